Context: an optimization exercise on an open-source flow, tuned for small area. The choices shown serve that exercise and are no tape-out recipe.
At most, simulation tests tie the RTL to the original design; equivalence was not proved.
Runs are listed by start time; runs that overlapped did not see each other's results, and the first one shown may already differ from the original design.
Not every run is shown, and edits may drop behaviour that the tests do not exercise.
Only the layout flow was run in runs 1 and 4; the RTL was not checked for function there.
Power and IR drop assume default switching activity.

==> flow/design.v <==
module normalize (
    input signed [15:0] data_in,
    output reg signed [7:0] data_out
);
    always @(*) begin
        if (data_in >= 128) begin
            data_out = 8'd127;
        end else if (data_in <= -128) begin
            data_out = -8'd128;
        end else begin
            data_out = $signed(data_in[7:0]);
        end
    end
endmodule
module int8mac (
    input signed [7:0] inA,
    input signed [7:0] inB,
    input clk, reset,
    output reg signed [7:0] outA,
    output reg signed [7:0] outB,
    output signed [7:0] result 
);
reg signed [15:0] product;
wire [7:0] norm_product;
normalize norm(.data_in(product), .data_out(norm_product));
always @(posedge clk or negedge reset) begin
    if (!reset) begin
        product <= 16'd0;
        outA <= 8'd0;
        outB <= 8'd0;
    end
    else begin
        product <= product + inA*inB;
        outA <= inA;
        outB <= inB;
    end
end
assign result = norm_product;
endmodule
module systolic_array(
    input clk,
    input reset,
    input [31:0] matrixA,
    input [31:0] matrixB,
    input valid_in,
    output [127:0] result,
    output reg valid_out
);
    wire [31:0] inA,inB;
    wire [7:0] inA0,inA1,inA2,inA3,inA4,inA5,inA6,inA7,inA8,inA9,inA10,inA11,inA12,inA13,inA14,inA15;
    wire [7:0] inB0,inB1,inB2,inB3,inB4,inB5,inB6,inB7,inB8,inB9,inB10,inB11,inB12,inB13,inB14,inB15;
    wire [7:0] out0,out1,out2,out3,out4,out5,out6,out7,out8,out9,out10,out11,out12,out13,out14,out15;
    assign inA = valid_in ? matrixA : 32'd0;
    assign inB = valid_in ? matrixB : 32'd0;
    reg [3:0]count;
    reg [7:0] inA1_buf0,inA2_buf0,inA2_buf1,inA3_buf0,inA3_buf1,inA3_buf2;
    reg [7:0] inB4_buf0,inB8_buf0,inB8_buf1,inB12_buf0,inB12_buf1,inB12_buf2;
    assign inA0 = inA[31:24];
    assign inA1 = inA[23:16];
    assign inA2 = inA[15:8];
    assign inA3 = inA[7:0];
    assign inB0 = inB[31:24];
    assign inB4 = inB[23:16];
    assign inB8 = inB[15:8];
    assign inB12 = inB[7:0];
    assign result = {out0,out1,out2,out3,out4,out5,out6,out7,out8,out9,out10,out11,out12,out13,out14,out15};
    int8mac mac0(inA0,inB0,clk,reset,inA4,inB1,out0);
    int8mac mac1(inA1_buf0,inB1,clk,reset,inA5,inB2,out1);
    int8mac mac2(inA2_buf1,inB2,clk,reset,inA6,inB3,out2);
    int8mac mac3(inA3_buf2,inB3,clk,reset,inA7,,out3);
    int8mac mac4(inA4,inB4_buf0,clk,reset,inA8,inB5,out4);
    int8mac mac5(inA5,inB5,clk,reset,inA9,inB6,out5);
    int8mac mac6(inA6,inB6,clk,reset,inA10,inB7,out6);
    int8mac mac7(inA7,inB7,clk,reset,inA11,,out7);
    int8mac mac8(inA8,inB8_buf1,clk,reset,inA12,inB9,out8);
    int8mac mac9(inA9,inB9,clk,reset,inA13,inB10,out9);
    int8mac mac10(inA10,inB10,clk,reset,inA14,inB11,out10);
    int8mac mac11(inA11,inB11,clk,reset,inA15,,out11);
    int8mac mac12(inA12,inB12_buf2,clk,reset,,inB13,out12);
    int8mac mac13(inA13,inB13,clk,reset,,inB14,out13);
    int8mac mac14(inA14,inB14,clk,reset,,inB15,out14);
    int8mac mac15(inA15,inB15,clk,reset,,,out15);
    always @(posedge clk or negedge reset) begin
        if (!reset) begin
            inA1_buf0 <= 8'd0;
            inA2_buf0 <= 8'd0;
            inA2_buf1 <= 8'd0;
            inA3_buf0 <= 8'd0;
            inA3_buf1 <= 8'd0;
            inA3_buf2 <= 8'd0;
            inB4_buf0 <= 8'd0;
            inB8_buf0 <= 8'd0;
            inB8_buf1 <= 8'd0;
            inB12_buf0 <= 8'd0;
            inB12_buf1 <= 8'd0;
            inB12_buf2 <= 8'd0;
        end else begin
            inA1_buf0 <= inA1;
            inA2_buf0 <= inA2;
            inA2_buf1 <= inA2_buf0;
            inA3_buf0 <= inA3;
            inA3_buf1 <= inA3_buf0;
            inA3_buf2 <= inA3_buf1;
            inB4_buf0 <= inB4;
            inB8_buf0 <= inB8;
            inB8_buf1 <= inB8_buf0;
            inB12_buf0 <= inB12;
            inB12_buf1 <= inB12_buf0;
            inB12_buf2 <= inB12_buf1;
        end
    end
    always @(posedge clk or negedge reset) begin
        if (!reset) begin
            valid_out <= 0;
            count <= 0;
        end else begin
            if (!valid_in) begin
                if (count < 6) begin
                    count <= count + 1;
                end else begin
                    valid_out <= 1;
                end
            end else begin
                count <= 0;
                valid_out <= 0;
            end
        end
    end
endmodule
module top (
    input axi_clk,axi_rst_n,
    output reg m_axis_valid,
    output reg [127:0] m_axis_data,
    input m_axis_ready,
    input s_axis_valid,
    input [63:0] s_axis_data,
    output reg s_axis_ready
);
    wire [127:0] result;
    wire valid_out;
    systolic_array uut (
        .clk(axi_clk),
        .reset(axi_rst_n),
        .matrixA(s_axis_data[63:32]),
        .matrixB(s_axis_data[31:0]),
        .valid_in(s_axis_valid),
        .result(result),
        .valid_out(valid_out)
    );
    always @(posedge axi_clk or negedge axi_rst_n) begin
        if (!axi_rst_n) begin
            m_axis_valid <= 0;
            m_axis_data <= 128'd0;
            s_axis_ready <= 1;
        end else begin
            m_axis_valid <= valid_out & !s_axis_valid;
            m_axis_data <= result;
            s_axis_ready <= 1;
        end
    end
endmodule
==> flow/run.sh <==
#!/bin/bash
# synth_recipe.tcl (not shown) runs the flow's synth.tcl, then flattens the netlist and writes it again
# the make line also repeats each setting of config.mk as NAME=value (left out here)
make -C /OpenROAD-flow-scripts/flow DESIGN_CONFIG=/design/flow/config.mk WORK_HOME=/design/flow/orfs CLKGATE_MAP_FILE= SYNTH_SCRIPT=/design/flow/synth_recipe.tcl finish
==> flow/config.mk <==
export PLATFORM = sky130hd
export DESIGN_NAME = top
export DESIGN_NICKNAME = top
export VERILOG_FILES = /design/flow/design.v
export SDC_FILE = /design/flow/constraint.sdc
export NUM_CORES = 4
export LEC_CHECK = 0
export CAP_MARGIN = 20
export CORE_MARGIN = 2
export CORE_UTILIZATION = 40
export PLACE_DENSITY = 0.6
export SLEW_MARGIN = 20
==> flow/constraint.sdc <==
create_clock -name core_clock -period 8.0 [get_ports {axi_clk}]
set_input_delay 1.6000 -clock core_clock [delete_from_list [all_inputs] [get_ports {axi_clk}]]
set_output_delay 1.6000 -clock core_clock [all_outputs]
set_load 0.01 [all_outputs]
==> metrics.cfg, run 1 <==
[synth]
synth-async-reset-ratio_pct = 100.0
yosysSeqAreaShare_pct = 25.98
netlist-cell-type-count = 66
yosys_warnings = 4
syn_area_um2 = 65300
synth.most_common_cell = inv_1
yosys.area.top_type = fa_1
synth-main-ff-cell = dfrtp_1
synth-seq-cells = 678
synth-edff-count = 0
synth_top_area_share_pct = 34.83
syn_avg_cell_area_um2 = 10.98
yosys-top-cells-count = 1165 x inv_1, 1136 x fa_1, 678 x dfrtp_1, 593 x ha_1, 573 x and2_1
syn-instance-count = 5948
synth_area_leaders = fa_1 35%, dfrtp_1 26%, ha_1 11%

[die]
core_um2 = 162400
die_area_um2 = 166500
die_x_um = 408.0
ios = 198
row_count = 148
start_util_pct = 40.21
die_h_um = 408.0

[route]
post_drt_wl_per_cell_um = 16.44
via_per_inst = 4.840
totalWireLength_um = 138800
vias = 40870
ant_nets = 0
route.detailed.drc = 0
first_pass_iters = 5
drt_iter0_markers = 1902

[critical_path]
start_kind = input port
arrival_ps = 6790
crit_buf_inv = 6
cp.required_ps = 8620
crit_chain = clkdlybuf4s50_1 > and3_1 > buf_4 > inv_1 > fa_1 > inv_1 > fa_1 > fa_1 > fa_1 > inv_1 > fa_1 > inv_1 > ha_1 > o21ai_1 > nor2_1 > o41ai_2 > o21ai_1 > a31oi_1 > xnor2_1
cp_top_family = adder cells
crit_type = in -> reg
cp_common_cell = fa_1
cp-end-kind = flip-flop
crit_fanout = 9
max_stage_delay_ps = 630
critPathSlowestCell = clkdlybuf4s50_1

[sta]
fin_hold_ws_ps = 342.1
finalCritPeriodShare_pct = 77.11
layout_setup_ws_ps = 1831
finalSetupTns_ps = 0
max_freq_ghz = 0.1621
worst_pin_slew_ps = 925.1
final-hold-violation-count = 0
period_minus_slack_ps = 6169
rsz0062_at_grt = false
slew_headroom_pct = 38.33
clock_skew_ps = 22.97
final_max_slew_viol_count = 0
finalSetupViolations = 0

[layout]
nNetsFinal = 7997
area_growth_pct = 11.69
fill_cells = 15210
final_layout_size_suffix_gt1_share_pct = 2.840
multi_input_area_um2 = 43800
final_cells = 8445
regArea_um2 = 16970

[clock_network]
cts_buffers = 87
htreeDepth = 3
cts.clk_slew.worst_paths_ps = 60
cts.sinks = 678
clk_latency_ps = 700
postCtsSetupBuffers = 0
hold_buffers = 0
clock-root-buffer = clkbuf_16
post_cts_resize_count = 0
clk_path_buf_depth = 3
cts_tree = yes

[grt]
grt_remaining_overflow = 0
grt_max_degree = 160
grt_pass1_wl_um = 241900
antenna_found_initial = 2
track_usage_pct = 17.87
grt_pass1_vias = 46290

[placement]
gp_congestion = 0.8456
dpl_worst_slack_ps = 1094
dp.cells = 8286
io_buffers = 195
dp_hpwl_um = 111200

[run_status]
outcome = finished clean

[min_path]
hold_path_class = reg -> reg

[power]
power_density_nw_per_um2 = 346.5
ir_drop_uv = 255.3
leakage_nw = 36.95

[job]
maxCapViolCount = 0

==> cells by family after synthesis <==
family,share of synthesized area (%)
fa+ha+maj,46.19
simple gates,12.99
buf+inv,6.939
flops,25.98
compound gates,3.756
xor+xnor,4.091
mux,0.04790
other cells,0.005743
==> placed cells by master, fill, tap and decap left out, drive strengths merged, types with 17 or more instances in the layout <==
master,n
clkbuf,108
nor2b,36
ha,593
a21o,33
nor4,60
a211oi,29
nor3,24
xnor2,268
and2,573
o21ai,86
a31oi,17
xor2,37
dfrtp,678
clkinv,24
nand2b,59
fa,1136
nand2,386
clkdlybuf4s50,193
o31a,19
o21a,36
and3,37
nand4,44
or4,20
inv,1173
a21oi,79
nor2,387
==> state kept, by name, indices dropped and copies added (netlist names), 16 cells and up <==
name and cells:
uut.mac9.product 16, uut.mac5.product 16, m_axis_data 128, uut.mac15.product 16, uut.mac8.product 16, uut.mac4.product 16, uut.mac12.product 16, uut.mac1.product 16
uut.mac14.product 16, uut.mac3.product 16, uut.mac11.product 16, uut.mac7.product 16, uut.mac0.product 16, uut.mac10.product 16, uut.mac6.product 16, uut.mac13.product 16
uut.mac2.product 16
==> layer usage <==
metal / part of all wire [%] / global-route usage (%) / wire length [um] / vias up
li1: - / - / - / 18790
met1: 45 / 24.43 / 62570 / 21340
met2: 49 / 30.06 / 68540 / 586
met3: 3.6 / 2.312 / 5005 / 153
met4: 1.9 / 4.566 / 2704 / 2
met5: 0.0094 / 0 / 13 / -
==> where the power goes <==
part	total, mW	internal, mW	switching, mW
Sequential	5.86	4.70	1.16
Clock	4.11	2.45	1.66
Combinational	15.3	7.17	8.14
==> worst paths after layout <==
| path | startpoint | endpoint | slack, ps | cells after the start |
|---|---|---|---|---|
| min in group asynchronous | axi_rst_n | uut.mac14.product[1]$_DFF_PN0_ | 900 | 1 |
| setup / recovery | s_axis_data[63] | uut.mac0.product[15]$_DFF_PN0_ | 1830 | 19 |
| max in group asynchronous | axi_rst_n | m_axis_data[94]$_DFF_PN0_ | 5420 | 3 |
| hold reg to reg | uut.inA3_buf0[0]$_DFF_PN0_ | uut.inA3_buf1[0]$_DFF_PN0_ | 340 | 0 |
| hold / removal | uut.inA3_buf0[0]$_DFF_PN0_ | uut.inA3_buf1[0]$_DFF_PN0_ | 340 | 0 |
| setup reg to reg | uut.inB4_buf0[0]$_DFF_PN0_ | uut.mac4.product[15]$_DFF_PN0_ | 2460 | 15 |
==> stage by stage <==
| step | power [mW] | area (um2) | utilization [%] |
|---|---|---|---|
| after floorplan | 17.27 | 65300 | - |
| after global placement | 20.95 | 69930 | 43.06 |
| after detailed placement | 21.32 | 69930 | 43.06 |
| after CTS | 25.75 | 72920 | 44.90 |
| after global routing | 28.26 | 72920 | 44.90 |
| final | 25.27 | 72930 | 44.91 |
==> cell type report <==
type | instances | area share (%)
clock inverters | 49 | 0.7858
repair buffers | 204 | 2.841
diodes | 2 | 0.006863
clock buffers | 108 | 3.316
flip-flops and latches | 678 | 23.26
inverters | 1165 | 5.996
multi-input cells | 4064 | 60.06
well taps | 2175 | 3.732
==> run 2: changes to the inputs <==
==> flow/design.v (replaced) <==
module normalize (
    input  [15:0] data_in,
    output [7:0]  data_out
);
    wire ovf = ~((&data_in[15:7]) | ~(|data_in[15:7]));
    assign data_out = ovf ? {data_in[15], {7{~data_in[15]}}} : data_in[7:0];
endmodule
module int8mac (
    input  [7:0] inA,
    input  [7:0] inB,
    input        clk, reset,
    output [7:0] result
);
    reg  [15:0] acc;
    wire [7:0]  a = inA;
    wire [7:0]  b = inB;
    wire p0_0 = (a[0] & b[0]);
    wire p0_1 = (a[0] & b[1]);
    wire p0_2 = (a[0] & b[2]);
    wire p0_3 = (a[0] & b[3]);
    wire p0_4 = (a[0] & b[4]);
    wire p0_5 = (a[0] & b[5]);
    wire p0_6 = (a[0] & b[6]);
    wire p0_7 = ~(a[0] & b[7]);
    wire p1_0 = (a[1] & b[0]);
    wire p1_1 = (a[1] & b[1]);
    wire p1_2 = (a[1] & b[2]);
    wire p1_3 = (a[1] & b[3]);
    wire p1_4 = (a[1] & b[4]);
    wire p1_5 = (a[1] & b[5]);
    wire p1_6 = (a[1] & b[6]);
    wire p1_7 = ~(a[1] & b[7]);
    wire p2_0 = (a[2] & b[0]);
    wire p2_1 = (a[2] & b[1]);
    wire p2_2 = (a[2] & b[2]);
    wire p2_3 = (a[2] & b[3]);
    wire p2_4 = (a[2] & b[4]);
    wire p2_5 = (a[2] & b[5]);
    wire p2_6 = (a[2] & b[6]);
    wire p2_7 = ~(a[2] & b[7]);
    wire p3_0 = (a[3] & b[0]);
    wire p3_1 = (a[3] & b[1]);
    wire p3_2 = (a[3] & b[2]);
    wire p3_3 = (a[3] & b[3]);
    wire p3_4 = (a[3] & b[4]);
    wire p3_5 = (a[3] & b[5]);
    wire p3_6 = (a[3] & b[6]);
    wire p3_7 = ~(a[3] & b[7]);
    wire p4_0 = (a[4] & b[0]);
    wire p4_1 = (a[4] & b[1]);
    wire p4_2 = (a[4] & b[2]);
    wire p4_3 = (a[4] & b[3]);
    wire p4_4 = (a[4] & b[4]);
    wire p4_5 = (a[4] & b[5]);
    wire p4_6 = (a[4] & b[6]);
    wire p4_7 = ~(a[4] & b[7]);
    wire p5_0 = (a[5] & b[0]);
    wire p5_1 = (a[5] & b[1]);
    wire p5_2 = (a[5] & b[2]);
    wire p5_3 = (a[5] & b[3]);
    wire p5_4 = (a[5] & b[4]);
    wire p5_5 = (a[5] & b[5]);
    wire p5_6 = (a[5] & b[6]);
    wire p5_7 = ~(a[5] & b[7]);
    wire p6_0 = (a[6] & b[0]);
    wire p6_1 = (a[6] & b[1]);
    wire p6_2 = (a[6] & b[2]);
    wire p6_3 = (a[6] & b[3]);
    wire p6_4 = (a[6] & b[4]);
    wire p6_5 = (a[6] & b[5]);
    wire p6_6 = (a[6] & b[6]);
    wire p6_7 = ~(a[6] & b[7]);
    wire p7_0 = ~(a[7] & b[0]);
    wire p7_1 = ~(a[7] & b[1]);
    wire p7_2 = ~(a[7] & b[2]);
    wire p7_3 = ~(a[7] & b[3]);
    wire p7_4 = ~(a[7] & b[4]);
    wire p7_5 = ~(a[7] & b[5]);
    wire p7_6 = ~(a[7] & b[6]);
    wire p7_7 = (a[7] & b[7]);
    wire s1 = acc[0] ^ p0_0;
    wire c2 = acc[0] & p0_0;
    wire s3 = acc[1] ^ p0_1 ^ p1_0;
    wire c4 = (acc[1] & p0_1) | (acc[1] & p1_0) | (p0_1 & p1_0);
    wire s5 = c2 ^ s3;
    wire c6 = c2 & s3;
    wire s7 = acc[2] ^ p0_2 ^ p1_1;
    wire c8 = (acc[2] & p0_2) | (acc[2] & p1_1) | (p0_2 & p1_1);
    wire s9 = p2_0 ^ c4 ^ s7;
    wire c10 = (p2_0 & c4) | (p2_0 & s7) | (c4 & s7);
    wire s11 = c6 ^ s9;
    wire c12 = c6 & s9;
    wire s13 = acc[3] ^ p0_3 ^ p1_2;
    wire c14 = (acc[3] & p0_3) | (acc[3] & p1_2) | (p0_3 & p1_2);
    wire s15 = p2_1 ^ p3_0 ^ c8;
    wire c16 = (p2_1 & p3_0) | (p2_1 & c8) | (p3_0 & c8);
    wire s17 = s13 ^ c10 ^ s15;
    wire c18 = (s13 & c10) | (s13 & s15) | (c10 & s15);
    wire s19 = c12 ^ s17;
    wire c20 = c12 & s17;
    wire s21 = acc[4] ^ p0_4 ^ p1_3;
    wire c22 = (acc[4] & p0_4) | (acc[4] & p1_3) | (p0_4 & p1_3);
    wire s23 = p2_2 ^ p3_1 ^ p4_0;
    wire c24 = (p2_2 & p3_1) | (p2_2 & p4_0) | (p3_1 & p4_0);
    wire s25 = c14 ^ s21 ^ s23;
    wire c26 = (c14 & s21) | (c14 & s23) | (s21 & s23);
    wire s27 = c16 ^ s25 ^ c18;
    wire c28 = (c16 & s25) | (c16 & c18) | (s25 & c18);
    wire s29 = c20 ^ s27;
    wire c30 = c20 & s27;
    wire s31 = acc[5] ^ p0_5 ^ p1_4;
    wire c32 = (acc[5] & p0_5) | (acc[5] & p1_4) | (p0_5 & p1_4);
    wire s33 = p2_3 ^ p3_2 ^ p4_1;
    wire c34 = (p2_3 & p3_2) | (p2_3 & p4_1) | (p3_2 & p4_1);
    wire s35 = p5_0 ^ c22 ^ c24;
    wire c36 = (p5_0 & c22) | (p5_0 & c24) | (c22 & c24);
    wire s37 = s31 ^ s33 ^ c26;
    wire c38 = (s31 & s33) | (s31 & c26) | (s33 & c26);
    wire s39 = s35 ^ s37 ^ c28;
    wire c40 = (s35 & s37) | (s35 & c28) | (s37 & c28);
    wire s41 = c30 ^ s39;
    wire c42 = c30 & s39;
    wire s43 = acc[6] ^ p0_6 ^ p1_5;
    wire c44 = (acc[6] & p0_6) | (acc[6] & p1_5) | (p0_6 & p1_5);
    wire s45 = p2_4 ^ p3_3 ^ p4_2;
    wire c46 = (p2_4 & p3_3) | (p2_4 & p4_2) | (p3_3 & p4_2);
    wire s47 = p5_1 ^ p6_0 ^ c32;
    wire c48 = (p5_1 & p6_0) | (p5_1 & c32) | (p6_0 & c32);
    wire s49 = c34 ^ s43 ^ s45;
    wire c50 = (c34 & s43) | (c34 & s45) | (s43 & s45);
    wire s51 = c36 ^ s47 ^ s49;
    wire c52 = (c36 & s47) | (c36 & s49) | (s47 & s49);
    wire s53 = c38 ^ s51 ^ c40;
    wire c54 = (c38 & s51) | (c38 & c40) | (s51 & c40);
    wire s55 = c42 ^ s53;
    wire c56 = c42 & s53;
    wire s57 = acc[7] ^ p0_7 ^ p1_6;
    wire c58 = (acc[7] & p0_7) | (acc[7] & p1_6) | (p0_7 & p1_6);
    wire s59 = p2_5 ^ p3_4 ^ p4_3;
    wire c60 = (p2_5 & p3_4) | (p2_5 & p4_3) | (p3_4 & p4_3);
    wire s61 = p5_2 ^ p6_1 ^ p7_0;
    wire c62 = (p5_2 & p6_1) | (p5_2 & p7_0) | (p6_1 & p7_0);
    wire s63 = c44 ^ c46 ^ s57;
    wire c64 = (c44 & c46) | (c44 & s57) | (c46 & s57);
    wire s65 = s59 ^ s61 ^ c48;
    wire c66 = (s59 & s61) | (s59 & c48) | (s61 & c48);
    wire s67 = c50 ^ s63 ^ s65;
    wire c68 = (c50 & s63) | (c50 & s65) | (s63 & s65);
    wire s69 = c52 ^ s67 ^ c54;
    wire c70 = (c52 & s67) | (c52 & c54) | (s67 & c54);
    wire s71 = c56 ^ s69;
    wire c72 = c56 & s69;
    wire s73 = 1'b1 ^ acc[8] ^ p1_7;
    wire c74 = (1'b1 & acc[8]) | (1'b1 & p1_7) | (acc[8] & p1_7);
    wire s75 = p2_6 ^ p3_5 ^ p4_4;
    wire c76 = (p2_6 & p3_5) | (p2_6 & p4_4) | (p3_5 & p4_4);
    wire s77 = p5_3 ^ p6_2 ^ p7_1;
    wire c78 = (p5_3 & p6_2) | (p5_3 & p7_1) | (p6_2 & p7_1);
    wire s79 = c58 ^ c60 ^ c62;
    wire c80 = (c58 & c60) | (c58 & c62) | (c60 & c62);
    wire s81 = s73 ^ s75 ^ s77;
    wire c82 = (s73 & s75) | (s73 & s77) | (s75 & s77);
    wire s83 = c64 ^ s79 ^ s81;
    wire c84 = (c64 & s79) | (c64 & s81) | (s79 & s81);
    wire s85 = c66 ^ s83 ^ c68;
    wire c86 = (c66 & s83) | (c66 & c68) | (s83 & c68);
    wire s87 = s85 ^ c70 ^ c72;
    wire c88 = (s85 & c70) | (s85 & c72) | (c70 & c72);
    wire s89 = acc[9] ^ p2_7 ^ p3_6;
    wire c90 = (acc[9] & p2_7) | (acc[9] & p3_6) | (p2_7 & p3_6);
    wire s91 = p4_5 ^ p5_4 ^ p6_3;
    wire c92 = (p4_5 & p5_4) | (p4_5 & p6_3) | (p5_4 & p6_3);
    wire s93 = p7_2 ^ c74 ^ c76;
    wire c94 = (p7_2 & c74) | (p7_2 & c76) | (c74 & c76);
    wire s95 = c78 ^ s89 ^ s91;
    wire c96 = (c78 & s89) | (c78 & s91) | (s89 & s91);
    wire s97 = c80 ^ c82 ^ s93;
    wire c98 = (c80 & c82) | (c80 & s93) | (c82 & s93);
    wire s99 = s95 ^ c84 ^ s97;
    wire c100 = (s95 & c84) | (s95 & s97) | (c84 & s97);
    wire s101 = s99 ^ c86 ^ c88;
    wire c102 = (s99 & c86) | (s99 & c88) | (c86 & c88);
    wire s103 = acc[10] ^ p3_7 ^ p4_6;
    wire c104 = (acc[10] & p3_7) | (acc[10] & p4_6) | (p3_7 & p4_6);
    wire s105 = p5_5 ^ p6_4 ^ p7_3;
    wire c106 = (p5_5 & p6_4) | (p5_5 & p7_3) | (p6_4 & p7_3);
    wire s107 = c90 ^ c92 ^ s103;
    wire c108 = (c90 & c92) | (c90 & s103) | (c92 & s103);
    wire s109 = s105 ^ c94 ^ c96;
    wire c110 = (s105 & c94) | (s105 & c96) | (c94 & c96);
    wire s111 = s107 ^ c98 ^ s109;
    wire c112 = (s107 & c98) | (s107 & s109) | (c98 & s109);
    wire s113 = c100 ^ s111 ^ c102;
    wire c114 = (c100 & s111) | (c100 & c102) | (s111 & c102);
    wire s115 = acc[11] ^ p4_7 ^ p5_6;
    wire c116 = (acc[11] & p4_7) | (acc[11] & p5_6) | (p4_7 & p5_6);
    wire s117 = p6_5 ^ p7_4 ^ c104;
    wire c118 = (p6_5 & p7_4) | (p6_5 & c104) | (p7_4 & c104);
    wire s119 = c106 ^ s115 ^ c108;
    wire c120 = (c106 & s115) | (c106 & c108) | (s115 & c108);
    wire s121 = s117 ^ c110 ^ s119;
    wire c122 = (s117 & c110) | (s117 & s119) | (c110 & s119);
    wire s123 = c112 ^ s121 ^ c114;
    wire c124 = (c112 & s121) | (c112 & c114) | (s121 & c114);
    wire s125 = acc[12] ^ p5_7 ^ p6_6;
    wire c126 = (acc[12] & p5_7) | (acc[12] & p6_6) | (p5_7 & p6_6);
    wire s127 = p7_5 ^ c116 ^ s125;
    wire c128 = (p7_5 & c116) | (p7_5 & s125) | (c116 & s125);
    wire s129 = c118 ^ s127 ^ c120;
    wire c130 = (c118 & s127) | (c118 & c120) | (s127 & c120);
    wire s131 = c122 ^ s129 ^ c124;
    wire c132 = (c122 & s129) | (c122 & c124) | (s129 & c124);
    wire s133 = acc[13] ^ p6_7 ^ p7_6;
    wire c134 = (acc[13] & p6_7) | (acc[13] & p7_6) | (p6_7 & p7_6);
    wire s135 = c126 ^ s133 ^ c128;
    wire c136 = (c126 & s133) | (c126 & c128) | (s133 & c128);
    wire s137 = s135 ^ c130 ^ c132;
    wire c138 = (s135 & c130) | (s135 & c132) | (c130 & c132);
    wire s139 = acc[14] ^ p7_7 ^ c134;
    wire c140 = (acc[14] & p7_7) | (acc[14] & c134) | (p7_7 & c134);
    wire s141 = s139 ^ c136 ^ c138;
    wire c142 = (s139 & c136) | (s139 & c138) | (c136 & c138);
    wire [15:0] nxt;
    assign nxt[0] = s1;
    assign nxt[1] = s5;
    assign nxt[2] = s11;
    assign nxt[3] = s19;
    assign nxt[4] = s29;
    assign nxt[5] = s41;
    assign nxt[6] = s55;
    assign nxt[7] = s71;
    assign nxt[8] = s87;
    assign nxt[9] = s101;
    assign nxt[10] = s113;
    assign nxt[11] = s123;
    assign nxt[12] = s131;
    assign nxt[13] = s137;
    assign nxt[14] = s141;
    assign nxt[15] = acc[15] ^ 1'b1 ^ c140 ^ c142;
    always @(posedge clk or negedge reset) begin
        if (!reset) acc <= 16'd0;
        else        acc <= nxt;
    end
    normalize norm(.data_in(acc), .data_out(result));
endmodule
module systolic_array (
    input          clk,
    input          reset,
    input  [31:0]  matrixA,
    input  [31:0]  matrixB,
    input          valid_in,
    output [127:0] result
);
    wire [31:0] inA = valid_in ? matrixA : 32'd0;
    genvar r, c;
    generate
        for (r = 0; r < 4; r = r + 1) begin : row
            for (c = 0; c < 4; c = c + 1) begin : col
                int8mac mac (
                    .inA(inA[31-8*c -: 8]),
                    .inB(matrixB[31-8*r -: 8]),
                    .clk(clk), .reset(reset),
                    .result(result[127-8*(4*r+c) -: 8])
                );
            end
        end
    endgenerate
endmodule
module top (
    input axi_clk,axi_rst_n,
    output reg m_axis_valid,
    output [127:0] m_axis_data,
    input m_axis_ready,
    input s_axis_valid,
    input [63:0] s_axis_data,
    output s_axis_ready
);
    systolic_array uut (
        .clk(axi_clk),
        .reset(axi_rst_n),
        .matrixA(s_axis_data[63:32]),
        .matrixB(s_axis_data[31:0]),
        .valid_in(s_axis_valid),
        .result(m_axis_data)
    );
    assign s_axis_ready = 1'b1;
    always @(posedge axi_clk or negedge axi_rst_n) begin
        if (!axi_rst_n) m_axis_valid <= 1'b0;
        else            m_axis_valid <= 1'b1;
    end
endmodule
==> run 2 against run 1 <==
First-iteration DRC count decreased by 8.4%. Via count shrank 29%. Synthesized area fell by 38%. Utilization is 2.9 points higher. Critical endpoint is now uut.row[3].col[1].mac.acc[15]$_DFF_PN0_.
==> metrics.cfg, run 2 <==
[run_status]
outcome = finished clean

[clock_network]
cts_buffers = 40  ; -54%
clock-root-buffer = clkbuf_16
cts.clk_slew.worst_paths_ps = 60  ; about the same
clk_path_buf_depth = 3  ; unchanged
cts_tree = yes
cts.sinks = 257  ; -62%
clk_latency_ps = 590  ; -110 ps
hold_buffers = 0  ; unchanged
htreeDepth = 2  ; -1

[die]
start_util_pct = 40.19  ; about the same
die_h_um = 323.0  ; -21%
die_x_um = 323.0  ; -21%
core_um2 = 101300  ; -38%
ios = 198  ; unchanged
die_area_um2 = 104300  ; -37%
row_count = 117  ; -21%

[synth]
synth_simple_gate_area_share_pct = 15.74  ; +2.8 points
yosys.area.top_type = fa_1
syn_avg_cell_area_um2 = 9.881  ; -10%
synthAdderAreaFrac_pct = 53.21  ; +7.0 points
synth_top_area_share_pct = 48.78  ; +14 points
yosysSeqAreaShare_pct = 15.80  ; -10 points
yosys-top-cells-count = 1023 x inv_1, 992 x fa_1, 577 x and3_1, 474 x nand2_1, 282 x clkbuf_1
synth_top_family_by_area = adder cells
synth_area_leaders = fa_1 49%, dfrtp_1 16%, inv_1 9.4%
synthMuxAreaShare_pct = 0.6884  ; +0.64 points
syn_area_um2 = 40710  ; -38%
synth-async-reset-ratio_pct = 100.0  ; unchanged
synth_compound_area_share_pct = 1.666  ; -2.1 points
synth_xor_area_share_pct = 0.6884  ; -3.4 points
synth-seq-cells = 257  ; -62%
netlist-cell-type-count = 35  ; -47%
syn-instance-count = 4120  ; -31%
synth.most_common_cell = inv_1
synth-main-ff-cell = dfrtp_1
synth-edff-count = 0  ; unchanged
yosys_warnings = 2  ; -2

[sta]
slew_headroom_pct = 41.63  ; +3.3 points
clock_skew_ps = 20.12  ; -2.850 ps
final-hold-violation-count = 0  ; unchanged
fin_hold_ws_ps = 493.2  ; +151.2 ps
finalSetupTns_ps = 0  ; unchanged
final_max_slew_viol_count = 0  ; unchanged
finalSetupViolations = 0  ; unchanged
period_minus_slack_ps = 7860  ; +1692 ps
worst_pin_slew_ps = 875.6  ; -49.48 ps
finalCritPeriodShare_pct = 98.25  ; +21 points
max_freq_ghz = 0.1272  ; -22%

[critical_path]
crit_type = in -> reg
start_kind = input port
reg2regPathDepth = 18  ; +3
r2r_end = uut.row[3].col[1].mac.acc[15]$_DFF_PN0_
reg2reg_slack_ps = 1620  ; -840 ps
critPathSlowestCell = fa_1
arrival_ps = 8320  ; +1530 ps
crit_buf_inv = 4  ; -2
crit_fanout = 8  ; -1
max_stage_delay_ps = 510  ; -120 ps
crit_chain = clkdlybuf4s50_1 > buf_4 > and3_1 > fa_1 > inv_1 > fa_1 > fa_1 > fa_2 > fa_1 > fa_1 > inv_1 > ha_1 > fa_1 > fa_2 > fa_2 > fa_2 > fa_2 > fa_2 > fa_2 > xnor2_2 > xnor2_1
cp-end-kind = flip-flop
cp_top_family = adder cells
cp.required_ps = 8450  ; -170 ps
rr_startpoint = uut.row[3].col[1].mac.acc[4]$_DFF_PN0_
cp_common_cell = fa_2

[route]
route.detailed.drc = 0  ; unchanged
drt_iter0_markers = 1743  ; -8.4%
totalWireLength_um = 113800  ; -18%
vias = 28960  ; -29%
first_pass_iters = 5  ; unchanged
ant_nets = 0  ; unchanged
via_per_inst = 4.979  ; +2.9%
post_drt_wl_per_cell_um = 19.57  ; +19%

[layout]
area_growth_pct = 19.03
multi_input_area_um2 = 29710  ; -32%
nNetsFinal = 5618  ; -30%
postLayoutCoreUtil_pct = 47.83  ; +2.9 points
top_regs = uut.row.col.mac.acc (256), m_axis_valid (1)
fill_cells = 9510  ; -37%
most-common-layout-cells = 1023 x inv_1, 850 x fa_1, 577 x and3_1, 474 x nand2_1, 283 x buf_4
largest_reg_flops = 256  ; +100%
fin_area_um2 = 48460  ; -34%
final_layout_size_suffix_gt1_share_pct = 13.03  ; +10 points
top_register = uut.row.col.mac.acc
final_common_cell = inv_1
regArea_um2 = 6431  ; -62%

[grt]
grt_max_degree = 137  ; -14%
grt_pass1_vias = 32340  ; -30%
grt_pass1_wl_um = 184100  ; -24%
antenna_found_initial = 3  ; +1
track_usage_pct = 23.03  ; +5.2 points
grt_remaining_overflow = 0  ; unchanged

[min_path]
hold_path_class = reg -> reg
min_from = uut.row[0].col[1].mac.acc[0]$_DFF_PN0_
min_to = uut.row[0].col[1].mac.acc[0]$_DFF_PN0_
hold_depth = 1  ; +1

[placement]
io_buffers = 195  ; unchanged
gp_congestion = 0.8635  ; +2.1%
dp_hpwl_um = 90420  ; -19%
place_area_um2 = 47030  ; -33%

[power]
leakage_nw = 24.75  ; -33%
power_density_nw_per_um2 = 363.4  ; +4.9%
ir_drop_uv = 200.2  ; -22%

[job]
maxCapViolCount = 0  ; unchanged

==> run 2: changes by cell type in the layout (fill, tap and decap cells not counted), moves of 238 or more <==
| cell | change |
|---|---|
| dfrtp_1 | -421 |
| and2_1 | -556 |
| and3_1 | +540 |
| buf_4 | +277 |
| xnor2_1 | -238 |
| nor2_1 | -331 |
| ha_1 | -449 |
| fa_1 | -286 |
==> run 2: what timing repair did <==
item                       in CTS  in global routing
gates cloned                    0                  1
setup buffers                   1                  0
resized for setup               2                 14
setup endpoints to repair       3                 17
==> run 2: final cells by class <==
| cell class | instances | share of cell area (%) |
|---|---|---|
| multi-input combinational | 2548 | 61.31 |
| tap | 1368 | 3.532 |
| sequential | 257 | 13.27 |
| clock buffer | 59 | 2.505 |
| timing repair buffer | 544 | 11.13 |
| antenna | 3 | 0.01549 |
| inverter | 1023 | 7.924 |
| clock inverter | 13 | 0.3047 |
==> run 2: cell families (layout without fill, tap and decap cells) <==
family | Yosys count | count (layout)
buffers and inverters | 1317 | 1639
and+or+nand+nor | 1238 | 1239
adders and majority gates | 1136 | 1136
DFF | 257 | 257
AOI/OAI and AO/OA | 111 | 111
xor gates and xnor gates | 32 | 32
muxes | 28 | 28
other | 1 | 5
==> run 2: power by group <==
group          internal, mW  total, mW  switching, mW  leakage, nW
clock network          1.14       1.86          0.721        0.681
registers              2.33       3.04          0.705         2.99
logic                  6.09       12.7           6.62         21.1
total                  9.57       17.6           8.04         24.7
==> run 2: worst max-delay path by stage <==
stage / startpoint / endpoint / slack [ps] / cells after the start
after floorplan: s_axis_valid / uut.row[3].col[2].mac.acc[15]$_DFF_PN0_ / 1 / 23
after global placement: s_axis_data[40] / uut.row[2].col[2].mac.acc[15]$_DFF_PN0_ / -610 / 22
after detailed placement: s_axis_data[40] / uut.row[2].col[2].mac.acc[15]$_DFF_PN0_ / -650 / 22
after CTS: s_axis_data[48] / uut.row[2].col[1].mac.acc[15]$_DFF_PN0_ / 2 / 21
after global routing: s_axis_data[4] / uut.row[3].col[1].mac.acc[15]$_DFF_PN0_ / -3 / 21
final: s_axis_data[4] / uut.row[3].col[1].mac.acc[15]$_DFF_PN0_ / 140 / 21
==> run 2: metal layers <==
layer | GRT usage (%) | share of wire [%] | up-vias
met2 | 39.38 | 50 | 733
li1 | - | - | 12770
met4 | 6.274 | 2.9 | 0
met3 | 3.544 | 5.8 | 160
met5 | 0 | 0 | -
met1 | 30.54 | 41 | 15290
==> run 2: through the flow <==
step / power, mW / std cells / setup slack [ps]
4_1_cts: 17.98 / 5811 / 1.823
3_3_place_gp: 15.44 / 5738 / -614.6
2_1_floorplan: 11.99 / 4121 / 1.180
6_report: 17.61 / 5815 / 139.6
3_5_place_dp: 15.90 / 5738 / -653.3
5_1_grt: 20.05 / 5813 / -2.953
==> run 3: changes to the inputs <==
--- a/flow/config.mk
+++ b/flow/config.mk
@@ -7,2 +7,3 @@
 export LEC_CHECK = 0
+export ABC_AREA = 1
 export CAP_MARGIN = 20
==> run 3 against run 2 <==
Still clean. Clock skew increased by 2.3 ps. Synthesized area decreased by 3.4%. Flip-flop and latch count is the same. Design area fell by 1.9%. Worst setup slack worse by 32 ps. Power fell by 2.1%. Fmax fell by 0.40%. Global-route usage increased by 0.73 points. Worst hold slack hardly changed. First-iteration DRC count rose by 3.2%. Die area down 3.4%. Routed wire length increased by 0.12%. Critical endpoint is now uut.row[1].col[2].mac.acc[15]$_DFF_PN0_. Largest cell class unchanged. Largest power group unchanged.
==> metrics.cfg, run 3 <==
[run_status]
outcome = finished clean

[synth]
yosys_warnings = 2  ; unchanged
synth-edff-count = 0  ; unchanged
synth_area_leaders = fa_1 51%, dfrtp_1 16%, inv_1 10%
yosys-top-cells-count = 1084 x inv_1, 992 x fa_1, 813 x nand2_1, 652 x nor2_1, 257 x dfrtp_1
synth_top_area_share_pct = 50.51  ; +1.7 points
syn-instance-count = 4250  ; +3.2%
syn_avg_cell_area_um2 = 9.252  ; -6.4%
yosysSeqAreaShare_pct = 16.36  ; +0.56 points
synth-main-ff-cell = dfrtp_1
synth.most_common_cell = inv_1
synth-async-reset-ratio_pct = 100.0  ; unchanged
netlist-cell-type-count = 21  ; -40%
synth-seq-cells = 257  ; unchanged
syn_area_um2 = 39320  ; -3.4%
yosys.area.top_type = fa_1

[grt]
antenna_found_initial = 1  ; -2
grt_pass1_wl_um = 182100  ; -1.1%
track_usage_pct = 23.76  ; +0.73 points
grt_max_degree = 116  ; -15%
grt_remaining_overflow = 0  ; unchanged
grt_pass1_vias = 31990  ; -1.1%

[clock_network]
clk_path_buf_depth = 3  ; unchanged
clk_latency_ps = 580  ; about the same
clock-root-buffer = clkbuf_16
cts_buffers = 37  ; -7.5%
cts.sinks = 257  ; unchanged
cts.clk_slew.worst_paths_ps = 60  ; about the same
htreeDepth = 2  ; unchanged
hold_buffers = 0  ; unchanged
cts_tree = yes

[power]
sequentialPowerShare_pct = 17.1  ; about the same
sw_frac_of_total_pct = 46.32  ; +0.64 points
p_int_mw = 9.258  ; -3.2%
clkPwrFrac_pct = 9.7  ; -0.9 points
power_density_nw_per_um2 = 362.6  ; -0.22%
p_total_mw = 17.25  ; -2.1%
p_switching_mw = 7.988  ; -0.70%
leakage_nw = 23.72  ; -4.2%
pwr-share-comb_pct = 73.2  ; +1.0 points
ir_drop_uv = 190.0  ; -5.1%

[route]
totalWireLength_um = 114000  ; +0.12%
first_pass_iters = 6  ; +1
drt_iter0_markers = 1798  ; +3.2%
post_drt_wl_per_cell_um = 18.95  ; -3.2%
via_per_inst = 4.780  ; -4.0%
vias = 28740  ; -0.74%
route.detailed.drc = 0  ; unchanged
ant_nets = 0  ; unchanged

[sta]
finalSetupViolations = 0  ; unchanged
finalCritPeriodShare_pct = 98.65  ; +0.39 points
clock_skew_ps = 22.46  ; +2.345 ps
slew_headroom_pct = 35.23  ; -6.4 points
max_freq_ghz = 0.1267  ; -0.40%
final_max_slew_viol_count = 0  ; unchanged
final-hold-violation-count = 0  ; unchanged
worst_pin_slew_ps = 971.6  ; +96.00 ps
period_minus_slack_ps = 7892  ; +31.52 ps

[critical_path]
critPathSlowestCell = fa_1
cp_common_cell = fa_2
crit_chain = clkdlybuf4s50_1 > nand2_2 > inv_2 > buf_12 > nand2_1 > fa_1 > fa_1 > fa_2 > fa_2 > fa_2 > fa_1 > fa_1 > inv_1 > ha_1 > fa_2 > fa_2 > fa_2 > fa_2 > fa_2 > fa_2 > fa_2 > xnor2_2 > xor2_1
cp-end-kind = flip-flop
start_kind = input port
arrival_ps = 8330  ; about the same
max_stage_delay_ps = 490  ; -20 ps
cp.required_ps = 8440  ; about the same
crit_fanout = 9  ; +1
crit_type = in -> reg

[placement]
dp.cells = 5929  ; +3.3%
io_buffers = 195  ; unchanged
dp_hpwl_um = 96180  ; +6.4%
gp_congestion = 0.8970  ; +3.9%

[min_path]
hold_path_class = reg -> reg

[die]
row_count = 115  ; -1.7%
core_um2 = 97840  ; -3.4%
die_h_um = 317.5  ; -1.7%
ios = 198  ; unchanged
die_x_um = 317.5  ; -1.7%
die_area_um2 = 100800  ; -3.4%
start_util_pct = 40.19  ; about the same

[layout]
nNetsFinal = 5902  ; +5.1%
regArea_um2 = 6431  ; unchanged
final_common_cell = inv_1
final_layout_size_suffix_gt1_share_pct = 13.99  ; +0.96 points
postLayoutCoreUtil_pct = 48.61  ; +0.77 points
final_cells = 6013  ; +3.4%
most-common-layout-cells = 1075 x inv_1, 874 x fa_1, 808 x nand2_1, 629 x nor2_1, 343 x buf_4
area_growth_pct = 20.95
fill_cells = 9233  ; -2.9%
top_register = uut.row.col.mac.acc
largest_reg_flops = 256  ; unchanged
top_regs = uut.row.col.mac.acc (256), m_axis_valid (1)
multi_input_area_um2 = 28310  ; -4.7%

[job]
maxCapViolCount = 0  ; unchanged

[run 3: stage by stage]
stage | hold slack, ps | area [um2] | setup TNS, ps | setup WS [ps]
after floorplan | 466.4 | 39580 | -30.47 | -30.47
after global placement | 476.6 | 45840 | -17790 | -638.1
after detailed placement | 485.5 | 45840 | -20920 | -724.9
after CTS | 500.1 | 47150 | -48.45 | -18.10
after global routing | 521.3 | 47560 | -17.98 | -11.46
final | 493.7 | 47560 | 0 | 108.1
[run 3: worst max-delay path: cells and delay by family]
family | cells | cell delay (ps)
fa+ha+maj | 15 | 5530
buf+inv | 4 | 740
xor+xnor | 2 | 290
simple gates | 2 | 170
[run 3: logic make-up (layout without fill, tap and decap cells)]
kind of cell | Yosys count | count (layout) | share of synthesized area, %
other | 1 | 3 | 0.009537
flip-flops | 257 | 257 | 16.36
buffers and inverters | 1292 | 1766 | 12.86
adder cells (fa/ha/maj) | 1136 | 1136 | 55.09
AND/OR/NAND/NOR | 1532 | 1532 | 14.98
XOR/XNOR | 32 | 32 | 0.7128
[run 3: per-layer routing]
layer | track usage [%] | routed length, um | share of wire (%)
met1 | 30.96 | 45630 | 40
met2 | 39.34 | 54730 | 48
met3 | 4.318 | 8107 | 7.1
met4 | 9.693 | 5498 | 4.8
met5 | 0.04728 | 0 | 0
[run 3: path summary, 6_finish.rpt]
path                                                         from                                       to  slack [ps]  cells past startpoint
max                                               s_axis_data[40]  uut.row[1].col[2].mac.acc[15]$_DFF_PN0_         110                     23
max reg2reg                uut.row[1].col[0].mac.acc[2]$_DFF_PN0_  uut.row[1].col[0].mac.acc[15]$_DFF_PN0_        1590                     19
min reg2reg                uut.row[0].col[3].mac.acc[0]$_DFF_PN0_   uut.row[0].col[3].mac.acc[0]$_DFF_PN0_         490                      1
min in group asynchronous                               axi_rst_n   uut.row[2].col[0].mac.acc[0]$_DFF_PN0_        1110                      1
max in group asynchronous                               axi_rst_n   uut.row[3].col[2].mac.acc[3]$_DFF_PN0_        5390                      2
min                        uut.row[0].col[3].mac.acc[0]$_DFF_PN0_   uut.row[0].col[3].mac.acc[0]$_DFF_PN0_         490                      1
[run 3: final cells by class]
class | instances | area share [%]
multi-input combinational | 2702 | 59.52
sequential | 257 | 13.52
timing repair buffer | 608 | 12.41
inverter | 1092 | 8.674
tap | 1287 | 3.386
clock buffer | 47 | 2.110
clock inverter | 19 | 0.3762
antenna | 1 | 0.005262
[run 3: power groups by stage]
stage	combinational, mW	clock (mW)	sequential, mW
after floorplan	8.89	0	2.73
after global placement	12.1	0	2.96
after detailed placement	12.6	0	2.97
after CTS	12.8	1.71	2.96
after global routing	14.9	1.74	3.05
final	12.6	1.66	2.95
[run 3: repair_timing]
action,CTS,global route
setup buffers,7,10
pin swaps,1,11
endpoints found under the setup margin,13,28
gates resized for setup,17,98
==> run 4: changes to the inputs <==
==> flow/design.v (replaced) <==
module int8mac (
    input  [7:0] ag,      
    input  [7:0] agn,     
    input  [7:0] b,       
    input  [7:0] bn,      
    input        clk, reset,
    output [7:0] result
);
    reg  [15:0] nacc;
    wire [15:0] nxt;
    wire c66, c68, c70, c72, c74, c76, c78, c80, c82, c84, c86, c88, c90, c92, c94, c96, c98, c100, c102, c104, c106, c108, c110, c112, c114, c116, c118, c120, c122, c124, c126, c128, c130, c132, c134, c136, c138, c140, c142, c144, c146, c148, c150, c152, c154, c156, c158, c160, c162, c164, c166, c168, c170, c172, c174, c176, c178, c180, c182, c184, c186, c188, c190, c192, c194, c196, c198, c200, c202, c204, c206, p1, p2, p3, p4, p5, p6, p7, p8, p9, p10, p11, p12, p13, p14, p15, p16, p17, p18, p19, p20, p21, p22, p23, p24, p25, p26, p27, p28, p29, p30, p31, p32, p33, p34, p35, p36, p37, p38, p39, p40, p41, p42, p43, p44, p45, p46, p47, p48, p49, p50, p51, p52, p53, p54, p55, p56, p57, p58, p59, p60, p61, p62, p63, p64, q209, q210, q211, q212, q213, q214, s67, s71, s73, s77, s79, s81, s85, s87, s89, s91, s95, s97, s99, s101, s103, s107, s109, s111, s113, s115, s117, s121, s123, s125, s127, s129, s131, s133, s137, s139, s141, s143, s145, s147, s149, s153, s155, s157, s159, s161, s163, s167, s169, s171, s173, s175, s179, s181, s183, s185, s189, s191, s193, s197, s199, s203, x207;
    assign p1 = ~(ag[0] & b[0]);
    assign p2 = ~(ag[0] & b[1]);
    assign p3 = ~(ag[0] & b[2]);
    assign p4 = ~(ag[0] & b[3]);
    assign p5 = ~(ag[0] & b[4]);
    assign p6 = ~(ag[0] & b[5]);
    assign p7 = ~(ag[0] & b[6]);
    assign p8 = ~(agn[0] | bn[7]);
    assign p9 = ~(ag[1] & b[0]);
    assign p10 = ~(ag[1] & b[1]);
    assign p11 = ~(ag[1] & b[2]);
    assign p12 = ~(ag[1] & b[3]);
    assign p13 = ~(ag[1] & b[4]);
    assign p14 = ~(ag[1] & b[5]);
    assign p15 = ~(ag[1] & b[6]);
    assign p16 = ~(agn[1] | bn[7]);
    assign p17 = ~(ag[2] & b[0]);
    assign p18 = ~(ag[2] & b[1]);
    assign p19 = ~(ag[2] & b[2]);
    assign p20 = ~(ag[2] & b[3]);
    assign p21 = ~(ag[2] & b[4]);
    assign p22 = ~(ag[2] & b[5]);
    assign p23 = ~(ag[2] & b[6]);
    assign p24 = ~(agn[2] | bn[7]);
    assign p25 = ~(ag[3] & b[0]);
    assign p26 = ~(ag[3] & b[1]);
    assign p27 = ~(ag[3] & b[2]);
    assign p28 = ~(ag[3] & b[3]);
    assign p29 = ~(ag[3] & b[4]);
    assign p30 = ~(ag[3] & b[5]);
    assign p31 = ~(ag[3] & b[6]);
    assign p32 = ~(agn[3] | bn[7]);
    assign p33 = ~(ag[4] & b[0]);
    assign p34 = ~(ag[4] & b[1]);
    assign p35 = ~(ag[4] & b[2]);
    assign p36 = ~(ag[4] & b[3]);
    assign p37 = ~(ag[4] & b[4]);
    assign p38 = ~(ag[4] & b[5]);
    assign p39 = ~(ag[4] & b[6]);
    assign p40 = ~(agn[4] | bn[7]);
    assign p41 = ~(ag[5] & b[0]);
    assign p42 = ~(ag[5] & b[1]);
    assign p43 = ~(ag[5] & b[2]);
    assign p44 = ~(ag[5] & b[3]);
    assign p45 = ~(ag[5] & b[4]);
    assign p46 = ~(ag[5] & b[5]);
    assign p47 = ~(ag[5] & b[6]);
    assign p48 = ~(agn[5] | bn[7]);
    assign p49 = ~(ag[6] & b[0]);
    assign p50 = ~(ag[6] & b[1]);
    assign p51 = ~(ag[6] & b[2]);
    assign p52 = ~(ag[6] & b[3]);
    assign p53 = ~(ag[6] & b[4]);
    assign p54 = ~(ag[6] & b[5]);
    assign p55 = ~(ag[6] & b[6]);
    assign p56 = ~(agn[6] | bn[7]);
    assign p57 = ~(agn[7] | bn[0]);
    assign p58 = ~(agn[7] | bn[1]);
    assign p59 = ~(agn[7] | bn[2]);
    assign p60 = ~(agn[7] | bn[3]);
    assign p61 = ~(agn[7] | bn[4]);
    assign p62 = ~(agn[7] | bn[5]);
    assign p63 = ~(agn[7] | bn[6]);
    assign p64 = ~(ag[7] & b[7]);
    assign nxt[0] = ~(nacc[0] ^ p1);
    assign c66 = nacc[0] | p1;
    assign s67 = nacc[1] ^ p2 ^ p9;
    assign c68 = (nacc[1] & p2) | (nacc[1] & p9) | (p2 & p9);
    assign nxt[1] = ~(c66 ^ s67);
    assign c70 = c66 | s67;
    assign s71 = nacc[2] ^ p3 ^ p10;
    assign c72 = (nacc[2] & p3) | (nacc[2] & p10) | (p3 & p10);
    assign s73 = p17 ^ c68 ^ s71;
    assign c74 = (p17 & c68) | (p17 & s71) | (c68 & s71);
    assign nxt[2] = ~(c70 ^ s73);
    assign c76 = c70 | s73;
    assign s77 = nacc[3] ^ p4 ^ p11;
    assign c78 = (nacc[3] & p4) | (nacc[3] & p11) | (p4 & p11);
    assign s79 = p18 ^ p25 ^ c72;
    assign c80 = (p18 & p25) | (p18 & c72) | (p25 & c72);
    assign s81 = s77 ^ c74 ^ s79;
    assign c82 = (s77 & c74) | (s77 & s79) | (c74 & s79);
    assign nxt[3] = ~(c76 ^ s81);
    assign c84 = c76 | s81;
    assign s85 = nacc[4] ^ p5 ^ p12;
    assign c86 = (nacc[4] & p5) | (nacc[4] & p12) | (p5 & p12);
    assign s87 = p19 ^ p26 ^ p33;
    assign c88 = (p19 & p26) | (p19 & p33) | (p26 & p33);
    assign s89 = c78 ^ s85 ^ s87;
    assign c90 = (c78 & s85) | (c78 & s87) | (s85 & s87);
    assign s91 = c80 ^ s89 ^ c82;
    assign c92 = (c80 & s89) | (c80 & c82) | (s89 & c82);
    assign nxt[4] = ~(c84 ^ s91);
    assign c94 = c84 | s91;
    assign s95 = nacc[5] ^ p6 ^ p13;
    assign c96 = (nacc[5] & p6) | (nacc[5] & p13) | (p6 & p13);
    assign s97 = p20 ^ p27 ^ p34;
    assign c98 = (p20 & p27) | (p20 & p34) | (p27 & p34);
    assign s99 = p41 ^ c86 ^ c88;
    assign c100 = (p41 & c86) | (p41 & c88) | (c86 & c88);
    assign s101 = s95 ^ s97 ^ c90;
    assign c102 = (s95 & s97) | (s95 & c90) | (s97 & c90);
    assign s103 = s99 ^ s101 ^ c92;
    assign c104 = (s99 & s101) | (s99 & c92) | (s101 & c92);
    assign nxt[5] = ~(c94 ^ s103);
    assign c106 = c94 | s103;
    assign s107 = nacc[6] ^ p7 ^ p14;
    assign c108 = (nacc[6] & p7) | (nacc[6] & p14) | (p7 & p14);
    assign s109 = p21 ^ p28 ^ p35;
    assign c110 = (p21 & p28) | (p21 & p35) | (p28 & p35);
    assign s111 = p42 ^ p49 ^ c96;
    assign c112 = (p42 & p49) | (p42 & c96) | (p49 & c96);
    assign s113 = c98 ^ s107 ^ s109;
    assign c114 = (c98 & s107) | (c98 & s109) | (s107 & s109);
    assign s115 = c100 ^ s111 ^ s113;
    assign c116 = (c100 & s111) | (c100 & s113) | (s111 & s113);
    assign s117 = c102 ^ s115 ^ c104;
    assign c118 = (c102 & s115) | (c102 & c104) | (s115 & c104);
    assign nxt[6] = ~(c106 ^ s117);
    assign c120 = c106 | s117;
    assign s121 = nacc[7] ^ p8 ^ p15;
    assign c122 = (nacc[7] & p8) | (nacc[7] & p15) | (p8 & p15);
    assign s123 = p22 ^ p29 ^ p36;
    assign c124 = (p22 & p29) | (p22 & p36) | (p29 & p36);
    assign s125 = p43 ^ p50 ^ p57;
    assign c126 = (p43 & p50) | (p43 & p57) | (p50 & p57);
    assign s127 = c108 ^ c110 ^ s121;
    assign c128 = (c108 & c110) | (c108 & s121) | (c110 & s121);
    assign s129 = s123 ^ s125 ^ c112;
    assign c130 = (s123 & s125) | (s123 & c112) | (s125 & c112);
    assign s131 = c114 ^ s127 ^ s129;
    assign c132 = (c114 & s127) | (c114 & s129) | (s127 & s129);
    assign s133 = c116 ^ s131 ^ c118;
    assign c134 = (c116 & s131) | (c116 & c118) | (s131 & c118);
    assign nxt[7] = ~(c120 ^ s133);
    assign c136 = c120 | s133;
    assign s137 = nacc[8] ^ p16;
    assign c138 = nacc[8] & p16;
    assign s139 = p23 ^ p30 ^ p37;
    assign c140 = (p23 & p30) | (p23 & p37) | (p30 & p37);
    assign s141 = p44 ^ p51 ^ p58;
    assign c142 = (p44 & p51) | (p44 & p58) | (p51 & p58);
    assign s143 = s137 ^ c122 ^ c124;
    assign c144 = (s137 & c122) | (s137 & c124) | (c122 & c124);
    assign s145 = c126 ^ s139 ^ s141;
    assign c146 = (c126 & s139) | (c126 & s141) | (s139 & s141);
    assign s147 = c128 ^ s143 ^ s145;
    assign c148 = (c128 & s143) | (c128 & s145) | (s143 & s145);
    assign s149 = c130 ^ s147 ^ c132;
    assign c150 = (c130 & s147) | (c130 & c132) | (s147 & c132);
    assign nxt[8] = s149 ^ c134 ^ c136;
    assign c152 = (s149 & c134) | (s149 & c136) | (c134 & c136);
    assign s153 = nacc[9] ^ p24 ^ p31;
    assign c154 = (nacc[9] & p24) | (nacc[9] & p31) | (p24 & p31);
    assign s155 = p38 ^ p45 ^ p52;
    assign c156 = (p38 & p45) | (p38 & p52) | (p45 & p52);
    assign s157 = p59 ^ c138 ^ c140;
    assign c158 = (p59 & c138) | (p59 & c140) | (c138 & c140);
    assign s159 = c142 ^ s153 ^ s155;
    assign c160 = (c142 & s153) | (c142 & s155) | (s153 & s155);
    assign s161 = c144 ^ c146 ^ s157;
    assign c162 = (c144 & c146) | (c144 & s157) | (c146 & s157);
    assign s163 = s159 ^ c148 ^ s161;
    assign c164 = (s159 & c148) | (s159 & s161) | (c148 & s161);
    assign nxt[9] = s163 ^ c150 ^ c152;
    assign c166 = (s163 & c150) | (s163 & c152) | (c150 & c152);
    assign s167 = nacc[10] ^ p32 ^ p39;
    assign c168 = (nacc[10] & p32) | (nacc[10] & p39) | (p32 & p39);
    assign s169 = p46 ^ p53 ^ p60;
    assign c170 = (p46 & p53) | (p46 & p60) | (p53 & p60);
    assign s171 = c154 ^ c156 ^ s167;
    assign c172 = (c154 & c156) | (c154 & s167) | (c156 & s167);
    assign s173 = s169 ^ c158 ^ c160;
    assign c174 = (s169 & c158) | (s169 & c160) | (c158 & c160);
    assign s175 = s171 ^ c162 ^ s173;
    assign c176 = (s171 & c162) | (s171 & s173) | (c162 & s173);
    assign nxt[10] = c164 ^ s175 ^ c166;
    assign c178 = (c164 & s175) | (c164 & c166) | (s175 & c166);
    assign s179 = nacc[11] ^ p40 ^ p47;
    assign c180 = (nacc[11] & p40) | (nacc[11] & p47) | (p40 & p47);
    assign s181 = p54 ^ p61 ^ c168;
    assign c182 = (p54 & p61) | (p54 & c168) | (p61 & c168);
    assign s183 = c170 ^ s179 ^ c172;
    assign c184 = (c170 & s179) | (c170 & c172) | (s179 & c172);
    assign s185 = s181 ^ c174 ^ s183;
    assign c186 = (s181 & c174) | (s181 & s183) | (c174 & s183);
    assign nxt[11] = c176 ^ s185 ^ c178;
    assign c188 = (c176 & s185) | (c176 & c178) | (s185 & c178);
    assign s189 = nacc[12] ^ p48 ^ p55;
    assign c190 = (nacc[12] & p48) | (nacc[12] & p55) | (p48 & p55);
    assign s191 = p62 ^ c180 ^ s189;
    assign c192 = (p62 & c180) | (p62 & s189) | (c180 & s189);
    assign s193 = c182 ^ s191 ^ c184;
    assign c194 = (c182 & s191) | (c182 & c184) | (s191 & c184);
    assign nxt[12] = c186 ^ s193 ^ c188;
    assign c196 = (c186 & s193) | (c186 & c188) | (s193 & c188);
    assign s197 = nacc[13] ^ p56 ^ p63;
    assign c198 = (nacc[13] & p56) | (nacc[13] & p63) | (p56 & p63);
    assign s199 = c190 ^ s197 ^ c192;
    assign c200 = (c190 & s197) | (c190 & c192) | (s197 & c192);
    assign nxt[13] = s199 ^ c194 ^ c196;
    assign c202 = (s199 & c194) | (s199 & c196) | (c194 & c196);
    assign s203 = nacc[14] ^ p64 ^ c198;
    assign c204 = (nacc[14] & p64) | (nacc[14] & c198) | (p64 & c198);
    assign nxt[14] = s203 ^ c200 ^ c202;
    assign c206 = (s203 & c200) | (s203 & c202) | (c200 & c202);
    assign x207 = nacc[15] ^ c204;
    assign nxt[15] = ~(x207 ^ c206);
    assign q209 = ~(nacc[14] & nacc[13] & nacc[12] & nacc[11]);
    assign q210 = ~(nacc[10] & nacc[9] & nacc[8] & nacc[7]);
    assign q211 = ~(nacc[14] | nacc[13] | nacc[12] | nacc[11]);
    assign q212 = ~(nacc[10] | nacc[9] | nacc[8] | nacc[7]);
    assign q213 = ~((q209 | q210) & nacc[15]);
    assign q214 = ~((q211 & q212) | nacc[15]);
    assign result[0] = ~((nacc[0] & q213) | q214);
    assign result[1] = ~((nacc[1] & q213) | q214);
    assign result[2] = ~((nacc[2] & q213) | q214);
    assign result[3] = ~((nacc[3] & q213) | q214);
    assign result[4] = ~((nacc[4] & q213) | q214);
    assign result[5] = ~((nacc[5] & q213) | q214);
    assign result[6] = ~((nacc[6] & q213) | q214);
    assign result[7] = ~nacc[15];
    always @(posedge clk or negedge reset) begin
        if (!reset) nacc <= 16'hffff;
        else        nacc <= nxt;
    end
endmodule
module systolic_array (
    input          clk,
    input          reset,
    input  [31:0]  matrixA,
    input  [31:0]  matrixB,
    input          valid_in,
    output [127:0] result
);
    wire [31:0] agn = ~(matrixA & {32{valid_in}});
    wire [31:0] ag  = ~agn;
    wire [31:0] bn  = ~matrixB;
    genvar r, c;
    generate
        for (r = 0; r < 4; r = r + 1) begin : row
            for (c = 0; c < 4; c = c + 1) begin : col
                int8mac mac (
                    .ag(ag[31-8*c -: 8]),
                    .agn(agn[31-8*c -: 8]),
                    .b(matrixB[31-8*r -: 8]),
                    .bn(bn[31-8*r -: 8]),
                    .clk(clk), .reset(reset),
                    .result(result[127-8*(4*r+c) -: 8])
                );
            end
        end
    endgenerate
endmodule
module top (
    input axi_clk,axi_rst_n,
    output reg m_axis_valid,
    output [127:0] m_axis_data,
    input m_axis_ready,
    input s_axis_valid,
    input [63:0] s_axis_data,
    output s_axis_ready
);
    systolic_array uut (
        .clk(axi_clk),
        .reset(axi_rst_n),
        .matrixA(s_axis_data[63:32]),
        .matrixB(s_axis_data[31:0]),
        .valid_in(s_axis_valid),
        .result(m_axis_data)
    );
    assign s_axis_ready = 1'b1;
    always @(posedge axi_clk or negedge axi_rst_n) begin
        if (!axi_rst_n) m_axis_valid <= 1'b0;
        else            m_axis_valid <= 1'b1;
    end
endmodule
==> flow/flow/run.sh (new file) <==
#!/bin/bash
# Layout flow: the standard synthesis (for the register set and names), then
# the combinational logic is replaced by the gate-level netlist that
# flow/gen.py builds (the same gates as rtl/), then the standard layout.
set -euo pipefail
R=orfs/results/sky130hd/top/base
bash standard.sh synth > synth.log 2>&1
cp $R/1_2_yosys.v $R/1_2_yosys_std.v
python3 flow/gen.py net $R/1_2_yosys_std.v $R/1_2_yosys.v > gen.log 2>&1
rm -f $R/1_synth.odb $R/1_synth.sdc
bash standard.sh finish > layout.log 2>&1
==> flow/flow/gen.py (new file) <==
#!/usr/bin/env python3
"""Gate-level generator for the 4x4 int8 MAC array.

One gate list describes every multiply-accumulate cell: Baugh-Wooley partial
products fused with the 16-bit accumulator into a single column-compression
tree of full and half adders.  The accumulator is stored inverted
(nacc = ~acc, reset to all ones), so every partial product is a NAND/NOR and
the whole tree runs on inverted bits without inverters (a full adder is
self-dual).

  gen.py rtl DIR              write DIR/rtl/*.v (plain Verilog, same gates)
  gen.py net STD.v OUT.v      write a sky130hd netlist for the layout, taking
                              the flip-flop instances verbatim from the
                              standard synthesis netlist STD.v
"""
import re
import sys

W = 16
T_IN, T_Q = 1.9, 0.45          # arrival of gated a / b and of flop outputs
D = {"fa_s": 0.50, "fa_c": 0.40, "ha_s": 0.30, "ha_c": 0.20, "x2": 0.22,
     "g": 0.12}


class Mac:
    """Gate list of one MAC cell with local net names."""

    def __init__(self):
        self.g = []            # (cell, {pin: net}) ; outputs included
        self.n = 0
        self.inv = {}          # net -> inverted net (shared inverters)

    def new(self, p="n"):
        self.n += 1
        return "%s%d" % (p, self.n)

    def add(self, cell, **pins):
        self.g.append((cell, pins))

    def invert(self, net):
        if net not in self.inv:
            o = self.new("i")
            self.add("inv_1", A=net, Y=o)
            self.inv[net] = o
        return self.inv[net]


def build_mac():
    m = Mac()
    # columns hold signals (net, pol, t): true value = net ^ pol
    cols = [[] for _ in range(W)]
    const = 0
    for i in range(8):
        for j in range(8):
            k = i + j
            if k >= W:
                continue
            o = m.new("p")
            if i == 7 and j < 7:
                # true term ~(a7 b_j); its inverse a7 b_j = nor(~a7, ~b_j)
                m.add("nor2_1", A="agn[7]", B="bn[%d]" % j, Y=o)
            elif j == 7 and i < 7:
                m.add("nor2_1", A="agn[%d]" % i, B="bn[7]", Y=o)
            else:
                m.add("nand2_1", A="ag[%d]" % i, B="b[%d]" % j, Y=o)
            cols[k].append((o, 1, T_IN + D["g"]))
    const = ((1 << 15) + (1 << 8)) % (1 << W)
    for k in range(W):
        cols[k].append(("nacc[%d]" % k, 1, T_Q))
    consts = [(const >> k) & 1 for k in range(W)]

    nxt = [None] * W
    stats = {"fa": 0, "ha": 0, "inv": 0, "x": 0}

    def same_pol(col, n):
        """pick n earliest signals, preferring one polarity"""
        col.sort(key=lambda s: s[2])
        best = None
        for pol in (1, 0):
            cand = [s for s in col if s[1] == pol][:n]
            if len(cand) == n:
                t = max(s[2] for s in cand)
                if best is None or t < best[0]:
                    best = (t, cand)
        if best is None:
            cand = col[:n]
        else:
            cand = best[1]
        for s in cand:
            col.remove(s)
        return cand

    def to_pol(s, pol):
        if s[1] == pol:
            return s
        stats["inv"] += 1
        return (m.invert(s[0]), pol, s[2] + 0.1)

    for k in range(W):
        col = cols[k]
        if k == W - 1:
            # only the sum bit: xor chain, parity of polarities and constant
            col.sort(key=lambda s: s[2])
            par = consts[k]
            nets = []
            for s in col:
                par ^= s[1]
                nets.append((s[0], s[2]))
            while len(nets) > 1:
                nets.sort(key=lambda s: s[1])
                (x, tx), (y, ty) = nets[0], nets[1]
                del nets[0:2]
                o = m.new("x")
                if len(nets) == 0 and par == 0:
                    # result must be stored inverted: ~(x ^ y)
                    m.add("xnor2_1", A=x, B=y, Y=o)
                    par = 1
                else:
                    m.add("xor2_1", A=x, B=y, X=o)
                stats["x"] += 1
                nets.append((o, max(tx, ty) + D["x2"]))
            if par == 0:
                nxt[k] = m.invert(nets[0][0])
            else:
                nxt[k] = nets[0][0]
            continue
        while True:
            q = consts[k]
            n = len(col)
            if n + q <= 1 and n == 1:
                break
            if q and n >= 2 and (n + q) % 2 == 1 or (q and n == 2):
                # full adder with constant 1: on inverted inputs this is a
                # half adder cell with inverted outputs
                x, y = same_pol(col, 2)
                if x[1] != y[1]:
                    y = to_pol(y, x[1])
                s, c = m.new("s"), m.new("c")
                t = max(x[2], y[2])
                if x[1] == 1:
                    m.add("ha_1", A=x[0], B=y[0], SUM=s, COUT=c)
                    col.append((s, 1, t + D["ha_s"]))
                    cols[k + 1].append((c, 1, t + D["ha_c"]))
                else:
                    m.add("xnor2_1", A=x[0], B=y[0], Y=s)
                    m.add("or2_1", A=x[0], B=y[0], X=c)
                    col.append((s, 0, t + D["ha_s"]))
                    cols[k + 1].append((c, 0, t + D["ha_c"]))
                consts[k] = 0
                stats["ha"] += 1
                continue
            if q and n == 1:
                # add constant 1 to a single bit: sum = ~x, carry = x
                x = col.pop()
                col.append((x[0], x[1] ^ 1, x[2]))
                cols[k + 1].append(x)
                consts[k] = 0
                continue
            if n >= 3:
                x, y, z = same_pol(col, 3)
                pol = 1 if (x[1] + y[1] + z[1]) >= 2 else 0
                x, y, z = to_pol(x, pol), to_pol(y, pol), to_pol(z, pol)
                s, c = m.new("s"), m.new("c")
                m.add("fa_1", A=x[0], B=y[0], CIN=z[0], SUM=s, COUT=c)
                t = max(x[2], y[2], z[2])
                col.append((s, pol, t + D["fa_s"]))
                cols[k + 1].append((c, pol, t + D["fa_c"]))
                stats["fa"] += 1
                continue
            # two bits: half adder
            x, y = same_pol(col, 2)
            if x[1] != y[1]:
                y = to_pol(y, x[1])
            s, c = m.new("s"), m.new("c")
            t = max(x[2], y[2])
            if x[1] == 0:
                m.add("ha_1", A=x[0], B=y[0], SUM=s, COUT=c)
                col.append((s, 0, t + D["ha_s"]))
                cols[k + 1].append((c, 0, t + D["ha_c"]))
            else:
                # true sum x^y = ~x ^ ~y, inverted: xnor ; true carry x&y,
                # inverted: ~x | ~y
                m.add("xnor2_1", A=x[0], B=y[0], Y=s)
                m.add("or2_1", A=x[0], B=y[0], X=c)
                col.append((s, 1, t + D["ha_s"]))
                cols[k + 1].append((c, 1, t + D["ha_c"]))
            stats["ha"] += 1
        s = col[0]
        if s[1] == 0:
            nxt[k] = m.invert(s[0])
        else:
            nxt[k] = s[0]
    # name each column's final bit after the register input it drives
    assert len(set(nxt)) == W
    ren = {}
    for k in range(W):
        assert not nxt[k].startswith("nacc") and "[" not in nxt[k]
        ren[nxt[k]] = "nxt[%d]" % k
    m.g = [(cell, dict((p, ren.get(v, v)) for p, v in pins.items()))
           for cell, pins in m.g]

    # saturation of acc = ~nacc to signed 8 bits
    x1, x2, y1, y2, A, B = (m.new("q") for _ in range(6))
    m.add("nand4_1", A="nacc[14]", B="nacc[13]", C="nacc[12]", D="nacc[11]", Y=x1)
    m.add("nand4_1", A="nacc[10]", B="nacc[9]", C="nacc[8]", D="nacc[7]", Y=x2)
    m.add("nor4_1", A="nacc[14]", B="nacc[13]", C="nacc[12]", D="nacc[11]", Y=y1)
    m.add("nor4_1", A="nacc[10]", B="nacc[9]", C="nacc[8]", D="nacc[7]", Y=y2)
    m.add("o21ai_0", A1=x1, A2=x2, B1="nacc[15]", Y=A)
    m.add("a21oi_1", A1=y1, A2=y2, B1="nacc[15]", Y=B)
    for i in range(7):
        m.add("a21oi_1", A1="nacc[%d]" % i, A2=A, B1=B, Y="result[%d]" % i)
    m.add("inv_1", A="nacc[15]", Y="result[7]")
    m.stats = stats
    return m


OUTS = {"Y", "X", "SUM", "COUT", "HI", "LO"}

EXPR = {
    "inv_1": lambda p: "~%s" % p["A"],
    "nand2_1": lambda p: "~(%s & %s)" % (p["A"], p["B"]),
    "nor2_1": lambda p: "~(%s | %s)" % (p["A"], p["B"]),
    "or2_1": lambda p: "%s | %s" % (p["A"], p["B"]),
    "xor2_1": lambda p: "%s ^ %s" % (p["A"], p["B"]),
    "xnor2_1": lambda p: "~(%s ^ %s)" % (p["A"], p["B"]),
    "nand4_1": lambda p: "~(%s & %s & %s & %s)" % (p["A"], p["B"], p["C"], p["D"]),
    "nor4_1": lambda p: "~(%s | %s | %s | %s)" % (p["A"], p["B"], p["C"], p["D"]),
    "o21ai_0": lambda p: "~((%s | %s) & %s)" % (p["A1"], p["A2"], p["B1"]),
    "a21oi_1": lambda p: "~((%s & %s) | %s)" % (p["A1"], p["A2"], p["B1"]),
    "buf_alias": lambda p: p["A"],
}


def rtl_lines(m):
    out = []
    for cell, p in m.g:
        if cell == "fa_1":
            a, b, c = p["A"], p["B"], p["CIN"]
            out.append("    assign %s = %s ^ %s ^ %s;" % (p["SUM"], a, b, c))
            out.append("    assign %s = (%s & %s) | (%s & %s) | (%s & %s);"
                       % (p["COUT"], a, b, a, c, b, c))
        elif cell == "ha_1":
            out.append("    assign %s = %s ^ %s;" % (p["SUM"], p["A"], p["B"]))
            out.append("    assign %s = %s & %s;" % (p["COUT"], p["A"], p["B"]))
        else:
            o = [v for k, v in p.items() if k in OUTS][0]
            out.append("    assign %s = %s;" % (o, EXPR[cell](p)))
    return out


def local_wires(m):
    ws = set()
    for cell, p in m.g:
        for k, v in p.items():
            if k in OUTS and "[" not in v:
                ws.add(v)
    return sorted(ws, key=lambda s: (s[0], int(s[1:])))


def write_rtl(d):
    m = build_mac()
    mac = ["// Generated by flow/gen.py (see gen/README.md). Do not edit.",
           "// One multiply-accumulate cell: nacc holds the inverted 16-bit",
           "// accumulator; each accepted beat adds ag*b to acc = ~nacc.",
           "module int8mac (",
           "    input  [7:0] ag,     // gated A[c]",
           "    input  [7:0] agn,    // ~ag",
           "    input  [7:0] b,      // B[r]",
           "    input  [7:0] bn,     // ~b",
           "    input        clk, reset,",
           "    output [7:0] result",
           ");",
           "    reg  [15:0] nacc;",
           "    wire [15:0] nxt;",
           "    wire " + ", ".join(local_wires(m)) + ";"]
    mac += rtl_lines(m)
    mac += ["",
            "    always @(posedge clk or negedge reset) begin",
            "        if (!reset) nacc <= 16'hffff;",
            "        else        nacc <= nxt;",
            "    end",
            "endmodule", ""]
    open(d + "/rtl/int8mac.v", "w").write("\n".join(mac))
    open(d + "/rtl/normalizer.v", "w").write(
        "// The saturation to signed 8 bits is part of int8mac (rtl/int8mac.v),\n"
        "// computed from the inverted accumulator.\n")
    sa = """// 4x4 array of multiply-accumulate cells; cell (r, c) accumulates
// A[c] * B[r] for every accepted beat, in the cycle the beat is accepted.
module systolic_array (
    input          clk,
    input          reset,
    input  [31:0]  matrixA,
    input  [31:0]  matrixB,
    input          valid_in,
    output [127:0] result
);
    wire [31:0] agn = ~(matrixA & {32{valid_in}});
    wire [31:0] ag  = ~agn;
    wire [31:0] bn  = ~matrixB;

    genvar r, c;
    generate
        for (r = 0; r < 4; r = r + 1) begin : row
            for (c = 0; c < 4; c = c + 1) begin : col
                int8mac mac (
                    .ag(ag[31-8*c -: 8]),
                    .agn(agn[31-8*c -: 8]),
                    .b(matrixB[31-8*r -: 8]),
                    .bn(bn[31-8*r -: 8]),
                    .clk(clk), .reset(reset),
                    .result(result[127-8*(4*r+c) -: 8])
                );
            end
        end
    endgenerate
endmodule
"""
    open(d + "/rtl/systolic_array.v", "w").write(sa)
    top = """module top (
    input axi_clk,axi_rst_n,
    //AXI4-S Master
    output reg m_axis_valid,
    output [127:0] m_axis_data,
    input m_axis_ready,
    //AXI4-S Slave
    input s_axis_valid,
    input [63:0] s_axis_data,
    output s_axis_ready
);
    // every accepted beat is in the accumulators right after its edge,
    // so the results are valid from the first edge after reset
    systolic_array uut (
        .clk(axi_clk),
        .reset(axi_rst_n),
        .matrixA(s_axis_data[63:32]),
        .matrixB(s_axis_data[31:0]),
        .valid_in(s_axis_valid),
        .result(m_axis_data)
    );

    assign s_axis_ready = 1'b1;

    always @(posedge axi_clk or negedge axi_rst_n) begin
        if (!axi_rst_n) m_axis_valid <= 1'b0;
        else            m_axis_valid <= 1'b1;
    end
endmodule
"""
    open(d + "/rtl/AXI4_Stream_wrapper.v", "w").write(top)
    sys.stderr.write("mac: %s, gates %d\n" % (m.stats, len(m.g)))


def esc(n):
    if re.match(r"^(s_axis_data|m_axis_data)\[\d+\]$", n):
        return n
    return n if re.match(r"^[A-Za-z_][A-Za-z0-9_]*$", n) else "\\" + n + " "


def write_net(std, outp):
    txt = open(std).read()
    cells = re.findall(r"^\s*(sky130_fd_sc_hd__\w+)\s+(\\\S+|\S+)\s*\((.*?)\);",
                       txt, re.S | re.M)
    flops = {}
    other = None
    keep = []
    for typ, name, body in cells:
        if not re.match(r"sky130_fd_sc_hd__(df|sdf|edf)", typ):
            continue
        pins = dict((p, v.strip()) for p, v in re.findall(r"\.(\w+)\(([^()]*)\)", body))
        nm = name.lstrip("\\").strip()
        mm = re.match(r"uut\.row\[(\d)\]\.col\[(\d)\]\.mac\.nacc\[(\d+)\]\$_DFF_PN1_$", nm)
        if mm:
            flops[tuple(int(x) for x in mm.groups())] = pins
        elif nm == "m_axis_valid$_DFF_PN0_":
            other = pins
        else:
            raise SystemExit("unexpected register " + nm)
        keep.append("  %s %s (%s);" % (typ, name.strip() if name.startswith("\\") else name,
                                        body.strip()))
    if len(flops) != 256 or other is None:
        raise SystemExit("register set differs: %d" % len(flops))
    m = build_mac()
    lines = []
    wires = set()
    cnt = [0]

    def inst(cell, pins):
        cnt[0] += 1
        lines.append("  sky130_fd_sc_hd__%s g%d (%s);" % (
            cell, cnt[0], ", ".join(".%s(%s)" % (k, esc(v)) for k, v in pins.items())))
        for k, v in pins.items():
            if k in OUTS:
                wires.add(v)

    def net_of(q, d_, v):
        return esc(v)

    # m_axis_valid's D and s_axis_ready are constant 1
    inst("conb_1", {"HI": other["D"].lstrip("\\").strip()})
    inst("conb_1", {"HI": "s_axis_ready"})
    # shared signals
    for c in range(4):
        for i in range(8):
            a = "s_axis_data[%d]" % (56 - 8 * c + i)
            inst("nand2_1", {"A": a, "B": "s_axis_valid", "Y": "agn_%d_%d" % (c, i)})
            inst("inv_1", {"A": "agn_%d_%d" % (c, i), "Y": "ag_%d_%d" % (c, i)})
    for r in range(4):
        for j in range(8):
            inst("inv_1", {"A": "s_axis_data[%d]" % (24 - 8 * r + j), "Y": "bn_%d_%d" % (r, j)})
    for r in range(4):
        for c in range(4):
            pre = "m%d%d_" % (r, c)

            def mp(v):
                mm = re.match(r"^(\w+)\[(\d+)\]$", v)
                if mm:
                    s, i = mm.group(1), int(mm.group(2))
                    if s == "ag":
                        return "ag_%d_%d" % (c, i)
                    if s == "agn":
                        return "agn_%d_%d" % (c, i)
                    if s == "b":
                        return "s_axis_data[%d]" % (24 - 8 * r + i)
                    if s == "bn":
                        return "bn_%d_%d" % (r, i)
                    if s == "nacc":
                        return flops[(r, c, i)]["Q"].lstrip("\\").strip()
                    if s == "nxt":
                        return flops[(r, c, i)]["D"].lstrip("\\").strip()
                    if s == "result":
                        return "m_axis_data[%d]" % (127 - 8 * (4 * r + c) - 7 + i)
                    raise SystemExit(v)
                return pre + v
            for cell, p in m.g:
                inst(cell, dict((k, mp(v)) for k, v in p.items()))
    ports = """module top(axi_clk, axi_rst_n, m_axis_valid, m_axis_data, m_axis_ready, s_axis_valid, s_axis_data, s_axis_ready);
  input axi_clk;
  input axi_rst_n;
  output m_axis_valid;
  output [127:0] m_axis_data;
  input m_axis_ready;
  input s_axis_valid;
  input [63:0] s_axis_data;
  output s_axis_ready;
"""
    portnames = {"m_axis_valid", "s_axis_ready"}
    decl = []
    allw = set(wires)
    for f in list(flops.values()) + [other]:
        allw.add(f["Q"].lstrip("\\").strip())
        allw.add(f["D"].lstrip("\\").strip())
    for w in sorted(allw):
        if "[" in w and w.split("[")[0] in ("m_axis_data", "s_axis_data"):
            continue
        if w in portnames:
            continue
        decl.append("  wire %s;" % esc(w))
    body = ports + "\n".join(decl) + "\n" + "\n".join(keep) + "\n" + "\n".join(lines) + "\nendmodule\n"
    open(outp, "w").write(body)


if __name__ == "__main__":
    if sys.argv[1] == "rtl":
        write_rtl(sys.argv[2])
    else:
        write_net(sys.argv[2], sys.argv[3])
==> flow/standard.sh (new file) <==
#!/bin/bash
# synth_recipe.tcl (not shown) runs the flow's synth.tcl, then flattens the netlist and writes it again
# the make line also repeats each setting of config.mk as NAME=value (left out here)
make -C /OpenROAD-flow-scripts/flow DESIGN_CONFIG=/design/flow/config.mk WORK_HOME=/design/flow/orfs CLKGATE_MAP_FILE= SYNTH_SCRIPT=/design/flow/synth_recipe.tcl "${@:-finish}"
--- a/flow/config.mk
+++ b/flow/config.mk
@@ -7,3 +7,2 @@
 export LEC_CHECK = 0
-export ABC_AREA = 1
 export CAP_MARGIN = 20
removed: flow/run.sh
==> run 4 against run 3 <==
Power up 14%. Critical path depth decreased by 3. Die area decreased by 12%. Clock-buffer cell count rose by 1. Routed wire length decreased by 5.4%. Largest power group unchanged. Clock skew rose by 0.84 ps. Cell count decreased by 20%. Still clean.
==> metrics.cfg, run 4 <==
[grt]
grt_pass1_wl_um = 169400  ; -7.0%
track_usage_pct = 25.58  ; +1.8 points
antenna_found_initial = 3  ; +2
grt_max_degree = 70  ; -40%
grt_pass1_vias = 28300  ; -12%
grt_remaining_overflow = 0  ; unchanged

[layout]
multi_input_area_um2 = 27790  ; -1.8%
top_regs = uut.row.col.mac.nacc (256), m_axis_valid (1)
regArea_um2 = 6751  ; +5.0%
nNetsFinal = 4701  ; -20%
final_cells = 4793  ; -20%
largest_reg_flops = 256  ; unchanged
most-common-layout-cells = 862 x fa_1, 805 x nand2_1, 415 x buf_4, 256 x dfstp_2, 224 x nor2_1
area_growth_pct = 28.02
final_layout_size_suffix_gt1_share_pct = 26.73  ; +13 points
fill_cells = 7574  ; -18%
top_register = uut.row.col.mac.nacc
final_common_cell = fa_1
fin_area_um2 = 44050  ; -7.4%

[synth]
syn_avg_cell_area_um2 = 11.87  ; +28%
syn_area_um2 = 34410  ; -12%
syn-instance-count = 2899  ; -32%
yosys_warnings = 2  ; unchanged

[route]
first_pass_iters = 6  ; unchanged
ant_nets = 0  ; unchanged
via_per_inst = 5.225  ; +9.3%
route.detailed.drc = 0  ; unchanged
totalWireLength_um = 107800  ; -5.4%
vias = 25040  ; -13%
post_drt_wl_per_cell_um = 22.48  ; +19%
drt_iter0_markers = 1788  ; -0.56%

[placement]
dp.cells = 4710  ; -21%
place_area_um2 = 42390  ; -7.5%
dp_hpwl_um = 85930  ; -11%
dpl_worst_slack_ps = -866.7  ; -141.8 ps
gp_congestion = 0.8911  ; -0.66%
io_buffers = 195  ; unchanged

[sta]
clock_skew_ps = 23.30  ; +0.8387 ps
max_freq_ghz = 0.1272  ; +0.38%
rsz0062_at_grt = false
finalSetupViolations = 0  ; unchanged
layout_setup_ws_ps = 138.0  ; +29.94 ps
finalCritPeriodShare_pct = 98.27  ; -0.37 points
slew_headroom_pct = 19.60  ; -16 points
final-hold-violation-count = 0  ; unchanged
final_max_slew_viol_count = 0  ; unchanged
worst_pin_slew_ps = 1193  ; +221.8 ps
period_minus_slack_ps = 7862  ; -29.94 ps

[critical_path]
crit_cells = 20  ; -13%
crit_buf_inv = 3  ; -1
critPathSlowestCell = fa_2
cp.required_ps = 8500  ; +60 ps
max_stage_delay_ps = 530  ; +40 ps
reg2regPathDepth = 15  ; -4
crit_type = in -> reg
start_kind = input port
arrival_ps = 8360  ; +30 ps
crit_fanout = 10  ; +1
cp-end-kind = flip-flop
cp_common_cell = fa_2
cp_top_family = adder cells
crit_chain = clkdlybuf4s50_1 > nand2_4 > clkinvlp_4 > buf_12 > nand2_1 > fa_1 > fa_1 > fa_2 > fa_1 > fa_1 > fa_2 > fa_1 > or2_1 > fa_2 > fa_1 > fa_2 > fa_2 > fa_2 > fa_2 > fa_2

[die]
row_count = 107  ; -7.0%
die_h_um = 297.3  ; -6.4%
ios = 198  ; unchanged
start_util_pct = 40.41  ; +0.22 points
die_x_um = 297.3  ; -6.4%
core_um2 = 85150  ; -13%
die_area_um2 = 88380  ; -12%

[clock_network]
hold_buffers = 0  ; unchanged
clk_path_buf_depth = 3  ; unchanged
clock-root-buffer = clkbuf_16
cts.sinks = 257  ; unchanged
htreeDepth = 2  ; unchanged
cts_buffers = 36  ; -2.7%
cts.clk_slew.worst_paths_ps = 60  ; about the same
clk_latency_ps = 570  ; about the same
cts_tree = yes

[power]
power_density_nw_per_um2 = 446.3  ; +23%
p_total_mw = 19.66  ; +14%
leakage_nw = 15.38  ; -35%
ir_drop_uv = 267.3  ; +41%

[job]
maxCapViolCount = 0  ; unchanged

[min_path]
hold_depth = 1  ; unchanged
hold_path_class = reg -> reg

[run_status]
outcome = finished clean

[run 4: power by group]
| group | leakage, nW | internal [mW] | switching (mW) |
|---|---|---|---|
| logic | 12.1 | 7.50 | 6.67 |
| clock network | 0.575 | 0.990 | 0.690 |
| registers | 2.70 | 2.96 | 0.841 |
[run 4: layout make-up]
cell class / count / area share (%)
clock inverter: 13 / 0.3636
tap: 1144 / 3.250
antenna: 1 / 0.005681
clock buffer: 48 / 2.309
sequential: 257 / 15.33
inverter: 80 / 0.7556
multi-input combinational: 2562 / 63.08
timing repair buffer: 688 / 14.90
[run 4: timing repair]
action	in CTS	in global routing
buffers inserted	11	6
resized for setup	66	28
endpoints found under the setup margin	32	32
hold endpoints to repair	0	0
cloned	2	0
pin swaps	1	4
[run 4: per-stage QoR]
stage               utilization, %  setup TNS, ps  hold slack, ps
floorplan                        -              0           474.4
global placement             49.78         -31260           482.0
detailed placement           49.78         -35270           488.1
CTS                          51.57              0           498.8
global route                 51.73              0           502.5
finish                       51.73              0           493.5
[run 4: worst reg2reg max path, delay by kind of cell, from the launching register on]
family / cells / cell delay (ps)
fa+ha+maj: 14 / 5510
flops: 1 / 560
simple gates: 1 / 230
[run 4: per-layer routing]
layer  track usage, %  up-vias  share of wire [%]
met4            10.32        2                4.7
met5                0        -              0.017
met2            38.35     1023                 45
met1            35.68    13360                 41
li1                 -    10450                  -
met3            6.580      210                9.4
[run 4: worst paths after layout]
kind / startpoint / endpoint / slack (ps)
max in group asynchronous: axi_rst_n / m_axis_valid$_DFF_PN0_ / 5640
min in group asynchronous: axi_rst_n / uut.row[2].col[3].mac.nacc[1]$_DFF_PN1_ / 1250
min: uut.row[1].col[0].mac.nacc[0]$_DFF_PN1_ / uut.row[1].col[0].mac.nacc[0]$_DFF_PN1_ / 490
min reg2reg: uut.row[1].col[0].mac.nacc[0]$_DFF_PN1_ / uut.row[1].col[0].mac.nacc[0]$_DFF_PN1_ / 490
max: s_axis_data[57] / uut.row[1].col[0].mac.nacc[14]$_DFF_PN1_ / 140
max reg2reg: uut.row[3].col[2].mac.nacc[2]$_DFF_PN1_ / uut.row[3].col[2].mac.nacc[14]$_DFF_PN1_ / 1640
==> run 5: changes to the inputs <==
--- a/flow/design.v
+++ b/flow/design.v
@@ -244,7 +244,19 @@
     input          valid_in,
-    output [127:0] result
+    output [127:0] result,
+    output         busy       
 );
-    wire [31:0] agn = ~(matrixA & {32{valid_in}});
+    reg  [31:0] a_q, b_q;
+    reg         pv;
+    always @(posedge clk) begin
+        a_q <= matrixA;
+        b_q <= matrixB;
+    end
+    always @(posedge clk or negedge reset) begin
+        if (!reset) pv <= 1'b0;
+        else        pv <= valid_in;
+    end
+    assign busy = pv;
+    wire [31:0] agn = ~(a_q & {32{pv}});
     wire [31:0] ag  = ~agn;
-    wire [31:0] bn  = ~matrixB;
+    wire [31:0] bn  = ~b_q;
     genvar r, c;
@@ -256,3 +268,3 @@
                     .agn(agn[31-8*c -: 8]),
-                    .b(matrixB[31-8*r -: 8]),
+                    .b(b_q[31-8*r -: 8]),
                     .bn(bn[31-8*r -: 8]),
@@ -274,2 +286,3 @@
 );
+    wire busy;
     systolic_array uut (
@@ -280,3 +293,4 @@
         .valid_in(s_axis_valid),
-        .result(m_axis_data)
+        .result(m_axis_data),
+        .busy(busy)
     );
@@ -285,3 +299,3 @@
         if (!axi_rst_n) m_axis_valid <= 1'b0;
-        else            m_axis_valid <= 1'b1;
+        else            m_axis_valid <= !s_axis_valid;
     end
--- a/flow/flow/gen.py
+++ b/flow/flow/gen.py
@@ -5,3 +5,4 @@
 products fused with the 16-bit accumulator into a single column-compression
-tree of full and half adders.  The accumulator is stored inverted
+tree of full and half adders.  The beat is registered first (a_q, b_q, pv),
+so the tree runs register to register.  The accumulator is stored inverted
 (nacc = ~acc, reset to all ones), so every partial product is a NAND/NOR and
@@ -19,3 +20,3 @@
 W = 16
-T_IN, T_Q = 1.9, 0.45          # arrival of gated a / b and of flop outputs
+T_IN, T_Q = 0.9, 0.45          # arrival of gated a / b and of flop outputs
 D = {"fa_s": 0.50, "fa_c": 0.40, "ha_s": 0.30, "ha_c": 0.20, "x2": 0.22,
@@ -263,3 +264,4 @@
            "// One multiply-accumulate cell: nacc holds the inverted 16-bit",
-           "// accumulator; each accepted beat adds ag*b to acc = ~nacc.",
+           "// accumulator; each step adds ag*b to acc = ~nacc, and result is",
+           "// acc saturated to signed 8 bits.",
            "module int8mac (",
@@ -286,4 +288,5 @@
         "// computed from the inverted accumulator.\n")
-    sa = """// 4x4 array of multiply-accumulate cells; cell (r, c) accumulates
-// A[c] * B[r] for every accepted beat, in the cycle the beat is accepted.
+    sa = """// 4x4 array of multiply-accumulate cells.  A beat is registered in the
+// cycle it is accepted (a_q, b_q, pv) and added in the next: cell (r, c)
+// accumulates A[c] * B[r].
 module systolic_array (
@@ -294,7 +297,23 @@
     input          valid_in,
-    output [127:0] result
+    output [127:0] result,
+    output         busy      // a registered beat is not yet accumulated
 );
-    wire [31:0] agn = ~(matrixA & {32{valid_in}});
+    reg  [31:0] a_q, b_q;
+    reg         pv;
+
+    always @(posedge clk) begin
+        a_q <= matrixA;
+        b_q <= matrixB;
+    end
+
+    always @(posedge clk or negedge reset) begin
+        if (!reset) pv <= 1'b0;
+        else        pv <= valid_in;
+    end
+
+    assign busy = pv;
+
+    wire [31:0] agn = ~(a_q & {32{pv}});
     wire [31:0] ag  = ~agn;
-    wire [31:0] bn  = ~matrixB;
+    wire [31:0] bn  = ~b_q;
 
@@ -307,3 +326,3 @@
                     .agn(agn[31-8*c -: 8]),
-                    .b(matrixB[31-8*r -: 8]),
+                    .b(b_q[31-8*r -: 8]),
                     .bn(bn[31-8*r -: 8]),
@@ -329,4 +348,4 @@
 );
-    // every accepted beat is in the accumulators right after its edge,
-    // so the results are valid from the first edge after reset
+    wire busy;
+
     systolic_array uut (
@@ -337,3 +356,4 @@
         .valid_in(s_axis_valid),
-        .result(m_axis_data)
+        .result(m_axis_data),
+        .busy(busy)
     );
@@ -342,5 +362,7 @@
 
+    // a beat accepted at an edge is in the accumulators one edge later, so
+    // the results are valid after every edge at which no beat is accepted
     always @(posedge axi_clk or negedge axi_rst_n) begin
         if (!axi_rst_n) m_axis_valid <= 1'b0;
-        else            m_axis_valid <= 1'b1;
+        else            m_axis_valid <= !s_axis_valid;
     end
@@ -358,2 +380,7 @@
 
+def unesc(n):
+    n = n.strip()
+    return n[1:].strip() if n.startswith("\\") else n
+
+
 def write_net(std, outp):
@@ -362,4 +389,3 @@
                        txt, re.S | re.M)
-    flops = {}
-    other = None
+    regs = {}
     keep = []
@@ -368,15 +394,28 @@
             continue
-        pins = dict((p, v.strip()) for p, v in re.findall(r"\.(\w+)\(([^()]*)\)", body))
-        nm = name.lstrip("\\").strip()
-        mm = re.match(r"uut\.row\[(\d)\]\.col\[(\d)\]\.mac\.nacc\[(\d+)\]\$_DFF_PN1_$", nm)
-        if mm:
-            flops[tuple(int(x) for x in mm.groups())] = pins
-        elif nm == "m_axis_valid$_DFF_PN0_":
-            other = pins
-        else:
-            raise SystemExit("unexpected register " + nm)
-        keep.append("  %s %s (%s);" % (typ, name.strip() if name.startswith("\\") else name,
+        pins = dict((p, unesc(v)) for p, v in re.findall(r"\.(\w+)\(([^()]*)\)", body))
+        nm = unesc(name)
+        base = nm.split("$")[0]
+        regs[base] = (typ, pins)
+        keep.append("  %s %s (%s);" % (typ, name.strip() + (" " if name.startswith("\\") else ""),
                                         body.strip()))
-    if len(flops) != 256 or other is None:
-        raise SystemExit("register set differs: %d" % len(flops))
+    expect = {"m_axis_valid": "dfrtp", "uut.pv": "dfrtp"}
+    for i in range(32):
+        expect["uut.a_q[%d]" % i] = "dfxtp"
+        expect["uut.b_q[%d]" % i] = "dfxtp"
+    for r in range(4):
+        for c in range(4):
+            for k in range(W):
+                expect["uut.row[%d].col[%d].mac.nacc[%d]" % (r, c, k)] = "dfstp"
+    if set(regs) != set(expect):
+        raise SystemExit("register set differs: %s" % sorted(set(regs) ^ set(expect))[:10])
+    for k, t in expect.items():
+        if not regs[k][0].startswith("sky130_fd_sc_hd__" + t):
+            raise SystemExit("register %s is %s" % (k, regs[k][0]))
+
+    def Q(b):
+        return regs[b][1]["Q"]
+
+    def Dn(b):
+        return regs[b][1]["D"]
+
     m = build_mac()
@@ -394,7 +433,11 @@
 
-    def net_of(q, d_, v):
-        return esc(v)
-
-    # m_axis_valid's D and s_axis_ready are constant 1
-    inst("conb_1", {"HI": other["D"].lstrip("\\").strip()})
+    # registers loaded straight from ports
+    direct = {"uut.pv": "s_axis_valid"}
+    for i in range(32):
+        direct["uut.a_q[%d]" % i] = "s_axis_data[%d]" % (32 + i)
+        direct["uut.b_q[%d]" % i] = "s_axis_data[%d]" % i
+    for b, p in direct.items():
+        if Dn(b) != p:
+            inst("buf_1", {"A": p, "X": Dn(b)})
+    inst("inv_1", {"A": "s_axis_valid", "Y": Dn("m_axis_valid")})
     inst("conb_1", {"HI": "s_axis_ready"})
@@ -403,4 +446,4 @@
         for i in range(8):
-            a = "s_axis_data[%d]" % (56 - 8 * c + i)
-            inst("nand2_1", {"A": a, "B": "s_axis_valid", "Y": "agn_%d_%d" % (c, i)})
+            a = Q("uut.a_q[%d]" % (24 - 8 * c + i))
+            inst("nand2_1", {"A": a, "B": Q("uut.pv"), "Y": "agn_%d_%d" % (c, i)})
             inst("inv_1", {"A": "agn_%d_%d" % (c, i), "Y": "ag_%d_%d" % (c, i)})
@@ -408,3 +451,3 @@
         for j in range(8):
-            inst("inv_1", {"A": "s_axis_data[%d]" % (24 - 8 * r + j), "Y": "bn_%d_%d" % (r, j)})
+            inst("inv_1", {"A": Q("uut.b_q[%d]" % (24 - 8 * r + j)), "Y": "bn_%d_%d" % (r, j)})
     for r in range(4):
@@ -412,2 +455,3 @@
             pre = "m%d%d_" % (r, c)
+            mac = "uut.row[%d].col[%d].mac." % (r, c)
 
@@ -422,3 +466,3 @@
                     if s == "b":
-                        return "s_axis_data[%d]" % (24 - 8 * r + i)
+                        return Q("uut.b_q[%d]" % (24 - 8 * r + i))
                     if s == "bn":
@@ -426,5 +470,5 @@
                     if s == "nacc":
-                        return flops[(r, c, i)]["Q"].lstrip("\\").strip()
+                        return Q(mac + "nacc[%d]" % i)
                     if s == "nxt":
-                        return flops[(r, c, i)]["D"].lstrip("\\").strip()
+                        return Dn(mac + "nacc[%d]" % i)
                     if s == "result":
@@ -445,12 +489,10 @@
 """
-    portnames = {"m_axis_valid", "s_axis_ready"}
-    decl = []
+    portnames = {"m_axis_valid", "s_axis_ready", "s_axis_valid", "axi_clk", "axi_rst_n"}
     allw = set(wires)
-    for f in list(flops.values()) + [other]:
-        allw.add(f["Q"].lstrip("\\").strip())
-        allw.add(f["D"].lstrip("\\").strip())
+    for typ, pins in regs.values():
+        allw.add(pins["Q"])
+        allw.add(pins["D"])
+    decl = []
     for w in sorted(allw):
-        if "[" in w and w.split("[")[0] in ("m_axis_data", "s_axis_data"):
-            continue
-        if w in portnames:
+        if re.match(r"^(m_axis_data|s_axis_data)\[\d+\]$", w) or w in portnames:
             continue
==> run 5 against run 4 <==
Worst setup slack better by 220 ps. Via count fell by 3.5%. Fmax up 2.8%. Clock skew increased by 6.7 ps. Die area is 3.7% higher. Synthesized area increased by 3.8%. Critical path type is now reg -> reg. Highest routed layer is now met4. Utilization is 4.4 points lower. Power down 5.3%. Global-route usage shrank 0.87 points. Largest power group unchanged. Clock power grew 19%. Critical path depth unchanged. Critical endpoint is now uut.row[1].col[0].mac.nacc[15]$_DFF_PN1_. Cell count fell by 5.2%.
==> metrics.cfg, run 5 <==
[sta]
slew_headroom_pct = 22.97  ; +3.4 points
worst_pin_slew_ps = 1143  ; -50.01 ps
max_freq_ghz = 0.1308  ; +2.8%
rsz0062_at_grt = false
period_minus_slack_ps = 7645  ; -216.5 ps
finalCritPeriodShare_pct = 95.57  ; -2.7 points
final-hold-violation-count = 0  ; unchanged
finalSetupViolations = 0  ; unchanged
finalSetupTns_ps = 0  ; unchanged
final_max_slew_viol_count = 0  ; unchanged
clock_skew_ps = 30.00  ; +6.702 ps

[critical_path]
crit_fanout = 21  ; +11
arrival_ps = 8140  ; -220 ps
crit_chain = buf_4 > nand2_1 > inv_1 > buf_12 > nand2_1 > fa_1 > fa_1 > fa_1 > fa_1 > fa_1 > fa_1 > or2_1 > fa_1 > fa_1 > fa_1 > fa_1 > fa_1 > fa_1 > fa_1 > xnor2_1
critPathSlowestCell = fa_1
start_kind = flip-flop
cp.required_ps = 8500  ; about the same
cp_common_cell = fa_1
reg2reg_slack_ps = 350  ; -1290 ps
rr_startpoint = uut.pv$_DFF_PN0_
crit_type = reg -> reg
startpoint = uut.pv$_DFF_PN0_
max_stage_delay_ps = 570  ; +40 ps
cp-end-kind = flip-flop

[layout]
most-common-layout-cells = 992 x fa_1, 832 x nand2_1, 256 x dfstp_2, 224 x nor2_1, 194 x clkdlybuf4s50_1
fin_area_um2 = 41830  ; -5.0%
largest_reg_flops = 256  ; unchanged
diodes = 0  ; -1
regArea_um2 = 8058  ; +19%
top_regs = uut.row.col.mac.nacc (256), uut.a_q (32), uut.b_q (32)
nNetsFinal = 4422  ; -5.9%
final_common_cell = fa_1
multi_input_area_um2 = 27350  ; -1.6%
fill_cells = 8126  ; +7.3%
top_register = uut.row.col.mac.nacc
final_layout_size_suffix_gt1_share_pct = 14.02  ; -13 points
area_growth_pct = 17.14

[route]
vias = 24160  ; -3.5%
totalWireLength_um = 106900  ; -0.78%
ant_nets = 0  ; unchanged
first_pass_iters = 6  ; unchanged
route.detailed.drc = 0  ; unchanged
drt_iter0_markers = 1537  ; -14%
via_per_inst = 5.313  ; +1.7%
post_drt_wl_per_cell_um = 23.52  ; +4.6%

[min_path]
hold_path_class = reg -> reg
min_from = uut.row[2].col[1].mac.nacc[0]$_DFF_PN1_

[run_status]
outcome = finished clean

[clock_network]
cts.sinks = 322  ; +25%
hold_buffers = 0  ; unchanged
postCtsSetupBuffers = 0  ; -11
post_cts_resize_count = 0  ; -100%
cts_tree = yes
cts.clk_slew.worst_paths_ps = 60  ; about the same
clk_latency_ps = 600  ; +30 ps
htreeDepth = 2  ; unchanged
clk_path_buf_depth = 3  ; unchanged
cts_buffers = 43  ; +19%
clock-root-buffer = clkbuf_16

[synth]
yosys_warnings = 3  ; +1
syn_area_um2 = 35710  ; +3.8%
syn-instance-count = 2964  ; +2.2%
syn_avg_cell_area_um2 = 12.05  ; +1.5%

[job]
maxCapViolCount = 0  ; unchanged

[die]
die_h_um = 302.8  ; +1.9%
ios = 198  ; unchanged
core_um2 = 88370  ; +3.8%
die_area_um2 = 91680  ; +3.7%
start_util_pct = 40.41  ; about the same
die_x_um = 302.8  ; +1.9%
row_count = 109  ; +1.9%

[grt]
grt_pass1_wl_um = 167900  ; -0.87%
grt_pass1_vias = 27420  ; -3.1%
antenna_found_initial = 0  ; -3
grt_remaining_overflow = 0  ; unchanged
grt_max_degree = 118  ; +69%
track_usage_pct = 24.71  ; -0.87 points

[placement]
dp_hpwl_um = 82460  ; -4.0%
place_area_um2 = 40390  ; -4.7%
gp_congestion = 0.9030  ; +1.3%
io_buffers = 195  ; unchanged

[power]
ir_drop_uv = 225.5  ; -16%
power_density_nw_per_um2 = 444.9  ; -0.32%
leakage_nw = 14.20  ; -7.7%

run 5: changes by cell type in the layout (fill, tap and decap cells not counted), sizes merged, moves of 5 or more:
cell / delta
buf: -348
dfxtp: +64
clkinv: +9
inv: +8
clkbuf: +6
clkinvlp: -5
run 5: area by class of cell:
cell class,instances,area share [%]
multi-input cells,2561,65.38
flip-flops and latches,322,19.26
repair buffers,337,7.705
well taps,1165,3.485
clock buffers,56,2.907
inverters,81,0.7268
clock inverters,24,0.5324
run 5: layer usage:
layer | GRT usage (%) | up-vias | wire [um]
li1 | - | 9942 | -
met1 | 34.15 | 13180 | 43940
met2 | 39.23 | 876 | 51080
met3 | 5.779 | 157 | 8650
met4 | 7.131 | 0 | 3248
met5 | 0 | - | 0
run 5: final timing paths:
kind | cells after the start | to
max | 20 | uut.row[1].col[0].mac.nacc[15]$_DFF_PN1_
min reg2reg | 1 | uut.row[2].col[1].mac.nacc[0]$_DFF_PN1_
min in group asynchronous | 1 | m_axis_valid$_DFF_PN0_
max in group asynchronous | 2 | uut.row[0].col[1].mac.nacc[0]$_DFF_PN1_
min | 1 | uut.row[2].col[1].mac.nacc[0]$_DFF_PN1_
max reg2reg | 20 | uut.row[1].col[0].mac.nacc[15]$_DFF_PN1_
run 5: where the power goes:
group	internal, mW	switching, mW	total (mW)
clock network	1.17	0.829	2.00
logic	6.21	6.25	12.5
registers	3.31	0.850	4.16
total	10.7	7.93	18.6
run 5: metrics by stage:
| step | hold slack, ps | setup slack (ps) | power (mW) | instances | utilization, % |
|---|---|---|---|---|---|
| floorplan | 475.0 | 447.0 | 12.94 | 2964 | - |
| global placement | 482.2 | 453.3 | 16.35 | 4466 | 45.71 |
| detailed placement | 484.9 | 361.6 | 16.70 | 4466 | 45.71 |
| CTS | 494.5 | 328.4 | 18.92 | 4546 | 47.33 |
| global route | 500.4 | 73.24 | 20.75 | 4546 | 47.33 |
| finish | 492.3 | 354.6 | 18.61 | 4546 | 47.33 |
run 5: worst max-delay path: cells and delay by family (launching register included):
family                   cells  cell delay [ps]
buffers and inverters        3              900
adder cells (fa/ha/maj)     13             5410
AND/OR/NAND/NOR              3              680
XOR/XNOR                     1              160
flip-flops                   1              340
==> run 6: changes to the inputs <==
--- a/flow/flow/run.sh
+++ b/flow/flow/run.sh
@@ -10,2 +10,2 @@
 rm -f $R/1_synth.odb $R/1_synth.sdc
-bash standard.sh finish > layout.log 2>&1
+bash standard.sh "BUFFER_PORTS_ARGS=-buffer_cell sky130_fd_sc_hd__buf_1" finish > layout.log 2>&1
--- a/flow/config.mk
+++ b/flow/config.mk
@@ -10,2 +10,3 @@
 export CORE_UTILIZATION = 40
+export GPL_TIMING_DRIVEN = 0
 export PLACE_DENSITY = 0.6
==> run 6 against run 5 <==
Worst setup slack worse by 140 ps. Clock skew is 11 ps lower. Via count about the same. Routed wire length fell by 0.16%. Power shrank 1.6%. First-iteration DRC count is 11% higher. Sequential power about the same. Sequential share of layout area rose by 0.70 points. Worst hold slack is essentially flat. Largest cell class unchanged.
==> metrics.cfg, run 6 <==
[clock_network]
cts_tree = yes
htreeDepth = 2  ; unchanged
cts.sinks = 322  ; unchanged
clk_latency_ps = 600  ; about the same
cts_buffers = 46  ; +7.0%
cts.clk_slew.worst_paths_ps = 50  ; about the same
clock-root-buffer = clkbuf_16
clk_path_buf_depth = 3  ; unchanged

[sta]
worst_pin_slew_ps = 1111  ; -32.72 ps
finalSetupViolations = 0  ; unchanged
slew_headroom_pct = 25.17  ; +2.2 points
max_freq_ghz = 0.1285  ; -1.8%
finalCritPeriodShare_pct = 97.28  ; +1.7 points
final-hold-violation-count = 0  ; unchanged
finalSetupTns_ps = 0  ; unchanged
period_minus_slack_ps = 7783  ; +137.2 ps
rsz0062_at_grt = false
final_max_slew_viol_count = 0  ; unchanged
layout_setup_ws_ps = 217.4  ; -137.2 ps
clock_skew_ps = 19.45  ; -10.56 ps

[grt]
track_usage_pct = 24.57  ; -0.14 points
grt_max_degree = 30  ; -75%
grt_pass1_vias = 27770  ; +1.3%
grt_pass1_wl_um = 168500  ; +0.35%
antenna_found_initial = 2  ; +2
grt_remaining_overflow = 0  ; unchanged

[placement]
dpl_worst_slack_ps = -413.5  ; -775.1 ps
dp_hpwl_um = 80520  ; -2.4%
gp_congestion = 0.8545  ; -5.4%
io_buffers = 195  ; unchanged

[critical_path]
cp_common_cell = fa_1
max_stage_delay_ps = 590  ; +20 ps
start_kind = flip-flop
crit_type = reg -> reg
crit_buf_inv = 2  ; -1
cp.required_ps = 8520  ; +20 ps
cp_top_family = adder cells
critPathSlowestCell = fa_1
cp-end-kind = flip-flop
crit_chain = buf_16 > nand2_1 > inv_6 > nand2_1 > fa_1 > fa_1 > fa_1 > fa_1 > fa_1 > fa_1 > or2_1 > fa_1 > fa_1 > fa_1 > fa_1 > fa_1 > fa_1 > fa_1 > xnor2_1
arrival_ps = 8300  ; +160 ps
crit_fanout = 28  ; +33%

[die]
start_util_pct = 40.41  ; unchanged
ios = 198  ; unchanged
die_x_um = 302.8  ; unchanged
die_h_um = 302.8  ; unchanged
row_count = 109  ; unchanged
core_um2 = 88370  ; unchanged
die_area_um2 = 91680  ; unchanged

[synth]
syn-instance-count = 2964  ; unchanged
syn_avg_cell_area_um2 = 12.05  ; unchanged
yosys_warnings = 3  ; unchanged
syn_area_um2 = 35710  ; unchanged

[layout]
top_regs = uut.row.col.mac.nacc (256), uut.a_q (32), uut.b_q (32)
final_common_cell = fa_1
diodes = 0  ; unchanged
nNetsFinal = 4332  ; -2.0%
final_layout_size_suffix_gt1_share_pct = 13.49  ; -0.53 points
postLayoutCoreUtil_pct = 45.91  ; -1.4 points
area_growth_pct = 13.60
largest_reg_flops = 256  ; unchanged
top_register = uut.row.col.mac.nacc
most-common-layout-cells = 992 x fa_1, 821 x nand2_1, 256 x dfstp_2, 224 x nor2_1, 194 x buf_1

[route]
via_per_inst = 5.425  ; +2.1%
totalWireLength_um = 106700  ; -0.16%
drt_iter0_markers = 1710  ; +11%
route.detailed.drc = 0  ; unchanged
post_drt_wl_per_cell_um = 23.95  ; +1.8%
vias = 24180  ; +0.091%
ant_nets = 0  ; unchanged
first_pass_iters = 5  ; -1

[power]
leakage_nw = 13.34  ; -6.0%
ir_drop_uv = 189.0  ; -16%
power_density_nw_per_um2 = 451.2  ; +1.4%

[run_status]
outcome = finished clean

[min_path]
hold_path_class = reg -> reg

[job]
maxCapViolCount = 0  ; unchanged

[run 6: stage by stage]
| stage | std cells | power, mW | area, um2 | hold WS, ps |
|---|---|---|---|---|
| global route | 4457 | 20.42 | 40570 | 499.9 |
| floorplan | 2964 | 12.94 | 35710 | 475.0 |
| CTS | 4450 | 18.58 | 40460 | 492.5 |
| detailed placement | 4363 | 16.15 | 38830 | 484.6 |
| finish | 4457 | 18.30 | 40570 | 492.3 |
| global placement | 4324 | 15.87 | 37900 | 483.2 |
[run 6: area by class of cell]
| type | count | area (um2) |
|---|---|---|
| flip-flops and latches | 322 | 8097 |
| fillers | 8156 | 47810 |
| clock inverters | 12 | 141.4 |
| well taps | 1165 | 1458 |
| clock buffers | 72 | 1400 |
| multi-input cells | 2561 | 27380 |
| repair buffers | 241 | 1672 |
| repair inverters | 3 | 22.52 |
| inverters | 81 | 401.6 |
[run 6: metal layers]
layer  up-vias  GRT usage [%]  share of wire, %
met4         6          7.495               3.4
met1     13240          33.22                40
met2       948          39.44                48
li1       9780              -                 -
met3       201          5.922               8.2
met5         -         0.6211             0.084
[run 6: power breakdown]
part           switching (mW)  internal, mW  leakage [nW]
Sequential              0.864          3.31          3.25
Clock                   0.839          1.29         0.761
Combinational            6.30          5.70          9.32
[run 6: path summary, 6_finish.rpt]
kind | start | cells after the start | to | slack [ps]
worst max-delay path | uut.pv$_DFF_PN0_ | 19 | uut.row[2].col[2].mac.nacc[15]$_DFF_PN1_ | 220
worst max register to register | uut.pv$_DFF_PN0_ | 19 | uut.row[2].col[2].mac.nacc[15]$_DFF_PN1_ | 220
worst min-delay path | uut.row[1].col[1].mac.nacc[0]$_DFF_PN1_ | 1 | uut.row[1].col[1].mac.nacc[0]$_DFF_PN1_ | 490
worst min register to register | uut.row[1].col[1].mac.nacc[0]$_DFF_PN1_ | 1 | uut.row[1].col[1].mac.nacc[0]$_DFF_PN1_ | 490
min in group asynchronous | axi_rst_n | 1 | uut.row[1].col[2].mac.nacc[0]$_DFF_PN1_ | 1350
max in group asynchronous | axi_rst_n | 6 | uut.row[1].col[0].mac.nacc[6]$_DFF_PN1_ | 5410
[run 6: what timing repair did]
action	in CTS	in global routing
cloned	2	1
gates resized for setup	22	31
buffers inserted	1	5
endpoints found under the setup margin	32	29
hold endpoints to repair	0	0
hold buffers	0	0
==> run 7: changes to the inputs <==
==> flow/design.v (replaced) <==
module int8mac (
    input  [7:0] ag,      
    input  [7:0] agn,     
    input  [7:0] b,       
    input  [7:0] bn,      
    input  [8:1] t,       
    input  [2:0] s1, s2, s3, s12, nzn,   
    input        clk, reset,
    output [7:0] result
);
    reg  [15:0] nacc;
    wire [15:0] nxt;
    reg  [2:0] cq;       
    wire [2:0] cqd;
    wire c48, c50, c52, c54, c56, c58, c60, c62, c64, c72, c74, c76, c78, c80, c82, c84, c86, c88, c90, c92, c94, c96, c98, c100, c102, c104, c106, c108, c111, c113, c115, c117, c119, c122, c124, c126, c128, c130, c132, c134, c136, c138, c141, c143, c145, c147, c150, c152, c154, p1, p2, p3, p4, p5, p6, p7, p8, p9, p10, p11, p12, p13, p14, p15, p16, p17, p18, p19, p20, p21, p22, p23, p24, p25, p26, p27, p28, p29, p30, p31, p32, p33, p34, p35, p36, p37, p38, p39, p40, p41, p42, p43, p44, p45, p46, q160, q161, q162, q163, q164, q165, s51, s55, s59, s61, s65, s67, s71, s73, s75, s79, s81, s83, s85, s89, s91, s93, s95, s99, s101, s103, s105, s107, s110, s112, s114, s116, s118, s121, s123, s125, s127, s131, s133, s135, s137, s140, s142, s144, s146, s149, s151, s153, x156, x157, x158;
    assign p1 = ~(ag[0] & b[0]);
    assign p2 = ~((s1[0] & ag[1]) | (s2[0] & ag[0]) | (s3[0] & t[1]));
    assign p3 = ~((s1[0] & ag[2]) | (s2[0] & ag[1]) | (s3[0] & t[2]));
    assign p4 = ~((s1[0] & ag[3]) | (s2[0] & ag[2]) | (s3[0] & t[3]));
    assign p5 = ~((s1[0] & ag[4]) | (s2[0] & ag[3]) | (s3[0] & t[4]));
    assign p6 = ~((s1[0] & ag[5]) | (s2[0] & ag[4]) | (s3[0] & t[5]));
    assign p7 = ~((s1[0] & ag[6]) | (s2[0] & ag[5]) | (s3[0] & t[6]));
    assign p8 = ~((s1[0] & ag[7]) | (s2[0] & ag[6]) | (s3[0] & t[7]));
    assign p9 = ~((s12[0] & ag[7]) | (s3[0] & t[8]));
    assign p10 = ~(nzn[0] | agn[7]);
    assign p11 = ~(ag[0] & b[2]);
    assign p12 = ~((s1[1] & ag[1]) | (s2[1] & ag[0]) | (s3[1] & t[1]));
    assign p13 = ~((s1[1] & ag[2]) | (s2[1] & ag[1]) | (s3[1] & t[2]));
    assign p14 = ~((s1[1] & ag[3]) | (s2[1] & ag[2]) | (s3[1] & t[3]));
    assign p15 = ~((s1[1] & ag[4]) | (s2[1] & ag[3]) | (s3[1] & t[4]));
    assign p16 = ~((s1[1] & ag[5]) | (s2[1] & ag[4]) | (s3[1] & t[5]));
    assign p17 = ~((s1[1] & ag[6]) | (s2[1] & ag[5]) | (s3[1] & t[6]));
    assign p18 = ~((s1[1] & ag[7]) | (s2[1] & ag[6]) | (s3[1] & t[7]));
    assign p19 = ~((s12[1] & ag[7]) | (s3[1] & t[8]));
    assign p20 = ~(nzn[1] | agn[7]);
    assign p21 = ~(ag[0] & b[4]);
    assign p22 = ~((s1[2] & ag[1]) | (s2[2] & ag[0]) | (s3[2] & t[1]));
    assign p23 = ~((s1[2] & ag[2]) | (s2[2] & ag[1]) | (s3[2] & t[2]));
    assign p24 = ~((s1[2] & ag[3]) | (s2[2] & ag[2]) | (s3[2] & t[3]));
    assign p25 = ~((s1[2] & ag[4]) | (s2[2] & ag[3]) | (s3[2] & t[4]));
    assign p26 = ~((s1[2] & ag[5]) | (s2[2] & ag[4]) | (s3[2] & t[5]));
    assign p27 = ~((s1[2] & ag[6]) | (s2[2] & ag[5]) | (s3[2] & t[6]));
    assign p28 = ~((s1[2] & ag[7]) | (s2[2] & ag[6]) | (s3[2] & t[7]));
    assign p29 = ~((s12[2] & ag[7]) | (s3[2] & t[8]));
    assign p30 = ~(nzn[2] | agn[7]);
    assign p31 = ~(ag[0] & b[6]);
    assign p32 = ~(ag[1] & b[6]);
    assign p33 = ~(ag[2] & b[6]);
    assign p34 = ~(ag[3] & b[6]);
    assign p35 = ~(ag[4] & b[6]);
    assign p36 = ~(ag[5] & b[6]);
    assign p37 = ~(ag[6] & b[6]);
    assign p38 = ~(agn[7] | bn[6]);
    assign p39 = ~(agn[0] | bn[7]);
    assign p40 = ~(agn[1] | bn[7]);
    assign p41 = ~(agn[2] | bn[7]);
    assign p42 = ~(agn[3] | bn[7]);
    assign p43 = ~(agn[4] | bn[7]);
    assign p44 = ~(agn[5] | bn[7]);
    assign p45 = ~(agn[6] | bn[7]);
    assign p46 = ~(ag[7] & b[7]);
    assign nxt[0] = ~(nacc[0] ^ p1);
    assign c48 = nacc[0] | p1;
    assign nxt[1] = nacc[1] ^ p2 ^ c48;
    assign c50 = (nacc[1] & p2) | (nacc[1] & c48) | (p2 & c48);
    assign s51 = nacc[2] ^ p11 ^ p3;
    assign c52 = (nacc[2] & p11) | (nacc[2] & p3) | (p11 & p3);
    assign nxt[2] = ~(s51 ^ c50);
    assign c54 = s51 | c50;
    assign s55 = nacc[3] ^ p12 ^ p4;
    assign c56 = (nacc[3] & p12) | (nacc[3] & p4) | (p12 & p4);
    assign nxt[3] = c52 ^ s55 ^ c54;
    assign c58 = (c52 & s55) | (c52 & c54) | (s55 & c54);
    assign s59 = nacc[4] ^ p21 ^ p5;
    assign c60 = (nacc[4] & p21) | (nacc[4] & p5) | (p21 & p5);
    assign s61 = p13 ^ c56 ^ s59;
    assign c62 = (p13 & c56) | (p13 & s59) | (c56 & s59);
    assign nxt[4] = ~(s61 ^ c58);
    assign c64 = s61 | c58;
    assign s65 = nacc[5] ^ p22 ^ p6;
    assign cqd[0] = (nacc[5] & p22) | (nacc[5] & p6) | (p22 & p6);
    assign s67 = p14 ^ c60 ^ s65;
    assign cqd[1] = (p14 & c60) | (p14 & s65) | (c60 & s65);
    assign nxt[5] = c62 ^ s67 ^ c64;
    assign cqd[2] = (c62 & s67) | (c62 & c64) | (s67 & c64);
    assign s71 = nacc[6] ^ cq[0] ^ cq[1];
    assign c72 = (nacc[6] & cq[0]) | (nacc[6] & cq[1]) | (cq[0] & cq[1]);
    assign s73 = cq[2] ^ s71 ^ p31;
    assign c74 = (cq[2] & s71) | (cq[2] & p31) | (s71 & p31);
    assign s75 = p7 ^ p15 ^ p23;
    assign c76 = (p7 & p15) | (p7 & p23) | (p15 & p23);
    assign nxt[6] = ~(s73 ^ s75);
    assign c78 = s73 | s75;
    assign s79 = nacc[7] ^ c72;
    assign c80 = nacc[7] & c72;
    assign s81 = s79 ^ p32 ^ p39;
    assign c82 = (s79 & p32) | (s79 & p39) | (p32 & p39);
    assign s83 = p8 ^ p16 ^ p24;
    assign c84 = (p8 & p16) | (p8 & p24) | (p16 & p24);
    assign s85 = c74 ^ s81 ^ c76;
    assign c86 = (c74 & s81) | (c74 & c76) | (s81 & c76);
    assign nxt[7] = s83 ^ c78 ^ s85;
    assign c88 = (s83 & c78) | (s83 & s85) | (c78 & s85);
    assign s89 = nacc[8] ^ c80 ^ p33;
    assign c90 = (nacc[8] & c80) | (nacc[8] & p33) | (c80 & p33);
    assign s91 = p40 ^ p9 ^ p17;
    assign c92 = (p40 & p9) | (p40 & p17) | (p9 & p17);
    assign s93 = p25 ^ c82 ^ s89;
    assign c94 = (p25 & c82) | (p25 & s89) | (c82 & s89);
    assign s95 = c84 ^ s91 ^ c86;
    assign c96 = (c84 & s91) | (c84 & c86) | (s91 & c86);
    assign nxt[8] = s93 ^ c88 ^ s95;
    assign c98 = (s93 & c88) | (s93 & s95) | (c88 & s95);
    assign s99 = nacc[9] ^ p10 ^ p34;
    assign c100 = (nacc[9] & p10) | (nacc[9] & p34) | (p10 & p34);
    assign s101 = p41 ^ p18 ^ p26;
    assign c102 = (p41 & p18) | (p41 & p26) | (p18 & p26);
    assign s103 = c90 ^ s99 ^ c92;
    assign c104 = (c90 & s99) | (c90 & c92) | (s99 & c92);
    assign s105 = s101 ^ c94 ^ s103;
    assign c106 = (s101 & c94) | (s101 & s103) | (c94 & s103);
    assign s107 = c96 ^ s105 ^ c98;
    assign c108 = (c96 & s105) | (c96 & c98) | (s105 & c98);
    assign nxt[9] = ~s107;
    assign s110 = nacc[10] ^ p35 ^ p42;
    assign c111 = (nacc[10] & p35) | (nacc[10] & p42) | (p35 & p42);
    assign s112 = p19 ^ p27 ^ c100;
    assign c113 = (p19 & p27) | (p19 & c100) | (p27 & c100);
    assign s114 = s110 ^ c102 ^ s112;
    assign c115 = (s110 & c102) | (s110 & s112) | (c102 & s112);
    assign s116 = c104 ^ s114 ^ c106;
    assign c117 = (c104 & s114) | (c104 & c106) | (s114 & c106);
    assign s118 = s116 ^ c108 ^ s107;
    assign c119 = (s116 & c108) | (s116 & s107) | (c108 & s107);
    assign nxt[10] = ~s118;
    assign s121 = nacc[11] ^ p20 ^ p36;
    assign c122 = (nacc[11] & p20) | (nacc[11] & p36) | (p20 & p36);
    assign s123 = p43 ^ p28 ^ c111;
    assign c124 = (p43 & p28) | (p43 & c111) | (p28 & c111);
    assign s125 = s121 ^ c113 ^ s123;
    assign c126 = (s121 & c113) | (s121 & s123) | (c113 & s123);
    assign s127 = c115 ^ s125 ^ c117;
    assign c128 = (c115 & s125) | (c115 & c117) | (s125 & c117);
    assign nxt[11] = s127 ^ c119 ^ s118;
    assign c130 = (s127 & c119) | (s127 & s118) | (c119 & s118);
    assign s131 = nacc[12] ^ p37 ^ p44;
    assign c132 = (nacc[12] & p37) | (nacc[12] & p44) | (p37 & p44);
    assign s133 = p29 ^ c122 ^ s131;
    assign c134 = (p29 & c122) | (p29 & s131) | (c122 & s131);
    assign s135 = c124 ^ s133 ^ c126;
    assign c136 = (c124 & s133) | (c124 & c126) | (s133 & c126);
    assign s137 = s135 ^ c128 ^ c130;
    assign c138 = (s135 & c128) | (s135 & c130) | (c128 & c130);
    assign nxt[12] = ~s137;
    assign s140 = nacc[13] ^ p30 ^ p38;
    assign c141 = (nacc[13] & p30) | (nacc[13] & p38) | (p30 & p38);
    assign s142 = p45 ^ c132 ^ s140;
    assign c143 = (p45 & c132) | (p45 & s140) | (c132 & s140);
    assign s144 = c134 ^ s142 ^ c136;
    assign c145 = (c134 & s142) | (c134 & c136) | (s142 & c136);
    assign s146 = s144 ^ c138 ^ s137;
    assign c147 = (s144 & c138) | (s144 & s137) | (c138 & s137);
    assign nxt[13] = ~s146;
    assign s149 = nacc[14] ^ p46 ^ c141;
    assign c150 = (nacc[14] & p46) | (nacc[14] & c141) | (p46 & c141);
    assign s151 = c143 ^ s149 ^ c145;
    assign c152 = (c143 & s149) | (c143 & c145) | (s149 & c145);
    assign s153 = s151 ^ c147 ^ s146;
    assign c154 = (s151 & c147) | (s151 & s146) | (c147 & s146);
    assign nxt[14] = ~s153;
    assign x156 = nacc[15] ^ c150;
    assign x157 = x156 ^ c152;
    assign x158 = x157 ^ c154;
    assign nxt[15] = s153 ^ x158;
    assign q160 = ~(nacc[14] & nacc[13] & nacc[12] & nacc[11]);
    assign q161 = ~(nacc[10] & nacc[9] & nacc[8] & nacc[7]);
    assign q162 = ~(nacc[14] | nacc[13] | nacc[12] | nacc[11]);
    assign q163 = ~(nacc[10] | nacc[9] | nacc[8] | nacc[7]);
    assign q164 = ~((q160 | q161) & nacc[15]);
    assign q165 = ~((q162 & q163) | nacc[15]);
    assign result[0] = ~((nacc[0] & q164) | q165);
    assign result[1] = ~((nacc[1] & q164) | q165);
    assign result[2] = ~((nacc[2] & q164) | q165);
    assign result[3] = ~((nacc[3] & q164) | q165);
    assign result[4] = ~((nacc[4] & q164) | q165);
    assign result[5] = ~((nacc[5] & q164) | q165);
    assign result[6] = ~((nacc[6] & q164) | q165);
    assign result[7] = ~nacc[15];
    always @(posedge clk or negedge reset) begin
        if (!reset) begin
            nacc <= 16'hffff;
            cq   <= 3'b111;
        end else begin
            nacc <= nxt;
            cq   <= cqd;
        end
    end
endmodule
module systolic_array (
    input          clk,
    input          reset,
    input  [31:0]  matrixA,
    input  [31:0]  matrixB,
    input          valid_in,
    output [127:0] result,
    output         busy       
);
    reg  [31:0] a_q, b_q;
    reg         pv;
    always @(posedge clk) begin
        a_q <= matrixA;
        b_q <= matrixB;
    end
    always @(posedge clk or negedge reset) begin
        if (!reset) pv <= 1'b0;
        else        pv <= valid_in;
    end
    assign busy = pv;
    wire [31:0] ag  = a_q;
    wire [31:0] agn = ~a_q;
    wire [31:0] bn  = ~(b_q & {32{pv}});
    wire [31:0] bg  = ~bn;
    wire [31:0] t;
    wire m3c0_C5, m3c0_C6, m3c0_C7, m3c0_G1, m3c0_G2, m3c0_G3, m3c0_G4, m3c0_G5, m3c0_G6, m3c0_G75, m3c0_P2, m3c0_P3, m3c0_P6, m3c0_P75, m3c0_g1, m3c0_g2, m3c0_g3, m3c0_g4, m3c0_g5, m3c0_g6, m3c0_g7, m3c0_p1, m3c0_p2, m3c0_p3, m3c0_p4, m3c0_p5, m3c0_p6, m3c0_p7;
    assign m3c0_p1 = ag[25] ^ ag[24];
    assign m3c0_g1 = ag[25] & ag[24];
    assign m3c0_p2 = ag[26] ^ ag[25];
    assign m3c0_g2 = ag[26] & ag[25];
    assign m3c0_p3 = ag[27] ^ ag[26];
    assign m3c0_g3 = ag[27] & ag[26];
    assign m3c0_p4 = ag[28] ^ ag[27];
    assign m3c0_g4 = ag[28] & ag[27];
    assign m3c0_p5 = ag[29] ^ ag[28];
    assign m3c0_g5 = ag[29] & ag[28];
    assign m3c0_p6 = ag[30] ^ ag[29];
    assign m3c0_g6 = ag[30] & ag[29];
    assign m3c0_p7 = ag[31] ^ ag[30];
    assign m3c0_g7 = ag[31] & ag[30];
    assign m3c0_G1 = (m3c0_p2 & m3c0_g1) | m3c0_g2;
    assign m3c0_G2 = (m3c0_p4 & m3c0_g3) | m3c0_g4;
    assign m3c0_P2 = m3c0_p4 & m3c0_p3;
    assign m3c0_G3 = (m3c0_p6 & m3c0_g5) | m3c0_g6;
    assign m3c0_P3 = m3c0_p6 & m3c0_p5;
    assign m3c0_G4 = (m3c0_p3 & m3c0_G1) | m3c0_g3;
    assign m3c0_G5 = (m3c0_P2 & m3c0_G1) | m3c0_G2;
    assign m3c0_G6 = (m3c0_p7 & m3c0_g6) | m3c0_g7;
    assign m3c0_P6 = m3c0_p7 & m3c0_p6;
    assign m3c0_G75 = (m3c0_P6 & m3c0_g5) | m3c0_G6;
    assign m3c0_P75 = m3c0_P6 & m3c0_p5;
    assign m3c0_C5 = (m3c0_p5 & m3c0_G5) | m3c0_g5;
    assign m3c0_C6 = (m3c0_P3 & m3c0_G5) | m3c0_G3;
    assign m3c0_C7 = (m3c0_P75 & m3c0_G5) | m3c0_G75;
    assign t[1] = m3c0_p1;
    assign t[2] = m3c0_p2 ^ m3c0_g1;
    assign t[3] = m3c0_p3 ^ m3c0_G1;
    assign t[4] = m3c0_p4 ^ m3c0_G4;
    assign t[5] = m3c0_p5 ^ m3c0_G5;
    assign t[6] = m3c0_p6 ^ m3c0_C5;
    assign t[7] = m3c0_p7 ^ m3c0_C6;
    assign t[0] = m3c0_C7;
    wire m3c1_C5, m3c1_C6, m3c1_C7, m3c1_G1, m3c1_G2, m3c1_G3, m3c1_G4, m3c1_G5, m3c1_G6, m3c1_G75, m3c1_P2, m3c1_P3, m3c1_P6, m3c1_P75, m3c1_g1, m3c1_g2, m3c1_g3, m3c1_g4, m3c1_g5, m3c1_g6, m3c1_g7, m3c1_p1, m3c1_p2, m3c1_p3, m3c1_p4, m3c1_p5, m3c1_p6, m3c1_p7;
    assign m3c1_p1 = ag[17] ^ ag[16];
    assign m3c1_g1 = ag[17] & ag[16];
    assign m3c1_p2 = ag[18] ^ ag[17];
    assign m3c1_g2 = ag[18] & ag[17];
    assign m3c1_p3 = ag[19] ^ ag[18];
    assign m3c1_g3 = ag[19] & ag[18];
    assign m3c1_p4 = ag[20] ^ ag[19];
    assign m3c1_g4 = ag[20] & ag[19];
    assign m3c1_p5 = ag[21] ^ ag[20];
    assign m3c1_g5 = ag[21] & ag[20];
    assign m3c1_p6 = ag[22] ^ ag[21];
    assign m3c1_g6 = ag[22] & ag[21];
    assign m3c1_p7 = ag[23] ^ ag[22];
    assign m3c1_g7 = ag[23] & ag[22];
    assign m3c1_G1 = (m3c1_p2 & m3c1_g1) | m3c1_g2;
    assign m3c1_G2 = (m3c1_p4 & m3c1_g3) | m3c1_g4;
    assign m3c1_P2 = m3c1_p4 & m3c1_p3;
    assign m3c1_G3 = (m3c1_p6 & m3c1_g5) | m3c1_g6;
    assign m3c1_P3 = m3c1_p6 & m3c1_p5;
    assign m3c1_G4 = (m3c1_p3 & m3c1_G1) | m3c1_g3;
    assign m3c1_G5 = (m3c1_P2 & m3c1_G1) | m3c1_G2;
    assign m3c1_G6 = (m3c1_p7 & m3c1_g6) | m3c1_g7;
    assign m3c1_P6 = m3c1_p7 & m3c1_p6;
    assign m3c1_G75 = (m3c1_P6 & m3c1_g5) | m3c1_G6;
    assign m3c1_P75 = m3c1_P6 & m3c1_p5;
    assign m3c1_C5 = (m3c1_p5 & m3c1_G5) | m3c1_g5;
    assign m3c1_C6 = (m3c1_P3 & m3c1_G5) | m3c1_G3;
    assign m3c1_C7 = (m3c1_P75 & m3c1_G5) | m3c1_G75;
    assign t[9] = m3c1_p1;
    assign t[10] = m3c1_p2 ^ m3c1_g1;
    assign t[11] = m3c1_p3 ^ m3c1_G1;
    assign t[12] = m3c1_p4 ^ m3c1_G4;
    assign t[13] = m3c1_p5 ^ m3c1_G5;
    assign t[14] = m3c1_p6 ^ m3c1_C5;
    assign t[15] = m3c1_p7 ^ m3c1_C6;
    assign t[8] = m3c1_C7;
    wire m3c2_C5, m3c2_C6, m3c2_C7, m3c2_G1, m3c2_G2, m3c2_G3, m3c2_G4, m3c2_G5, m3c2_G6, m3c2_G75, m3c2_P2, m3c2_P3, m3c2_P6, m3c2_P75, m3c2_g1, m3c2_g2, m3c2_g3, m3c2_g4, m3c2_g5, m3c2_g6, m3c2_g7, m3c2_p1, m3c2_p2, m3c2_p3, m3c2_p4, m3c2_p5, m3c2_p6, m3c2_p7;
    assign m3c2_p1 = ag[9] ^ ag[8];
    assign m3c2_g1 = ag[9] & ag[8];
    assign m3c2_p2 = ag[10] ^ ag[9];
    assign m3c2_g2 = ag[10] & ag[9];
    assign m3c2_p3 = ag[11] ^ ag[10];
    assign m3c2_g3 = ag[11] & ag[10];
    assign m3c2_p4 = ag[12] ^ ag[11];
    assign m3c2_g4 = ag[12] & ag[11];
    assign m3c2_p5 = ag[13] ^ ag[12];
    assign m3c2_g5 = ag[13] & ag[12];
    assign m3c2_p6 = ag[14] ^ ag[13];
    assign m3c2_g6 = ag[14] & ag[13];
    assign m3c2_p7 = ag[15] ^ ag[14];
    assign m3c2_g7 = ag[15] & ag[14];
    assign m3c2_G1 = (m3c2_p2 & m3c2_g1) | m3c2_g2;
    assign m3c2_G2 = (m3c2_p4 & m3c2_g3) | m3c2_g4;
    assign m3c2_P2 = m3c2_p4 & m3c2_p3;
    assign m3c2_G3 = (m3c2_p6 & m3c2_g5) | m3c2_g6;
    assign m3c2_P3 = m3c2_p6 & m3c2_p5;
    assign m3c2_G4 = (m3c2_p3 & m3c2_G1) | m3c2_g3;
    assign m3c2_G5 = (m3c2_P2 & m3c2_G1) | m3c2_G2;
    assign m3c2_G6 = (m3c2_p7 & m3c2_g6) | m3c2_g7;
    assign m3c2_P6 = m3c2_p7 & m3c2_p6;
    assign m3c2_G75 = (m3c2_P6 & m3c2_g5) | m3c2_G6;
    assign m3c2_P75 = m3c2_P6 & m3c2_p5;
    assign m3c2_C5 = (m3c2_p5 & m3c2_G5) | m3c2_g5;
    assign m3c2_C6 = (m3c2_P3 & m3c2_G5) | m3c2_G3;
    assign m3c2_C7 = (m3c2_P75 & m3c2_G5) | m3c2_G75;
    assign t[17] = m3c2_p1;
    assign t[18] = m3c2_p2 ^ m3c2_g1;
    assign t[19] = m3c2_p3 ^ m3c2_G1;
    assign t[20] = m3c2_p4 ^ m3c2_G4;
    assign t[21] = m3c2_p5 ^ m3c2_G5;
    assign t[22] = m3c2_p6 ^ m3c2_C5;
    assign t[23] = m3c2_p7 ^ m3c2_C6;
    assign t[16] = m3c2_C7;
    wire m3c3_C5, m3c3_C6, m3c3_C7, m3c3_G1, m3c3_G2, m3c3_G3, m3c3_G4, m3c3_G5, m3c3_G6, m3c3_G75, m3c3_P2, m3c3_P3, m3c3_P6, m3c3_P75, m3c3_g1, m3c3_g2, m3c3_g3, m3c3_g4, m3c3_g5, m3c3_g6, m3c3_g7, m3c3_p1, m3c3_p2, m3c3_p3, m3c3_p4, m3c3_p5, m3c3_p6, m3c3_p7;
    assign m3c3_p1 = ag[1] ^ ag[0];
    assign m3c3_g1 = ag[1] & ag[0];
    assign m3c3_p2 = ag[2] ^ ag[1];
    assign m3c3_g2 = ag[2] & ag[1];
    assign m3c3_p3 = ag[3] ^ ag[2];
    assign m3c3_g3 = ag[3] & ag[2];
    assign m3c3_p4 = ag[4] ^ ag[3];
    assign m3c3_g4 = ag[4] & ag[3];
    assign m3c3_p5 = ag[5] ^ ag[4];
    assign m3c3_g5 = ag[5] & ag[4];
    assign m3c3_p6 = ag[6] ^ ag[5];
    assign m3c3_g6 = ag[6] & ag[5];
    assign m3c3_p7 = ag[7] ^ ag[6];
    assign m3c3_g7 = ag[7] & ag[6];
    assign m3c3_G1 = (m3c3_p2 & m3c3_g1) | m3c3_g2;
    assign m3c3_G2 = (m3c3_p4 & m3c3_g3) | m3c3_g4;
    assign m3c3_P2 = m3c3_p4 & m3c3_p3;
    assign m3c3_G3 = (m3c3_p6 & m3c3_g5) | m3c3_g6;
    assign m3c3_P3 = m3c3_p6 & m3c3_p5;
    assign m3c3_G4 = (m3c3_p3 & m3c3_G1) | m3c3_g3;
    assign m3c3_G5 = (m3c3_P2 & m3c3_G1) | m3c3_G2;
    assign m3c3_G6 = (m3c3_p7 & m3c3_g6) | m3c3_g7;
    assign m3c3_P6 = m3c3_p7 & m3c3_p6;
    assign m3c3_G75 = (m3c3_P6 & m3c3_g5) | m3c3_G6;
    assign m3c3_P75 = m3c3_P6 & m3c3_p5;
    assign m3c3_C5 = (m3c3_p5 & m3c3_G5) | m3c3_g5;
    assign m3c3_C6 = (m3c3_P3 & m3c3_G5) | m3c3_G3;
    assign m3c3_C7 = (m3c3_P75 & m3c3_G5) | m3c3_G75;
    assign t[25] = m3c3_p1;
    assign t[26] = m3c3_p2 ^ m3c3_g1;
    assign t[27] = m3c3_p3 ^ m3c3_G1;
    assign t[28] = m3c3_p4 ^ m3c3_G4;
    assign t[29] = m3c3_p5 ^ m3c3_G5;
    assign t[30] = m3c3_p6 ^ m3c3_C5;
    assign t[31] = m3c3_p7 ^ m3c3_C6;
    assign t[24] = m3c3_C7;
    genvar r, c, i;
    wire [11:0] s1, s2, s3, s12, nzn;
    generate
        for (r = 0; r < 4; r = r + 1) begin : dig
            for (i = 0; i < 3; i = i + 1) begin : d
                wire lo = bg[24-8*r+2*i], hi = bg[24-8*r+2*i+1];
                wire lon = bn[24-8*r+2*i], hin = bn[24-8*r+2*i+1];
                assign s1[3*r+i]  = ~(hi | lon);
                assign s2[3*r+i]  = ~(lo | hin);
                assign s3[3*r+i]  = ~(lon | hin);
                assign s12[3*r+i] = lo ^ hi;
                assign nzn[3*r+i] = ~(lo | hi);
            end
        end
    endgenerate
    generate
        for (r = 0; r < 4; r = r + 1) begin : row
            for (c = 0; c < 4; c = c + 1) begin : col
                int8mac mac (
                    .ag(ag[31-8*c -: 8]),
                    .agn(agn[31-8*c -: 8]),
                    .b(bg[31-8*r -: 8]),
                    .bn(bn[31-8*r -: 8]),
                    .t({t[8*c], t[8*c+7 -: 7]}),
                    .s1(s1[3*r+2 -: 3]), .s2(s2[3*r+2 -: 3]), .s3(s3[3*r+2 -: 3]),
                    .s12(s12[3*r+2 -: 3]), .nzn(nzn[3*r+2 -: 3]),
                    .clk(clk), .reset(reset),
                    .result(result[127-8*(4*r+c) -: 8])
                );
            end
        end
    endgenerate
endmodule
module top (
    input axi_clk,axi_rst_n,
    output reg m_axis_valid,
    output [127:0] m_axis_data,
    input m_axis_ready,
    input s_axis_valid,
    input [63:0] s_axis_data,
    output s_axis_ready
);
    wire busy;
    systolic_array uut (
        .clk(axi_clk),
        .reset(axi_rst_n),
        .matrixA(s_axis_data[63:32]),
        .matrixB(s_axis_data[31:0]),
        .valid_in(s_axis_valid),
        .result(m_axis_data),
        .busy(busy)
    );
    assign s_axis_ready = 1'b1;
    always @(posedge axi_clk or negedge axi_rst_n) begin
        if (!axi_rst_n) m_axis_valid <= 1'b0;
        else            m_axis_valid <= !(s_axis_valid | busy);
    end
endmodule
--- a/flow/flow/gen.py
+++ b/flow/flow/gen.py
@@ -16,2 +16,3 @@
 """
+import os
 import re
@@ -20,4 +21,5 @@
 W = 16
-T_IN, T_Q = 0.9, 0.45          # arrival of gated a / b and of flop outputs
-D = {"fa_s": 0.50, "fa_c": 0.40, "ha_s": 0.30, "ha_c": 0.20, "x2": 0.22,
+T_IN, T_Q = 1.88, 0.45          # arrival of gated a / b and of flop outputs
+SPLIT = int(os.environ.get("SPLIT", "5"))   # carries out of this column are registered
+D = {"fa_s": 0.50, "fa_c": 0.42, "ha_s": 0.30, "ha_c": 0.25, "x2": 0.22,
      "g": 0.12}
@@ -53,17 +55,36 @@
     const = 0
-    for i in range(8):
-        for j in range(8):
-            k = i + j
-            if k >= W:
-                continue
-            o = m.new("p")
-            if i == 7 and j < 7:
-                # true term ~(a7 b_j); its inverse a7 b_j = nor(~a7, ~b_j)
-                m.add("nor2_1", A="agn[7]", B="bn[%d]" % j, Y=o)
-            elif j == 7 and i < 7:
-                m.add("nor2_1", A="agn[%d]" % i, B="bn[7]", Y=o)
-            else:
-                m.add("nand2_1", A="ag[%d]" % i, B="b[%d]" % j, Y=o)
-            cols[k].append((o, 1, T_IN + D["g"]))
-    const = ((1 << 15) + (1 << 8)) % (1 << W)
+    def pp(k, cell, **pins):
+        o = m.new("p")
+        m.add(cell, Y=o, **pins)
+        t = T_IN + D["g"]
+        for v in pins.values():
+            mm = re.match(r"t\[(\d)\]", v)
+            if mm:
+                t = max(t, T_Q + 0.35 + (1.3 if int(mm.group(1)) >= 2 else 0.25))
+        cols[k].append((o, 1, t))
+
+    const = 0
+    for i in range(3):
+        sh = 2 * i
+        pp(sh, "nand2_1", A="ag[0]", B="b[%d]" % sh)
+        for j in range(1, 8):
+            pp(sh + j, "a222oi_1", A1="s1[%d]" % i, A2="ag[%d]" % j,
+               B1="s2[%d]" % i, B2="ag[%d]" % (j - 1), C1="s3[%d]" % i,
+               C2="t[%d]" % j)
+        pp(sh + 8, "a22oi_1", A1="s12[%d]" % i, A2="ag[7]", B1="s3[%d]" % i,
+           B2="t[8]")
+        # sign bit r9 = (d != 0) & a7, weight -2^(sh+9): add ~r9 and -2^(sh+9)
+        pp(sh + 9, "nor2_1", A="nzn[%d]" % i, B="agn[7]")
+        const -= 1 << (sh + 9)
+    # b6 * A * 2^6 (Baugh-Wooley)
+    for j in range(7):
+        pp(6 + j, "nand2_1", A="ag[%d]" % j, B="b[6]")
+    pp(13, "nor2_1", A="agn[7]", B="bn[6]")
+    const -= 1 << 13
+    # -b7 * A * 2^7
+    for j in range(7):
+        pp(7 + j, "nor2_1", A="agn[%d]" % j, B="bn[7]")
+        const -= 1 << (7 + j)
+    pp(14, "nand2_1", A="ag[7]", B="b[7]")
+    const %= 1 << W
     for k in range(W):
@@ -74,2 +95,13 @@
     stats = {"fa": 0, "ha": 0, "inv": 0, "x": 0}
+    m.cq = []
+    res_t = []
+
+    def carry(k, sig):
+        if k != SPLIT:
+            cols[k + 1].append(sig)
+            return
+        # registered carry: added one cycle later
+        i = len(m.cq)
+        m.cq.append(sig)
+        cols[k + 1].append(("cq[%d]" % i, sig[1], T_Q))
 
@@ -143,3 +175,3 @@
                     col.append((s, 1, t + D["ha_s"]))
-                    cols[k + 1].append((c, 1, t + D["ha_c"]))
+                    carry(k, (c, 1, t + D["ha_c"]))
                 else:
@@ -148,3 +180,3 @@
                     col.append((s, 0, t + D["ha_s"]))
-                    cols[k + 1].append((c, 0, t + D["ha_c"]))
+                    carry(k, (c, 0, t + D["ha_c"]))
                 consts[k] = 0
@@ -156,3 +188,3 @@
                 col.append((x[0], x[1] ^ 1, x[2]))
-                cols[k + 1].append(x)
+                carry(k, x)
                 consts[k] = 0
@@ -167,3 +199,3 @@
                 col.append((s, pol, t + D["fa_s"]))
-                cols[k + 1].append((c, pol, t + D["fa_c"]))
+                carry(k, (c, pol, t + D["fa_c"]))
                 stats["fa"] += 1
@@ -179,3 +211,3 @@
                 col.append((s, 0, t + D["ha_s"]))
-                cols[k + 1].append((c, 0, t + D["ha_c"]))
+                carry(k, (c, 0, t + D["ha_c"]))
             else:
@@ -186,5 +218,6 @@
                 col.append((s, 1, t + D["ha_s"]))
-                cols[k + 1].append((c, 1, t + D["ha_c"]))
+                carry(k, (c, 1, t + D["ha_c"]))
             stats["ha"] += 1
         s = col[0]
+        res_t.append(s)
         if s[1] == 0:
@@ -196,2 +229,5 @@
     ren = {}
+    for i, sig in enumerate(m.cq):
+        assert sig[0] not in ren and "[" not in sig[0]
+        ren[sig[0]] = "cqd[%d]" % i
     for k in range(W):
@@ -214,2 +250,4 @@
     m.stats = stats
+    stats["cq"] = len(m.cq)
+    stats["t"] = round(max(t for _, _, t in res_t), 2) if res_t else 0
     return m
@@ -217,2 +255,52 @@
 
+def mul3_gates(x, t, pre):
+    """t[1..8] = bits 1..8 of 3*x (x signed 8-bit, x[i] net names) as a
+    Sklansky prefix adder of x and x << 1."""
+    g = []
+    p = [None] * 8
+    gg = [None] * 8
+    for j in range(1, 8):
+        p[j] = pre + "p%d" % j
+        gg[j] = pre + "g%d" % j
+        g.append(("xor2_1", {"A": x[j], "B": x[j - 1], "X": p[j]}))
+        g.append(("and2_1", {"A": x[j], "B": x[j - 1], "X": gg[j]}))
+    # (G, P) over spans; G[lo..hi]; carry into j+1 is G[1..j]
+    G = {(j, j): gg[j] for j in range(1, 8)}
+    P = {(j, j): p[j] for j in range(1, 8)}
+    n = [0]
+
+    def comb(hi, mid, lo, needp):
+        n[0] += 1
+        o = pre + "G%d" % n[0]
+        g.append(("a21o_1", {"A1": P[(hi, mid + 1)], "A2": G[(mid, lo)],
+                             "B1": G[(hi, mid + 1)], "X": o}))
+        G[(hi, lo)] = o
+        if needp:
+            op = pre + "P%d" % n[0]
+            g.append(("and2_1", {"A": P[(hi, mid + 1)], "B": P[(mid, lo)], "X": op}))
+            P[(hi, lo)] = op
+    # Sklansky over positions 1..7 (prefix from 1 only needs G)
+    comb(2, 1, 1, False)
+    comb(4, 3, 3, True)
+    comb(6, 5, 5, True)
+    comb(3, 2, 1, False)
+    comb(4, 2, 1, False)
+    comb(7, 6, 6, True)     # (7..6)
+    g.append(("a21o_1", {"A1": P[(7, 6)], "A2": G[(5, 5)], "B1": G[(7, 6)],
+                         "X": pre + "G75"}))
+    G[(7, 5)] = pre + "G75"
+    g.append(("and2_1", {"A": P[(7, 6)], "B": P[(5, 5)], "X": pre + "P75"}))
+    P[(7, 5)] = pre + "P75"
+    for hi, span in ((5, (5, 5)), (6, (6, 5)), (7, (7, 5))):
+        o = pre + "C%d" % hi
+        g.append(("a21o_1", {"A1": P[span], "A2": G[(4, 1)], "B1": G[span], "X": o}))
+        G[(hi, 1)] = o
+    # sums
+    g.append(("buf_alias", {"A": p[1], "X": t[1]}))
+    for j in range(2, 8):
+        g.append(("xor2_1", {"A": p[j], "B": G[(j - 1, 1)], "X": t[j]}))
+    g.append(("buf_alias", {"A": G[(7, 1)], "X": t[8]}))
+    return g
+
+
 OUTS = {"Y", "X", "SUM", "COUT", "HI", "LO"}
@@ -230,2 +318,7 @@
     "a21oi_1": lambda p: "~((%s & %s) | %s)" % (p["A1"], p["A2"], p["B1"]),
+    "and2_1": lambda p: "%s & %s" % (p["A"], p["B"]),
+    "a21o_1": lambda p: "(%s & %s) | %s" % (p["A1"], p["A2"], p["B1"]),
+    "a22oi_1": lambda p: "~((%s & %s) | (%s & %s))" % (p["A1"], p["A2"], p["B1"], p["B2"]),
+    "a222oi_1": lambda p: "~((%s & %s) | (%s & %s) | (%s & %s))" % (
+        p["A1"], p["A2"], p["B1"], p["B2"], p["C1"], p["C2"]),
     "buf_alias": lambda p: p["A"],
@@ -260,2 +353,19 @@
 
+def mul3_rtl():
+    out = []
+    for c in range(4):
+        pre = "m3c%d_" % c
+        x = ["ag[%d]" % (24 - 8 * c + i) for i in range(8)]
+        t = ["t[%d]" % (8 * c + j) for j in range(1, 8)]
+        t = [None] + t + ["t[%d]" % (8 * c)]
+        gl = mul3_gates(x, t, pre)
+        ws = sorted(set(v for cell, p in gl for k, v in p.items()
+                        if k in OUTS and "[" not in v))
+        out.append("    wire " + ", ".join(ws) + ";")
+        for cell, p in gl:
+            o = [v for k, v in p.items() if k in OUTS][0]
+            out.append("    assign %s = %s;" % (o, EXPR[cell](p)))
+    return "\n".join(out)
+
+
 def write_rtl(d):
@@ -267,6 +377,8 @@
            "module int8mac (",
-           "    input  [7:0] ag,     // gated A[c]",
+           "    input  [7:0] ag,     // A[c]",
            "    input  [7:0] agn,    // ~ag",
-           "    input  [7:0] b,      // B[r]",
+           "    input  [7:0] b,      // B[r], zero when no beat is pending",
            "    input  [7:0] bn,     // ~b",
+           "    input  [8:1] t,      // bits of 3*ag",
+           "    input  [2:0] s1, s2, s3, s12, nzn,  // radix-4 digit selects of b",
            "    input        clk, reset,",
@@ -276,2 +388,4 @@
            "    wire [15:0] nxt;",
+           "    reg  [%d:0] cq;      // carries out of column %d, added next cycle" % (len(m.cq) - 1, SPLIT),
+           "    wire [%d:0] cqd;" % (len(m.cq) - 1),
            "    wire " + ", ".join(local_wires(m)) + ";"]
@@ -280,4 +394,9 @@
             "    always @(posedge clk or negedge reset) begin",
-            "        if (!reset) nacc <= 16'hffff;",
-            "        else        nacc <= nxt;",
+            "        if (!reset) begin",
+            "            nacc <= 16'hffff;",
+            "            cq   <= %d'b%s;" % (len(m.cq), "".join(str(p) for _, p, _ in reversed(m.cq))),
+            "        end else begin",
+            "            nacc <= nxt;",
+            "            cq   <= cqd;",
+            "        end",
             "    end",
@@ -315,7 +434,28 @@
 
-    wire [31:0] agn = ~(a_q & {32{pv}});
-    wire [31:0] ag  = ~agn;
-    wire [31:0] bn  = ~b_q;
+    wire [31:0] ag  = a_q;
+    wire [31:0] agn = ~a_q;
+    wire [31:0] bn  = ~(b_q & {32{pv}});
+    wire [31:0] bg  = ~bn;
+
+    // t = 3 * A[c] (bits 1..8) for each column
+    wire [31:0] t;
+""" + mul3_rtl() + """
+    genvar r, c, i;
+
+    // radix-4 digit selects of B[r]: d = 2 b[2i+1] + b[2i]
+    wire [11:0] s1, s2, s3, s12, nzn;
+    generate
+        for (r = 0; r < 4; r = r + 1) begin : dig
+            for (i = 0; i < 3; i = i + 1) begin : d
+                wire lo = bg[24-8*r+2*i], hi = bg[24-8*r+2*i+1];
+                wire lon = bn[24-8*r+2*i], hin = bn[24-8*r+2*i+1];
+                assign s1[3*r+i]  = ~(hi | lon);
+                assign s2[3*r+i]  = ~(lo | hin);
+                assign s3[3*r+i]  = ~(lon | hin);
+                assign s12[3*r+i] = lo ^ hi;
+                assign nzn[3*r+i] = ~(lo | hi);
+            end
+        end
+    endgenerate
 
-    genvar r, c;
     generate
@@ -326,4 +466,7 @@
                     .agn(agn[31-8*c -: 8]),
-                    .b(b_q[31-8*r -: 8]),
+                    .b(bg[31-8*r -: 8]),
                     .bn(bn[31-8*r -: 8]),
+                    .t({t[8*c], t[8*c+7 -: 7]}),
+                    .s1(s1[3*r+2 -: 3]), .s2(s2[3*r+2 -: 3]), .s3(s3[3*r+2 -: 3]),
+                    .s12(s12[3*r+2 -: 3]), .nzn(nzn[3*r+2 -: 3]),
                     .clk(clk), .reset(reset),
@@ -362,7 +505,8 @@
 
-    // a beat accepted at an edge is in the accumulators one edge later, so
-    // the results are valid after every edge at which no beat is accepted
+    // a beat accepted at an edge is added one edge later, and the carries
+    // that addition leaves in cq one more edge later, so the results are
+    // valid after two edges in a row at which no beat is accepted
     always @(posedge axi_clk or negedge axi_rst_n) begin
         if (!axi_rst_n) m_axis_valid <= 1'b0;
-        else            m_axis_valid <= !s_axis_valid;
+        else            m_axis_valid <= !(s_axis_valid | busy);
     end
@@ -400,2 +544,3 @@
                                         body.strip()))
+    mq = build_mac()
     expect = {"m_axis_valid": "dfrtp", "uut.pv": "dfrtp"}
@@ -408,2 +553,4 @@
                 expect["uut.row[%d].col[%d].mac.nacc[%d]" % (r, c, k)] = "dfstp"
+            for i, (_, p, _) in enumerate(mq.cq):
+                expect["uut.row[%d].col[%d].mac.cq[%d]" % (r, c, i)] = "dfstp" if p else "dfrtp"
     if set(regs) != set(expect):
@@ -441,13 +588,43 @@
             inst("buf_1", {"A": p, "X": Dn(b)})
-    inst("inv_1", {"A": "s_axis_valid", "Y": Dn("m_axis_valid")})
+    inst("nor2_1", {"A": "s_axis_valid", "B": Q("uut.pv"), "Y": Dn("m_axis_valid")})
     inst("conb_1", {"HI": "s_axis_ready"})
     # shared signals
+    def AG(c, i):
+        return Q("uut.a_q[%d]" % (24 - 8 * c + i))
+
+    def BG(r, j):
+        return "bg_%d_%d" % (r, j)
     for c in range(4):
         for i in range(8):
-            a = Q("uut.a_q[%d]" % (24 - 8 * c + i))
-            inst("nand2_1", {"A": a, "B": Q("uut.pv"), "Y": "agn_%d_%d" % (c, i)})
-            inst("inv_1", {"A": "agn_%d_%d" % (c, i), "Y": "ag_%d_%d" % (c, i)})
+            inst("inv_1", {"A": AG(c, i), "Y": "agn_%d_%d" % (c, i)})
     for r in range(4):
         for j in range(8):
-            inst("inv_1", {"A": Q("uut.b_q[%d]" % (24 - 8 * r + j)), "Y": "bn_%d_%d" % (r, j)})
+            b = Q("uut.b_q[%d]" % (24 - 8 * r + j))
+            inst("nand2_1", {"A": b, "B": Q("uut.pv"), "Y": "bn_%d_%d" % (r, j)})
+            inst("inv_1", {"A": "bn_%d_%d" % (r, j), "Y": BG(r, j)})
+    # t = 3 * A[c]
+    tmap = {}
+    for c in range(4):
+        x = [AG(c, i) for i in range(8)]
+        t = ["t_%d_%d" % (c, j) for j in range(9)]
+        cy = ["cy_%d_%d" % (c, j) for j in range(9)]
+        gl = mul3_gates(x, t, "m3c%d_" % c)
+        alias = dict((p["X"], p["A"]) for cell, p in gl if cell == "buf_alias")
+        for cell, p in gl:
+            if cell != "buf_alias":
+                inst(cell, p)
+        tmap[c] = alias
+    # radix-4 digit selects
+    for r in range(4):
+        for i in range(3):
+            lo = BG(r, 2 * i)
+            hi = BG(r, 2 * i + 1)
+            lon = "bn_%d_%d" % (r, 2 * i)
+            hin = "bn_%d_%d" % (r, 2 * i + 1)
+            sfx = "_%d_%d" % (r, i)
+            inst("nor2_1", {"A": hi, "B": lon, "Y": "s1" + sfx})
+            inst("nor2_1", {"A": lo, "B": hin, "Y": "s2" + sfx})
+            inst("nor2_1", {"A": lon, "B": hin, "Y": "s3" + sfx})
+            inst("xor2_1", {"A": lo, "B": hi, "X": "s12" + sfx})
+            inst("nor2_1", {"A": lo, "B": hi, "Y": "nzn" + sfx})
     for r in range(4):
@@ -462,3 +639,3 @@
                     if s == "ag":
-                        return "ag_%d_%d" % (c, i)
+                        return AG(c, i)
                     if s == "agn":
@@ -466,5 +643,10 @@
                     if s == "b":
-                        return Q("uut.b_q[%d]" % (24 - 8 * r + i))
+                        return BG(r, i)
                     if s == "bn":
                         return "bn_%d_%d" % (r, i)
+                    if s == "t":
+                        v = "t_%d_%d" % (c, i)
+                        return tmap[c].get(v, v)
+                    if s in ("s1", "s2", "s3", "s12", "nzn"):
+                        return "%s_%d_%d" % (s, r, i)
                     if s == "nacc":
@@ -473,2 +655,6 @@
                         return Dn(mac + "nacc[%d]" % i)
+                    if s == "cq":
+                        return Q(mac + "cq[%d]" % i)
+                    if s == "cqd":
+                        return Dn(mac + "cq[%d]" % i)
                     if s == "result":
--- a/flow/config.mk
+++ b/flow/config.mk
@@ -8,4 +8,6 @@
 export CAP_MARGIN = 20
+export CELL_PAD_IN_SITES_DETAIL_PLACEMENT = 1
+export CELL_PAD_IN_SITES_GLOBAL_PLACEMENT = 1
 export CORE_MARGIN = 2
-export CORE_UTILIZATION = 40
+export CORE_UTILIZATION = 45
 export GPL_TIMING_DRIVEN = 0
==> run 7 against run 6 <==
Synthesized cell count is 10% lower. Clock skew decreased by 0.91 ps. Worst setup slack improved by 32 ps. Non-clock buffer count rose by 33. Critical path depth grew 1.
==> metrics.cfg, run 7 <==
[run_status]
outcome = finished clean

[die]
die_x_um = 280.1  ; -7.5%
ios = 198  ; unchanged
start_util_pct = 45.32  ; +4.9 points
row_count = 101  ; -7.3%
die_area_um2 = 78460  ; -14%
die_h_um = 280.1  ; -7.5%
core_um2 = 75700  ; -14%

[critical_path]
reg2regPathDepth = 20  ; +1
startpoint = uut.a_q[17]$_DFF_P_
crit_type = reg -> reg
rr_startpoint = uut.a_q[17]$_DFF_P_
cp.required_ps = 8520  ; about the same
reg2reg_slack_ps = 250  ; +30 ps
cp-end-kind = flip-flop
crit_fanout = 27  ; -3.6%
r2r_end = uut.row[2].col[1].mac.nacc[15]$_DFF_PN1_
arrival_ps = 8270  ; -30 ps
start_kind = flip-flop

[synth]
syn-instance-count = 2664  ; -10%
yosys_warnings = 3  ; unchanged
syn_avg_cell_area_um2 = 12.88  ; +6.9%
syn_area_um2 = 34310  ; -3.9%

[sta]
worst_pin_slew_ps = 1193  ; +82.65 ps
final_max_slew_viol_count = 0  ; unchanged
layout_setup_ws_ps = 249.0  ; +31.59 ps
max_freq_ghz = 0.1290  ; +0.41%
clock_skew_ps = 18.53  ; -0.9125 ps
finalCritPeriodShare_pct = 96.89  ; -0.39 points
finalSetupViolations = 0  ; unchanged
final-hold-violation-count = 0  ; unchanged
slew_headroom_pct = 20.15  ; -5.0 points
fin_hold_ws_ps = 494.4  ; +2.122 ps
period_minus_slack_ps = 7751  ; -31.59 ps

[layout]
final_layout_size_suffix_gt1_share_pct = 19.44  ; +6.0 points
most-common-layout-cells = 752 x fa_1, 336 x a222oi_1, 304 x dfstp_2, 204 x nand2_1, 194 x buf_1
postLayoutCoreUtil_pct = 53.31  ; +7.4 points
multi_input_area_um2 = 24990  ; -8.7%
top_register = uut.row.col.mac.nacc
top_regs = uut.row.col.mac.nacc (256), uut.row.col.mac.cq (48)
nNetsFinal = 3824  ; -12%
fill_cells = 7561  ; -7.3%
largest_reg_flops = 256  ; unchanged
regArea_um2 = 9370  ; +16%
final_common_cell = fa_1
final_cells = 4007  ; -10%
area_growth_pct = 17.63

[clock_network]
cts_tree = yes
clk_latency_ps = 610  ; about the same
clock-root-buffer = clkbuf_16
cts.clk_slew.worst_paths_ps = 60  ; about the same
cts_buffers = 48  ; +4.3%
htreeDepth = 2  ; unchanged
cts.sinks = 370  ; +15%
hold_buffers = 0  ; unchanged
clk_path_buf_depth = 3  ; unchanged

[grt]
antenna_found_initial = 5  ; +3
grt_remaining_overflow = 0  ; unchanged
track_usage_pct = 36.49  ; +12 points
grt_pass1_vias = 30580  ; +10%
grt_max_degree = 34  ; +13%
grt_pass1_wl_um = 207700  ; +23%

[placement]
gp_congestion = 0.8857  ; +3.7%
dp_hpwl_um = 100800  ; +25%
io_buffers = 195  ; unchanged
dpl_worst_slack_ps = 1.084  ; +414.6 ps
dp.cells = 3906  ; -10%

[route]
vias = 27050  ; +12%
totalWireLength_um = 139400  ; +31%
drt_iter0_markers = 4614  ; +170%
via_per_inst = 6.752  ; +24%
post_drt_wl_per_cell_um = 34.80  ; +45%
route.detailed.drc = 0  ; unchanged
ant_nets = 0  ; unchanged
first_pass_iters = 12  ; +7

[min_path]
min_to = uut.row[0].col[0].mac.nacc[0]$_DFF_PN1_
hold_depth = 1  ; unchanged
min_from = uut.row[0].col[0].mac.nacc[0]$_DFF_PN1_
hold_path_class = reg -> reg

[job]
maxCapViolCount = 0  ; unchanged

## run 7: how the worst max path moves through the flow
stage | cells past startpoint | slack (ps) | endpoint
floorplan | 18 | 890 | uut.row[0].col[0].mac.nacc[15]$_DFF_PN1_
detailed placement | 17 | 1 | uut.row[3].col[2].mac.nacc[15]$_DFF_PN1_
global placement | 1 | -11090 | m_axis_valid$_DFF_PN0_
global route | 18 | -20 | uut.row[0].col[0].mac.nacc[15]$_DFF_PN1_
CTS | 17 | 20 | uut.row[2].col[3].mac.nacc[15]$_DFF_PN1_
finish | 20 | 250 | uut.row[2].col[1].mac.nacc[15]$_DFF_PN1_
## run 7: critical path, cell delays in order (launching register included)
cell and delay (ps):
dfxtp_2 450, buf_12 240, xor2_1 410, a21o_1 310
a21o_1 260, a21o_1 180, xor2_2 480, buf_6 240
a222oi_1 100, fa_1 500, fa_1 460, fa_1 400
fa_1 420, fa_1 550, fa_1 470, fa_1 400
fa_1 540, fa_1 460, fa_1 390, xor2_1 170
xor2_1 200
## run 7: layout make-up
cell class | instances | share of cell area, %
inverter | 160 | 1.575
multi-input combinational | 2134 | 61.94
clock buffer | 64 | 3.327
clock inverter | 22 | 0.7937
timing repair buffer | 274 | 6.083
tap | 978 | 3.032
antenna | 5 | 0.03101
sequential | 370 | 23.22
## run 7: what timing repair did
| item | CTS | global route |
|---|---|---|
| endpoints found under the hold margin | 0 | 0 |
| setup buffers | 0 | 9 |
| endpoints found under the setup margin | 1 | 21 |
| pin swaps | 0 | 4 |
| gates resized for setup | 1 | 16 |
## run 7: metal layers
metal	track usage, %	vias to the layer above	part of all wire [%]	wire length (um)
met5	0	-	0.032	45
met4	13.27	6	3.6	4998
met3	10.62	249	12	16920
met2	53.40	1864	44	61870
met1	51.79	14610	40	55610
li1	-	10330	-	-
## run 7: through the flow
stage          cell area (um2)  TNS (ps)
2_1_floorplan            34310         0
3_3_place_gp             36260  -1884740
3_5_place_dp             38480         0
4_1_cts                  40150         0
5_1_grt                  40340    -18.12
6_report                 40350         0
Power of run 7 is left out: the tool's default activity adds up to more than one toggle a clock period on the data nets, which glitch-free logic cannot reach.
==> run 8: changes to the inputs <==
==> flow/design.v: back to that of run 5 <==
==> flow/flow/gen.py: back to that of run 5 <==
==> flow/config.mk (replaced) <==
export PLATFORM = sky130hd
export DESIGN_NAME = top
export DESIGN_NICKNAME = top
export VERILOG_FILES = /design/flow/design.v
export SDC_FILE = /design/flow/constraint.sdc
export NUM_CORES = 4
export LEC_CHECK = 0
export CAP_MARGIN = 20
export CORE_MARGIN = 2
export CORE_UTILIZATION = 55
export GPL_TIMING_DRIVEN = 0
export PLACE_DENSITY = 0.7
export SLEW_MARGIN = 20
==> run 8 against run 7 <==
Worst hold slack better by 1.0 ps. Clock skew decreased by 3.0 ps. Register-to-register slack worse by 140 ps. Fmax down 1.8%. Flip-flop and latch count down 48. Critical path depth decreased by 2. Cell count is 2.6% higher. Synthesized area is 4.1% higher.
==> metrics.cfg, run 8 <==
[layout]
area_growth_pct = 10.78
postLayoutCoreUtil_pct = 61.48  ; +8.2 points
final_cells = 4110  ; +2.6%
nNetsFinal = 4297  ; +12%
most-common-layout-cells = 992 x fa_1, 814 x nand2_1, 256 x dfstp_2, 224 x nor2_1, 194 x buf_1
final_common_cell = fa_1
regArea_um2 = 8097  ; -14%
top_register = uut.row.col.mac.nacc
diodes = 0  ; -5
fill_cells = 5067  ; -33%
largest_reg_flops = 256  ; unchanged
multi_input_area_um2 = 27440  ; +9.8%
top_regs = uut.row.col.mac.nacc (256), uut.a_q (32), uut.b_q (32)
final_layout_size_suffix_gt1_share_pct = 13.09  ; -6.4 points
fin_area_um2 = 39560  ; -2.0%

[sta]
finalSetupTns_ps = 0  ; unchanged
final-hold-violation-count = 0  ; unchanged
fin_hold_ws_ps = 495.4  ; +1.017 ps
period_minus_slack_ps = 7890  ; +139.2 ps
worst_pin_slew_ps = 1147  ; -46.55 ps
finalSetupViolations = 0  ; unchanged
rsz0062_at_grt = true
layout_setup_ws_ps = 109.8  ; -139.2 ps
clock_skew_ps = 15.51  ; -3.026 ps
max_freq_ghz = 0.1267  ; -1.8%
final_max_slew_viol_count = 0  ; unchanged
finalCritPeriodShare_pct = 98.63  ; +1.7 points
slew_headroom_pct = 23.46  ; +3.3 points

[grt]
grt_pass1_vias = 27840  ; -9.0%
track_usage_pct = 31.65  ; -4.8 points
grt_max_degree = 33  ; -2.9%
gr-usage-met1_pct = 43.39  ; -8.4 points
grt_pass1_wl_um = 159300  ; -23%
use_met3_pct = 9.233  ; -1.4 points
grt_remaining_overflow = 0  ; unchanged
top_usage_layer = met2
antenna_found_initial = 0  ; -5
use_met2_pct = 47.80  ; -5.6 points

[critical_path]
cp-end-kind = flip-flop
crit_type = reg -> reg
cp.required_ps = 8520  ; about the same
crit_fanout = 28  ; +3.7%
start_kind = flip-flop
arrival_ps = 8410  ; +140 ps

[clock_network]
clk_path_buf_depth = 3  ; unchanged
clock-root-buffer = clkbuf_16
clk_latency_ps = 600  ; about the same
htreeDepth = 2  ; unchanged
cts_buffers = 44  ; -8.3%
cts_tree = yes
cts.sinks = 322  ; -13%
cts.clk_slew.worst_paths_ps = 70  ; about the same

[die]
die_area_um2 = 66990  ; -15%
start_util_pct = 55.50  ; +10 points
die_x_um = 258.8  ; -7.6%
die_h_um = 258.8  ; -7.6%
core_um2 = 64350  ; -15%
row_count = 93  ; -7.9%
ios = 198  ; unchanged

[power]
sequentialPowerShare_pct = 23.0
leakage_nw = 13.05
p_int_mw = 10.24
ir_drop_uv = 228.2
pwr-share-comb_pct = 65.6
power_density_nw_per_um2 = 462.8
p_switching_mw = 8.073
clkPwrFrac_pct = 11.4
sw_frac_of_total_pct = 44.09
p_total_mw = 18.31

[route]
drt_iter0_markers = 2007  ; -57%
totalWireLength_um = 99740  ; -28%
ant_nets = 0  ; unchanged
route.detailed.drc = 0  ; unchanged
via_per_inst = 5.895  ; -13%
vias = 24230  ; -10%
first_pass_iters = 5  ; -7
post_drt_wl_per_cell_um = 24.27  ; -30%

[placement]
dpl_worst_slack_ps = -820.5  ; -821.6 ps
dp_hpwl_um = 71290  ; -29%
gp_congestion = 0.9171  ; +3.5%
io_buffers = 195  ; unchanged
place_area_um2 = 37770  ; -1.9%
dp.cells = 4024  ; +3.0%

[synth]
syn_avg_cell_area_um2 = 12.05  ; -6.4%
syn-instance-count = 2964  ; +11%
yosys_warnings = 3  ; unchanged
syn_area_um2 = 35710  ; +4.1%

[min_path]
hold_path_class = reg -> reg

[run_status]
outcome = finished clean

[job]
maxCapViolCount = 0  ; unchanged

run 8: critical path, stage by stage, from the launching register on:
cell and delay (ps):
dfrtp_4 640, nand2_1 530, inv_6 500, nand2_1 140, fa_1 590, fa_1 450
fa_1 430, fa_1 400, fa_1 400, fa_1 470, or2_1 230, fa_1 380
fa_1 410, fa_1 430, fa_1 410, fa_1 390, fa_1 400, fa_1 390
xnor2_1 190
run 8: layer usage:
layer | vias up | share of wire, %
met5 | - | 0
met4 | 0 | 4.9
met3 | 247 | 11
met2 | 1297 | 46
met1 | 12970 | 38
li1 | 9721 | -
run 8: path summary, 6_finish.rpt:
path                                                              start                                       end  slack [ps]  cells past startpoint
worst max-delay path                                   uut.pv$_DFF_PN0_  uut.row[2].col[2].mac.nacc[15]$_DFF_PN1_         110                     18
min in group asynchronous                                     axi_rst_n                          uut.pv$_DFF_PN0_        1050                      1
worst min register to register  uut.row[2].col[2].mac.nacc[0]$_DFF_PN1_   uut.row[2].col[2].mac.nacc[0]$_DFF_PN1_         500                      1
worst max register to register                         uut.pv$_DFF_PN0_  uut.row[2].col[2].mac.nacc[15]$_DFF_PN1_         110                     18
worst min-delay path            uut.row[2].col[2].mac.nacc[0]$_DFF_PN1_   uut.row[2].col[2].mac.nacc[0]$_DFF_PN1_         500                      1
max in group asynchronous                                     axi_rst_n  uut.row[2].col[3].mac.nacc[14]$_DFF_PN1_        5610                      5
run 8: layout make-up:
cell class / instances / share of cell area [%]
Inverter: 81 / 1.126
Sequential cell: 322 / 20.47
Tap cell: 855 / 2.704
Clock buffer: 51 / 3.005
Clock inverter: 29 / 0.7780
Multi-Input combinational cell: 2561 / 69.37
Timing Repair Buffer: 211 / 2.555
run 8: power groups by stage:
stage | Sequential, mW | Combinational (mW) | Clock [mW]
CTS | 4.20 | 12.1 | 2.12
finish | 4.21 | 12.0 | 2.08
global placement | 4.18 | 11.2 | 0
floorplan | 3.89 | 9.05 | 0
detailed placement | 4.22 | 11.9 | 0
global route | 4.35 | 13.7 | 2.17
run 8: what timing repair did:
item,in CTS,in global routing
hold buffers,0,0
gates resized for setup,39,34
setup buffers,0,5
endpoints found under the setup margin,49,30
==> run 9: changes to the inputs <==
--- a/flow/config.mk
+++ b/flow/config.mk
@@ -10,2 +10,4 @@
 export CORE_UTILIZATION = 55
+export CTS_CLUSTER_DIAMETER = 80
+export CTS_CLUSTER_SIZE = 25
 export GPL_TIMING_DRIVEN = 0
==> run 9 against run 8 <==
Via count is 1.1% lower. Sequential power barely moved. Cell count is 0.39% lower. Combinational power barely moved. Worst setup slack better by 18 ps. Synthesized cell count stayed put. Routed wire length fell by 0.21%. First-iteration DRC count shrank 6.5%. Critical path depth increased by 2. Fmax is 0.22% higher. Register-to-register slack improved by 20 ps. Worst hold slack improved by 2.4 ps.
==> metrics.cfg, run 9 <==
[job]
maxCapViolCount = 0  ; unchanged

[synth]
yosys_warnings = 3  ; unchanged
syn_area_um2 = 35710  ; unchanged
syn-instance-count = 2964  ; unchanged
syn_avg_cell_area_um2 = 12.05  ; unchanged

[layout]
largest_reg_flops = 256  ; unchanged
postLayoutCoreUtil_pct = 61.03  ; -0.46 points
nNetsFinal = 4288  ; -0.21%
final_layout_size_suffix_gt1_share_pct = 12.57  ; -0.52 points
top_register = uut.row.col.mac.nacc
fill_cells = 5097  ; +0.59%
most-common-layout-cells = 992 x fa_1, 816 x nand2_1, 256 x dfstp_2, 224 x nor2_1, 194 x buf_1
top_regs = uut.row.col.mac.nacc (256), uut.a_q (32), uut.b_q (32)
final_common_cell = fa_1
fin_area_um2 = 39270  ; -0.74%
final_cells = 4094  ; -0.39%
area_growth_pct = 9.961

[power]
p_switching_mw = 8.084  ; +0.13%
p_int_mw = 9.966  ; -2.6%
leakage_nw = 12.94  ; -0.85%
sw_frac_of_total_pct = 44.79  ; +0.70 points
power_density_nw_per_um2 = 459.7  ; -0.69%
ir_drop_uv = 258.0  ; +13%
p_total_mw = 18.05  ; -1.4%
clkPwrFrac_pct = 10.1  ; -1.3 points
sequentialPowerShare_pct = 23.3  ; +0.3 points
pwr-share-comb_pct = 66.6  ; +1.0 points

[clock_network]
htreeDepth = 2  ; unchanged
cts_tree = yes
clock-root-buffer = clkbuf_16
hold_buffers = 0  ; unchanged
cts.sinks = 322  ; unchanged
cts.clk_slew.worst_paths_ps = 80  ; about the same
clk_path_buf_depth = 3  ; unchanged
clk_latency_ps = 590  ; about the same
cts_buffers = 36  ; -18%

[critical_path]
max_stage_delay_ps = 520  ; -120 ps
cp.required_ps = 8510  ; about the same
critPathSlowestCell = fa_1
startpoint = uut.pv$_DFF_PN0_
cp_common_cell = fa_1
cp-end-kind = flip-flop
crit_fanout = 28  ; unchanged
crit_chain = buf_12 > nand2_2 > inv_8 > nand2_1 > fa_1 > fa_1 > fa_1 > fa_1 > fa_1 > fa_1 > fa_1 > or2_1 > fa_1 > fa_1 > fa_1 > fa_1 > fa_1 > fa_1 > fa_1 > xnor2_1
cp_top_family = adder cells
start_kind = flip-flop
rr_startpoint = uut.pv$_DFF_PN0_
arrival_ps = 8390  ; -20 ps
crit_buf_inv = 2  ; +1
crit_type = reg -> reg

[grt]
grt_pass1_vias = 27700  ; -0.48%
track_usage_pct = 31.70  ; +0.046 points
grt_remaining_overflow = 0  ; unchanged
grt_pass1_wl_um = 158900  ; -0.24%
antenna_found_initial = 1  ; +1
grt_max_degree = 33  ; unchanged

[sta]
worst_pin_slew_ps = 1151  ; +3.955 ps
max_freq_ghz = 0.1270  ; +0.22%
final_max_slew_viol_count = 0  ; unchanged
period_minus_slack_ps = 7872  ; -17.70 ps
final-hold-violation-count = 0  ; unchanged
slew_headroom_pct = 23.20  ; -0.26 points
clock_skew_ps = 34.35  ; +18.84 ps
finalCritPeriodShare_pct = 98.41  ; -0.22 points
finalSetupViolations = 0  ; unchanged

[min_path]
min_from = uut.row[3].col[0].mac.nacc[0]$_DFF_PN1_
hold_path_class = reg -> reg

[route]
ant_nets = 0  ; unchanged
first_pass_iters = 5  ; unchanged
vias = 23960  ; -1.1%
totalWireLength_um = 99530  ; -0.21%
via_per_inst = 5.853  ; -0.72%
route.detailed.drc = 0  ; unchanged
drt_iter0_markers = 1877  ; -6.5%
post_drt_wl_per_cell_um = 24.31  ; +0.18%

[die]
die_h_um = 258.8  ; unchanged
ios = 198  ; unchanged
core_um2 = 64350  ; unchanged
die_x_um = 258.8  ; unchanged
start_util_pct = 55.50  ; unchanged
die_area_um2 = 66990  ; unchanged
row_count = 93  ; unchanged

[placement]
place_area_um2 = 37770  ; unchanged
gp_congestion = 0.9171  ; unchanged
dp.cells = 4024  ; unchanged
dp_hpwl_um = 71290  ; unchanged
io_buffers = 195  ; unchanged

[run_status]
outcome = finished clean

==> run 9: timing repair <==
| action | in CTS | in global routing |
|---|---|---|
| resized for setup | 29 | 39 |
| setup endpoints to repair | 49 | 24 |
| endpoints found under the hold margin | 0 | 0 |
| setup buffers | 1 | 3 |
==> run 9: worst reg2reg max path, cell delays in order, from the launching register on <==
cell and delay (ps):
dfrtp_4 440, buf_12 180, nand2_2 310, inv_8 350, nand2_1 130, fa_1 520
fa_1 430, fa_1 430, fa_1 430, fa_1 410, fa_1 420, fa_1 490
or2_1 240, fa_1 400, fa_1 420, fa_1 430, fa_1 410, fa_1 400
fa_1 420, fa_1 400, xnor2_1 160
==> run 9: metal layers <==
| metal | GRT usage, % | part of all wire, % | vias to the layer above |
|---|---|---|---|
| li1 | - | - | 9687 |
| met1 | 42.74 | 38 | 12790 |
| met2 | 47.42 | 46 | 1252 |
| met3 | 10.45 | 11 | 238 |
| met4 | 14.24 | 5.1 | 0 |
| met5 | 0 | 0 | - |
==> run 9: worst paths after layout <==
check	endpoint	slack, ps	cells after the start
worst max-delay path	uut.row[1].col[3].mac.nacc[15]$_DFF_PN1_	130	20
worst min-delay path	uut.row[3].col[0].mac.nacc[0]$_DFF_PN1_	500	1
worst max register to register	uut.row[1].col[3].mac.nacc[15]$_DFF_PN1_	130	20
worst min register to register	uut.row[3].col[0].mac.nacc[0]$_DFF_PN1_	500	1
max in group asynchronous	uut.row[2].col[3].mac.nacc[5]$_DFF_PN1_	5600	5
min in group asynchronous	uut.pv$_DFF_PN0_	1070	1
==> run 9: through the flow <==
step                      setup TNS, ps  hold WS [ps]  setup WS [ps]
after CTS                             0         498.2          17.95
after detailed placement         -23210         486.4         -820.5
after global routing             -2.325         506.1         -2.325
after global placement         -1030970         482.1          -7823
after floorplan                       0         475.0          447.0
final                                 0         497.8          127.5
==> run 9: layout make-up <==
class,instances,area (um2),area share (%)
antenna,1,2.502,0.006372
clock buffer,42,974.7,2.482
clock inverter,22,286.5,0.7296
inverter,81,425.4,1.083
multi-input combinational,2561,27410,69.80
sequential,322,8097,20.62
tap,855,1070,2.724
timing repair buffer,210,1003,2.555
==> run 9: power by group through the flow <==
stage	registers, mW	clock network [mW]	logic [mW]
after floorplan	3.89	0	9.05
after global placement	4.18	0	11.2
after detailed placement	4.22	0	11.9
after CTS	4.20	1.88	12.1
after global routing	4.34	1.93	13.7
final	4.20	1.83	12.0
==> run 10: changes to the inputs <==
--- a/flow/config.mk
+++ b/flow/config.mk
@@ -10,4 +10,4 @@
 export CORE_UTILIZATION = 55
-export CTS_CLUSTER_DIAMETER = 80
-export CTS_CLUSTER_SIZE = 25
+export CTS_CLUSTER_DIAMETER = 100
+export CTS_CLUSTER_SIZE = 30
 export GPL_TIMING_DRIVEN = 0
==> run 10 against run 9 <==
Synthesized area unchanged. Design area decreased by 0.85%. Sequential power about the same. Utilization decreased by 0.52 points. Flip-flop and latch count stayed put.
==> metrics.cfg, run 10 <==
[layout]
final_common_cell = fa_1
largest_reg_flops = 256  ; unchanged
postLayoutCoreUtil_pct = 60.50  ; -0.52 points
nNetsFinal = 4275  ; -0.30%
final_cells = 4073  ; -0.51%
most-common-layout-cells = 992 x fa_1, 816 x nand2_1, 256 x dfstp_2, 224 x nor2_1, 194 x buf_1
area_growth_pct = 9.022
top_regs = uut.row.col.mac.nacc (256), uut.a_q (32), uut.b_q (32)
final_layout_size_suffix_gt1_share_pct = 12.06  ; -0.51 points
top_register = uut.row.col.mac.nacc

[route]
route.detailed.drc = 0  ; unchanged
vias = 23830  ; -0.54%
via_per_inst = 5.852  ; about the same
drt_iter0_markers = 1946  ; +3.7%
totalWireLength_um = 98420  ; -1.1%
first_pass_iters = 6  ; +1
ant_nets = 0  ; unchanged
post_drt_wl_per_cell_um = 24.16  ; -0.61%

[synth]
syn-instance-count = 2964  ; unchanged
syn_avg_cell_area_um2 = 12.05  ; unchanged
syn_area_um2 = 35710  ; unchanged
yosys_warnings = 3  ; unchanged

[sta]
fin_hold_ws_ps = 499.4  ; +1.636 ps
finalSetupViolations = 0  ; unchanged
finalCritPeriodShare_pct = 99.07  ; +0.67 points
period_minus_slack_ps = 7926  ; +53.24 ps
finalSetupTns_ps = 0  ; unchanged
clock_skew_ps = 33.00  ; -1.348 ps
final_max_slew_viol_count = 0  ; unchanged
worst_pin_slew_ps = 1138  ; -12.55 ps
rsz0062_at_grt = true
final-hold-violation-count = 0  ; unchanged
max_freq_ghz = 0.1262  ; -0.67%
slew_headroom_pct = 24.04  ; +0.84 points

[critical_path]
cp-end-kind = flip-flop
cp_top_family = adder cells
max_stage_delay_ps = 510  ; about the same
cp.required_ps = 8520  ; about the same
crit_type = reg -> reg
r2r_end = uut.row[1].col[3].mac.nacc[15]$_DFF_PN1_
reg2regPathDepth = 20  ; unchanged
crit_fanout = 28  ; unchanged
reg2reg_slack_ps = 70  ; -50 ps
crit_chain = buf_12 > nand2_2 > inv_8 > nand2_1 > fa_1 > fa_1 > fa_1 > fa_1 > fa_1 > fa_1 > fa_1 > or2_1 > fa_1 > fa_1 > fa_1 > fa_1 > fa_1 > fa_1 > fa_1 > xnor2_1
endpoint = uut.row[1].col[3].mac.nacc[15]$_DFF_PN1_
rr_startpoint = uut.pv$_DFF_PN0_
startpoint = uut.pv$_DFF_PN0_
crit_buf_inv = 2  ; unchanged
critPathSlowestCell = fa_1
crit_cells = 20  ; unchanged
arrival_ps = 8450  ; +60 ps
start_kind = flip-flop
cp_common_cell = fa_1

[power]
power_density_nw_per_um2 = 454.6  ; -1.1%
p_total_mw = 17.70  ; -2.0%
leakage_nw = 12.75  ; -1.4%
ir_drop_uv = 259.1  ; +0.43%

[clock_network]
cts.clk_slew.worst_paths_ps = 100  ; +20 ps
htreeDepth = 1  ; -1
clock-root-buffer = clkbuf_16
cts_tree = yes
hold_buffers = 0  ; unchanged
cts_buffers = 24  ; -33%
clk_path_buf_depth = 3  ; unchanged
clk_latency_ps = 610  ; +20 ps
cts.sinks = 322  ; unchanged

[die]
die_h_um = 258.8  ; unchanged
row_count = 93  ; unchanged
core_um2 = 64350  ; unchanged
ios = 198  ; unchanged
start_util_pct = 55.50  ; unchanged
die_x_um = 258.8  ; unchanged
die_area_um2 = 66990  ; unchanged

[min_path]
hold_path_class = reg -> reg
min_from = uut.row[2].col[2].mac.nacc[0]$_DFF_PN1_

[placement]
dp_hpwl_um = 71290  ; unchanged
io_buffers = 195  ; unchanged
gp_congestion = 0.9171  ; unchanged
dp.cells = 4024  ; unchanged

[grt]
track_usage_pct = 31.28  ; -0.43 points
grt_max_degree = 33  ; unchanged
grt_pass1_vias = 27550  ; -0.56%
antenna_found_initial = 2  ; +1
grt_remaining_overflow = 0  ; unchanged
grt_pass1_wl_um = 157400  ; -0.94%

[job]
maxCapViolCount = 0  ; unchanged

[run_status]
outcome = finished clean

[run 10: cell types whose count changed in the layout (fill, tap and decap cells not counted), sizes merged]
cell,delta
clkinv,-5
bufinv,+1
inv,+1
buf,-1
clkbuf,-17
[run 10: worst min-delay path by stage]
stage | depth (start not counted) | slack, ps | endpoint
6_report | 1 | 500 | uut.row[2].col[2].mac.nacc[0]$_DFF_PN1_
3_5_place_dp | 1 | 490 | uut.row[2].col[0].mac.nacc[0]$_DFF_PN1_
3_3_place_gp | 1 | 480 | uut.row[3].col[0].mac.nacc[0]$_DFF_PN1_
4_1_cts | 1 | 500 | uut.row[2].col[0].mac.nacc[0]$_DFF_PN1_
2_1_floorplan | 1 | 470 | uut.row[0].col[0].mac.nacc[0]$_DFF_PN1_
5_1_grt | 1 | 510 | uut.row[2].col[0].mac.nacc[0]$_DFF_PN1_
[run 10: repair_timing]
| item | 4_1_cts | 5_1_grt |
|---|---|---|
| setup endpoints to repair | 50 | 26 |
| resized for setup | 34 | 33 |
| buffers inserted | 1 | 2 |
[run 10: per-stage QoR]
step,area [um2],setup slack [ps]
5_1_grt,38930,-30.27
4_1_cts,38810,7.112
6_report,38930,74.27
2_1_floorplan,35710,447.0
3_5_place_dp,37770,-820.5
3_3_place_gp,37510,-7823
[run 10: area by class of cell]
class	count	area, um2
Antenna cell	1	2.502
Clock buffer	25	625.6
Clock inverter	19	319.1
Fill cell	5141	25410
Inverter	81	419.2
Multi-Input combinational cell	2561	27410
Sequential cell	322	8097
Tap cell	855	1070
Timing Repair Buffer	209	996.0
[run 10: power breakdown]
group / internal, mW / total, mW / switching, mW / leakage, nW
Sequential: 3.30 / 4.20 / 0.898 / 3.25
Combinational: 5.72 / 12.0 / 6.28 / 9.05
Clock: 0.701 / 1.50 / 0.803 / 0.450
[run 10: per-layer routing]
layer / track usage, % / part of all wire (%)
met5: 0.4274 / 0.011
met3: 9.849 / 11
met1: 42.47 / 38
met4: 13.50 / 5.1
met2: 47.02 / 46
==> run 11: changes to the inputs <==
--- a/flow/config.mk
+++ b/flow/config.mk
@@ -9,3 +9,3 @@
 export CORE_MARGIN = 2
-export CORE_UTILIZATION = 55
+export CORE_UTILIZATION = 65
 export CTS_CLUSTER_DIAMETER = 100
@@ -13,3 +13,3 @@
 export GPL_TIMING_DRIVEN = 0
-export PLACE_DENSITY = 0.7
+export PLACE_DENSITY = 0.8
 export SLEW_MARGIN = 20
==> run 11 against run 10 <==
Clock-buffer cell count down 6. Cell count down 2.2%. First-iteration DRC count up 42%. Critical path depth down 2. Utilization up 12 points. Fmax up 0.64%. Register-to-register slack better by 50 ps. Worst hold slack better by 2.6 ps. Via count up 6.7%. Flip-flop and latch count unchanged. Highest routed layer unchanged. Combinational power about the same. Clock power down 19%.
==> metrics.cfg, run 11 <==
[route]
drt_iter0_markers = 2764  ; +42%
ant_nets = 0  ; unchanged
vias = 25430  ; +6.7%
route.detailed.drc = 0  ; unchanged
first_pass_iters = 6  ; unchanged
totalWireLength_um = 102900  ; +4.6%
post_drt_wl_per_cell_um = 25.83  ; +6.9%
via_per_inst = 6.382  ; +9.1%

[critical_path]
reg2regPathDepth = 18  ; -10%
crit_cells = 18  ; -10%
crit_buf_inv = 2  ; unchanged
cp_common_cell = fa_1
max_stage_delay_ps = 830  ; +320 ps
cp_top_family = adder cells
crit_chain = buf_12 > nand2_1 > clkinvlp_2 > nand2_1 > fa_1 > fa_1 > fa_1 > fa_1 > fa_1 > or2_1 > fa_1 > fa_1 > fa_1 > fa_1 > fa_1 > fa_1 > fa_1 > xnor2_1
arrival_ps = 8380  ; -70 ps
critPathSlowestCell = clkinvlp_2
cp-end-kind = flip-flop
rr_startpoint = uut.pv$_DFF_PN0_
crit_fanout = 23  ; -18%
cp.required_ps = 8500  ; -20 ps
startpoint = uut.pv$_DFF_PN0_
crit_type = reg -> reg
start_kind = flip-flop

[min_path]
hold_path_class = reg -> reg
hold_depth = 1  ; unchanged
min_from = uut.row[1].col[0].mac.nacc[0]$_DFF_PN1_

[clock_network]
cts_tree = yes
hold_buffers = 0  ; unchanged
clk_path_buf_depth = 3  ; unchanged
clk_latency_ps = 600  ; about the same
cts_buffers = 19  ; -21%
cts.clk_slew.worst_paths_ps = 120  ; +20 ps
htreeDepth = 1  ; unchanged
cts.sinks = 322  ; unchanged
clock-root-buffer = clkbuf_16

[power]
ir_drop_uv = 300.4  ; +16%
power_density_nw_per_um2 = 452.9  ; -0.36%
leakage_nw = 12.92  ; +1.4%
p_total_mw = 17.78  ; +0.44%

[placement]
dp_hpwl_um = 71740  ; +0.63%
io_buffers = 195  ; unchanged
gp_congestion = 0.9177  ; about the same
place_area_um2 = 37910  ; +0.36%
dpl_worst_slack_ps = -461.4  ; +359.0 ps

[synth]
yosys_warnings = 3  ; unchanged
syn_avg_cell_area_um2 = 12.05  ; unchanged
syn_area_um2 = 35710  ; unchanged
syn-instance-count = 2964  ; unchanged

[die]
ios = 198  ; unchanged
core_um2 = 54030  ; -16%
die_x_um = 238.4  ; -7.9%
die_h_um = 238.4  ; -7.9%
start_util_pct = 66.10  ; +11 points
die_area_um2 = 56830  ; -15%
row_count = 85  ; -8.6%

[sta]
slew_headroom_pct = 22.67  ; -1.4 points
finalCritPeriodShare_pct = 98.44  ; -0.63 points
clock_skew_ps = 50.96  ; +17.96 ps
layout_setup_ws_ps = 124.5  ; +50.25 ps
finalSetupViolations = 0  ; unchanged
finalSetupTns_ps = 0  ; unchanged
max_freq_ghz = 0.1270  ; +0.64%
final-hold-violation-count = 0  ; unchanged
period_minus_slack_ps = 7875  ; -50.25 ps
final_max_slew_viol_count = 0  ; unchanged
worst_pin_slew_ps = 1159  ; +20.52 ps

[run_status]
outcome = finished clean

[job]
maxCapViolCount = 0  ; unchanged

[layout]
top_register = uut.row.col.mac.nacc
largest_reg_flops = 256  ; unchanged
final_layout_size_suffix_gt1_share_pct = 13.51  ; +1.4 points
fin_area_um2 = 39250  ; +0.81%
most-common-layout-cells = 992 x fa_1, 824 x nand2_1, 256 x dfstp_2, 224 x nor2_1, 194 x buf_1
top_regs = uut.row.col.mac.nacc (256), uut.a_q (32), uut.b_q (32)
nNetsFinal = 4350  ; +1.8%
area_growth_pct = 9.905
final_common_cell = fa_1
fill_cells = 3566  ; -31%

[grt]
track_usage_pct = 37.80  ; +6.5 points
grt_remaining_overflow = 0  ; unchanged
antenna_found_initial = 2  ; unchanged
grt_pass1_vias = 29050  ; +5.5%
grt_max_degree = 34  ; +3.0%
grt_pass1_wl_um = 160000  ; +1.6%

[run 11: area by class of cell]
class / instances / area (um2) / area share, %
Clock buffer: 19 / 475.5 / 1.211
Tap cell: 696 / 870.8 / 2.219
Inverter: 81 / 375.4 / 0.9564
Sequential cell: 322 / 8094 / 20.62
Clock inverter: 15 / 206.4 / 0.5260
Antenna cell: 2 / 5.005 / 0.01275
Multi-Input combinational cell: 2561 / 27370 / 69.73
Timing Repair inverter: 17 / 112.6 / 0.2869
Timing Repair Buffer: 272 / 1739 / 4.431
[run 11: routing by layer]
metal / vias to the layer above / GRT usage, % / routed length (um)
li1: 9809 / - / -
met1: 13310 / 48.52 / 34560
met2: 1838 / 57.29 / 47790
met3: 480 / 11.18 / 12690
met4: 2 / 23.92 / 7867
met5: - / 0 / 9
[run 11: worst reg2reg max path, cell delays in order (launching register included)]
cell and delay [ps]:
dfrtp_2 540, buf_12 230, nand2_1 450, clkinvlp_2 830
nand2_1 300, fa_1 470, fa_1 510, fa_1 430
fa_1 430, fa_1 490, or2_1 260, fa_1 380
fa_1 400, fa_1 390, fa_1 380, fa_1 390
fa_1 390, fa_1 390, xnor2_1 150
[run 11: path summary, 6_finish.rpt]
kind | to | slack [ps]
setup / recovery | uut.row[2].col[3].mac.nacc[15]$_DFF_PN1_ | 120
hold / removal | uut.row[1].col[0].mac.nacc[0]$_DFF_PN1_ | 500
setup reg to reg | uut.row[2].col[3].mac.nacc[15]$_DFF_PN1_ | 120
hold reg to reg | uut.row[1].col[0].mac.nacc[0]$_DFF_PN1_ | 500
max in group asynchronous | uut.row[3].col[0].mac.nacc[1]$_DFF_PN1_ | 5720
min in group asynchronous | m_axis_valid$_DFF_PN0_ | 1000
[run 11: per-stage QoR]
step                      hold WS, ps  std cells  util, %
after CTS                       502.7       3931    71.77
after floorplan                 475.0       2964        -
final                           502.0       3985    72.65
after global placement          480.8       3855    69.07
after detailed placement        486.3       3880    70.16
after global routing            509.1       3983    72.64
[run 11: what timing repair did]
item / 4_1_cts / 5_1_grt
setup buffers: 12 / 35
gates cloned: 5 / 12
resized for setup: 20 / 15
pin swaps: 0 / 0
endpoints found under the setup margin: 33 / 30
[run 11: where the power goes]
group	switching (mW)	internal, mW	total, mW
logic	6.50	5.83	12.3
registers	0.921	3.30	4.22
clock network	0.729	0.491	1.22

## afterwards: timing with drivers on the ports
How much do the figures lean on ideal ports? The routed layouts below were timed once more, with nothing changed but the port constraints.
Step 1 assumes that a clkbuf_16 drives the clock port and a buf_2 every other input.
Step 2 also shifts input and output timing later by t, the mid clock arrival at the registers, as if the neighbouring blocks saw the same clock.
a / b / c = no drivers / after step 1 / after step 2; a / b = the first two.
run	t, ns	slack for setup (ns)	worst setup path at the end	clock arrival spread, ns	worst data-port slew with drivers (ns)
run 1	0.762	1.831 / 1.882 / 1.120	input to register	0.032 / 0.033	0.06
run 2	0.647	0.140 / 0.188 / -0.460	input to register	0.025 / 0.025	0.11
run 3	0.631	0.108 / 0.153 / -0.477	input to register	0.028 / 0.029	0.12
run 4	0.631	0.138 / 0.181 / -0.450	input to register	0.027 / 0.027	0.06
run 5	0.649	0.355 / 0.355 / 0.355	register to register	0.032 / 0.032	0.09
run 6	0.656	0.217 / 0.217 / 0.217	register to register	0.026 / 0.026	0.05
run 7	0.673	0.249 / 0.249 / 0.249	register to register	0.019 / 0.020	0.04
run 8	0.663	0.110 / 0.110 / 0.110	register to register	0.017 / 0.017	0.04
run 9	0.647	0.128 / 0.128 / 0.128	register to register	0.035 / 0.035	0.04
run 10	0.663	0.074 / 0.074 / 0.074	register to register	0.036 / 0.036	0.04
run 11	0.637	0.125 / 0.125 / 0.125	register to register	0.062 / 0.063	0.04
Met with ideal ports but missed after step 2: setup timing in run 2, run 3 and run 4. For run 1, which loses most, drivers alone change the setup slack by +0.051 ns; drivers and shift together by -0.711 ns.
